Source: an optimization exercise on an open RTL-to-GDS flow (aim: small area). Production flows keep margins and buffers that such runs may drop.
Only simulation tests tie the RTL to the original design; equivalence was not proved.
The runs stand in the order in which they began. Some may have run side by side, so a run need not build on the results above it, and the first need not be the original design.
The series may have gaps, and a smaller design here may also do less where the tests do not look.
The clock cells of runs 12 to 15 come from the design's own scripts or RTL, not from TritonCTS.
The flow treats the clock pin as an ideal source. Dropping or thinning the clock tree relies on that and would not hold on a real chip.
No activity file was given, so power comes from the tool's default toggle rates.

==> flow/design.v <==
`timescale 1ns/1ps
module btn_debounce_pulse #(
    parameter integer CLK_HZ = 50_000_000,
    parameter integer DEBOUNCE_MS = 10
)(
    input  wire clk,            
    input  wire rst,            
    input  wire btn_raw_n,       
    output wire press_pulse,     
    output wire btn_stable       
);
    wire btn_raw = ~btn_raw_n;
    reg sync_ff1, sync_ff2;
    always @(posedge clk) begin
        if (rst) begin
            sync_ff1 <= 1'b0;
            sync_ff2 <= 1'b0;
        end else begin
        sync_ff1 <= btn_raw;
        sync_ff2 <= sync_ff1;
        end
    end
    localparam integer DEBOUNCE_CNT_MAX =
        (CLK_HZ / 1000) * DEBOUNCE_MS;
    reg [$clog2(DEBOUNCE_CNT_MAX+1)-1:0] debounce_cnt;
    reg btn_filtered;    
    reg sync_prev;    
    always @(posedge clk) begin
        if (rst) begin
            sync_prev    <= 1'b0;
            debounce_cnt <= 0;
            btn_filtered <= 1'b0;
        end else
        if (sync_ff2 != sync_prev) begin
            sync_prev   <= sync_ff2;
            debounce_cnt <= 0;
        end else begin
            if (debounce_cnt < DEBOUNCE_CNT_MAX)
                debounce_cnt <= debounce_cnt + 1;
            else
                btn_filtered <= sync_prev;
        end
    end
    assign btn_stable = btn_filtered;
    reg btn_filtered_d;
    always @(posedge clk)
        if (rst)
            btn_filtered_d <= 1'b0;
        else
            btn_filtered_d <= btn_filtered;
    assign press_pulse = btn_filtered & ~btn_filtered_d;
endmodule
`timescale 1ns/1ps
module vending_machine(
    input  wire clk,             
    input  wire rst,             
    input  wire resetBtn_n,       
    input  wire nickelBtn_n,      
    input  wire dimeBtn_n,        
    input  wire quarterBtn_n,     
    output reg  dispenseLed,      
    output reg  changeLed,        
    output reg  [6:0] segOut,     
    output reg  [5:0] digitSel    
);
    localparam [6:0] itemPrice = 7'd40;
    wire resetPulse, resetLevel;
    wire nickelPulse, dimePulse, quarterPulse;
    wire nickelLevel, dimeLevel, quarterLevel;
    btn_debounce_pulse #(.CLK_HZ(50_000_000), .DEBOUNCE_MS(10)) debounceReset (
        .clk(clk),
        .rst(rst),
        .btn_raw_n(resetBtn_n),
        .press_pulse(resetPulse),
        .btn_stable(resetLevel)
    );
    btn_debounce_pulse #(.CLK_HZ(50_000_000), .DEBOUNCE_MS(10)) debounceNickel (
        .clk(clk),
        .rst(rst),
        .btn_raw_n(nickelBtn_n),
        .press_pulse(nickelPulse),
        .btn_stable(nickelLevel)
    );
    btn_debounce_pulse #(.CLK_HZ(50_000_000), .DEBOUNCE_MS(10)) debounceDime (
        .clk(clk),
        .rst(rst),
        .btn_raw_n(dimeBtn_n),
        .press_pulse(dimePulse),
        .btn_stable(dimeLevel)
    );
    btn_debounce_pulse #(.CLK_HZ(50_000_000), .DEBOUNCE_MS(10)) debounceQuarter (
        .clk(clk),
        .rst(rst),
        .btn_raw_n(quarterBtn_n),
        .press_pulse(quarterPulse),
        .btn_stable(quarterLevel)
    );
    function [6:0] sevenSegDecode;
        input [3:0] digitValue;
        begin
            case (digitValue)
                4'd0: sevenSegDecode = 7'b1000000;
                4'd1: sevenSegDecode = 7'b1111001;
                4'd2: sevenSegDecode = 7'b0100100;
                4'd3: sevenSegDecode = 7'b0110000;
                4'd4: sevenSegDecode = 7'b0011001;
                4'd5: sevenSegDecode = 7'b0010010;
                4'd6: sevenSegDecode = 7'b0000010;
                4'd7: sevenSegDecode = 7'b1111000;
                4'd8: sevenSegDecode = 7'b0000000;
                4'd9: sevenSegDecode = 7'b0010000;
                default: sevenSegDecode = 7'b1111111;  
            endcase
        end
    endfunction
    reg [6:0] totalCents;
    wire enableLogic = 1'b1;
    always @(posedge clk) begin
        if (rst || resetLevel) begin
            totalCents <= 7'd0;
        end else if (enableLogic) begin
            if      (nickelPulse)  totalCents <= totalCents + 7'd5;
            else if (dimePulse)    totalCents <= totalCents + 7'd10;
            else if (quarterPulse) totalCents <= totalCents + 7'd25;
            else                   totalCents <= totalCents;
        end
    end
    wire [6:0] displayValue =
        (totalCents >= itemPrice) ? (totalCents - itemPrice) : totalCents;
    wire [3:0] onesDigit = displayValue % 10;
    wire [3:0] tensDigit = displayValue / 10;
    reg [15:0] muxCounter;
    reg activeDigit;
    always @(posedge clk) begin
        if (rst) begin
            muxCounter  <= 16'd0;
            activeDigit <= 1'b0;
        end else begin
        muxCounter <= muxCounter + 1;
        if (muxCounter == 16'd25000) begin
            muxCounter <= 0;
            activeDigit <= ~activeDigit;
        end
        end
    end
    always @(*) begin
        dispenseLed = 1'b0;
        changeLed   = 1'b0;
        if (!resetLevel && totalCents >= itemPrice) begin
            dispenseLed = 1'b1;
            changeLed   = (totalCents > itemPrice);
        end
        segOut   = 7'b1111111;
        digitSel = 6'b111111;
        if (resetLevel) begin
            if (!activeDigit) begin
                digitSel = 6'b011111;  
                segOut   = sevenSegDecode(4'd0);
            end else begin
                digitSel = 6'b101111;  
                segOut   = sevenSegDecode(4'd0);
            end
        end else begin
            if (!activeDigit) begin
                digitSel = 6'b011111;  
                segOut   = sevenSegDecode(onesDigit);
            end else begin
                digitSel = 6'b101111;  
                segOut   = sevenSegDecode(tensDigit);
            end
        end
    end
endmodule
==> flow/run.sh <==
#!/bin/bash
# synth_recipe.tcl (not shown) runs the flow's synth.tcl, then flattens the netlist and writes it again
# the make line also repeats each setting of config.mk as NAME=value (left out here)
make -C /OpenROAD-flow-scripts/flow DESIGN_CONFIG=/design/flow/config.mk WORK_HOME=/design/flow/orfs CLKGATE_MAP_FILE= SYNTH_SCRIPT=/design/flow/synth_recipe.tcl finish
==> flow/config.mk <==
export PLATFORM = sky130hd
export DESIGN_NAME = vending_machine
export DESIGN_NICKNAME = vending_machine
export VERILOG_FILES = /design/flow/design.v
export SDC_FILE = /design/flow/constraint.sdc
export NUM_CORES = 4
export LEC_CHECK = 0
export CAP_MARGIN = 20
export CORE_MARGIN = 2
export CORE_UTILIZATION = 40
export SLEW_MARGIN = 20
==> flow/constraint.sdc <==
create_clock -name core_clock -period 10.0 [get_ports {clk}]
set_input_delay 2.0000 -clock core_clock [delete_from_list [all_inputs] [get_ports {clk}]]
set_output_delay 2.0000 -clock core_clock [all_outputs]
set_load 0.01 [all_outputs]
==> impl_results.md, run 1 <==
- R2R Setup Slk: 7.32 ns
- Compound-Gate Fraction of Synth Area: 14.7%
- Cell Area, Synth: 0.00670 mm^2
- Hold_sp: debounceQuarter.sync_ff1$_SDFF_PP0_
- CTS tree: built
- HP Class: reg -> reg
- MaxCap Viol Count: 0
- Fin crit share: 91.6%
- Largest family of logic cells by synthesized area: simple AND/OR/NAND/NOR gates
- Met1 usage: 20.6%
- Flops & latches, synth: 119
- Layout Nets: 869
- Final setup TNS: 0 ns
- Cts hold-fix bufs: 0
- Peak VDD IR: 138 uV
- Share of layout cells above drive strength 1: 5.44%
- Sw Share: 19.5%
- Root Driver: clkbuf_16
- Routability congestion estimate: 0.823
- Internal: 920 uW
- RSZ-0062 raised after global routing: false
- M2 GR Usage: 23.7%
- PD cells: 151 mW/mm^2
- Top Usage Layer GRT: met2
- Syn avg cell area: 8.06 um^2
- Max Clk Rate: 0.109 GHz
- Hold endpoint: debounceQuarter.sync_ff2$_SDFF_PP0_
- Final worst path period need: 9.16 ns
- P_sw: 222 uW
- Synth Area in Simple Gates: 26.8%
- LEAKAGE: 0.00281 uW
- Clock Path Buffers: 2
- Worst Hold Depth: 1
- Crit path launch type: flop
- Number of synthesized flops with an enable pin: 0
- CP endpoint kind: primary output
- GRT Total Usage: 15.2%
- Worst-path clk slew: 0.05 ns
- Post-Synth Adder-Cell Area: 5.79%
- Std cell rows: 47
- Pre-Repair DR Iteration Count: 5
- Crit path DAT: 7.16 ns
- Register area share after synthesis: 35.6%
- CP Class: reg -> out
- Largest stage delay on the critical path: 0.59 ns
- RR Startpoint: debounceNickel.debounce_cnt[9]$_SDFFE_PP0N_
- Vias per cell: 5.18
- Worst slew pin tran: 0.865 ns
- Diodes inserted: 0
- Die area: 0.0178 mm^2
- Syn. warnings: 2
- CTS HTree Levels: 4
- Asr flop ratio synth: 0%
- # IOs: 21
- Setup bufs post-CTS: 0
- Synth unique cells: 65
- Initial DRC Count: 407
- Vertical die dimension: 133 um
- Reg2reg path depth: 8
- Fin util: 46.0%
- Post-CTS sizing: 0
- Setup violators final: 0
- Global-route wire length before repair: 22,900 um
- Largest net degree at the start of global routing: 27
- Initial Util: 40.7%
- Clock Latency Late Sink: 0.41 ns
- Clk pwr share: 54.9%
- Antenna violations before repair: 0
- Post-synthesis mux area share: 1.36%
- Worst r2r dst: debounceNickel.debounce_cnt[11]$_SDFFE_PP0N_
- Commonest cells in the synthesized netlist: 124 x nor2_1, 119 x dfxtp_1, 74 x nand2_1
- Post-route non-filler standard cell count: 1,065
- Outcome: timing/DRC/antenna clean
- Core Region: 0.0165 mm^2
- Flop pwr share: 42.7%
- CP Max Fanout: 15
- Sink Count: 119
- HPWL Detailed: 8970 um
- Top post-synthesis cells by area: dfxtp_1 36%, nor2_1 6.9%, xor2_1 6.8%, ha_1 5.8%, xnor2_1 4.3%
- WL/cell: 12.1 um
- Post-DRT Antenna Nets: 0
- Port buffer count: 16
- Vias in the first global route: 5,058
- Num CTS Buffers: 17
- Syn-to-layout area delta: 13.2%
- GR Util met3: 4.22%
- Top-area cell type share of the netlist area: 35.6%
- Placed instance count: 1,033
- Top-count cell post-synth: nor2_1
- Via count: 5,519
- Fin Clk Skew: 0.00696 ns
- Die width: 133 um
- Critical Path RT: 8.00 ns
- WP buf/inv: 6
- Top delay family on crit path: simple AND/OR/NAND/NOR gates
- Max Slew Vio Count: 0
- Max-slew headroom: 42.1%
- XOR/XNOR Fraction of Synth Area: 11.7%
- Residual DRC: 0
- Final WL: 12,900 um
- Prevailing post-synth register cell: dfxtp_1
- Final Hold Vio Count: 0
- Fillers: 1,644
- GRT overflow: 0
- Crit path max-delay cell type: dfxtp_1
- Post-Synthesis Cells: 831
- Dominant cell type by area after synthesis: dfxtp_1
- Comb pwr share: 2.3%
[cells in the final DEF, fill, tap and decap left out, types with 10 or more instances in the layout]
| cell | instances |
|---|---|
| dfxtp_1 | 119 |
| ha_1 | 31 |
| xor2_1 | 52 |
| xnor2_1 | 33 |
| o21ai_0 | 30 |
| nand3_1 | 48 |
| or3_1 | 13 |
| nand2b_1 | 12 |
| a31oi_1 | 11 |
| clkdlybuf4s50_1 | 16 |
| nand4_1 | 14 |
| and3_1 | 19 |
| nor2b_1 | 18 |
| nor3_1 | 17 |
| nor2_1 | 124 |
| inv_1 | 20 |
| clkbuf_16 | 17 |
| a21oi_1 | 46 |
| nand2_1 | 74 |
| nor4_1 | 10 |
[flip-flops by register name, summed over array words and instances (netlist names), 7 cells and up]
name / count
muxCounter: 16
debounceNickel.debounce_cnt: 19
debounceQuarter.debounce_cnt: 19
debounceReset.debounce_cnt: 19
debounceDime.debounce_cnt: 19
totalCents: 7
[metal layers]
layer  wire [um]  up-vias
li1            -     2895
met1        6620     2527
met2        5700       83
met3         422       14
met4         148        0
met5           0        -
[through the flow]
step	worst slack (ns)	area (um^2)	total power [uW]	hold slack [ns]
floorplan	2.63	6710	519	0.414
global placement	1.45	6970	525	0.418
detailed placement	1.30	6970	525	0.429
CTS	0.847	7580	1160	0.441
global route	0.306	7580	1190	0.468
finish	0.843	7580	1140	0.436
[final cells by class]
cell class,instances,area [um^2],area share [%]
Clock buffer,23,468,6.17
Sequential cell,119,2380,31.4
Timing Repair Buffer,17,168,2.21
Tap cell,220,275,3.63
Multi-Input combinational cell,654,4050,53.5
Clock inverter,9,148,1.95
Inverter,23,87.6,1.16
[worst reg2reg max path, stage by stage (launching register included)]
cell and delay (ns):
dfxtp_1 0.34, nor4_1 0.31, a21boi_0 0.14, o211ai_1 0.71
nand4_1 0.39, nor2_1 0.32, nand3_1 0.13, xor2_1 0.15
nor2_1 0.05
[kinds of logic after synthesis]
| family | count (synthesis) |
|---|---|
| XOR/XNOR | 87 |
| AO/OA/AOI/OAI | 150 |
| multiplexers | 9 |
| adder cells (fa/ha/maj) | 31 |
| AND/OR/NAND/NOR | 373 |
| flip-flops | 119 |
| buffers and inverters | 61 |
| other | 1 |
[worst max-delay path by stage]
stage | from | end | slack (ns) | cells after the start
after detailed placement | totalCents[3]$_SDFFE_PP0P_ | segOut[4] | 1.30 | 25
after floorplan | totalCents[4]$_SDFFE_PP0P_ | segOut[4] | 2.63 | 29
after global routing | totalCents[3]$_SDFFE_PP0P_ | segOut[4] | 0.31 | 25
after CTS | totalCents[3]$_SDFFE_PP0P_ | segOut[4] | 0.85 | 25
after global placement | totalCents[3]$_SDFFE_PP0P_ | segOut[4] | 1.45 | 25
final | totalCents[3]$_SDFFE_PP0P_ | segOut[4] | 0.84 | 25
[power by group through the flow]
stage | Combinational [uW] | Sequential (uW) | Clock, uW
CTS | 27.5 | 488 | 644
detailed placement | 27.4 | 498 | 0
global route | 31.1 | 489 | 668
floorplan | 22.5 | 496 | 0
global placement | 27.1 | 497 | 0
finish | 26.7 | 488 | 628
==> run 2, diff against run 1 <==
==> flow/design.v (replaced) <==
`timescale 1ns/1ps
module btn_debounce_pulse #(
    parameter integer CLK_HZ = 50_000_000,
    parameter integer DEBOUNCE_MS = 10
)(
    input  wire clk,
    input  wire rst,
    input  wire btn_raw_n,
    output wire press_pulse,
    output wire btn_stable
);
    reg sync_ff1, sync_ff2, sync_prev;
    always @(posedge clk) begin
        sync_ff1  <= ~(btn_raw_n | rst);
        sync_ff2  <= sync_ff1 & ~rst;
        sync_prev <= sync_ff2 & ~rst;
    end
    wire change = sync_ff2 ^ sync_prev;
    reg [18:0] cnt;
    always @(posedge clk)
        cnt <= ~({cnt[17:0], ~(cnt[18] ^ cnt[5])} | {19{change}});
    wire fire = ~change & (cnt == 19'h5ce5e);
    reg btn_filtered, btn_filtered_d;
    always @(posedge clk) begin
        btn_filtered   <= ~rst & (fire ? sync_prev : btn_filtered);
        btn_filtered_d <= ~rst & btn_filtered;
    end
    assign btn_stable  = btn_filtered;
    assign press_pulse = btn_filtered & ~btn_filtered_d;
endmodule
`timescale 1ns/1ps
module vending_machine(
    input  wire clk,
    input  wire rst,
    input  wire resetBtn_n,
    input  wire nickelBtn_n,
    input  wire dimeBtn_n,
    input  wire quarterBtn_n,
    output reg  dispenseLed,
    output reg  changeLed,
    output reg  [6:0] segOut,
    output reg  [5:0] digitSel
);
    wire resetPulse, resetLevel;
    wire nickelPulse, dimePulse, quarterPulse;
    wire nickelLevel, dimeLevel, quarterLevel;
    btn_debounce_pulse debounceReset (.clk(clk), .rst(rst), .btn_raw_n(resetBtn_n),
        .press_pulse(resetPulse), .btn_stable(resetLevel));
    btn_debounce_pulse debounceNickel (.clk(clk), .rst(rst), .btn_raw_n(nickelBtn_n),
        .press_pulse(nickelPulse), .btn_stable(nickelLevel));
    btn_debounce_pulse debounceDime (.clk(clk), .rst(rst), .btn_raw_n(dimeBtn_n),
        .press_pulse(dimePulse), .btn_stable(dimeLevel));
    btn_debounce_pulse debounceQuarter (.clk(clk), .rst(rst), .btn_raw_n(quarterBtn_n),
        .press_pulse(quarterPulse), .btn_stable(quarterLevel));
    function [6:0] sevenSegDecode;
        input [3:0] digitValue;
        begin
            case (digitValue)
                4'd0: sevenSegDecode = 7'b1000000;
                4'd1: sevenSegDecode = 7'b1111001;
                4'd2: sevenSegDecode = 7'b0100100;
                4'd3: sevenSegDecode = 7'b0110000;
                4'd4: sevenSegDecode = 7'b0011001;
                4'd5: sevenSegDecode = 7'b0010010;
                4'd6: sevenSegDecode = 7'b0000010;
                4'd7: sevenSegDecode = 7'b1111000;
                4'd8: sevenSegDecode = 7'b0000000;
                4'd9: sevenSegDecode = 7'b0010000;
                default: sevenSegDecode = 7'b1111111;
            endcase
        end
    endfunction
    reg [6:0] totalCents;
    always @(posedge clk) begin
        if (rst || resetLevel)   totalCents <= 7'd0;
        else if (nickelPulse)    totalCents <= totalCents + 7'd5;
        else if (dimePulse)      totalCents <= totalCents + 7'd10;
        else if (quarterPulse)   totalCents <= totalCents + 7'd25;
    end
    wire [6:0] displayValue = (totalCents >= 7'd40) ? (totalCents - 7'd40) : totalCents;
    wire [3:0] onesDigit = displayValue % 10;
    wire [3:0] tensDigit = displayValue / 10;
    reg [14:0] muxCounter;
    reg activeDigit;
    wire muxWrap = (muxCounter == 15'h8c);
    wire muxClear = rst | muxWrap;
    always @(posedge clk) begin
        muxCounter  <= ~({muxCounter[13:0], ~(muxCounter[14] ^ muxCounter[0])} | {15{muxClear}});
        activeDigit <= ~rst & (activeDigit ^ muxWrap);
    end
    always @(*) begin
        dispenseLed = ~resetLevel & (totalCents >= 7'd40);
        changeLed   = ~resetLevel & (totalCents > 7'd40);
        digitSel    = activeDigit ? 6'b101111 : 6'b011111;
        if (resetLevel)
            segOut = sevenSegDecode(4'd0);
        else
            segOut = sevenSegDecode(activeDigit ? tensDigit : onesDigit);
    end
endmodule
==> run 2 against run 1 <==
  * Worst setup slack gained 0.74 ns
  * Utilization grew 2.2 points
  * Sequential power grew 26%
  * Synthesized cell count shrank 36%
  * Worst hold slack lost 0.040 ns
  * Combinational power grew to 2.8 times the previous value
  * Synthesized area shrank 27%
==> impl_results.md, run 2 <==
- HPWL Detailed: 6420 um (was 8970 um)
- Max Clk Rate: 0.119 GHz (was 0.109 GHz)
- Worst slew pin tran: 0.811 ns (was 0.865 ns)
- Initial DRC Count: 219 (was 407)
- Highest metal used: met4 (unchanged)
- Critical Path RT: 8.00 ns (about the same)
- GRT Total Usage: 15.2% (about the same)
- Setup bufs post-CTS: 0 (unchanged)
- Global-route wire length before repair: 16,000 um (was 22,900 um)
- Pre-Repair DR Iteration Count: 6 (was 5)
- Metal3 WL: 349 um (was 422 um)
- Worst-path clk slew: 0.06 ns (was 0.05 ns)
- HP Class: reg -> reg (unchanged)
- Cts hold-fix bufs: 0 (unchanged)
- WL met2: 4280 um (was 5700 um)
- Register area share after synthesis: 48.1% (was 35.6%)
- MaxCap Viol Count: 0 (unchanged)
- Post-CTS sizing: 0 (unchanged)
- Crit path launch type: flop (unchanged)
- Sink Count: 118 (was 119)
- Initial Util: 40.9% (was 40.7%)
- Fin crit share: 84.1% (was 91.6%)
- Fillers: 1,155 (was 1,644)
- Max-slew headroom: 45.8% (was 42.1%)
- Synth unique cells: 74 (was 65)
- Crit path max-delay cell type: dfxtp_1 (unchanged)
- Root Driver: clkbuf_16 (unchanged)
- Prevailing post-synth register cell: dfxtp_1 (unchanged)
- RSZ-0062 raised after global routing: false (unchanged)
- Most common library cell in the layout ignoring fill and taps: nor2_1 (unchanged)
- RR Startpoint: totalCents[3]$_SDFFE_PP0P_ (was debounceNickel.debounce_cnt[9]$_SDFFE_PP0N_)
- CP endpoint kind: primary output (unchanged)
- Placed inst area: 0.00518 mm^2 (was 0.00697 mm^2)
- Asr flop ratio synth: 0% (unchanged)
- Diodes inserted: 0 (unchanged)
- Syn avg cell area: 9.20 um^2 (was 8.06 um^2)
- Syn-to-layout area delta: 17.9% (was 13.2%)
- Final WL: 9240 um (was 12,900 um)
- Largest stage delay on the critical path: 0.70 ns (was 0.59 ns)
- WP buf/inv: 6 (unchanged)
- Peak VDD IR: 169 uV (was 138 uV)
- Largest net degree at the start of global routing: 24 (was 27)
- Layout Nets: 575 (was 869)
- Routability congestion estimate: 0.886 (was 0.823)
- Final worst path period need: 8.41 ns (was 9.16 ns)
- Core Region: 0.0120 mm^2 (was 0.0165 mm^2)
- PD cells: 225 mW/mm^2 (was 151 mW/mm^2)
- Top delay family on crit path: compound AO/OA/AOI/OAI gates (was simple AND/OR/NAND/NOR gates)
- Post-DRT Antenna Nets: 0 (unchanged)
- Cell Area, Synth: 0.00491 mm^2 (was 0.00670 mm^2)
- Hold_sp: debounceReset.cnt[8]$_DFF_P_ (was debounceQuarter.sync_ff1$_SDFF_PP0_)
- Dominant cell type by area after synthesis: dfxtp_1 (unchanged)
- Port buffer count: 16 (unchanged)
- CTS HTree Levels: 4 (unchanged)
- Post-route non-filler standard cell count: 711 (was 1,065)
- Die area: 0.0132 mm^2 (was 0.0178 mm^2)
- Vias in the first global route: 3,512 (was 5,058)
- Top post-synthesis cells by area: dfxtp_1 48%, nor2_1 9.8%, ha_1 4.6%, xnor2_1 2.7%, nor2b_1 2.2% (was dfxtp_1 36%, nor2_1 6.9%, xor2_1 6.8%, ha_1 5.8%, xnor2_1 4.3%)
- Antenna violations before repair: 0 (unchanged)
- CP Cell Sequence: inv_1 > ha_1 > inv_1 > o221a_2 > a21oi_1 > inv_1 > ha_1 > inv_1 > a221oi_2 > a41oi_2 > a21boi_1 > o221ai_2 > nor4_4 > o21ai_1 > a211oi_2 > nor2_1 > o31ai_2 > inv_1 > ha_1 > o21ai_0 > nand3_1 > a311oi_1 > o21ai_1 > clkdlybuf4s50_1
- Register area: 0.00236 mm^2 (was 0.00238 mm^2)
- Final Hold Vio Count: 0 (unchanged)
- CP Max Fanout: 18 (was 15)
- Fin Clk Skew: 0.00824 ns (was 0.00696 ns)
- Post-Synthesis Cells: 534 (was 831)
- Cell repeated most along the worst path: inv_1
- Most frequent cells in the layout: 128 x nor2_1, 118 x dfxtp_1, 21 x a21oi_1 (was 124 x nor2_1, 119 x dfxtp_1, 74 x nand2_1)
- Via count: 3,660 (was 5,519)
- CTS tree: built (unchanged)
- Crit path DAT: 6.41 ns (was 7.16 ns)
- Flops & latches, synth: 118 (was 119)
- Number of synthesized flops with an enable pin: 0 (unchanged)
- Placed instance count: 679 (was 1,033)
- Num CTS Buffers: 17 (unchanged)
- Setup violators final: 0 (unchanged)
- Commonest cells in the synthesized netlist: 128 x nor2_1, 118 x dfxtp_1, 21 x a21oi_1 (was 124 x nor2_1, 119 x dfxtp_1, 74 x nand2_1)
- Outcome: timing/DRC/antenna clean (unchanged)
- Syn. warnings: 2 (unchanged)
- Critical Path Start: totalCents[3]$_SDFFE_PP0P_ (unchanged)
- Multi-input gate area: 0.00239 mm^2 (was 0.00405 mm^2)
- Clock Latency Late Sink: 0.41 ns (about the same)
- WL/cell: 13.0 um (was 12.1 um)
- Top-area cell type share of the netlist area: 48.1% (was 35.6%)
- Max Slew Vio Count: 0 (unchanged)
- LEAKAGE: 0.00231 uW (was 0.00281 uW)
- Clock Path Buffers: 2 (unchanged)
- # IOs: 21 (unchanged)
- Top-count cell post-synth: nor2_1 (unchanged)
- Die width: 115 um (was 133 um)
- GRT overflow: 0 (unchanged)
- Std cell rows: 40 (was 47)
- CP Class: reg -> out (unchanged)
- Post-layout instance area: 0.00580 mm^2 (was 0.00758 mm^2)
- Vertical die dimension: 115 um (was 133 um)
- Share of layout cells above drive strength 1: 10.6% (was 5.44%)
- Vias per cell: 5.15 (was 5.18)
- WL met1: 4510 um (was 6620 um)
- Residual DRC: 0 (unchanged)
- Final setup TNS: 0 ns (unchanged)
==> run 2: changes by cell type in the layout (fill, tap and decap cells not counted), moves of 8 or more <==
cell | previous run | this run
and3_1 | 19 | 2
xor2_1 | 52 | 4
nand3_1 | 48 | 5
o21ai_0 | 30 | 14
nor3_1 | 17 | 3
xnor2_1 | 33 | 15
or3_1 | 13 | 5
ha_1 | 31 | 18
nand4b_1 | 0 | 9
a21oi_1 | 46 | 21
a31oi_1 | 11 | 3
nand2_1 | 74 | 20
==> run 2: worst register-to-register path: stages (launching register included) <==
cell and delay (ns):
dfxtp_1 0.70, inv_1 0.21, ha_1 0.25, nand2_1 0.06, a21oi_1 0.06, o21ai_0 0.21, a41oi_1 0.08, xnor2_1 0.21
nor2_1 0.05
==> run 2: worst paths after layout <==
| kind | endpoint | slack (ns) | cells after the start |
|---|---|---|---|
| worst max register to register | totalCents[5]$_SDFFE_PP0P_ | 8.05 | 8 |
| worst min register to register | debounceReset.cnt[9]$_DFF_P_ | 0.40 | 1 |
| worst min-delay path | debounceReset.cnt[9]$_DFF_P_ | 0.40 | 1 |
| worst max-delay path | segOut[6] | 1.59 | 24 |
==> run 2: power by group <==
part | switching (uW) | internal [uW]
sequential | 49.7 | 567
combinational | 33.8 | 39.9
clock | 214 | 401
total | 297 | 1010
==> run 2: kinds of logic after synthesis <==
family                     count (synthesis)  share of synthesized area [%]
xor gates and xnor gates                  20                           3.56
other                                      1                         0.0763
DFF                                      118                           48.1
muxes                                      8                           1.71
buffers and inverters                     40                           3.59
and+or+nand+nor                          242                           24.9
adders and majority gates                 19                           4.81
AOI/OAI and AO/OA                         86                           13.3
==> run 2: layout make-up <==
cell class | count | share of cell area, %
Timing Repair Buffer | 19 | 3.15
Clock buffer | 18 | 7.58
Inverter | 16 | 1.04
Tap cell | 147 | 3.17
Clock inverter | 14 | 3.00
Sequential cell | 118 | 40.8
Multi-Input combinational cell | 379 | 41.3
==> run 2: metrics by stage <==
step | power [uW] | util (%) | setup WS [ns] | hold slack [ns]
3_5_place_dp | 700 | 43.2 | 2.05 | 0.392
6_report | 1310 | 48.3 | 1.59 | 0.396
5_1_grt | 1370 | 48.3 | 0.949 | 0.412
2_1_floorplan | 674 | - | 3.03 | 0.378
4_1_cts | 1320 | 48.3 | 1.60 | 0.400
3_3_place_gp | 695 | 43.1 | 2.30 | 0.391
==> run 2: routing by layer <==
metal | global-route usage [%] | vias to the layer above
met4 | 6.35 | 0
met5 | 0 | -
met3 | 4.59 | 11
met2 | 24.3 | 74
met1 | 19.2 | 1695
li1 | - | 1880
==> run 3, diff against run 2 <==
--- a/flow/config.mk
+++ b/flow/config.mk
@@ -8,4 +8,6 @@
 export CAP_MARGIN = 20
 export CORE_MARGIN = 2
 export CORE_UTILIZATION = 40
+export CTS_BUF_LIST = sky130_fd_sc_hd__clkbuf_4
+export CTS_CLUSTER_SIZE = 30
 export SLEW_MARGIN = 20
==> run 3 against run 2 <==
  * Still clean
  * Combinational power is 0.7% lower
  * Cell area is 5.3% lower
  * Synthesized area stayed put
  * Register-to-register slack hardly changed
  * Sequential share of layout area is 2.3 points higher
  * Clock-buffer cell count is 1 lower
  * Final cell count stayed put
  * Fmax is 1.3% lower
  * Synthesized cell count stayed put
  * Highest routed layer unchanged
==> impl_results.md, run 3 <==
- Outcome: timing/DRC/antenna clean (unchanged)
- Die area: 0.0132 mm^2 (unchanged)
- Largest net degree at the start of global routing: 24 (unchanged)
- Max-slew headroom: 46.5% (was 45.8%)
- Register area share after synthesis: 48.1% (unchanged)
- Dominant cell type by area after synthesis: dfxtp_1 (unchanged)
- Max Slew Vio Count: 0 (unchanged)
- Die width: 115 um (unchanged)
- Final worst path period need: 8.53 ns (was 8.41 ns)
- Critical Path RT: 8.00 ns (about the same)
- Setup violators final: 0 (unchanged)
- CTS HTree Levels: 4 (unchanged)
- Syn-to-layout area delta: 11.7% (was 17.9%)
- Worst Hold Depth: 1 (unchanged)
- CP Max Fanout: 18 (unchanged)
- CP Class: reg -> out (unchanged)
- CTS tree: built (unchanged)
- Sink Count: 118 (unchanged)
- Diodes inserted: 0 (unchanged)
- Tot Pwr: 1050 uW (was 1310 uW)
- Antenna violations before repair: 0 (unchanged)
- Cell Area, Synth: 0.00491 mm^2 (unchanged)
- Post-CTS sizing: 0 (unchanged)
- Number of synthesized flops with an enable pin: 0 (unchanged)
- Synth unique cells: 74 (unchanged)
- Peak VDD IR: 106 uV (was 169 uV)
- Post-Synthesis Cells: 534 (unchanged)
- Vias per cell: 5.17 (was 5.15)
- Most common library cell in the layout ignoring fill and taps: nor2_1 (unchanged)
- Pre-Repair DR Iteration Count: 5 (was 6)
- Std cell rows: 40 (unchanged)
- # IOs: 21 (unchanged)
- RR Startpoint: totalCents[3]$_SDFFE_PP0P_ (unchanged)
- Reg2reg path depth: 8 (unchanged)
- MaxCap Viol Count: 0 (unchanged)
- HP Class: reg -> reg (unchanged)
- Flops & latches, synth: 118 (unchanged)
- Hold_sp: debounceReset.cnt[8]$_DFF_P_ (unchanged)
- Syn avg cell area: 9.20 um^2 (unchanged)
- Port buffer count: 16 (unchanged)
- Crit path launch type: flop (unchanged)
- Final Hold Vio Count: 0 (unchanged)
- Prevailing post-synth register cell: dfxtp_1 (unchanged)
- Fin util: 45.7% (was 48.3%)
- Final setup TNS: 0 ns (unchanged)
- Pre-CTS setup slack: 2.05 ns (unchanged)
- Num CTS Buffers: 17 (unchanged)
- Asr flop ratio synth: 0% (unchanged)
- Syn. warnings: 2 (unchanged)
- Top-count cell post-synth: nor2_1 (unchanged)
- Top post-synthesis cells by area: dfxtp_1 48%, nor2_1 9.8%, ha_1 4.6%, xnor2_1 2.7%, nor2b_1 2.2% (unchanged)
- GRT Total Usage: 14.7% (was 15.2%)
- Most frequent cells in the layout: 128 x nor2_1, 118 x dfxtp_1, 21 x a21oi_1 (unchanged)
- Clock Latency Late Sink: 0.50 ns (was 0.41 ns)
- Max Clk Rate: 0.117 GHz (was 0.119 GHz)
- Worst r2r dst: totalCents[5]$_SDFFE_PP0P_ (unchanged)
- Routability congestion estimate: 0.886 (unchanged)
- Root Driver: clkbuf_4 (was clkbuf_16)
- Largest stage delay on the critical path: 0.71 ns (was 0.70 ns)
- Vertical die dimension: 115 um (unchanged)
- Layout Nets: 575 (unchanged)
- Global-route wire length before repair: 15,500 um (was 16,000 um)
- RSZ-0062 raised after global routing: false (unchanged)
- R2R Setup Slk: 8.05 ns (about the same)
- Final WL: 9070 um (was 9240 um)
- CP Cell Sequence: inv_1 > ha_1 > inv_1 > o221a_2 > a21oi_1 > inv_1 > ha_1 > inv_1 > a221oi_2 > a41oi_2 > and2_1 > maj3_2 > a31oi_1 > o311ai_1 > a211oi_2 > nor2_1 > o31ai_2 > inv_1 > ha_1 > o21ai_0 > nand3_1 > a311oi_1 > o21ai_1 > clkdlybuf4s50_1 (was inv_1 > ha_1 > inv_1 > o221a_2 > a21oi_1 > inv_1 > ha_1 > inv_1 > a221oi_2 > a41oi_2 > a21boi_1 > o221ai_2 > nor4_4 > o21ai_1 > a211oi_2 > nor2_1 > o31ai_2 > inv_1 > ha_1 > o21ai_0 > nand3_1 > a311oi_1 > o21ai_1 > clkdlybuf4s50_1)
- HPWL Detailed: 6420 um (unchanged)
- Post-DRT Antenna Nets: 0 (unchanged)
- Crit path DAT: 6.53 ns (was 6.41 ns)
- Via count: 3,675 (was 3,660)
- WP buf/inv: 6 (unchanged)
- Commonest cells in the synthesized netlist: 128 x nor2_1, 118 x dfxtp_1, 21 x a21oi_1 (unchanged)
- Final worst slack: 1.47 ns (was 1.59 ns)
- Cell repeated most along the worst path: inv_1 (unchanged)
- Vias in the first global route: 3,435 (was 3,512)
- Worst slew pin tran: 0.799 ns (was 0.811 ns)
- Top delay family on crit path: compound AO/OA/AOI/OAI gates (unchanged)
- Core Region: 0.0120 mm^2 (unchanged)
- Initial Util: 40.9% (unchanged)
- Setup bufs post-CTS: 0 (unchanged)
- Residual DRC: 0 (unchanged)
- LEAKAGE: 0.00217 uW (was 0.00231 uW)
- Top-area cell type share of the netlist area: 48.1% (unchanged)
- Worst-path clk slew: 0.11 ns (was 0.06 ns)
- Share of layout cells above drive strength 1: 10.5% (was 10.6%)
- Post-route non-filler standard cell count: 711 (unchanged)
- Cts hold-fix bufs: 0 (unchanged)
- CP endpoint kind: primary output (unchanged)
- GRT overflow: 0 (unchanged)
- Fin crit share: 85.3% (was 84.1%)
- PD cells: 190 mW/mm^2 (was 225 mW/mm^2)
- WL/cell: 12.8 um (was 13.0 um)
- Initial DRC Count: 217 (was 219)
- Placed instance count: 679 (unchanged)
- Hold endpoint: debounceReset.cnt[9]$_DFF_P_ (unchanged)
- Fin Clk Skew: 0.0142 ns (was 0.00824 ns)
- Clock Path Buffers: 2 (unchanged)
- Crit path max-delay cell type: dfxtp_1 (unchanged)
-- run 3: cell count changes in the layout (fill, tap and decap cells not counted), sizes merged --
cell	delta
clkinv	+1
clkbuf	-1
-- run 3: how the worst max path moves through the flow --
stage | to | from | cells after the start
2_1_floorplan | segOut[6] | totalCents[3]$_SDFFE_PP0P_ | 25
3_3_place_gp | segOut[6] | totalCents[3]$_SDFFE_PP0P_ | 24
3_5_place_dp | segOut[6] | totalCents[3]$_SDFFE_PP0P_ | 24
4_1_cts | segOut[6] | totalCents[3]$_SDFFE_PP0P_ | 24
5_1_grt | segOut[6] | totalCents[3]$_SDFFE_PP0P_ | 24
6_report | segOut[6] | totalCents[3]$_SDFFE_PP0P_ | 24
-- run 3: final cells by class --
type	instances	area, um^2
fillers	1191	6520
multi-input cells	379	2390
flip-flops and latches	118	2360
well taps	147	184
repair buffers	19	183
clock inverters	15	178
clock buffers	17	128
inverters	16	60.1
-- run 3: kinds of logic after synthesis --
group	Yosys count	share of synthesized area, %
AND/OR/NAND/NOR	242	24.9
buffers and inverters	40	3.59
AO/OA/AOI/OAI	86	13.3
other	1	0.0763
adder cells (fa/ha/maj)	19	4.81
flip-flops	118	48.1
multiplexers	8	1.71
XOR/XNOR	20	3.56
-- run 3: where the power goes --
part	switching, uW	internal (uW)	leakage (uW)	total, uW
sequential	49.0	566	0.000986	615
clock	182	175	0.000165	357
combinational	33.3	39.9	0.00102	73.2
-- run 3: stage by stage --
step | hold slack (ns) | area (um^2)
floorplan | 0.378 | 4930
global route | 0.416 | 5490
global placement | 0.391 | 5180
detailed placement | 0.392 | 5180
CTS | 0.393 | 5490
finish | 0.393 | 5490
-- run 3: worst reg2reg max path: cells and delay by family (launching register included) --
kind | cells | cell delay (ns)
buffers and inverters | 1 | 0.21
AOI/OAI and AO/OA | 3 | 0.35
adders and majority gates | 1 | 0.25
and+or+nand+nor | 2 | 0.11
DFF | 1 | 0.71
xor gates and xnor gates | 1 | 0.21
-- run 3: metal layers --
metal / global-route usage (%) / part of all wire [%]
met1: 19.0 / 49
met2: 22.9 / 46
met3: 4.59 / 4.2
met4: 6.10 / 1.1
met5: 0 / 0
==> run 4, diff against run 3 <==
--- a/flow/config.mk
+++ b/flow/config.mk
@@ -8,6 +8,6 @@
 export CAP_MARGIN = 20
 export CORE_MARGIN = 2
 export CORE_UTILIZATION = 40
-export CTS_BUF_LIST = sky130_fd_sc_hd__clkbuf_4
-export CTS_CLUSTER_SIZE = 30
+export CTS_BUF_LIST = sky130_fd_sc_hd__clkbuf_8
+export CTS_CLUSTER_SIZE = 50
 export SLEW_MARGIN = 20
==> run 4 against run 3 <==
  * Still clean on timing, DRC and antenna
  * Combinational power barely moved
  * Via count rose by 0.44%
  * Routed wire length rose by 0.85%
  * Register-to-register slack barely moved
  * First-iteration DRC count fell by 10%
  * Synthesized area did not move
  * Utilization rose by 0.97 points
  * Non-clock buffer count did not move
  * Global-route usage rose by 0.067 points
  * Critical path type unchanged
  * Largest cell class unchanged
==> impl_results.md, run 4 <==
- WL met1: 4450 um (was 4420 um)
- Dominant cell type by area after synthesis: dfxtp_1 (unchanged)
- HP Class: reg -> reg (unchanged)
- Via count: 3,691 (was 3,675)
- Global-route wire length before repair: 15,600 um (was 15,500 um)
- Crit path launch type: flop (unchanged)
- Placed inst area: 0.00518 mm^2 (unchanged)
- CP Class: reg -> out (unchanged)
- Die width: 115 um (unchanged)
- Sink Count: 118 (unchanged)
- Critical Path RT: 8.00 ns (about the same)
- MaxCap Viol Count: 0 (unchanged)
- Most frequent cells in the layout: 128 x nor2_1, 118 x dfxtp_1, 21 x a21oi_1 (unchanged)
- Post-layout instance area: 0.00561 mm^2 (was 0.00549 mm^2)
- Pre-Repair DR Iteration Count: 4 (was 5)
- Max-slew headroom: 46.1% (was 46.5%)
- Std cell rows: 40 (unchanged)
- Flops & latches, synth: 118 (unchanged)
- Vertical die dimension: 115 um (unchanged)
- PD cells: 203 mW/mm^2 (was 190 mW/mm^2)
- Share of layout cells above drive strength 1: 10.6% (was 10.5%)
- Final worst path period need: 8.44 ns (was 8.53 ns)
- RSZ-0062 raised after global routing: false (unchanged)
- Peak VDD IR: 147 uV (was 106 uV)
- HPWL Detailed: 6420 um (unchanged)
- WL/cell: 12.9 um (was 12.8 um)
- Outcome: timing/DRC/antenna clean (unchanged)
- Asr flop ratio synth: 0% (unchanged)
- Final setup TNS: 0 ns (unchanged)
- Fin util: 46.7% (was 45.7%)
- GRT overflow: 0 (unchanged)
- Most common library cell in the layout ignoring fill and taps: nor2_1 (unchanged)
- Clock Path Buffers: 2 (unchanged)
- Vias per cell: 5.19 (was 5.17)
- WL met2: 4140 um (was 4170 um)
- Port buffer count: 16 (unchanged)
- Commonest cells in the synthesized netlist: 128 x nor2_1, 118 x dfxtp_1, 21 x a21oi_1 (unchanged)
- Crit path DAT: 6.44 ns (was 6.53 ns)
- Setup violators final: 0 (unchanged)
- Cell Area, Synth: 0.00491 mm^2 (unchanged)
- Flop pwr share: 54.1% (was 58.8%)
- LEAKAGE: 0.00222 uW (was 0.00217 uW)
- Comb pwr share: 6.4% (was 7.0%)
- Root Driver: clkbuf_8 (was clkbuf_4)
- CP Max Fanout: 18 (unchanged)
- Metal3 WL: 389 um (was 381 um)
- Top-count cell post-synth: nor2_1 (unchanged)
- Post-Synthesis Cells: 534 (unchanged)
- Syn avg cell area: 9.20 um^2 (unchanged)
- Clock Latency Late Sink: 0.42 ns (was 0.50 ns)
- Worst slew pin tran: 0.806 ns (was 0.799 ns)
- # IOs: 21 (unchanged)
- Diodes inserted: 0 (unchanged)
- Post-DRT Antenna Nets: 0 (unchanged)
- Register area share after synthesis: 48.1% (unchanged)
- CTS HTree Levels: 4 (unchanged)
- Core Region: 0.0120 mm^2 (unchanged)
- Top post-synthesis cells by area: dfxtp_1 48%, nor2_1 9.8%, ha_1 4.6%, xnor2_1 2.7%, nor2b_1 2.2% (unchanged)
- Max Slew Vio Count: 0 (unchanged)
- Internal: 862 uW (was 781 uW)
- Final Hold Vio Count: 0 (unchanged)
- Final WL: 9140 um (was 9070 um)
- Synth unique cells: 74 (unchanged)
- Vias in the first global route: 3,468 (was 3,435)
- Cts hold-fix bufs: 0 (unchanged)
- P_sw: 277 uW (was 264 uW)
- Sw Share: 24.3% (was 25.3%)
- CP endpoint kind: primary output (unchanged)
- Antenna violations before repair: 0 (unchanged)
- Largest net degree at the start of global routing: 24 (unchanged)
- Top-area cell type share of the netlist area: 48.1% (unchanged)
- Syn-to-layout area delta: 14.1% (was 11.7%)
- CTS tree: built (unchanged)
- Initial DRC Count: 195 (was 217)
- Highest metal used: met4 (unchanged)
- Die area: 0.0132 mm^2 (unchanged)
- Fin crit share: 84.4% (was 85.3%)
- GRT Total Usage: 14.8% (was 14.7%)
- Residual DRC: 0 (unchanged)
- Initial Util: 40.9% (unchanged)
- Num CTS Buffers: 17 (unchanged)
- Worst-path clk slew: 0.07 ns (was 0.11 ns)
- Syn. warnings: 2 (unchanged)
- Layout Nets: 575 (unchanged)
- Post-CTS sizing: 0 (unchanged)
- Fin Clk Skew: 0.0103 ns (was 0.0142 ns)
- Max Clk Rate: 0.118 GHz (was 0.117 GHz)
- Number of synthesized flops with an enable pin: 0 (unchanged)
- Routability congestion estimate: 0.886 (unchanged)
- Setup bufs post-CTS: 0 (unchanged)
- Clk pwr share: 39.5% (was 34.2%)
- Prevailing post-synth register cell: dfxtp_1 (unchanged)
==> run 4: cell type report <==
type,instances,area [um^2]
clock inverter,14,174
multi-input combinational,379,2390
clock buffer,18,248
tap,147,184
inverter,16,60.1
fill,1177,6410
sequential,118,2360
timing repair buffer,19,183
==> run 4: logic make-up after synthesis <==
family	count (synthesis)	share of synthesized area, %
AOI/OAI and AO/OA	86	13.3
xor gates and xnor gates	20	3.56
adders and majority gates	19	4.81
buffers and inverters	40	3.59
DFF	118	48.1
muxes	8	1.71
other	1	0.0763
and+or+nand+nor	242	24.9
==> run 4: critical path, cell delays in order, from the launching register on <==
cell	delay [ns]
dfxtp_1	0.71
inv_1	0.21
ha_1	0.50
inv_1	0.13
o221a_2	0.26
a21oi_1	0.15
inv_1	0.06
ha_1	0.33
inv_1	0.08
a221oi_2	0.30
a41oi_2	0.10
and2_1	0.24
maj3_2	0.32
a31oi_1	0.17
o311ai_1	0.18
a211oi_2	0.29
nor2_1	0.09
o31ai_2	0.42
inv_1	0.17
ha_1	0.26
o21ai_0	0.08
nand3_1	0.10
a311oi_1	0.28
o21ai_1	0.10
clkdlybuf4s50_1	0.48
==> run 4: final timing paths <==
path                                                    from  cells past startpoint                      endpoint  slack (ns)
worst max-delay path              totalCents[3]$_SDFFE_PP0P_                     24                     segOut[6]        1.56
worst min-delay path            debounceReset.cnt[8]$_DFF_P_                      1  debounceReset.cnt[9]$_DFF_P_        0.40
worst max register to register    totalCents[3]$_SDFFE_PP0P_                      8    totalCents[5]$_SDFFE_PP0P_        8.05
worst min register to register  debounceReset.cnt[8]$_DFF_P_                      1  debounceReset.cnt[9]$_DFF_P_        0.40
==> run 4: routing by layer <==
layer / vias to the layer above / global-route usage (%)
met2: 83 / 23.5
met3: 17 / 4.11
met1: 1711 / 18.9
met5: - / 0
met4: 0 / 6.35
li1: 1880 / -
==> run 4: power by group through the flow <==
stage / combinational [uW] / sequential, uW / clock, uW
5_1_grt: 85.9 / 628 / 482
6_report: 73.4 / 616 / 450
3_3_place_gp: 71.7 / 623 / 0
3_5_place_dp: 75.3 / 625 / 0
2_1_floorplan: 62.3 / 611 / 0
4_1_cts: 75.5 / 617 / 463
==> run 4: metrics by stage <==
step | hold slack [ns] | setup WS [ns] | power (uW) | cells
after floorplan | 0.378 | 3.03 | 674 | 537
after global placement | 0.391 | 2.30 | 695 | 679
after detailed placement | 0.392 | 2.05 | 700 | 679
after CTS | 0.401 | 1.56 | 1150 | 711
after global routing | 0.415 | 0.914 | 1200 | 711
final | 0.395 | 1.56 | 1140 | 711
==> run 5, diff against run 4 <==
==> flow/design.v (replaced) <==
`timescale 1ns/1ps
module btn_debounce_pulse #(
    parameter integer CLK_HZ = 50_000_000,
    parameter integer DEBOUNCE_MS = 10
)(
    input  wire clk,
    input  wire rst,
    input  wire btn_raw_n,
    output wire press_pulse,
    output wire btn_stable,
    output wire btn_stable_next      
);
    reg sync_ff1, sync_ff2, sync_prev;
    always @(posedge clk) begin
        sync_ff1  <= ~(btn_raw_n | rst);
        sync_ff2  <= sync_ff1 & ~rst;
        sync_prev <= sync_ff2 & ~rst;
    end
    wire change = sync_ff2 ^ sync_prev;
    reg [18:0] cnt;
    always @(posedge clk)
        cnt <= ~({cnt[17:0], ~(cnt[18] ^ cnt[5])} | {19{change}});
    wire fire = ~change & (cnt == 19'h5ce5e);
    reg btn_filtered, btn_filtered_d;
    assign btn_stable_next = ~rst & (fire ? sync_prev : btn_filtered);
    always @(posedge clk) begin
        btn_filtered   <= btn_stable_next;
        btn_filtered_d <= ~rst & btn_filtered;
    end
    assign btn_stable  = btn_filtered;
    assign press_pulse = btn_filtered & ~btn_filtered_d;
endmodule
`timescale 1ns/1ps
module vending_machine(
    input  wire clk,
    input  wire rst,
    input  wire resetBtn_n,
    input  wire nickelBtn_n,
    input  wire dimeBtn_n,
    input  wire quarterBtn_n,
    output wire dispenseLed,
    output wire changeLed,
    output wire [6:0] segOut,
    output wire [5:0] digitSel
);
    wire resetPulse, resetLevel, resetLevelNext;
    wire nickelPulse, dimePulse, quarterPulse;
    wire nickelLevel, dimeLevel, quarterLevel;
    wire nickelNext, dimeNext, quarterNext;
    btn_debounce_pulse debounceReset (.clk(clk), .rst(rst), .btn_raw_n(resetBtn_n),
        .press_pulse(resetPulse), .btn_stable(resetLevel), .btn_stable_next(resetLevelNext));
    btn_debounce_pulse debounceNickel (.clk(clk), .rst(rst), .btn_raw_n(nickelBtn_n),
        .press_pulse(nickelPulse), .btn_stable(nickelLevel), .btn_stable_next(nickelNext));
    btn_debounce_pulse debounceDime (.clk(clk), .rst(rst), .btn_raw_n(dimeBtn_n),
        .press_pulse(dimePulse), .btn_stable(dimeLevel), .btn_stable_next(dimeNext));
    btn_debounce_pulse debounceQuarter (.clk(clk), .rst(rst), .btn_raw_n(quarterBtn_n),
        .press_pulse(quarterPulse), .btn_stable(quarterLevel), .btn_stable_next(quarterNext));
    reg  [3:0] tensR;
    reg        fiveR;
    reg  [2:0] onesR;
    wire [7:0] totalNext;
    wire       clr = rst | resetLevel | resetLevelNext;
    vm_total_next totalLogic (
        .x0(onesR[0]), .x1(onesR[1]), .x2(onesR[2]), .x3(fiveR),
        .x4(tensR[0]), .x5(tensR[1]), .x6(tensR[2]), .x7(tensR[3]),
        .x8(nickelPulse), .x9(dimePulse), .x10(quarterPulse), .x11(clr),
        .z0(totalNext[0]), .z1(totalNext[1]), .z2(totalNext[2]), .z3(totalNext[3]),
        .z4(totalNext[4]), .z5(totalNext[5]), .z6(totalNext[6]), .z7(totalNext[7]));
    always @(posedge clk)
        {tensR, fiveR, onesR} <= totalNext;
    reg [14:0] muxCounter;
    reg activeDigit;
    wire muxWrap = (muxCounter == 15'h8c);
    wire muxClear = rst | muxWrap;
    always @(posedge clk) begin
        muxCounter  <= ~({muxCounter[13:0], ~(muxCounter[14] ^ muxCounter[0])} | {15{muxClear}});
        activeDigit <= ~rst & (activeDigit ^ muxWrap);
    end
    vm_display displayLogic (
        .x0(onesR[0]), .x1(onesR[1]), .x2(onesR[2]), .x3(fiveR),
        .x4(tensR[0]), .x5(tensR[1]), .x6(tensR[2]), .x7(tensR[3]), .x8(activeDigit),
        .z0(segOut[0]), .z1(segOut[1]), .z2(segOut[2]), .z3(segOut[3]),
        .z4(segOut[4]), .z5(segOut[5]), .z6(segOut[6]), .z7(dispenseLed), .z8(changeLed));
    assign digitSel = activeDigit ? 6'b101111 : 6'b011111;
endmodule
module vm_total_next ( 
    x0, x1, x2, x3, x4, x5, x6, x7, x8, x9, x10, x11,
    z0, z1, z2, z3, z4, z5, z6, z7  );
  input  x0, x1, x2, x3, x4, x5, x6, x7, x8, x9, x10, x11;
  output z0, z1, z2, z3, z4, z5, z6, z7;
  wire new_n21, new_n22, new_n23, new_n24, new_n25, new_n26, new_n27,
    new_n28, new_n29, new_n30, new_n31, new_n32, new_n33, new_n34, new_n35,
    new_n36, new_n37, new_n38, new_n39, new_n40, new_n41, new_n42, new_n43,
    new_n44, new_n45, new_n46, new_n47, new_n48, new_n49, new_n50, new_n51,
    new_n52, new_n53, new_n54, new_n55, new_n56, new_n57, new_n58, new_n59,
    new_n61, new_n62, new_n63, new_n64, new_n66, new_n68, new_n69, new_n71,
    new_n72, new_n73, new_n74, new_n75, new_n76, new_n77, new_n78, new_n79,
    new_n80, new_n82, new_n83, new_n84, new_n85, new_n86, new_n87, new_n88,
    new_n90, new_n91, new_n93;
  assign new_n21 = x0 & x1;
  assign new_n22 = ~x2 & ~new_n21;
  assign new_n23 = ~x8 & ~x9;
  assign new_n24 = x10 & new_n23;
  assign new_n25 = x5 & new_n24;
  assign new_n26 = ~x5 & ~new_n24;
  assign new_n27 = ~new_n25 & ~new_n26;
  assign new_n28 = ~x8 & x9;
  assign new_n29 = ~x8 & ~new_n24;
  assign new_n30 = x3 & ~new_n29;
  assign new_n31 = ~new_n28 & ~new_n30;
  assign new_n32 = ~x4 & new_n31;
  assign new_n33 = ~new_n27 & new_n32;
  assign new_n34 = ~x6 & ~new_n25;
  assign new_n35 = x7 & ~new_n34;
  assign new_n36 = ~new_n33 & new_n35;
  assign new_n37 = x4 & ~new_n31;
  assign new_n38 = new_n27 & ~new_n37;
  assign new_n39 = ~new_n26 & ~new_n38;
  assign new_n40 = ~x6 & ~new_n39;
  assign new_n41 = ~x3 & new_n29;
  assign new_n42 = ~new_n30 & ~new_n41;
  assign new_n43 = x7 & new_n42;
  assign new_n44 = ~new_n40 & new_n43;
  assign new_n45 = ~new_n36 & ~new_n44;
  assign new_n46 = ~new_n22 & ~new_n45;
  assign new_n47 = ~x0 & ~x1;
  assign new_n48 = x2 & ~new_n47;
  assign new_n49 = ~x11 & ~new_n48;
  assign new_n50 = ~x4 & ~x5;
  assign new_n51 = x6 & x7;
  assign new_n52 = ~new_n50 & new_n51;
  assign new_n53 = new_n49 & ~new_n52;
  assign new_n54 = x3 & ~x5;
  assign new_n55 = new_n53 & ~new_n54;
  assign new_n56 = new_n46 & new_n55;
  assign new_n57 = ~x0 & ~new_n56;
  assign new_n58 = ~new_n46 & new_n53;
  assign new_n59 = x0 & ~new_n58;
  assign z0 = ~new_n57 & ~new_n59;
  assign new_n61 = ~new_n36 & new_n58;
  assign new_n62 = x1 & ~new_n61;
  assign new_n63 = new_n36 & new_n58;
  assign new_n64 = ~x1 & ~new_n63;
  assign z1 = ~new_n62 & ~new_n64;
  assign new_n66 = ~x2 & ~new_n62;
  assign z2 = new_n58 & ~new_n66;
  assign new_n68 = ~new_n42 & ~new_n56;
  assign new_n69 = new_n42 & ~new_n58;
  assign z3 = ~new_n68 & ~new_n69;
  assign new_n71 = ~x3 & new_n22;
  assign new_n72 = new_n50 & new_n71;
  assign new_n73 = x4 & ~x6;
  assign new_n74 = ~new_n71 & new_n73;
  assign new_n75 = ~new_n72 & ~new_n74;
  assign new_n76 = new_n23 & ~new_n75;
  assign new_n77 = ~new_n45 & new_n76;
  assign new_n78 = ~new_n32 & ~new_n37;
  assign new_n79 = new_n45 & new_n78;
  assign new_n80 = ~new_n77 & ~new_n79;
  assign z4 = new_n49 & ~new_n80;
  assign new_n82 = x3 & ~new_n22;
  assign new_n83 = new_n50 & ~new_n71;
  assign new_n84 = ~new_n82 & new_n83;
  assign new_n85 = ~new_n45 & ~new_n84;
  assign new_n86 = ~new_n27 & new_n37;
  assign new_n87 = ~new_n38 & ~new_n86;
  assign new_n88 = new_n49 & ~new_n87;
  assign z5 = ~new_n85 & new_n88;
  assign new_n90 = x6 & new_n39;
  assign new_n91 = ~new_n40 & ~new_n90;
  assign z6 = new_n61 & new_n91;
  assign new_n93 = ~x7 & ~new_n90;
  assign z7 = new_n61 & ~new_n93;
endmodule
module vm_display ( 
    x0, x1, x2, x3, x4, x5, x6, x7, x8,
    z0, z1, z2, z3, z4, z5, z6, z7, z8  );
  input  x0, x1, x2, x3, x4, x5, x6, x7, x8;
  output z0, z1, z2, z3, z4, z5, z6, z7, z8;
  wire new_n19, new_n20, new_n21, new_n22, new_n23, new_n24, new_n25,
    new_n26, new_n27, new_n28, new_n29, new_n30, new_n31, new_n32, new_n33,
    new_n34, new_n35, new_n36, new_n37, new_n38, new_n39, new_n40, new_n41,
    new_n42, new_n44, new_n45, new_n46, new_n47, new_n48, new_n49, new_n50,
    new_n51, new_n52, new_n55, new_n56, new_n58, new_n59, new_n60, new_n61,
    new_n65, new_n67, new_n68, new_n69;
  assign new_n19 = ~x1 & ~x8;
  assign new_n20 = ~x5 & x8;
  assign new_n21 = ~new_n19 & ~new_n20;
  assign new_n22 = ~x0 & ~x1;
  assign new_n23 = x2 & ~new_n22;
  assign new_n24 = ~x4 & ~x5;
  assign new_n25 = ~x0 & ~x2;
  assign new_n26 = ~x1 & ~x2;
  assign new_n27 = x3 & ~new_n26;
  assign new_n28 = ~new_n25 & new_n27;
  assign new_n29 = new_n24 & ~new_n28;
  assign new_n30 = x6 & x7;
  assign new_n31 = ~new_n29 & new_n30;
  assign new_n32 = ~new_n23 & ~new_n31;
  assign new_n33 = x3 & ~x8;
  assign new_n34 = x0 & new_n33;
  assign new_n35 = new_n32 & ~new_n34;
  assign new_n36 = ~x5 & ~x6;
  assign new_n37 = x7 & new_n36;
  assign new_n38 = ~x4 & x8;
  assign new_n39 = ~new_n37 & new_n38;
  assign new_n40 = ~x3 & new_n25;
  assign new_n41 = ~x8 & new_n40;
  assign new_n42 = ~new_n39 & ~new_n41;
  assign z4 = new_n35 & new_n42;
  assign new_n44 = ~new_n21 & ~new_n33;
  assign new_n45 = x7 & x8;
  assign new_n46 = x1 & new_n33;
  assign new_n47 = ~new_n45 & ~new_n46;
  assign new_n48 = ~new_n44 & new_n47;
  assign new_n49 = z4 & ~new_n48;
  assign new_n50 = x4 & x5;
  assign new_n51 = new_n45 & ~new_n50;
  assign new_n52 = ~new_n24 & new_n51;
  assign z3 = new_n49 & ~new_n52;
  assign z0 = ~new_n21 & z3;
  assign new_n55 = new_n26 & new_n33;
  assign new_n56 = ~new_n52 & ~new_n55;
  assign z1 = new_n32 & ~new_n56;
  assign new_n58 = x2 & ~x8;
  assign new_n59 = ~new_n51 & ~new_n58;
  assign new_n60 = new_n35 & new_n59;
  assign new_n61 = ~new_n21 & ~new_n49;
  assign z5 = new_n60 & ~new_n61;
  assign z2 = ~z4 & z5;
  assign z6 = ~new_n48 & new_n60;
  assign new_n65 = ~x6 & ~x7;
  assign z7 = new_n32 & ~new_n65;
  assign new_n67 = ~x1 & ~x7;
  assign new_n68 = new_n24 & new_n67;
  assign new_n69 = new_n40 & new_n68;
  assign z8 = z7 & ~new_n69;
endmodule
--- a/flow/config.mk
+++ b/flow/config.mk
@@ -8,6 +8,6 @@
 export CAP_MARGIN = 20
 export CORE_MARGIN = 2
 export CORE_UTILIZATION = 40
-export CTS_BUF_LIST = sky130_fd_sc_hd__clkbuf_8
-export CTS_CLUSTER_SIZE = 50
+export CTS_BUF_LIST = sky130_fd_sc_hd__clkbuf_4
+export CTS_CLUSTER_SIZE = 30
 export SLEW_MARGIN = 20
==> run 5 against run 4 <==
  * Worst hold slack gained 0.0063 ns
  * Register-to-register slack lost 1.3 ns
  * Synthesized cell count down 23%
  * Combinational power rose by 3.0%
  * Clock skew rose by 0.014 ns
  * Utilization shrank 1.6 points
  * Sequential cell count is 1 higher
  * Final cell count is 20% lower
  * Critical endpoint is now segOut[2]
==> impl_results.md, run 5 <==
- Outcome: timing/DRC/antenna clean (unchanged)
- RR Startpoint: debounceNickel.btn_filtered_d$_DFF_P_ (was totalCents[3]$_SDFFE_PP0P_)
- Num CTS Buffers: 17 (unchanged)
- CP endpoint kind: primary output (unchanged)
- CP Max Fanout: 11 (was 18)
- CP Class: reg -> out (unchanged)
- Post-CTS sizing: 0 (unchanged)
- Vias per cell: 4.68 (was 5.19)
- Final worst path period need: 4.62 ns (was 8.44 ns)
- Cts hold-fix bufs: 0 (unchanged)
- HP Class: reg -> reg (unchanged)
- Placed inst area: 0.00431 mm^2 (was 0.00518 mm^2)
- LEAKAGE: 0.00184 uW (was 0.00222 uW)
- Dominant cell type by area after synthesis: dfxtp_1 (unchanged)
- Via count: 2,673 (was 3,691)
- Flops & latches, synth: 119 (was 118)
- Peak VDD IR: 70.0 uV (was 147 uV)
- Syn-to-layout area delta: 11.4% (was 14.1%)
- Vertical die dimension: 106 um (was 115 um)
- Hold_sp: muxCounter[7]$_DFF_P_ (was debounceReset.cnt[8]$_DFF_P_)
- Root Driver: clkbuf_4 (was clkbuf_8)
- Share of layout cells above drive strength 1: 11.0% (was 10.6%)
- Post-route non-filler standard cell count: 571 (was 711)
- Post-DRT Antenna Nets: 0 (unchanged)
- Residual DRC: 0 (unchanged)
- GRT overflow: 0 (unchanged)
- Clock Latency Late Sink: 0.49 ns (was 0.42 ns)
- CTS HTree Levels: 4 (unchanged)
- Post-layout instance area: 0.00459 mm^2 (was 0.00561 mm^2)
- Register area share after synthesis: 57.8% (was 48.1%)
- Worst slew pin tran: 0.931 ns (was 0.806 ns)
- MaxCap Viol Count: 0 (unchanged)
- Fin Clk Skew: 0.0248 ns (was 0.0103 ns)
- Max-slew headroom: 37.7% (was 46.1%)
- WL/cell: 11.5 um (was 12.9 um)
- # IOs: 21 (unchanged)
- Syn avg cell area: 10.0 um^2 (was 9.20 um^2)
- Core Region: 0.0102 mm^2 (was 0.0120 mm^2)
- Setup violators final: 0 (unchanged)
- Top-area cell type share of the netlist area: 57.8% (was 48.1%)
- Port buffer count: 16 (unchanged)
- Initial Util: 40.5% (was 40.9%)
- Die area: 0.0111 mm^2 (was 0.0132 mm^2)
- Worst Hold Depth: 1 (unchanged)
- Final WL: 6560 um (was 9140 um)
- Die width: 106 um (was 115 um)
- Crit path launch type: flop (unchanged)
- Most frequent cells in the layout: 119 x dfxtp_1, 111 x nor2_1, 17 x clkbuf_4 (was 128 x nor2_1, 118 x dfxtp_1, 21 x a21oi_1)
- PD cells: 223 mW/mm^2 (was 203 mW/mm^2)
- Sink Count: 119 (was 118)
- Max Slew Vio Count: 0 (unchanged)
- Top-count cell post-synth: dfxtp_1 (was nor2_1)
- GRT Total Usage: 13.1% (was 14.8%)
- CTS tree: built (unchanged)
- Max Clk Rate: 0.216 GHz (was 0.118 GHz)
- Clock Path Buffers: 2 (unchanged)
- Antenna violations before repair: 0 (unchanged)
- Most common library cell in the layout ignoring fill and taps: dfxtp_1 (was nor2_1)
- Placed instance count: 539 (was 679)
- Prevailing post-synth register cell: dfxtp_1 (unchanged)
- Number of synthesized flops with an enable pin: 0 (unchanged)
- Syn. warnings: 2 (unchanged)
- Crit path DAT: 2.62 ns (was 6.44 ns)
- Reg2reg path depth: 14 (was 8)
- Layout Nets: 436 (was 575)
- Std cell rows: 37 (was 40)
- RSZ-0062 raised after global routing: false (unchanged)
- Pre-Repair DR Iteration Count: 4 (unchanged)
- Global-route wire length before repair: 11,600 um (was 15,600 um)
- Asr flop ratio synth: 0% (unchanged)
- Largest net degree at the start of global routing: 25 (was 24)
- Post-Synthesis Cells: 411 (was 534)
- Cell Area, Synth: 0.00412 mm^2 (was 0.00491 mm^2)
- Commonest cells in the synthesized netlist: 119 x dfxtp_1, 111 x nor2_1, 13 x nor2b_1 (was 128 x nor2_1, 118 x dfxtp_1, 21 x a21oi_1)
- Fin crit share: 46.2% (was 84.4%)
- Setup bufs post-CTS: 0 (unchanged)
- Worst-path clk slew: 0.11 ns (was 0.07 ns)
- Critical Path RT: 8.00 ns (about the same)
- Top post-synthesis cells by area: dfxtp_1 58%, nor2_1 10%, buf_4 2.2%, ha_1 2.1%, nor2b_1 2.0% (was dfxtp_1 48%, nor2_1 9.8%, ha_1 4.6%, xnor2_1 2.7%, nor2b_1 2.2%)
- Final Hold Vio Count: 0 (unchanged)
- HPWL Detailed: 4450 um (was 6420 um)
- Synth unique cells: 57 (was 74)
- Routability congestion estimate: 0.847 (was 0.886)
- Final setup TNS: 0 ns (unchanged)
- Vias in the first global route: 2,566 (was 3,468)
- Critical Path Start: onesR[1]$_DFF_P_ (was totalCents[3]$_SDFFE_PP0P_)
- Diodes inserted: 0 (unchanged)
- Initial DRC Count: 83 (was 195)
==> run 5: cell count changes in the layout (fill, tap and decap cells not counted), sizes merged, moves of 5 or more <==
cell   previous run  this run
or3               6         1
nand2            21         7
mux2i             8         1
o31ai             6         0
a21oi            21         9
nor2            129       112
o21ai            20         5
ha               18         7
xnor2            15         8
nor4             11         5
==> run 5: cell type report <==
type                    instances  area, um^2
flip-flops and latches        119        2380
multi-input cells             255        1540
clock inverters                15         153
clock buffers                  17         128
fillers                       979        5600
well taps                     136         170
repair buffers                 17         168
inverters                      12        45.0
==> run 5: logic make-up after synthesis <==
family	count (synthesis)	synth area share, %
compound gates	35	6.65
xor+xnor	16	3.95
fa+ha+maj	8	2.61
buf+inv	40	5.01
flops	119	57.8
mux	2	0.516
other cells	1	0.0910
simple gates	190	23.4
==> run 5: worst max-delay path, cell delays in order, from the launching register on <==
cell,delay (ns)
dfxtp_1,0.59
a21oi_2,0.21
o211ai_2,0.34
a211oi_2,0.11
nor4_1,0.31
clkdlybuf4s50_1,0.59
==> run 5: final timing paths <==
path	to	slack, ns
worst max-delay path	segOut[2]	5.38
worst min-delay path	muxCounter[8]$_DFF_P_	0.40
worst max register to register	onesR[0]$_DFF_P_	6.80
worst min register to register	muxCounter[8]$_DFF_P_	0.40
==> run 5: layer usage <==
metal  track usage (%)  wire, um  share of wire, %  up-vias
met5                 0         0                 0        -
met4              5.45        67               1.0        0
met3              5.32       251               3.8        6
met2              19.2      2890                44       43
met1              17.0      3360                51     1234
li1                  -         -                 -     1390
==> run 5: power breakdown <==
group	switching (uW)	total (uW)	internal, uW	leakage, uW
clock network	182	331	150	0.000156
logic	34.8	75.6	40.9	0.000689
registers	48.8	618	570	0.000994
==> run 5: metrics by stage <==
stage                     setup WS [ns]  hold slack (ns)  power, uW  util (%)
final                              5.38            0.402       1030      45.1
after global routing               5.14            0.412       1090      45.1
after CTS                          5.32            0.398       1040      45.1
after detailed placement           5.90            0.392        707      42.3
after global placement             5.99            0.384        701      42.3
after floorplan                    6.54            0.378        680         -
==> run 6, diff against run 5 <==
==> flow/flow/run.sh (new file) <==
#!/bin/bash
# Own layout flow: the standard flow (standard.sh) with three changes.
#  1. Synthesis: the standard flow's synthesis script (flow/synth.tcl) with ORFS's adder extraction skipped
#     and ABC run with an area-oriented script (flow/area.abc) instead of the speed script.
#     Registers come from the same dfflibmap step, so their names and cells are unchanged.
#  2. CTS without dummy loads, with clkbuf_4 buffers and sink clusters of up to 30.
#  3. Port buffers are buf_1 cells.
# Each tool's full output goes to the ORFS logs under orfs/logs; make's own output to flow_make.log.
set -euo pipefail
W=$(pwd)
export AREA_ABC_SCRIPT="$W/flow/area.abc"
bash standard.sh \
  "SYNTH_SCRIPT=$W/flow/synth.tcl" \
  "CTS_ARGS=-sink_clustering_enable -repair_clock_nets -dont_use_dummy_load -buf_list sky130_fd_sc_hd__clkbuf_4 -sink_clustering_size 30" \
  "BUFFER_PORTS_ARGS=-buffer_cell sky130_fd_sc_hd__buf_1" \
  finish > "$W/flow_make.log" 2>&1
==> flow/flow/area.abc (new file) <==
strash
dc2
&get -n
&deepsyn -T 60
&put
dch -f
amap
topo
==> flow/flow/synth.tcl (new file) <==
proc synth {args} { yosys synth -nofsm -noshare {*}$args }
proc extract_fa {args} { puts "extract_fa skipped" }
proc abc {args} {
  set i [lsearch -exact $args -script]
  if {$i >= 0} { set args [lreplace $args $i [expr {$i+1}] -script $::env(AREA_ABC_SCRIPT)] }
  set j [lsearch -exact $args -D]
  if {$j >= 0} { set args [lreplace $args $j [expr {$j+1}]] }
  yosys abc {*}$args
}
source $::env(SCRIPTS_DIR)/synth.tcl
# left out here: clear keep_hierarchy, flatten, clean up, hide names made inside functions, write 1_2_yosys.v
==> flow/standard.sh (new file) <==
#!/bin/bash
# synth_recipe.tcl (not shown) runs the flow's synth.tcl, then flattens the netlist and writes it again
# the make line also repeats each setting of config.mk as NAME=value (left out here)
make -C /OpenROAD-flow-scripts/flow DESIGN_CONFIG=/design/flow/config.mk WORK_HOME=/design/flow/orfs CLKGATE_MAP_FILE= SYNTH_SCRIPT=/design/flow/synth_recipe.tcl "${@:-finish}"
--- a/flow/config.mk
+++ b/flow/config.mk
@@ -8,6 +8,4 @@
 export CAP_MARGIN = 20
 export CORE_MARGIN = 2
 export CORE_UTILIZATION = 40
-export CTS_BUF_LIST = sky130_fd_sc_hd__clkbuf_4
-export CTS_CLUSTER_SIZE = 30
 export SLEW_MARGIN = 20
removed: flow/run.sh
==> run 6 against run 5 <==
  * Die area is 9.1% lower
  * Total power decreased by 13%
  * Worst setup slack better by 0.14 ns
  * Worst hold slack worse by 0.031 ns
  * Synthesized cell count down 3.6%
  * Fmax up 3.1%
  * Largest power group unchanged
  * Sequential cell count unchanged
  * Non-clock buffer count rose by 4
  * Final cell count down 6.1%
==> impl_results.md, run 6 <==
- Commonest cells in the synthesized netlist: 128 x nor2_1, 119 x dfxtp_1, 24 x clkinv_1 (was 119 x dfxtp_1, 111 x nor2_1, 13 x nor2b_1)
- Critical Path RT: 8.00 ns (about the same)
- Number of synthesized flops with an enable pin: 0 (unchanged)
- Outcome: timing/DRC/antenna clean (unchanged)
- Top post-synthesis cells by area: dfxtp_1 64%, nor2_1 13%, buf_4 2.4%, clkinv_1 2.4%, nand4b_1 2.3% (was dfxtp_1 58%, nor2_1 10%, buf_4 2.2%, ha_1 2.1%, nor2b_1 2.0%)
- Die width: 101 um (was 106 um)
- Via count: 2,562 (was 2,673)
- CP endpoint kind: primary output (unchanged)
- Final WL: 5790 um (was 6560 um)
- CP Max Fanout: 4 (was 11)
- Prevailing post-synth register cell: dfxtp_1 (unchanged)
- Post-Synthesis Cells: 396 (was 411)
- Peak VDD IR: 109 uV (was 70.0 uV)
- # IOs: 21 (unchanged)
- Largest net degree at the start of global routing: 24 (was 25)
- Share of layout cells above drive strength 1: 5.18% (was 11.0%)
- Top-area cell type share of the netlist area: 63.8% (was 57.8%)
- Syn-to-layout area delta: 7.64% (was 11.4%)
- Max-slew headroom: 52.8% (was 37.7%)
- R2R Setup Slk: 7.08 ns (was 6.80 ns)
- Dominant cell type by area after synthesis: dfxtp_1 (unchanged)
- Worst r2r dst: onesR[0]$_DFF_P_ (unchanged)
- Clock Latency Late Sink: 0.49 ns (about the same)
- Crit path DAT: 2.48 ns (was 2.62 ns)
- Antenna violations before repair: 0 (unchanged)
- Crit path launch type: flop (unchanged)
- Syn avg cell area: 9.43 um^2 (was 10.0 um^2)
- WL/cell: 10.8 um (was 11.5 um)
- Critical Path Start: tensR[1]$_DFF_P_ (was onesR[1]$_DFF_P_)
- CTS tree: built (unchanged)
- Placed instance count: 519 (was 539)
- Fin crit share: 44.8% (was 46.2%)
- Top-count cell post-synth: nor2_1 (was dfxtp_1)
- Register area share after synthesis: 63.8% (was 57.8%)
- Cts hold-fix bufs: 0 (unchanged)
- LEAKAGE: 0.00153 uW (was 0.00184 uW)
- Routability congestion estimate: 0.905 (was 0.847)
- Reg2reg path depth: 12 (was 14)
- RR Startpoint: debounceNickel.btn_filtered$_DFF_P_ (was debounceNickel.btn_filtered_d$_DFF_P_)
- Top Usage Layer GRT: met2 (unchanged)
- Core Region: 0.00915 mm^2 (was 0.0102 mm^2)
- Pre-Repair DR Iteration Count: 4 (unchanged)
- Asr flop ratio synth: 0% (unchanged)
- GR Util met3: 5.89% (was 5.32%)
- Worst Hold Depth: 1 (unchanged)
- Port buffer count: 16 (unchanged)
- Vias per cell: 4.78 (was 4.68)
- Num CTS Buffers: 17 (unchanged)
- Std cell rows: 35 (was 37)
- MaxCap Viol Count: 0 (unchanged)
- HPWL Detailed: 4050 um (was 4450 um)
- Synth unique cells: 30 (was 57)
- Final setup TNS: 0 ns (unchanged)
- Clock Path Buffers: 2 (unchanged)
- RSZ-0062 raised after global routing: false (unchanged)
- Initial Util: 40.8% (was 40.5%)
- Final Hold Vio Count: 0 (unchanged)
- Post-DRT Antenna Nets: 0 (unchanged)
- GRT overflow: 0 (unchanged)
- GRT Total Usage: 13.2% (was 13.1%)
- Flops & latches, synth: 119 (unchanged)
- Die area: 0.0101 mm^2 (was 0.0111 mm^2)
- Met1 usage: 17.3% (was 17.0%)
- Layout Nets: 433 (was 436)
- Final hold slack: 0.370 ns (was 0.402 ns)
- Max Clk Rate: 0.223 GHz (was 0.216 GHz)
- Worst-path clk slew: 0.12 ns (was 0.11 ns)
- PD cells: 221 mW/mm^2 (was 223 mW/mm^2)
- Sink Count: 119 (unchanged)
- CP Class: reg -> out (unchanged)
- Vertical die dimension: 101 um (was 106 um)
- Setup violators final: 0 (unchanged)
- Final worst path period need: 4.48 ns (was 4.62 ns)
- Diodes inserted: 0 (unchanged)
- Cell Area, Synth: 0.00373 mm^2 (was 0.00412 mm^2)
- Fin Clk Skew: 0.0410 ns (was 0.0248 ns)
- HP Class: reg -> reg (unchanged)
- Root Driver: clkbuf_4 (unchanged)
- CTS HTree Levels: 4 (unchanged)
- Vias in the first global route: 2,370 (was 2,566)
- Worst slew pin tran: 0.708 ns (was 0.931 ns)
- Residual DRC: 0 (unchanged)
- Hold_sp: debounceReset.cnt[4]$_DFF_P_ (was muxCounter[7]$_DFF_P_)
- Post-route non-filler standard cell count: 536 (was 571)
- Post-CTS sizing: 0 (unchanged)
- Initial DRC Count: 132 (was 83)
- Most common library cell in the layout ignoring fill and taps: nor2_1 (was dfxtp_1)
- Most frequent cells in the layout: 128 x nor2_1, 119 x dfxtp_1, 24 x clkinv_1 (was 119 x dfxtp_1, 111 x nor2_1, 17 x clkbuf_4)
- Global-route wire length before repair: 10,500 um (was 11,600 um)
- Setup bufs post-CTS: 0 (unchanged)
- Max Slew Vio Count: 0 (unchanged)
- Hold endpoint: debounceReset.cnt[5]$_DFF_P_ (was muxCounter[8]$_DFF_P_)
- Syn. warnings: 2 (unchanged)
- M2 GR Usage: 18.6% (was 19.2%)
-- run 6: cell count changes in the layout (fill, tap and decap cells not counted), sizes merged, moves of 5 or more --
cell / previous run / this run
buf: 1 / 21
clkdlybuf4s50: 16 / 0
nand4: 7 / 1
clkinv: 10 / 24
xnor2: 8 / 0
nor4b: 6 / 1
xor2: 8 / 0
nand3: 4 / 10
nor2: 112 / 128
ha: 7 / 0
nand2: 7 / 15
o21ai: 5 / 10
o31ai: 0 / 5
inv: 15 / 0
-- run 6: worst max-delay path by stage --
stage                endpoint  slack [ns]  cells past startpoint
global route        segOut[2]        5.21                      9
detailed placement  segOut[2]        6.08                      9
finish              segOut[2]        5.52                      9
global placement    segOut[2]        6.12                     11
floorplan           segOut[2]        6.27                     11
CTS                 segOut[2]        5.55                      9
-- run 6: power breakdown --
group          switching (uW)  internal [uW]
Combinational            48.9           40.5
Clock                     134           77.6
Sequential               38.2            549
-- run 6: metrics by stage --
| step | power (uW) | setup slack [ns] | util (%) | instance area (um^2) |
|---|---|---|---|---|
| final | 888 | 5.52 | 43.9 | 4020 |
| after global routing | 945 | 5.21 | 43.9 | 4020 |
| after CTS | 900 | 5.55 | 43.9 | 4020 |
| after detailed placement | 689 | 6.08 | 42.5 | 3890 |
| after global placement | 685 | 6.12 | 42.5 | 3890 |
| after floorplan | 669 | 6.27 | - | 3740 |
-- run 6: metal layers --
| layer | up-vias | share of wire, % |
|---|---|---|
| met1 | 1137 | 51 |
| met4 | 0 | 2.1 |
| met2 | 54 | 42 |
| met5 | - | 0 |
| met3 | 10 | 4.7 |
| li1 | 1361 | - |
-- run 6: layout make-up --
class	instances	area [um^2]
fillers	903	5130
flip-flops and latches	119	2380
multi-input cells	244	1180
well taps	111	139
clock buffers	17	128
repair buffers	21	97.6
inverters	24	90.1
-- run 6: logic make-up (layout without fill, tap and decap cells) --
kind of cell           Yosys count  after routing  synth area share, %
other                            1              4                0.100
and+or+nand+nor                195            195                 23.4
AOI/OAI and AO/OA               45             45                 7.81
DFF                            119            119                 63.8
buffers and inverters           36             62                 4.83
-- run 6: worst max-delay path, stage by stage (launching register included) --
cell and delay [ns]:
dfxtp_1 0.34, nor2_1 0.25, o21ai_0 0.17, a31oi_1 0.27, o21ai_0 0.17, nor2b_1 0.18, nand3_1 0.14, a21oi_1 0.20
nor2b_1 0.14, buf_1 0.15
==> run 7, diff against run 6 <==
==> flow/flow/area.abc (replaced) <==
strash
dc2
dch -f
amap
topo
==> run 7 against run 6 <==
  * Highest routed layer unchanged
  * First-iteration DRC count shrank 16%
  * Largest cell class unchanged
  * Still clean
  * Final cell count grew 1.7%
  * Sequential cell count is the same
  * Total power shrank 4.1%
==> impl_results.md, run 7 <==
- # IOs: 21 (unchanged)
- Flops & latches, synth: 119 (unchanged)
- Asr flop ratio synth: 0% (unchanged)
- Tot Pwr: 851 uW (was 888 uW)
- Crit path launch type: flop (unchanged)
- Global-route wire length before repair: 10,300 um (was 10,500 um)
- Share of layout cells above drive strength 1: 5.07% (was 5.18%)
- Largest net degree at the start of global routing: 20 (was 24)
- Post-Synthesis Cells: 405 (was 396)
- Initial DRC Count: 111 (was 132)
- Core Region: 0.00915 mm^2 (unchanged)
- Final setup TNS: 0 ns (unchanged)
- Max Clk Rate: 0.211 GHz (was 0.223 GHz)
- Clock Path Buffers: 2 (unchanged)
- Register area: 0.00238 mm^2 (unchanged)
- PD cells: 212 mW/mm^2 (was 221 mW/mm^2)
- Syn. warnings: 2 (unchanged)
- Post-DRT Antenna Nets: 0 (unchanged)
- Max Slew Vio Count: 0 (unchanged)
- CP endpoint kind: primary output (unchanged)
- Final Hold Vio Count: 0 (unchanged)
- Hold_sp: muxCounter[7]$_DFF_P_ (was debounceReset.cnt[4]$_DFF_P_)
- HPWL Detailed: 4090 um (was 4050 um)
- Placed inst area: 0.00389 mm^2 (about the same)
- Layout Nets: 442 (was 433)
- Worst-path clk slew: 0.10 ns (was 0.12 ns)
- Fin crit share: 47.4% (was 44.8%)
- Die width: 101 um (about the same)
- Vertical die dimension: 101 um (about the same)
- Cell Area, Synth: 0.00374 mm^2 (was 0.00373 mm^2)
- Placed instance count: 528 (was 519)
- Sink Count: 119 (unchanged)
- RR Startpoint: debounceDime.btn_filtered$_DFF_P_ (was debounceNickel.btn_filtered$_DFF_P_)
- LEAKAGE: 0.00156 uW (was 0.00153 uW)
- Final WL: 5770 um (was 5790 um)
- Dominant cell type by area after synthesis: dfxtp_1 (unchanged)
- Setup bufs post-CTS: 0 (unchanged)
- Critical Path Start: tensR[0]$_DFF_P_ (was tensR[1]$_DFF_P_)
- Port buffer count: 16 (unchanged)
- Std cell rows: 35 (unchanged)
- Pre-Repair DR Iteration Count: 4 (unchanged)
- MaxCap Viol Count: 0 (unchanged)
- Routability congestion estimate: 0.907 (was 0.905)
- Number of synthesized flops with an enable pin: 0 (unchanged)
- CP Class: reg -> out (unchanged)
- CTS HTree Levels: 4 (unchanged)
- Syn-to-layout area delta: 7.63% (was 7.64%)
- Die area: 0.0101 mm^2 (about the same)
- GRT overflow: 0 (unchanged)
- Outcome: timing/DRC/antenna clean (unchanged)
- Vias per cell: 4.75 (was 4.78)
- Via count: 2,590 (was 2,562)
- Post-route non-filler standard cell count: 545 (was 536)
- Top post-synthesis cells by area: dfxtp_1 64%, nor2_1 13%, buf_4 2.4%, clkinv_1 2.4%, a21oi_1 2.3% (was dfxtp_1 64%, nor2_1 13%, buf_4 2.4%, clkinv_1 2.4%, nand4b_1 2.3%)
- GRT Total Usage: 13.0% (was 13.2%)
- Initial Util: 40.8% (about the same)
- Top-count cell post-synth: nor2_1 (unchanged)
- RSZ-0062 raised after global routing: false (unchanged)
- CP Max Fanout: 7 (was 4)
- Syn avg cell area: 9.23 um^2 (was 9.43 um^2)
- Num CTS Buffers: 17 (unchanged)
- Synth unique cells: 27 (was 30)
- HP Class: reg -> reg (unchanged)
- Final worst path period need: 4.74 ns (was 4.48 ns)
- Diodes inserted: 0 (unchanged)
- Most frequent cells in the layout: 133 x nor2_1, 119 x dfxtp_1, 24 x clkinv_1 (was 128 x nor2_1, 119 x dfxtp_1, 24 x clkinv_1)
- Critical Path RT: 8.00 ns (about the same)
- Vias in the first global route: 2,477 (was 2,370)
- Fin Clk Skew: 0.0300 ns (was 0.0410 ns)
- Root Driver: clkbuf_4 (unchanged)
- Fillers: 903 (unchanged)
- Setup violators final: 0 (unchanged)
- Prevailing post-synth register cell: dfxtp_1 (unchanged)
- Residual DRC: 0 (unchanged)
- Post-CTS sizing: 0 (unchanged)
- Multi-input gate area: 0.00119 mm^2 (was 0.00118 mm^2)
- Fin util: 44.0% (was 43.9%)
- Post-layout instance area: 0.00402 mm^2 (about the same)
- WL/cell: 10.6 um (was 10.8 um)
- Peak VDD IR: 91.5 uV (was 109 uV)
- Crit path DAT: 2.74 ns (was 2.48 ns)
- CTS tree: built (unchanged)
- Cts hold-fix bufs: 0 (unchanged)
- Register area share after synthesis: 63.7% (was 63.8%)
- Top-area cell type share of the netlist area: 63.7% (was 63.8%)
- Clock Latency Late Sink: 0.48 ns (was 0.49 ns)
- Antenna violations before repair: 0 (unchanged)
- Commonest cells in the synthesized netlist: 133 x nor2_1, 119 x dfxtp_1, 24 x clkinv_1 (was 128 x nor2_1, 119 x dfxtp_1, 24 x clkinv_1)
- Most common library cell in the layout ignoring fill and taps: nor2_1 (unchanged)
==> run 7: cell count changes in the layout (fill, tap and decap cells not counted), moves of 3 or more <==
| cell | previous run | this run |
|---|---|---|
| nor3_1 | 8 | 11 |
| a21oi_1 | 9 | 17 |
| nand4b_1 | 10 | 7 |
| nand2_1 | 15 | 20 |
| nor2_1 | 128 | 133 |
| o211ai_1 | 3 | 0 |
| o31ai_1 | 5 | 1 |
| nand3_1 | 10 | 5 |
| o21ai_0 | 10 | 13 |
==> run 7: critical path, cell delays in order, from the launching register on <==
cell and delay, ns:
dfxtp_1 0.37, nor2_1 0.31, o21ai_0 0.18, a31oi_1 0.27
o21ai_0 0.15, a211oi_1 0.35, nor2b_1 0.21, nor2_1 0.07
nor3_1 0.20, buf_1 0.17
==> run 7: area by class of cell <==
type | count | share of cell area, %
flip-flops and latches | 119 | 59.2
multi-input cells | 253 | 29.5
well taps | 111 | 3.45
clock buffers | 17 | 3.17
repair buffers | 21 | 2.43
inverters | 24 | 2.24
==> run 7: power breakdown <==
| group | total (uW) | leakage (uW) | internal, uW | switching, uW |
|---|---|---|---|---|
| Combinational | 58.6 | 0.000490 | 29.1 | 29.6 |
| Clock | 211 | 0.0000782 | 77.7 | 133 |
| Sequential | 582 | 0.000994 | 546 | 35.6 |
| Total | 851 | 0.00156 | 653 | 199 |
==> run 7: worst paths after layout <==
path | end | slack, ns | cells after the start
min reg2reg | muxCounter[8]$_DFF_P_ | 0.38 | 1
min | muxCounter[8]$_DFF_P_ | 0.38 | 1
max reg2reg | onesR[2]$_DFF_P_ | 7.15 | 16
max | segOut[2] | 5.26 | 9
==> run 7: through the flow <==
step / setup WS [ns] / hold slack, ns
after floorplan: 6.06 / 0.379
after global placement: 5.84 / 0.388
after detailed placement: 5.74 / 0.392
after CTS: 5.21 / 0.383
after global routing: 4.87 / 0.400
final: 5.26 / 0.379
==> run 7: cells by family after synthesis <==
logic type             after synthesis  synth area share [%]
other                                1                 0.100
DFF                                119                  63.7
and+or+nand+nor                    200                  23.5
AOI/OAI and AO/OA                   49                  7.80
buffers and inverters               36                  4.82
==> run 7: metal layers <==
layer | track usage, % | up-vias | routed length, um
met5 | 0 | - | 0
met4 | 7.80 | 0 | 90
met3 | 4.92 | 9 | 259
met2 | 19.7 | 42 | 2550
met1 | 15.6 | 1163 | 2870
li1 | - | 1376 | -
==> run 8, diff against run 7 <==
--- a/flow/config.mk
+++ b/flow/config.mk
@@ -7,5 +7,5 @@
 export LEC_CHECK = 0
 export CAP_MARGIN = 20
 export CORE_MARGIN = 2
-export CORE_UTILIZATION = 40
+export CORE_UTILIZATION = 55
 export SLEW_MARGIN = 20
==> run 8 against run 7 <==
  * Synthesized area is the same
  * Critical path type unchanged
  * Combinational power is 1% lower
  * Critical path depth unchanged
  * Sequential share of layout area increased by 0.69 points
  * Sequential cell count unchanged
  * Global-route usage is 3.8 points higher
==> impl_results.md, run 8 <==
- Cell Area, Synth: 0.00374 mm^2 (unchanged)
- Critical Path Start: tensR[0]$_DFF_P_ (unchanged)
- Die width: 86.4 um (was 101 um)
- RSZ-0062 raised after global routing: false (unchanged)
- Final worst path period need: 4.83 ns (was 4.74 ns)
- P_sw: 196 uW (was 199 uW)
- Layout Nets: 441 (was 442)
- Flops & latches, synth: 119 (unchanged)
- Crit path max-delay cell type: a211oi_1 (was dfxtp_1)
- Clk pwr share: 24.7% (was 24.8%)
- Routability congestion estimate: 0.786 (was 0.907)
- Initial Util: 55.9% (was 40.8%)
- Vias in the first global route: 2,285 (was 2,477)
- Clock Latency Late Sink: 0.47 ns (was 0.48 ns)
- HPWL Detailed: 3990 um (was 4090 um)
- Crit path depth: 9 (unchanged)
- Placed inst area: 0.00385 mm^2 (was 0.00389 mm^2)
- Max-slew headroom: 45.0%
- HP Class: reg -> reg (unchanged)
- # IOs: 21 (unchanged)
- Worst r2r dst: onesR[2]$_DFF_P_ (unchanged)
- Syn. warnings: 2 (unchanged)
- Post-CTS sizing: 0 (unchanged)
- Sink Count: 119 (unchanged)
- Port buffer count: 16 (unchanged)
- Number of synthesized flops with an enable pin: 0 (unchanged)
- Pre-Repair DR Iteration Count: 4 (unchanged)
- Root Driver: clkbuf_4 (unchanged)
- Residual DRC: 0 (unchanged)
- Register area share after synthesis: 63.7% (unchanged)
- Fin util: 59.5% (was 44.0%)
- WP buf/inv: 1 (unchanged)
- Final setup TNS: 0 ns (unchanged)
- Most frequent cells in the layout: 133 x nor2_1, 119 x dfxtp_1, 24 x clkinv_1 (unchanged)
- Hold_sp: muxCounter[2]$_DFF_P_ (was muxCounter[7]$_DFF_P_)
- Std cell rows: 30 (was 35)
- Top delay family on crit path: compound AO/OA/AOI/OAI gates (unchanged)
- Largest net degree at the start of global routing: 20 (unchanged)
- Final WL: 5710 um (was 5770 um)
- Global-route wire length before repair: 9670 um (was 10,300 um)
- Core Region: 0.00668 mm^2 (was 0.00915 mm^2)
- Internal: 653 uW (about the same)
- Syn avg cell area: 9.23 um^2 (unchanged)
- Num CTS Buffers: 17 (unchanged)
- Antenna violations before repair: 0 (unchanged)
- Prevailing post-synth register cell: dfxtp_1 (unchanged)
- Worst slew pin tran: 0.824 ns
- Top-area cell type share of the netlist area: 63.7% (unchanged)
- Final hold slack: 0.370 ns (was 0.379 ns)
- Most common library cell in the layout ignoring fill and taps: nor2_1 (unchanged)
- Final Hold Vio Count: 0 (unchanged)
- Via count: 2,596 (was 2,590)
- Peak VDD IR: 139 uV (was 91.5 uV)
- Reg2reg path depth: 16 (unchanged)
- Commonest cells in the synthesized netlist: 133 x nor2_1, 119 x dfxtp_1, 24 x clkinv_1 (unchanged)
- CTS tree: built (unchanged)
- Fin crit share: 48.3% (was 47.4%)
- Tot Pwr: 848 uW (was 851 uW)
- Die area: 0.00747 mm^2 (was 0.0101 mm^2)
- Outcome: timing/DRC/antenna clean (unchanged)
- CP Max Fanout: 7 (unchanged)
- Setup crit end: segOut[2] (unchanged)
- Asr flop ratio synth: 0% (unchanged)
- Vertical die dimension: 86.4 um (was 101 um)
- PD cells: 213 mW/mm^2 (was 212 mW/mm^2)
- Post-DRT Antenna Nets: 0 (unchanged)
- Multi-input gate area: 0.00119 mm^2 (unchanged)
- Crit path DAT: 2.83 ns (was 2.74 ns)
- Comb pwr share: 6.8% (was 6.9%)
- CP Cell Sequence: nor2_1 > o21ai_0 > a31oi_1 > o21ai_0 > a211oi_1 > nor2b_1 > nor2_1 > nor3_1 > buf_1 (unchanged)
- Clock Path Buffers: 2 (unchanged)
- WL/cell: 11.1 um (was 10.6 um)
- Largest stage delay on the critical path: 0.38 ns (was 0.37 ns)
- Dominant cell type by area after synthesis: dfxtp_1 (unchanged)
- CP endpoint kind: primary output (unchanged)
- Max Clk Rate: 0.207 GHz (was 0.211 GHz)
- Fillers: 622 (was 903)
- Setup violators final: 0 (unchanged)
- Cts hold-fix bufs: 0 (unchanged)
- Top-count cell post-synth: nor2_1 (unchanged)
- Diodes inserted: 0 (unchanged)
- GRT Total Usage: 16.8% (was 13.0%)
- Sw Share: 23.1% (was 23.3%)
- Worst-path clk slew: 0.10 ns (about the same)
- Share of layout cells above drive strength 1: 4.85% (was 5.07%)
- Top post-synthesis cells by area: dfxtp_1 64%, nor2_1 13%, buf_4 2.4%, clkinv_1 2.4%, a21oi_1 2.3% (unchanged)
- Critical Path RT: 8.00 ns (about the same)
- MaxCap Viol Count: 0 (unchanged)
- Post-layout instance area: 0.00398 mm^2 (was 0.00402 mm^2)
- Syn-to-layout area delta: 6.39% (was 7.63%)
- Vias per cell: 5.06 (was 4.75)
- Max Slew Vio Count: 0 (unchanged)
- Crit path launch type: flop (unchanged)
- CTS HTree Levels: 4 (unchanged)
- GRT overflow: 0 (unchanged)
- Flop pwr share: 68.5% (was 68.3%)
- Synth unique cells: 27 (unchanged)
- Register area: 0.00238 mm^2 (unchanged)
- R2R Setup Slk: 6.93 ns (was 7.15 ns)
- CP Class: reg -> out (unchanged)
- Post-Synthesis Cells: 405 (unchanged)
- Fin Clk Skew: 0.0419 ns (was 0.0300 ns)
- RR Startpoint: debounceDime.btn_filtered$_DFF_P_ (unchanged)
- Setup bufs post-CTS: 0 (unchanged)
- LEAKAGE: 0.00156 uW (about the same)
- Initial DRC Count: 114 (was 111)
-- run 8: cell counts after synthesis --
No cell type changed its count.
-- run 8: how the worst min path moves through the flow --
stage / end / slack, ns / depth (start not counted)
5_1_grt: debounceQuarter.cnt[10]$_DFF_P_ / 0.40 / 1
2_1_floorplan: debounceReset.cnt[13]$_DFF_P_ / 0.38 / 1
4_1_cts: muxCounter[3]$_DFF_P_ / 0.37 / 1
3_5_place_dp: debounceQuarter.cnt[1]$_DFF_P_ / 0.39 / 1
6_report: muxCounter[3]$_DFF_P_ / 0.37 / 1
3_3_place_gp: debounceQuarter.cnt[1]$_DFF_P_ / 0.39 / 1
-- run 8: area by class of cell --
| cell class | instances | area share (%) |
|---|---|---|
| flip-flops and latches | 119 | 59.9 |
| multi-input cells | 253 | 29.8 |
| clock buffers | 17 | 3.21 |
| well taps | 80 | 2.52 |
| repair buffers | 20 | 2.27 |
| inverters | 24 | 2.27 |
-- run 8: power by group through the flow --
stage               clock, uW  combinational (uW)  sequential [uW]
floorplan                   0                48.8              583
global route              240                69.2              590
CTS                       221                60.0              582
global placement            0                57.7              592
detailed placement          0                59.8              592
finish                    209                58.0              581
-- run 8: kinds of logic after synthesis --
kind of cell,after synthesis,synth area share [%]
buffers and inverters,36,4.82
AOI/OAI and AO/OA,49,7.80
and+or+nand+nor,200,23.5
other,1,0.100
DFF,119,63.7
-- run 8: layer usage --
metal / track usage, % / vias up / routed length (um) / share of wire [%]
met3: 6.29 / 7 / 237 / 4.1
met4: 7.67 / 0 / 63 / 1.1
met2: 25.5 / 53 / 2610 / 46
met1: 21.2 / 1168 / 2800 / 49
met5: 0 / - / 0 / 0
li1: - / 1368 / - / -
-- run 8: stage by stage --
| step | instances | worst slack, ns |
|---|---|---|
| final | 513 | 5.17 |
| after global placement | 496 | 5.66 |
| after floorplan | 408 | 6.06 |
| after CTS | 513 | 5.11 |
| after detailed placement | 496 | 5.48 |
| after global routing | 513 | 4.78 |
==> run 9, diff against run 8 <==
==> flow/design.v (replaced) <==
`timescale 1ns/1ps
module btn_debounce_pulse #(
    parameter integer CLK_HZ = 50_000_000,
    parameter integer DEBOUNCE_MS = 10
)(
    input  wire clk,
    input  wire rst,
    input  wire btn_raw_n,
    output wire press_pulse,
    output wire btn_stable,
    output wire btn_stable_next      
);
    reg sync_ff1, sync_ff2, sync_prev;
    always @(posedge clk) begin
        sync_ff1  <= ~(btn_raw_n | rst);
        sync_ff2  <= sync_ff1 & ~rst;
        sync_prev <= sync_ff2;
    end
    wire change = sync_ff2 ^ sync_prev;
    reg [18:0] cnt;
    always @(posedge clk)
        cnt <= change ? 19'h5b694 : ~{cnt[17:0], ~(cnt[18] ^ cnt[5])};
    wire fire = ~change & (cnt == 19'h0);
    reg btn_filtered, btn_filtered_d;
    assign btn_stable_next = ~rst & (fire ? sync_prev : btn_filtered);
    always @(posedge clk) begin
        btn_filtered   <= btn_stable_next;
        btn_filtered_d <= btn_filtered;
    end
    assign btn_stable  = btn_filtered;
    assign press_pulse = btn_filtered & ~btn_filtered_d;
endmodule
`timescale 1ns/1ps
module vending_machine(
    input  wire clk,
    input  wire rst,
    input  wire resetBtn_n,
    input  wire nickelBtn_n,
    input  wire dimeBtn_n,
    input  wire quarterBtn_n,
    output wire dispenseLed,
    output wire changeLed,
    output wire [6:0] segOut,
    output wire [5:0] digitSel
);
    wire resetPulse, resetLevel, resetLevelNext;
    wire nickelPulse, dimePulse, quarterPulse;
    wire nickelLevel, dimeLevel, quarterLevel;
    wire nickelNext, dimeNext, quarterNext;
    btn_debounce_pulse debounceReset (.clk(clk), .rst(rst), .btn_raw_n(resetBtn_n),
        .press_pulse(resetPulse), .btn_stable(resetLevel), .btn_stable_next(resetLevelNext));
    btn_debounce_pulse debounceNickel (.clk(clk), .rst(rst), .btn_raw_n(nickelBtn_n),
        .press_pulse(nickelPulse), .btn_stable(nickelLevel), .btn_stable_next(nickelNext));
    btn_debounce_pulse debounceDime (.clk(clk), .rst(rst), .btn_raw_n(dimeBtn_n),
        .press_pulse(dimePulse), .btn_stable(dimeLevel), .btn_stable_next(dimeNext));
    btn_debounce_pulse debounceQuarter (.clk(clk), .rst(rst), .btn_raw_n(quarterBtn_n),
        .press_pulse(quarterPulse), .btn_stable(quarterLevel), .btn_stable_next(quarterNext));
    reg  [3:0] tensR;
    reg        fiveR;
    reg  [2:0] onesR;
    wire [7:0] totalNext;
    wire       clr = rst | resetLevel | resetLevelNext;
    vm_total totalLogic (
        .x0(onesR[0]), .x1(onesR[1]), .x2(onesR[2]), .x3(fiveR),
        .x4(tensR[0]), .x5(tensR[1]), .x6(tensR[2]), .x7(tensR[3]),
        .x8(nickelPulse), .x9(dimePulse), .x10(quarterPulse), .x11(clr), .x12(activeDigit),
        .z0(totalNext[0]), .z1(totalNext[1]), .z2(totalNext[2]), .z3(totalNext[3]),
        .z4(totalNext[4]), .z5(totalNext[5]), .z6(totalNext[6]), .z7(totalNext[7]),
        .z8(segOut[0]), .z9(segOut[1]), .z10(segOut[2]), .z11(segOut[3]),
        .z12(segOut[4]), .z13(segOut[5]), .z14(segOut[6]), .z15(dispenseLed), .z16(changeLed));
    always @(posedge clk)
        {tensR, fiveR, onesR} <= totalNext;
    reg [14:0] muxCounter;
    reg activeDigit;
    wire muxWrap = (muxCounter == 15'h0);
    wire muxClear = rst | muxWrap;
    always @(posedge clk) begin
        muxCounter  <= muxClear ? 15'h3a52 : ~{muxCounter[13:0], ~(muxCounter[14] ^ muxCounter[0])};
        activeDigit <= ~rst & (activeDigit ^ muxWrap);
    end
    assign digitSel = activeDigit ? 6'b101111 : 6'b011111;
endmodule
module vm_total ( 
    x0, x1, x2, x3, x4, x5, x6, x7, x8, x9, x10, x11, x12,
    z0, z1, z2, z3, z4, z5, z6, z7, z8, z9, z10, z11, z12, z13,
    z14, z15, z16  );
  input  x0, x1, x2, x3, x4, x5, x6, x7, x8, x9, x10, x11, x12;
  output z0, z1, z2, z3, z4, z5, z6, z7, z8, z9, z10, z11, z12, z13,
    z14, z15, z16;
  wire new_n31, new_n32, new_n33, new_n34, new_n35, new_n36, new_n37,
    new_n38, new_n39, new_n40, new_n41, new_n42, new_n43, new_n44, new_n45,
    new_n46, new_n47, new_n48, new_n49, new_n50, new_n51, new_n52, new_n53,
    new_n54, new_n55, new_n56, new_n57, new_n59, new_n60, new_n61, new_n62,
    new_n63, new_n64, new_n65, new_n66, new_n67, new_n68, new_n69, new_n70,
    new_n71, new_n72, new_n73, new_n74, new_n75, new_n77, new_n79, new_n80,
    new_n81, new_n82, new_n84, new_n85, new_n86, new_n87, new_n88, new_n89,
    new_n90, new_n91, new_n93, new_n95, new_n96, new_n97, new_n98, new_n99,
    new_n101, new_n103, new_n104, new_n105, new_n106, new_n107, new_n108,
    new_n109, new_n110, new_n111, new_n112, new_n113, new_n114, new_n115,
    new_n116, new_n117, new_n119, new_n120, new_n121, new_n122, new_n123,
    new_n124, new_n125, new_n126, new_n127, new_n129, new_n132, new_n133,
    new_n135, new_n136, new_n139, new_n141, new_n142, new_n143, new_n144;
  assign new_n31 = ~x0 & ~x1;
  assign new_n32 = x2 & ~new_n31;
  assign new_n33 = ~x4 & ~x5;
  assign new_n34 = x0 & x1;
  assign new_n35 = ~x2 & ~new_n34;
  assign new_n36 = x3 & ~new_n35;
  assign new_n37 = new_n33 & ~new_n36;
  assign new_n38 = x6 & x7;
  assign new_n39 = ~new_n37 & new_n38;
  assign new_n40 = ~new_n32 & ~new_n39;
  assign new_n41 = ~x11 & new_n40;
  assign new_n42 = x5 & x7;
  assign new_n43 = ~x8 & new_n42;
  assign new_n44 = ~new_n38 & ~new_n43;
  assign new_n45 = ~x9 & x10;
  assign new_n46 = ~x8 & ~new_n45;
  assign new_n47 = ~x9 & new_n46;
  assign new_n48 = x3 & x4;
  assign new_n49 = x5 & x9;
  assign new_n50 = ~new_n48 & new_n49;
  assign new_n51 = ~new_n47 & ~new_n50;
  assign new_n52 = ~new_n44 & new_n51;
  assign new_n53 = ~new_n35 & new_n52;
  assign new_n54 = new_n41 & ~new_n53;
  assign new_n55 = x0 & ~new_n54;
  assign new_n56 = new_n41 & new_n53;
  assign new_n57 = ~x0 & ~new_n56;
  assign z0 = ~new_n55 & ~new_n57;
  assign new_n59 = ~x3 & ~new_n46;
  assign new_n60 = ~new_n47 & ~new_n59;
  assign new_n61 = ~x4 & ~new_n60;
  assign new_n62 = x4 & new_n60;
  assign new_n63 = ~new_n61 & ~new_n62;
  assign new_n64 = ~x8 & new_n45;
  assign new_n65 = new_n48 & new_n64;
  assign new_n66 = ~new_n62 & ~new_n64;
  assign new_n67 = ~new_n65 & ~new_n66;
  assign new_n68 = x5 & new_n67;
  assign new_n69 = ~x5 & ~new_n67;
  assign new_n70 = ~new_n68 & ~new_n69;
  assign new_n71 = ~new_n63 & ~new_n70;
  assign new_n72 = new_n52 & ~new_n71;
  assign new_n73 = ~x1 & ~new_n72;
  assign new_n74 = x1 & new_n72;
  assign new_n75 = new_n54 & ~new_n74;
  assign z1 = ~new_n73 & new_n75;
  assign new_n77 = ~x2 & ~new_n74;
  assign z2 = new_n54 & ~new_n77;
  assign new_n79 = x3 & new_n46;
  assign new_n80 = ~new_n59 & ~new_n79;
  assign new_n81 = ~new_n54 & ~new_n80;
  assign new_n82 = ~new_n56 & new_n80;
  assign z3 = ~new_n81 & ~new_n82;
  assign new_n84 = x3 & ~x9;
  assign new_n85 = ~x3 & x9;
  assign new_n86 = ~new_n84 & ~new_n85;
  assign new_n87 = ~new_n35 & new_n86;
  assign new_n88 = new_n72 & ~new_n87;
  assign new_n89 = new_n63 & ~new_n88;
  assign new_n90 = ~new_n63 & new_n88;
  assign new_n91 = ~new_n89 & ~new_n90;
  assign z4 = new_n41 & ~new_n91;
  assign new_n93 = new_n41 & new_n70;
  assign z5 = ~new_n90 & new_n93;
  assign new_n95 = new_n54 & ~new_n72;
  assign new_n96 = ~new_n65 & ~new_n68;
  assign new_n97 = x6 & ~new_n96;
  assign new_n98 = ~x6 & new_n96;
  assign new_n99 = ~new_n97 & ~new_n98;
  assign z6 = new_n95 & new_n99;
  assign new_n101 = ~x7 & ~new_n97;
  assign z7 = new_n95 & ~new_n101;
  assign new_n103 = ~x5 & x12;
  assign new_n104 = ~x1 & ~x12;
  assign new_n105 = ~new_n103 & ~new_n104;
  assign new_n106 = x3 & ~x12;
  assign new_n107 = x0 & new_n106;
  assign new_n108 = new_n40 & ~new_n107;
  assign new_n109 = ~x4 & x12;
  assign new_n110 = ~x0 & ~x3;
  assign new_n111 = ~x12 & new_n110;
  assign new_n112 = ~new_n109 & ~new_n111;
  assign new_n113 = ~x6 & x7;
  assign new_n114 = new_n103 & new_n113;
  assign new_n115 = x2 & ~x12;
  assign new_n116 = ~new_n114 & ~new_n115;
  assign new_n117 = ~new_n112 & new_n116;
  assign z12 = new_n108 & ~new_n117;
  assign new_n119 = x7 & x12;
  assign new_n120 = ~x2 & new_n106;
  assign new_n121 = ~new_n119 & ~new_n120;
  assign new_n122 = new_n105 & ~new_n109;
  assign new_n123 = ~new_n121 & ~new_n122;
  assign new_n124 = new_n108 & ~new_n123;
  assign new_n125 = ~x2 & new_n104;
  assign new_n126 = ~new_n103 & ~new_n125;
  assign new_n127 = new_n121 & new_n126;
  assign z14 = new_n124 & ~new_n127;
  assign new_n129 = new_n112 & ~z14;
  assign z11 = z12 & ~new_n129;
  assign z8 = ~new_n105 & z11;
  assign new_n132 = ~x4 & new_n103;
  assign new_n133 = new_n123 & ~new_n132;
  assign z9 = new_n40 & new_n133;
  assign new_n135 = ~x0 & new_n104;
  assign new_n136 = ~new_n132 & ~new_n135;
  assign z13 = new_n124 & new_n136;
  assign z10 = ~new_n112 & z13;
  assign new_n139 = ~x6 & ~x7;
  assign z15 = new_n40 & ~new_n139;
  assign new_n141 = ~x2 & ~x3;
  assign new_n142 = ~x7 & new_n141;
  assign new_n143 = new_n31 & new_n33;
  assign new_n144 = new_n142 & new_n143;
  assign z16 = z15 & ~new_n144;
endmodule
==> flow/flow/area.abc (replaced) <==
strash
dch -f
amap -F 3 -A 10
topo
--- a/flow/config.mk
+++ b/flow/config.mk
@@ -7,5 +7,5 @@
 export LEC_CHECK = 0
 export CAP_MARGIN = 20
 export CORE_MARGIN = 2
-export CORE_UTILIZATION = 55
+export CORE_UTILIZATION = 40
 export SLEW_MARGIN = 20
==> run 9 against run 8 <==
  * Still clean
  * First-iteration DRC count shrank 44%
  * Sequential power decreased by 3%
  * Final cell count is 0.78% higher
  * Routed wire length grew 3.4%
  * Worst hold slack worse by 0.015 ns
  * Clock skew is 0.0064 ns lower
  * Synthesized area fell by 2.4%
  * Total power shrank 0.68%
  * Utilization is 15 points lower
  * Clock power about the same
  * Cell area fell by 2.2%
  * Synthesized cell count shrank 4.9%
  * Largest power group unchanged
  * Highest routed layer unchanged
==> impl_results.md, run 9 <==
- Fillers: 874 (was 622)
- Syn avg cell area: 9.47 um^2 (was 9.23 um^2)
- PD cells: 217 mW/mm^2 (was 213 mW/mm^2)
- Post-DRT Antenna Nets: 0 (unchanged)
- Final setup TNS: 0 ns (unchanged)
- Fin crit share: 44.2% (was 48.3%)
- CP Max Fanout: 6 (was 7)
- Internal: 636 uW (was 653 uW)
- Layout Nets: 417 (was 441)
- Critical Path RT: 8.00 ns (about the same)
- Post-CTS sizing: 0 (unchanged)
- CTS tree: built (unchanged)
- Outcome: timing/DRC/antenna clean (unchanged)
- Cts hold-fix bufs: 0 (unchanged)
- LEAKAGE: 0.00154 uW (was 0.00156 uW)
- Flop pwr share: 66.9% (was 68.5%)
- Syn. warnings: 2 (unchanged)
- HP Class: reg -> reg (unchanged)
- Top delay family on crit path: compound AO/OA/AOI/OAI gates (unchanged)
- Vias per cell: 4.82 (was 5.06)
- Root Driver: clkbuf_4 (unchanged)
- Worst slew pin tran: 0.808 ns (was 0.824 ns)
- CP endpoint kind: primary output (unchanged)
- Initial DRC Count: 64 (was 114)
- Final Hold Vio Count: 0 (unchanged)
- Crit path launch type: flop (unchanged)
- R2R Setup Slk: 7.14 ns (was 6.93 ns)
- Fin Clk Skew: 0.0355 ns (was 0.0419 ns)
- Clock Latency Late Sink: 0.48 ns (was 0.47 ns)
- RSZ-0062 raised after global routing: false (unchanged)
- GRT Total Usage: 13.7% (was 16.8%)
- GRT overflow: 0 (unchanged)
- Flops & latches, synth: 119 (unchanged)
- Most common library cell in the layout ignoring fill and taps: dfxtp_1 (was nor2_1)
- HPWL Detailed: 4130 um (was 3990 um)
- Antenna violations before repair: 0 (unchanged)
- P_sw: 207 uW (was 196 uW)
- Final WL: 5910 um (was 5710 um)
- Sink Count: 119 (unchanged)
- Setup violators final: 0 (unchanged)
- CP Cell Sequence: a21oi_1 > o21ai_0 > a31oi_1 > o31ai_1 > nor2b_1 > o21a_1 > o21ai_0 > nor2_1 > buf_1 (was nor2_1 > o21ai_0 > a31oi_1 > o21ai_0 > a211oi_1 > nor2b_1 > nor2_1 > nor3_1 > buf_1)
- Asr flop ratio synth: 0% (unchanged)
- Port buffer count: 16 (unchanged)
- Via count: 2,493 (was 2,596)
- Vias in the first global route: 2,509 (was 2,285)
- Sw Share: 24.5% (was 23.1%)
- Post-Synthesis Cells: 385 (was 405)
- Crit path DAT: 2.42 ns (was 2.83 ns)
- Cell repeated most along the worst path: o21ai_0
- Diodes inserted: 0 (unchanged)
- Comb pwr share: 7.9% (was 6.8%)
- Top-count cell post-synth: dfxtp_1 (was nor2_1)
- Residual DRC: 0 (unchanged)
- Die width: 99.5 um (was 86.4 um)
- Initial Util: 41.6% (was 55.9%)
- Register area share after synthesis: 65.3% (was 63.7%)
- Top-area cell type share of the netlist area: 65.3% (was 63.7%)
- Largest stage delay on the critical path: 0.39 ns (was 0.38 ns)
- Clk pwr share: 25.2% (was 24.7%)
- Largest net degree at the start of global routing: 17 (was 20)
- Syn-to-layout area delta: 6.69% (was 6.39%)
- Commonest cells in the synthesized netlist: 119 x dfxtp_1, 78 x nor2_1, 60 x nand2_1 (was 133 x nor2_1, 119 x dfxtp_1, 24 x clkinv_1)
- Prevailing post-synth register cell: dfxtp_1 (unchanged)
- WL/cell: 11.4 um (was 11.1 um)
- Share of layout cells above drive strength 1: 4.16% (was 4.85%)
- Final worst path period need: 4.42 ns (was 4.83 ns)
- Clock Path Buffers: 2 (unchanged)
- Global-route wire length before repair: 10,700 um (was 9670 um)
- CTS HTree Levels: 4 (unchanged)
- Num CTS Buffers: 17 (unchanged)
- Cell Area, Synth: 0.00365 mm^2 (was 0.00374 mm^2)
- Core Region: 0.00876 mm^2 (was 0.00668 mm^2)
- Setup bufs post-CTS: 0 (unchanged)
- Die area: 0.00989 mm^2 (was 0.00747 mm^2)
- Crit path max-delay cell type: dfxtp_1 (was a211oi_1)
- Routability congestion estimate: 0.896 (was 0.786)
- Std cell rows: 34 (was 30)
- Max-slew headroom: 46.1% (was 45.0%)
- Dominant cell type by area after synthesis: dfxtp_1 (unchanged)
- Max Clk Rate: 0.226 GHz (was 0.207 GHz)
- Pre-Repair DR Iteration Count: 4 (unchanged)
- Tot Pwr: 843 uW (was 848 uW)
- CP Class: reg -> out (unchanged)
- Most frequent cells in the layout: 119 x dfxtp_1, 78 x nor2_1, 60 x nand2_1 (was 133 x nor2_1, 119 x dfxtp_1, 24 x clkinv_1)
- Max Slew Vio Count: 0 (unchanged)
- MaxCap Viol Count: 0 (unchanged)
- # IOs: 21 (unchanged)
- Vertical die dimension: 99.5 um (was 86.4 um)
- Number of synthesized flops with an enable pin: 0 (unchanged)
- Peak VDD IR: 66.4 uV (was 139 uV)
- Top post-synthesis cells by area: dfxtp_1 65%, nor2_1 8.0%, nand2_1 6.2%, nor4_1 3.6%, buf_4 2.5% (was dfxtp_1 64%, nor2_1 13%, buf_4 2.4%, clkinv_1 2.4%, a21oi_1 2.3%)
- Synth unique cells: 28 (was 27)
- WP buf/inv: 1 (unchanged)
- Worst-path clk slew: 0.10 ns (about the same)
[run 9: cell count changes in the layout (fill, tap and decap cells not counted), moves of 3 or more]
cell	delta
nor3_1	-3
a211oi_1	+3
nand2_1	+40
nor2_1	-55
buf_4	-4
nand3_1	-3
nand4b_1	-7
nor4_1	+16
clkinv_1	-3
nor2b_1	-4
[run 9: cell type report]
class,instances,area [um^2],share of cell area (%)
Sequential cell,119,2380,61.2
Multi-Input combinational cell,236,1110,28.4
Tap cell,108,135,3.47
Clock buffer,17,128,3.28
Inverter,21,78.8,2.03
Timing Repair Buffer,16,60.1,1.54
[run 9: logic make-up after synthesis]
logic type | share of synthesized area, %
compound gates | 8.03
other cells | 0.103
buf+inv | 4.63
simple gates | 21.9
flops | 65.3
[run 9: power groups by stage]
stage | Combinational [uW] | Sequential, uW | Clock, uW
global placement | 64.9 | 573 | 0
floorplan | 61.3 | 567 | 0
CTS | 68.3 | 564 | 224
detailed placement | 68.0 | 574 | 0
finish | 66.9 | 564 | 212
global route | 78.6 | 573 | 243
[run 9: path summary, 6_finish.rpt]
| kind | from | end | cells past startpoint |
|---|---|---|---|
| max | onesR[2]$_DFF_P_ | segOut[0] | 9 |
| min | debounceNickel.btn_filtered$_DFF_P_ | debounceNickel.btn_filtered_d$_DFF_P_ | 0 |
| max reg2reg | debounceReset.sync_ff2$_DFF_P_ | tensR[3]$_DFF_P_ | 9 |
| min reg2reg | debounceNickel.btn_filtered$_DFF_P_ | debounceNickel.btn_filtered_d$_DFF_P_ | 0 |
[run 9: stage by stage]
stage	std cells	setup WS, ns	utilization (%)	hold WS (ns)	area [um^2]
detailed placement	500	6.10	42.9	0.343	3760
global route	517	5.25	44.4	0.353	3890
finish	517	5.58	44.4	0.355	3890
floorplan	388	6.33	-	0.338	3660
CTS	517	5.55	44.4	0.346	3890
global placement	500	6.22	42.9	0.341	3760
[run 9: routing by layer]
layer,vias to the layer above,routed length (um),track usage [%]
met5,-,0,0
met4,0,113,6.95
met3,9,192,5.34
met2,39,2590,20.7
met1,1128,3010,16.9
li1,1317,-,-
==> run 10, diff against run 9 <==
--- a/flow/flow/run.sh
+++ b/flow/flow/run.sh
@@ -11,6 +11,6 @@
 export AREA_ABC_SCRIPT="$W/flow/area.abc"
 bash standard.sh \
   "SYNTH_SCRIPT=$W/flow/synth.tcl" \
-  "CTS_ARGS=-sink_clustering_enable -repair_clock_nets -dont_use_dummy_load -buf_list sky130_fd_sc_hd__clkbuf_4 -sink_clustering_size 30" \
+  "CTS_ARGS=-sink_clustering_enable -repair_clock_nets -dont_use_dummy_load -buf_list sky130_fd_sc_hd__clkbuf_8 -sink_clustering_size 40 -distance_between_buffers 200 -wire_unit 60" \
   "BUFFER_PORTS_ARGS=-buffer_cell sky130_fd_sc_hd__buf_1" \
   finish > "$W/flow_make.log" 2>&1
==> run 10 against run 9 <==
  * Die area stayed put
  * Critical endpoint unchanged
  * Routed wire length rose by 0.78%
  * Clock power grew about 40%
  * Sequential share of layout area fell by 1.6 points
  * Global-route usage is 0.33 points higher
==> impl_results.md, run 10 <==
- Critical Path RT: 8.00 ns (about the same)
- CP Class: reg -> out (unchanged)
- Fin Clk Skew: 0.0254 ns (was 0.0355 ns)
- Max-slew headroom: 46.3% (was 46.1%)
- CTS HTree Levels: 4 (unchanged)
- Crit path launch type: flop (unchanged)
- Residual DRC: 0 (unchanged)
- XOR/XNOR Fraction of Synth Area: 0% (unchanged)
- Worst-path clk slew: 0.07 ns (was 0.10 ns)
- Sink Count: 119 (unchanged)
- Fillers: 850 (was 874)
- Crit path DAT: 2.36 ns (was 2.42 ns)
- Cell Area, Synth: 0.00365 mm^2 (unchanged)
- RR Startpoint: debounceReset.sync_prev$_DFF_P_ (was debounceReset.sync_ff2$_DFF_P_)
- Register area share after synthesis: 65.3% (unchanged)
- Num CTS Buffers: 17 (unchanged)
- GRT overflow: 0 (unchanged)
- Largest family of logic cells by synthesized area: simple AND/OR/NAND/NOR gates (unchanged)
- Number of synthesized flops with an enable pin: 0 (unchanged)
- Max Slew Vio Count: 0 (unchanged)
- Initial Util: 41.6% (unchanged)
- Pre-CTS setup slack: 6.10 ns (unchanged)
- CTS tree: built (unchanged)
- # IOs: 21 (unchanged)
- Hold endpoint: debounceDime.btn_filtered_d$_DFF_P_ (was debounceNickel.btn_filtered_d$_DFF_P_)
- Post-Synth Adder-Cell Area: 0% (unchanged)
- Largest net degree at the start of global routing: 17 (unchanged)
- RSZ-0062 raised after global routing: false (unchanged)
- Setup violators final: 0 (unchanged)
- Syn. warnings: 2 (unchanged)
- Antenna violations before repair: 0 (unchanged)
- Flops & latches, synth: 119 (unchanged)
- Diodes inserted: 0 (unchanged)
- Initial DRC Count: 73 (was 64)
- Synth Area in Simple Gates: 21.9% (unchanged)
- Vias per cell: 4.81 (was 4.82)
- Final setup TNS: 0 ns (unchanged)
- HPWL Detailed: 4130 um (unchanged)
- Top-count cell post-synth: dfxtp_1 (unchanged)
- Final Hold Vio Count: 0 (unchanged)
- Clock Path Buffers: 2 (unchanged)
- PD cells: 232 mW/mm^2 (was 217 mW/mm^2)
- Commonest cells in the synthesized netlist: 119 x dfxtp_1, 78 x nor2_1, 60 x nand2_1 (unchanged)
- Compound-Gate Fraction of Synth Area: 8.03% (unchanged)
- Max Clk Rate: 0.230 GHz (was 0.226 GHz)
- Global-route wire length before repair: 10,800 um (was 10,700 um)
- CP endpoint kind: primary output (unchanged)
- Final WL: 5950 um (was 5910 um)
- WL/cell: 11.5 um (was 11.4 um)
- Final worst path period need: 4.36 ns (was 4.42 ns)
- Worst Hold Depth: 0 (unchanged)
- Post-synthesis mux area share: 0% (unchanged)
- HP Class: reg -> reg (unchanged)
- Clock Latency Late Sink: 0.42 ns (was 0.48 ns)
- Port buffer count: 16 (unchanged)
- Pre-Repair DR Iteration Count: 4 (unchanged)
- Prevailing post-synth register cell: dfxtp_1 (unchanged)
- Die width: 99.5 um (unchanged)
- Top post-synthesis cells by area: dfxtp_1 65%, nor2_1 8.0%, nand2_1 6.2%, nor4_1 3.6%, buf_4 2.5% (unchanged)
- Routability congestion estimate: 0.896 (unchanged)
- Syn avg cell area: 9.47 um^2 (unchanged)
- Post-DRT Antenna Nets: 0 (unchanged)
- Std cell rows: 34 (unchanged)
- Core Region: 0.00876 mm^2 (unchanged)
- Peak VDD IR: 84.8 uV (was 66.4 uV)
- Post-CTS sizing: 0 (unchanged)
- Share of layout cells above drive strength 1: 4.16% (unchanged)
- Outcome: timing/DRC/antenna clean (unchanged)
- Die area: 0.00989 mm^2 (unchanged)
- Setup bufs post-CTS: 0 (unchanged)
- GRT Total Usage: 14.0% (was 13.7%)
- Post-layout instance area: 0.00400 mm^2 (was 0.00389 mm^2)
- Cts hold-fix bufs: 0 (unchanged)
- CP Max Fanout: 6 (unchanged)
- Layout Nets: 417 (unchanged)
- Synth unique cells: 28 (unchanged)
- Most common library cell in the layout ignoring fill and taps: dfxtp_1 (unchanged)
- Post-Synthesis Cells: 385 (unchanged)
- Most frequent cells in the layout: 119 x dfxtp_1, 78 x nor2_1, 60 x nand2_1 (unchanged)
- LEAKAGE: 0.00158 uW (was 0.00154 uW)
- Reg2reg path depth: 9 (unchanged)
- Worst r2r dst: tensR[3]$_DFF_P_ (unchanged)
- R2R Setup Slk: 7.18 ns (was 7.14 ns)
- Via count: 2,488 (was 2,493)
- Worst slew pin tran: 0.806 ns (was 0.808 ns)
- Root Driver: clkbuf_8 (was clkbuf_4)
- Top-area cell type share of the netlist area: 65.3% (unchanged)
- Dominant cell type by area after synthesis: dfxtp_1 (unchanged)
- Asr flop ratio synth: 0% (unchanged)
- Placed inst area: 0.00376 mm^2 (unchanged)
- Hold_sp: debounceDime.btn_filtered$_DFF_P_ (was debounceNickel.btn_filtered$_DFF_P_)
- Fin crit share: 43.6% (was 44.2%)
- Vias in the first global route: 2,504 (was 2,509)
- MaxCap Viol Count: 0 (unchanged)
- Syn-to-layout area delta: 9.61% (was 6.69%)
- Final worst slack: 5.64 ns (was 5.58 ns)
- Vertical die dimension: 99.5 um (unchanged)
run 10: cell counts after synthesis:
No cell type changed its count.
run 10: metal layers:
metal	vias up	wire length, um	GRT usage (%)
met5	-	0	0
met4	0	130	9.17
met3	13	182	5.34
met2	41	2590	20.4
met1	1119	3050	17.2
li1	1315	-	-
run 10: worst max path at each step:
stage	start	endpoint	slack [ns]	cells past startpoint
3_3_place_gp	fiveR$_DFF_P_	segOut[3]	6.22	8
4_1_cts	onesR[2]$_DFF_P_	segOut[2]	5.62	8
6_report	onesR[2]$_DFF_P_	segOut[0]	5.64	9
2_1_floorplan	fiveR$_DFF_P_	segOut[3]	6.33	8
3_5_place_dp	onesR[2]$_DFF_P_	segOut[2]	6.10	8
5_1_grt	onesR[2]$_DFF_P_	segOut[2]	5.34	8
run 10: cell families after synthesis:
family,after synthesis
buffers and inverters,33
AOI/OAI and AO/OA,48
DFF,119
and+or+nand+nor,184
other,1
run 10: stage by stage:
step	utilization (%)	total power, uW	hold WS [ns]	cells
detailed placement	42.9	642	0.343	500
floorplan	-	628	0.338	388
CTS	45.6	942	0.351	517
global placement	42.9	638	0.341	500
finish	45.6	928	0.349	517
global route	45.6	981	0.355	517
run 10: worst max-delay path: stages (launching register included):
cell and delay, ns:
dfxtp_1 0.38, a21oi_1 0.24, o21ai_0 0.11, a31oi_1 0.34, o31ai_1 0.16, nor2b_1 0.18
o21a_1 0.16, o21ai_0 0.10, nor2_1 0.11, buf_1 0.15
run 10: power breakdown:
part	switching [uW]	total, uW	leakage [uW]	internal [uW]
clock	147	296	0.000122	149
sequential	31.5	565	0.000990	533
combinational	40.5	66.8	0.000468	26.3
total	219	928	0.00158	708
run 10: cell type report:
class | instances | area (um^2) | share of cell area (%)
timing repair buffer | 16 | 60.1 | 1.50
sequential | 119 | 2380 | 59.6
tap | 108 | 135 | 3.38
inverter | 21 | 78.8 | 1.97
multi-input combinational | 236 | 1110 | 27.7
clock buffer | 17 | 234 | 5.85
==> run 11, diff against run 10 <==
--- a/flow/flow/run.sh
+++ b/flow/flow/run.sh
@@ -11,6 +11,6 @@
 export AREA_ABC_SCRIPT="$W/flow/area.abc"
 bash standard.sh \
   "SYNTH_SCRIPT=$W/flow/synth.tcl" \
-  "CTS_ARGS=-sink_clustering_enable -repair_clock_nets -dont_use_dummy_load -buf_list sky130_fd_sc_hd__clkbuf_8 -sink_clustering_size 40 -distance_between_buffers 200 -wire_unit 60" \
+  "CTS_ARGS=-sink_clustering_enable -repair_clock_nets -dont_use_dummy_load -buf_list sky130_fd_sc_hd__clkbuf_8 -sink_clustering_size 30 -sink_clustering_max_diameter 200 -sink_clustering_levels 1" \
   "BUFFER_PORTS_ARGS=-buffer_cell sky130_fd_sc_hd__buf_1" \
   finish > "$W/flow_make.log" 2>&1
==> run 11 against run 10 <==
  * Sequential share of layout area is the same
  * Sequential power hardly changed
  * Largest cell class unchanged
  * Sequential cell count stayed put
  * Critical path depth did not move
  * Critical path type unchanged
  * Via count is 0.12% lower
  * Synthesized area did not move
  * Clock-buffer cell count unchanged
  * Global-route usage fell by 0.21 points
==> impl_results.md, run 11 <==
- Outcome: timing/DRC/antenna clean (unchanged)
- Vertical die dimension: 99.5 um (unchanged)
- Die width: 99.5 um (unchanged)
- Pre-Repair DR Iteration Count: 4 (unchanged)
- Crit path launch type: flop (unchanged)
- RSZ-0062 raised after global routing: false (unchanged)
- R2R Setup Slk: 7.14 ns (was 7.18 ns)
- Fillers: 855 (was 850)
- HPWL Detailed: 4130 um (unchanged)
- Placed instance count: 500 (unchanged)
- CP endpoint kind: primary output (unchanged)
- Std cell rows: 34 (unchanged)
- HP Class: reg -> reg (unchanged)
- Hold_sp: debounceDime.btn_filtered$_DFF_P_ (unchanged)
- Sink Count: 119 (unchanged)
- Worst r2r dst: tensR[3]$_DFF_P_ (unchanged)
- Register area share after synthesis: 65.3% (unchanged)
- # IOs: 21 (unchanged)
- MaxCap Viol Count: 0 (unchanged)
- Worst-path clk slew: 0.07 ns (about the same)
- GRT Total Usage: 13.8% (was 14.0%)
- Final setup TNS: 0 ns (unchanged)
- Most frequent cells in the layout: 119 x dfxtp_1, 78 x nor2_1, 60 x nand2_1 (unchanged)
- P_sw: 218 uW (was 219 uW)
- Final worst path period need: 4.34 ns (was 4.36 ns)
- Residual DRC: 0 (unchanged)
- Peak VDD IR: 75.8 uV (was 84.8 uV)
- Multi-input gate area: 0.00111 mm^2 (unchanged)
- Top-count cell post-synth: dfxtp_1 (unchanged)
- Final worst slack: 5.66 ns (was 5.64 ns)
- Cell Area, Synth: 0.00365 mm^2 (unchanged)
- Max Slew Vio Count: 0 (unchanged)
- Worst Hold Depth: 0 (unchanged)
- Die area: 0.00989 mm^2 (unchanged)
- Antenna violations before repair: 0 (unchanged)
- Initial DRC Count: 67 (was 73)
- Dominant cell type by area after synthesis: dfxtp_1 (unchanged)
- Setup bufs post-CTS: 0 (unchanged)
- Vias in the first global route: 2,506 (was 2,504)
- Asr flop ratio synth: 0% (unchanged)
- Diodes inserted: 0 (unchanged)
- GRT overflow: 0 (unchanged)
- CTS HTree Levels: 4 (unchanged)
- Port buffer count: 16 (unchanged)
- Tot Pwr: 926 uW (was 928 uW)
- Syn. warnings: 2 (unchanged)
- Max-slew headroom: 46.2% (was 46.3%)
- CP Class: reg -> out (unchanged)
- Flop pwr share: 61.0% (was 60.9%)
- Final Hold Vio Count: 0 (unchanged)
- Prevailing post-synth register cell: dfxtp_1 (unchanged)
- Number of synthesized flops with an enable pin: 0 (unchanged)
- Syn-to-layout area delta: 9.61% (unchanged)
- Vias per cell: 4.81 (about the same)
- Top-area cell type share of the netlist area: 65.3% (unchanged)
- Max Clk Rate: 0.230 GHz (about the same)
- Reg2reg path depth: 9 (unchanged)
- Share of layout cells above drive strength 1: 4.16% (unchanged)
- Commonest cells in the synthesized netlist: 119 x dfxtp_1, 78 x nor2_1, 60 x nand2_1 (unchanged)
- Crit path DAT: 2.34 ns (was 2.36 ns)
- Worst slew pin tran: 0.807 ns (was 0.806 ns)
- RR Startpoint: debounceReset.sync_ff2$_DFF_P_ (was debounceReset.sync_prev$_DFF_P_)
- Sw Share: 23.5% (was 23.7%)
- Global-route wire length before repair: 10,700 um (was 10,800 um)
- Most common library cell in the layout ignoring fill and taps: dfxtp_1 (unchanged)
- Largest net degree at the start of global routing: 17 (unchanged)
- Clock Path Buffers: 2 (unchanged)
- Post-CTS sizing: 0 (unchanged)
- Pre-CTS setup slack: 6.10 ns (unchanged)
- Core Region: 0.00876 mm^2 (unchanged)
- Via count: 2,485 (was 2,488)
- WL/cell: 11.4 um (was 11.5 um)
- Routability congestion estimate: 0.896 (unchanged)
- Clock Latency Late Sink: 0.41 ns (was 0.42 ns)
- Root Driver: clkbuf_8 (unchanged)
- Internal: 708 uW (about the same)
- Post-DRT Antenna Nets: 0 (unchanged)
- Fin Clk Skew: 0.0257 ns (was 0.0254 ns)
- Layout Nets: 417 (unchanged)
- Post-Synthesis Cells: 385 (unchanged)
- CTS tree: built (unchanged)
- Num CTS Buffers: 17 (unchanged)
- Fin util: 45.6% (unchanged)
- Top post-synthesis cells by area: dfxtp_1 65%, nor2_1 8.0%, nand2_1 6.2%, nor4_1 3.6%, buf_4 2.5% (unchanged)
- PD cells: 232 mW/mm^2 (about the same)
- Comb pwr share: 7.2% (about the same)
- Syn avg cell area: 9.47 um^2 (unchanged)
- LEAKAGE: 0.00158 uW (unchanged)
- Fin crit share: 43.4% (was 43.6%)
- Final WL: 5920 um (was 5950 um)
- Setup violators final: 0 (unchanged)
- Initial Util: 41.6% (unchanged)
- Hold endpoint: debounceDime.btn_filtered_d$_DFF_P_ (unchanged)
- Cts hold-fix bufs: 0 (unchanged)
- Synth unique cells: 28 (unchanged)
- Post-route non-filler standard cell count: 517 (unchanged)
- Register area: 0.00238 mm^2 (unchanged)
- Critical Path RT: 8.00 ns (about the same)
- CP Max Fanout: 6 (unchanged)
- Clk pwr share: 31.8% (was 31.9%)
- Flops & latches, synth: 119 (unchanged)
==> run 11: cell counts after synthesis <==
No cell type changed its count.
==> run 11: power by group through the flow <==
stage,registers (uW),clock network (uW),logic (uW)
5_1_grt,573,329,78.6
6_report,565,294,66.9
3_3_place_gp,573,0,64.9
3_5_place_dp,574,0,68.0
2_1_floorplan,567,0,61.3
4_1_cts,565,307,68.3
==> run 11: how the worst max path moves through the flow <==
stage / depth (start not counted) / endpoint / slack (ns) / from
2_1_floorplan: 8 / segOut[3] / 6.33 / fiveR$_DFF_P_
5_1_grt: 8 / segOut[2] / 5.35 / onesR[2]$_DFF_P_
3_5_place_dp: 8 / segOut[2] / 6.10 / onesR[2]$_DFF_P_
4_1_cts: 8 / segOut[2] / 5.64 / onesR[2]$_DFF_P_
6_report: 9 / segOut[0] / 5.66 / onesR[2]$_DFF_P_
3_3_place_gp: 8 / segOut[3] / 6.22 / fiveR$_DFF_P_
==> run 11: cells by family (layout without fill, tap and decap cells) <==
logic type / Yosys count / count (layout) / share of synthesized area [%]
compound gates: 48 / 48 / 8.03
buf+inv: 33 / 54 / 4.63
flops: 119 / 119 / 65.3
other cells: 1 / 4 / 0.103
simple gates: 184 / 184 / 21.9
==> run 11: layout make-up <==
cell class                      count  share of cell area [%]
Clock buffer                       17                    5.85
Inverter                           21                    1.97
Multi-Input combinational cell    236                    27.7
Sequential cell                   119                    59.6
Tap cell                          108                    3.38
Timing Repair Buffer               16                    1.50
==> run 11: metrics by stage <==
stage               cell area [um^2]  hold slack (ns)
floorplan                       3660            0.338
global placement                3760            0.341
detailed placement              3760            0.343
CTS                             4000            0.350
global route                    4000            0.355
finish                          4000            0.350
==> run 11: worst max-delay path, stage by stage, from the launching register on <==
cell	delay (ns)
dfxtp_1	0.38
a21oi_1	0.24
o21ai_0	0.11
a31oi_1	0.34
o31ai_1	0.16
nor2b_1	0.18
o21a_1	0.16
o21ai_0	0.10
nor2_1	0.11
buf_1	0.15
==> run 11: routing by layer <==
layer,track usage (%),part of all wire [%],vias up
li1,-,-,1314
met1,17.1,51,1127
met2,20.8,44,36
met3,5.34,3.5,8
met4,7.27,1.4,0
met5,0,0,-
==> run 12, diff against run 11 <==
==> flow/flow/run.sh (replaced) <==
#!/bin/bash
# Own layout flow: the standard flow (standard.sh) with three changes.
#  1. Synthesis: the standard flow's synthesis script (flow/synth.tcl) with ORFS's adder extraction skipped
#     and ABC run with an area-oriented script (flow/area.abc) instead of the speed script.
#     Registers come from the same dfflibmap step, so their names and cells are unchanged.
#  2. A hand-built two-level clock tree (flow/cts_pre.tcl, run as ORFS's PRE_CTS_TCL hook):
#     CTS_K leaf buffers over equal groups of flip-flops, one root buffer.
#  3. Port buffers are buf_1 cells.
# Each tool's full output goes to the ORFS logs under orfs/logs; make's own output to flow_make.log.
set -euo pipefail
W=$(pwd)
export AREA_ABC_SCRIPT="$W/flow/area.abc"
export CTS_K=${CTS_K:-8} CTS_LEAF=${CTS_LEAF:-sky130_fd_sc_hd__clkbuf_8} CTS_ROOT=${CTS_ROOT:-sky130_fd_sc_hd__clkbuf_4}
bash standard.sh \
  "SYNTH_SCRIPT=$W/flow/synth.tcl" \
  "PRE_CTS_TCL=$W/flow/cts_pre.tcl" \
  "BUFFER_PORTS_ARGS=-buffer_cell sky130_fd_sc_hd__buf_1" \
  finish > "$W/flow_make.log" 2>&1
==> flow/flow/cts_pre.tcl (new file) <==
# Hand-built clock tree, sourced by ORFS cts.tcl as its PRE_CTS_TCL hook: the flip-flops are split
# by recursive median bisection of their placed locations into CTS_K equal groups; each group
# gets a leaf buffer (CTS_LEAF) at its centroid, and one root buffer (CTS_ROOT) drives the leaves
# from the clk port. clock_tree_synthesis is then replaced by setting the clock propagated,
# and cts.tcl goes on as usual (legalisation, timing repair).
proc bisect {pts K} {
  if {$K <= 1} { return [list $pts] }
  set xs [lsort -integer [lmap p $pts {lindex $p 1}]]; set ys [lsort -integer [lmap p $pts {lindex $p 2}]]
  set dx [expr {[lindex $xs end]-[lindex $xs 0]}]; set dy [expr {[lindex $ys end]-[lindex $ys 0]}]
  set ax [expr {$dx >= $dy ? 1 : 2}]
  set sorted [lsort -integer -index $ax $pts]
  set K1 [expr {$K/2}]; set K2 [expr {$K-$K1}]
  set n1 [expr {int(round(double([llength $pts])*$K1/$K))}]
  return [concat [bisect [lrange $sorted 0 [expr {$n1-1}]] $K1] [bisect [lrange $sorted $n1 end] $K2]]
}
# manual clock tree: K equal clusters (recursive bisection of flop locations), each driven by a leaf buffer LEAF;
# leaves driven by one root buffer ROOT from the clk port.
proc manual_clock_tree {K LEAF ROOT} {
  set block [ord::get_db_block]
  set db [ord::get_db]
  set clknet [$block findNet clk]
  set sinks {}
  foreach it [$clknet getITerms] { lappend sinks $it }
  set n [llength $sinks]
  set idx {}
  set pts {}
  set i 0
  foreach it $sinks { set inst [$it getInst]; set bb [$inst getBBox]; lappend pts [list $i [expr {([$bb xMin]+[$bb xMax])/2}] [expr {([$bb yMin]+[$bb yMax])/2}]]; incr i }
  set groups [bisect $pts $K]
  set asg [lrepeat $n 0]
  set cent {}
  set k 0
  foreach g $groups {
    set sx 0; set sy 0
    foreach p $g { lset asg [lindex $p 0] $k; set sx [expr {$sx+[lindex $p 1]}]; set sy [expr {$sy+[lindex $p 2]}] }
    lappend cent [list [expr {int($sx/[llength $g])}] [expr {int($sy/[llength $g])}]]
    incr k
  }
  set rmaster [$db findMaster $ROOT]
  set lmaster [$db findMaster $LEAF]
  set root [odb::dbInst_create $block $rmaster "clkroot_buf"]
  set rnet [odb::dbNet_create $block "clknet_root"]
  $rnet setSigType CLOCK
  # root at centroid of all
  set sx 0; set sy 0; foreach c $cent { set sx [expr {$sx+[lindex $c 0]}]; set sy [expr {$sy+[lindex $c 1]}] }
  $root setLocation [expr {int($sx/$K)}] [expr {int($sy/$K)}]
  $root setPlacementStatus PLACED
  for {set k 0} {$k < $K} {incr k} {
    set inst [odb::dbInst_create $block $lmaster "clkleaf_buf_$k"]
    set net [odb::dbNet_create $block "clknet_leaf_$k"]
    $net setSigType CLOCK
    [$inst findITerm A] connect $rnet
    [$inst findITerm X] connect $net
    set c [lindex $cent $k]
    $inst setLocation [lindex $c 0] [lindex $c 1]
    $inst setPlacementStatus PLACED
    foreach it $sinks a $asg { if {$a == $k} { $it disconnect; $it connect $net } }
  }
  [$root findITerm A] connect $clknet
  [$root findITerm X] connect $rnet
}
manual_clock_tree $::env(CTS_K) $::env(CTS_LEAF) $::env(CTS_ROOT)
rename clock_tree_synthesis orig_clock_tree_synthesis
proc clock_tree_synthesis {args} {
  puts "clock tree built by cts_pre.tcl: $::env(CTS_K) x $::env(CTS_LEAF), root $::env(CTS_ROOT)"
  set_propagated_clock [all_clocks]
}
==> run 12 against run 11 <==
  * Largest cell class unchanged
  * Sequential share of layout area rose by 1.8 points
  * Sequential cell count did not move
  * Highest routed layer unchanged
  * Critical path type unchanged
  * Total power fell by 9.7%
  * Die area did not move
==> impl_results.md, run 12 <==
- Crit path launch type: flop (unchanged)
- WL/cell: 11.4 um (about the same)
- CP Class: reg -> out (unchanged)
- Global-route wire length before repair: 10,500 um (was 10,700 um)
- PD cells: 215 mW/mm^2 (was 232 mW/mm^2)
- Hold endpoint: debounceNickel.btn_filtered_d$_DFF_P_ (was debounceDime.btn_filtered_d$_DFF_P_)
- CP Max Fanout: 6 (unchanged)
- Cell Area, Synth: 0.00365 mm^2 (unchanged)
- Final Hold Vio Count: 0 (unchanged)
- Post-CTS sizing: 0 (unchanged)
- Layout Nets: 409 (was 417)
- Fin crit share: 44.0% (was 43.4%)
- Initial Util: 41.6% (unchanged)
- Syn avg cell area: 9.47 um^2 (unchanged)
- Post-Synthesis Cells: 385 (unchanged)
- Clk pwr share: 24.6% (was 31.8%)
- HPWL Detailed: 4130 um (unchanged)
- Worst slew pin tran: 0.803 ns (was 0.807 ns)
- Final WL: 5790 um (was 5920 um)
- Final setup TNS: 0 ns (unchanged)
- Fillers: 860 (was 855)
- Dominant cell type by area after synthesis: dfxtp_1 (unchanged)
- Asr flop ratio synth: 0% (unchanged)
- P_sw: 202 uW (was 218 uW)
- Core Region: 0.00876 mm^2 (unchanged)
- Final worst path period need: 4.40 ns (was 4.34 ns)
- Multi-input gate area: 0.00111 mm^2 (unchanged)
- Cell repeated most along the worst path: o21ai_0 (unchanged)
- Residual DRC: 0 (unchanged)
- Vertical die dimension: 99.5 um (unchanged)
- RSZ-0062 raised after global routing: false (unchanged)
- Outcome: timing/DRC/antenna clean (unchanged)
- Setup bufs post-CTS: 0 (unchanged)
- Crit path max-delay cell type: dfxtp_1 (unchanged)
- MaxCap Viol Count: 0 (unchanged)
- Peak VDD IR: 88.6 uV (was 75.8 uV)
- Most common library cell in the layout ignoring fill and taps: dfxtp_1 (unchanged)
- Antenna violations before repair: 0 (unchanged)
- Share of layout cells above drive strength 1: 2.24% (was 4.16%)
- Register area share after synthesis: 65.3% (unchanged)
- HP Class: reg -> reg (unchanged)
- Largest net degree at the start of global routing: 16 (was 17)
- Cts hold-fix bufs: 0 (unchanged)
- Most frequent cells in the layout: 119 x dfxtp_1, 78 x nor2_1, 60 x nand2_1 (unchanged)
- Critical Path RT: 8.00 ns (about the same)
- Flops & latches, synth: 119 (unchanged)
- Hold_sp: debounceNickel.btn_filtered$_DFF_P_ (was debounceDime.btn_filtered$_DFF_P_)
- Prevailing post-synth register cell: dfxtp_1 (unchanged)
- Pre-Repair DR Iteration Count: 4 (unchanged)
- Syn. warnings: 2 (unchanged)
- Max-slew headroom: 46.4% (was 46.2%)
- GRT Total Usage: 12.1% (was 13.8%)
- Flop pwr share: 67.4% (was 61.0%)
- Number of synthesized flops with an enable pin: 0 (unchanged)
- Clock Latency Late Sink: 0.46 ns (was 0.41 ns)
- Max Clk Rate: 0.227 GHz (was 0.230 GHz)
- # IOs: 21 (unchanged)
- Top-count cell post-synth: dfxtp_1 (unchanged)
- Final hold slack: 0.358 ns (was 0.350 ns)
- Crit path DAT: 2.40 ns (was 2.34 ns)
- R2R Setup Slk: 7.18 ns (was 7.14 ns)
- Initial DRC Count: 57 (was 67)
- Crit path depth: 9 (unchanged)
- Top delay family on crit path: compound AO/OA/AOI/OAI gates (unchanged)
- Fin Clk Skew: 0.00391 ns (was 0.0257 ns)
- LEAKAGE: 0.00152 uW (was 0.00158 uW)
- Std cell rows: 34 (unchanged)
- Critical Path Start: onesR[2]$_DFF_P_ (unchanged)
- Via count: 2,441 (was 2,485)
- Syn-to-layout area delta: 6.42% (was 9.61%)
- Worst Hold Depth: 0 (unchanged)
- Reg2reg path depth: 9 (unchanged)
- Internal: 634 uW (was 708 uW)
- Die width: 99.5 um (unchanged)
- Die area: 0.00989 mm^2 (unchanged)
- Setup violators final: 0 (unchanged)
- Post-DRT Antenna Nets: 0 (unchanged)
- WP buf/inv: 1 (unchanged)
- Port buffer count: 16 (unchanged)
- RR Startpoint: debounceReset.sync_prev$_DFF_P_ (was debounceReset.sync_ff2$_DFF_P_)
- Register area: 0.00238 mm^2 (unchanged)
- Synth unique cells: 28 (unchanged)
- Worst r2r dst: tensR[3]$_DFF_P_ (unchanged)
- Commonest cells in the synthesized netlist: 119 x dfxtp_1, 78 x nor2_1, 60 x nand2_1 (unchanged)
- Sw Share: 24.2% (was 23.5%)
- Largest stage delay on the critical path: 0.38 ns (about the same)
- Vias per cell: 4.80 (was 4.81)
- Max Slew Vio Count: 0 (unchanged)
- Vias in the first global route: 2,450 (was 2,506)
- Diodes inserted: 0 (unchanged)
- CP endpoint kind: primary output (unchanged)
- Routability congestion estimate: 0.896 (unchanged)
- CP Cell Sequence: a21oi_1 > o21ai_0 > a31oi_1 > o31ai_1 > nor2b_1 > o21a_1 > o21ai_0 > nor2_1 > buf_1 (unchanged)
- Comb pwr share: 8.0% (was 7.2%)
- Tot Pwr: 836 uW (was 926 uW)
- Top post-synthesis cells by area: dfxtp_1 65%, nor2_1 8.0%, nand2_1 6.2%, nor4_1 3.6%, buf_4 2.5% (unchanged)
- Top-area cell type share of the netlist area: 65.3% (unchanged)
- GRT overflow: 0 (unchanged)
- Worst-path clk slew: 0.09 ns (was 0.07 ns)
==> run 12: cell counts after synthesis <==
Identical to the previous run, type by type.
==> run 12: power groups by stage <==
stage / clock network, uW / logic (uW) / registers, uW
after global routing: 232 / 78.6 / 573
after global placement: 0 / 64.9 / 573
after detailed placement: 0 / 68.0 / 574
after CTS: 217 / 68.3 / 564
after floorplan: 0 / 61.3 / 567
final: 206 / 66.7 / 563
==> run 12: how the worst max path moves through the flow <==
| stage | to | slack, ns |
|---|---|---|
| finish | segOut[0] | 5.60 |
| global route | segOut[2] | 5.32 |
| CTS | segOut[2] | 5.59 |
| detailed placement | segOut[2] | 6.10 |
| global placement | segOut[3] | 6.22 |
| floorplan | segOut[3] | 6.33 |
==> run 12: per-stage QoR <==
| step | std cells | cell area, um^2 | util [%] | setup slack (ns) |
|---|---|---|---|---|
| floorplan | 388 | 3660 | - | 6.33 |
| global placement | 500 | 3760 | 42.9 | 6.22 |
| detailed placement | 500 | 3760 | 42.9 | 6.10 |
| CTS | 509 | 3880 | 44.3 | 5.59 |
| global route | 509 | 3880 | 44.3 | 5.32 |
| finish | 509 | 3880 | 44.3 | 5.60 |
==> run 12: kinds of logic after synthesis <==
logic type	Yosys count	share of synthesized area (%)
compound gates	48	8.03
buf+inv	33	4.63
flops	119	65.3
other cells	1	0.103
simple gates	184	21.9
==> run 12: metal layers <==
metal / track usage (%) / vias to the layer above / part of all wire, %
met2: 20.3 / 37 / 43
met1: 16.8 / 1100 / 51
met3: 1.12 / 12 / 3.0
met4: 2.95 / 0 / 2.9
met5: 0 / - / 0
li1: - / 1292 / -
==> run 12: area by class of cell <==
cell class / count / area share, %
repair buffers: 16 / 1.55
plain buffers: 9 / 3.03
well taps: 108 / 3.48
inverters: 21 / 2.03
flip-flops and latches: 119 / 61.4
multi-input cells: 236 / 28.5
==> run 13, diff against run 12 <==
--- a/flow/flow/run.sh
+++ b/flow/flow/run.sh
@@ -10,7 +10,7 @@
 set -euo pipefail
 W=$(pwd)
 export AREA_ABC_SCRIPT="$W/flow/area.abc"
-export CTS_K=${CTS_K:-8} CTS_LEAF=${CTS_LEAF:-sky130_fd_sc_hd__clkbuf_8} CTS_ROOT=${CTS_ROOT:-sky130_fd_sc_hd__clkbuf_4}
+export CTS_K=${CTS_K:-10} CTS_LEAF=${CTS_LEAF:-sky130_fd_sc_hd__clkbuf_4} CTS_ROOT=${CTS_ROOT:-sky130_fd_sc_hd__clkbuf_4}
 bash standard.sh \
   "SYNTH_SCRIPT=$W/flow/synth.tcl" \
   "PRE_CTS_TCL=$W/flow/cts_pre.tcl" \
==> run 13 against run 12 <==
  * Worst setup slack got worse by 0.0061 ns
  * Worst hold slack better by 0.0036 ns
  * Register-to-register slack about the same
  * Final cell count grew 0.39%
  * Routed wire length grew 1.6%
  * Sequential share of layout area rose by 0.56 points
  * Cell area is 0.90% lower
  * Critical path depth decreased by 1
  * Sequential power is essentially flat
  * First-iteration DRC count grew 12%
==> impl_results.md, run 13 <==
- LEAKAGE: 0.00151 uW (was 0.00152 uW)
- Post-CTS sizing: 0 (unchanged)
- Fin Clk Skew: 0.00883 ns (was 0.00391 ns)
- CP Cell Sequence: a21oi_1 > o21ai_0 > a31oi_1 > o31ai_1 > nor2b_1 > o311ai_0 > nor2_1 > buf_1 (was a21oi_1 > o21ai_0 > a31oi_1 > o31ai_1 > nor2b_1 > o21a_1 > o21ai_0 > nor2_1 > buf_1)
- Commonest cells in the synthesized netlist: 119 x dfxtp_1, 78 x nor2_1, 60 x nand2_1 (unchanged)
- Fin crit share: 44.1% (was 44.0%)
- Initial Util: 41.6% (unchanged)
- Syn avg cell area: 9.47 um^2 (unchanged)
- Post-Synthesis Cells: 385 (unchanged)
- RSZ-0062 raised after global routing: false (unchanged)
- Peak VDD IR: 78.3 uV (was 88.6 uV)
- Final WL: 5880 um (was 5790 um)
- Vias in the first global route: 2,450 (unchanged)
- GRT overflow: 0 (unchanged)
- Max Slew Vio Count: 0 (unchanged)
- Final setup TNS: 0 ns (unchanged)
- Pre-CTS setup slack: 6.10 ns (unchanged)
- Placed inst area: 0.00376 mm^2 (unchanged)
- CP Class: reg -> out (unchanged)
- Post-DRT Antenna Nets: 0 (unchanged)
- Die width: 99.5 um (unchanged)
- Post-layout instance area: 0.00384 mm^2 (was 0.00388 mm^2)
- Crit path max-delay cell type: dfxtp_1 (unchanged)
- Core Region: 0.00876 mm^2 (unchanged)
- Via count: 2,454 (was 2,441)
- CP Max Fanout: 6 (unchanged)
- Antenna violations before repair: 0 (unchanged)
- Most common library cell in the layout ignoring fill and taps: dfxtp_1 (unchanged)
- Max Clk Rate: 0.227 GHz (about the same)
- Routability congestion estimate: 0.896 (unchanged)
- Syn. warnings: 2 (unchanged)
- Vertical die dimension: 99.5 um (unchanged)
- Syn-to-layout area delta: 5.46% (was 6.42%)
- Final worst path period need: 4.41 ns (was 4.40 ns)
- Number of synthesized flops with an enable pin: 0 (unchanged)
- Residual DRC: 0 (unchanged)
- Layout Nets: 411 (was 409)
- Initial DRC Count: 64 (was 57)
- Tot Pwr: 812 uW (was 836 uW)
- Cts hold-fix bufs: 0 (unchanged)
- Final worst slack: 5.59 ns (was 5.60 ns)
- Synth unique cells: 28 (unchanged)
- Worst-path clk slew: 0.12 ns (was 0.09 ns)
- Largest net degree at the start of global routing: 16 (unchanged)
- Clock Latency Late Sink: 0.45 ns (was 0.46 ns)
- Share of layout cells above drive strength 1: 2.73% (was 2.24%)
- Largest stage delay on the critical path: 0.40 ns (was 0.38 ns)
- Pre-Repair DR Iteration Count: 4 (unchanged)
- Top-area cell type share of the netlist area: 65.3% (unchanged)
- Vias per cell: 4.80 (about the same)
- Final Hold Vio Count: 0 (unchanged)
- Outcome: timing/DRC/antenna clean (unchanged)
- Top-count cell post-synth: dfxtp_1 (unchanged)
- Register area share after synthesis: 65.3% (unchanged)
- Port buffer count: 16 (unchanged)
- Diodes inserted: 0 (unchanged)
- Max-slew headroom: 46.9% (was 46.4%)
- Flops & latches, synth: 119 (unchanged)
- PD cells: 211 mW/mm^2 (was 215 mW/mm^2)
- Setup bufs post-CTS: 0 (unchanged)
- # IOs: 21 (unchanged)
- WL/cell: 11.5 um (was 11.4 um)
- Dominant cell type by area after synthesis: dfxtp_1 (unchanged)
- Std cell rows: 34 (unchanged)
- HP Class: reg -> reg (unchanged)
- Crit path DAT: 2.41 ns (was 2.40 ns)
- Most frequent cells in the layout: 119 x dfxtp_1, 78 x nor2_1, 60 x nand2_1 (unchanged)
- HPWL Detailed: 4130 um (unchanged)
- Setup violators final: 0 (unchanged)
- Top post-synthesis cells by area: dfxtp_1 65%, nor2_1 8.0%, nand2_1 6.2%, nor4_1 3.6%, buf_4 2.5% (unchanged)
- Asr flop ratio synth: 0% (unchanged)
- Cell Area, Synth: 0.00365 mm^2 (unchanged)
- Fin util: 43.9% (was 44.3%)
- Worst slew pin tran: 0.797 ns (was 0.803 ns)
- Critical Path RT: 8.00 ns (about the same)
- Prevailing post-synth register cell: dfxtp_1 (unchanged)
- MaxCap Viol Count: 0 (unchanged)
- Die area: 0.00989 mm^2 (unchanged)
- Global-route wire length before repair: 10,600 um (was 10,500 um)
- CP endpoint kind: primary output (unchanged)
- Crit path launch type: flop (unchanged)
- GRT Total Usage: 12.1% (about the same)
run 13: cell type report:
class	instances	area, um^2
fill	867	4920
multi-input combinational	236	1110
buffer	11	82.6
sequential	119	2380
tap	108	135
timing repair buffer	16	60.1
inverter	21	78.8
run 13: critical path, delay by kind of cell (launching register included):
family / cells / cell delay, ns
AO/OA/AOI/OAI: 5 / 1.07
flip-flops: 1 / 0.40
AND/OR/NAND/NOR: 2 / 0.33
buffers and inverters: 1 / 0.16
run 13: final timing paths:
kind	startpoint	endpoint	slack [ns]	cells after the start
setup / recovery	onesR[2]$_DFF_P_	segOut[2]	5.59	8
hold / removal	debounceNickel.btn_filtered$_DFF_P_	debounceNickel.btn_filtered_d$_DFF_P_	0.36	0
setup reg to reg	debounceReset.sync_prev$_DFF_P_	tensR[3]$_DFF_P_	7.17	9
hold reg to reg	debounceNickel.btn_filtered$_DFF_P_	debounceNickel.btn_filtered_d$_DFF_P_	0.36	0
run 13: kinds of logic after synthesis:
| group | count (synthesis) | synth area share, % |
|---|---|---|
| flops | 119 | 65.3 |
| buf+inv | 33 | 4.63 |
| compound gates | 48 | 8.03 |
| other cells | 1 | 0.103 |
| simple gates | 184 | 21.9 |
run 13: layer usage:
metal / global-route usage, % / vias up / share of wire, %
met3: 1.48 / 8 / 3.4
met4: 2.74 / 0 / 1.8
met2: 20.2 / 35 / 44
met1: 17.0 / 1101 / 51
met5: 0 / - / 0
li1: - / 1310 / -
run 13: power by group:
| group | leakage, uW | internal, uW | switching (uW) |
|---|---|---|---|
| logic | 0.000468 | 26.3 | 40.7 |
| clock network | 0.0000506 | 51.1 | 131 |
| registers | 0.000990 | 532 | 31.5 |
| total | 0.00151 | 609 | 203 |
run 13: per-stage QoR:
stage,cells,hold WS [ns]
floorplan,388,0.338
global placement,500,0.341
detailed placement,500,0.343
CTS,511,0.362
global route,511,0.375
finish,511,0.362
==> run 14, diff against run 13 <==
--- a/flow/flow/run.sh
+++ b/flow/flow/run.sh
@@ -10,7 +10,7 @@
 set -euo pipefail
 W=$(pwd)
 export AREA_ABC_SCRIPT="$W/flow/area.abc"
-export CTS_K=${CTS_K:-10} CTS_LEAF=${CTS_LEAF:-sky130_fd_sc_hd__clkbuf_4} CTS_ROOT=${CTS_ROOT:-sky130_fd_sc_hd__clkbuf_4}
+export CTS_K=${CTS_K:-6} CTS_LEAF=${CTS_LEAF:-sky130_fd_sc_hd__clkbuf_8} CTS_ROOT=${CTS_ROOT:-sky130_fd_sc_hd__clkbuf_4}
 bash standard.sh \
   "SYNTH_SCRIPT=$W/flow/synth.tcl" \
   "PRE_CTS_TCL=$W/flow/cts_pre.tcl" \
==> run 14 against run 13 <==
  * Highest routed layer unchanged
  * Synthesized area is the same
  * Critical path depth grew 1
  * Worst setup slack gained 0.032 ns
  * Routed wire length is 2.0% lower
  * Still clean on timing, DRC and antenna
  * Cell area increased by 0.20%
  * Global-route usage down 0.13 points
  * Utilization up 0.086 points
==> impl_results.md, run 14 <==
- Final setup TNS: 0 ns (unchanged)
- HP Class: reg -> reg (unchanged)
- Vias per cell: 4.81 (was 4.80)
- Prevailing post-synth register cell: dfxtp_1 (unchanged)
- Via count: 2,437 (was 2,454)
- Global-route wire length before repair: 10,400 um (was 10,600 um)
- Post-CTS sizing: 0 (unchanged)
- LEAKAGE: 0.00151 uW (about the same)
- Number of synthesized flops with an enable pin: 0 (unchanged)
- Final Hold Vio Count: 0 (unchanged)
- Max Clk Rate: 0.229 GHz (was 0.227 GHz)
- Setup bufs post-CTS: 0 (unchanged)
- Commonest cells in the synthesized netlist: 119 x dfxtp_1, 78 x nor2_1, 60 x nand2_1 (unchanged)
- Max Slew Vio Count: 0 (unchanged)
- Worst slew pin tran: 0.813 ns (was 0.797 ns)
- Max-slew headroom: 45.8% (was 46.9%)
- CP Class: reg -> out (unchanged)
- Fin crit share: 43.7% (was 44.1%)
- Fin Clk Skew: 0.00610 ns (was 0.00883 ns)
- Initial Util: 41.6% (unchanged)
- Top-area cell type share of the netlist area: 65.3% (unchanged)
- Asr flop ratio synth: 0% (unchanged)
- HPWL Detailed: 4130 um (unchanged)
- Outcome: timing/DRC/antenna clean (unchanged)
- R2R Setup Slk: 7.16 ns (was 7.17 ns)
- Die area: 0.00989 mm^2 (unchanged)
- Top-count cell post-synth: dfxtp_1 (unchanged)
- Core Region: 0.00876 mm^2 (unchanged)
- Initial DRC Count: 61 (was 64)
- Antenna violations before repair: 0 (unchanged)
- Die width: 99.5 um (unchanged)
- Routability congestion estimate: 0.896 (unchanged)
- Diodes inserted: 0 (unchanged)
- Pre-Repair DR Iteration Count: 4 (unchanged)
- Setup violators final: 0 (unchanged)
- GRT overflow: 0 (unchanged)
- Share of layout cells above drive strength 1: 1.75% (was 2.73%)
- WL/cell: 11.4 um (was 11.5 um)
- Dominant cell type by area after synthesis: dfxtp_1 (unchanged)
- Port buffer count: 16 (unchanged)
- Syn avg cell area: 9.47 um^2 (unchanged)
- Final WL: 5760 um (was 5880 um)
- Syn-to-layout area delta: 5.66% (was 5.46%)
- Register area share after synthesis: 65.3% (unchanged)
- Syn. warnings: 2 (unchanged)
- Largest net degree at the start of global routing: 21 (was 16)
- Most frequent cells in the layout: 119 x dfxtp_1, 78 x nor2_1, 60 x nand2_1 (unchanged)
- Crit path launch type: flop (unchanged)
- GRT Total Usage: 12.0% (was 12.1%)
- RSZ-0062 raised after global routing: false (unchanged)
- Vertical die dimension: 99.5 um (unchanged)
- MaxCap Viol Count: 0 (unchanged)
- Cts hold-fix bufs: 0 (unchanged)
- # IOs: 21 (unchanged)
- Layout Nets: 407 (was 411)
- Synth unique cells: 28 (unchanged)
- Fillers: 868 (was 867)
- Clock Latency Late Sink: 0.42 ns (was 0.45 ns)
- Peak VDD IR: 91.9 uV (was 78.3 uV)
- Cell Area, Synth: 0.00365 mm^2 (unchanged)
- CP endpoint kind: primary output (unchanged)
- Final worst path period need: 4.37 ns (was 4.41 ns)
- Most common library cell in the layout ignoring fill and taps: dfxtp_1 (unchanged)
- Critical Path RT: 8.00 ns (about the same)
- Post-DRT Antenna Nets: 0 (unchanged)
- Flops & latches, synth: 119 (unchanged)
- Std cell rows: 34 (unchanged)
- Post-Synthesis Cells: 385 (unchanged)
- CP Max Fanout: 6 (unchanged)
- PD cells: 212 mW/mm^2 (was 211 mW/mm^2)
- Worst-path clk slew: 0.11 ns (was 0.12 ns)
- Residual DRC: 0 (unchanged)
- Vias in the first global route: 2,429 (was 2,450)
- Fin util: 44.0% (was 43.9%)
- Top post-synthesis cells by area: dfxtp_1 65%, nor2_1 8.0%, nand2_1 6.2%, nor4_1 3.6%, buf_4 2.5% (unchanged)
- Crit path DAT: 2.37 ns (was 2.41 ns)
==> run 14: changes by cell type in the layout (fill, tap and decap cells not counted) <==
cell      previous run  this run
clkbuf_4            11         1
clkbuf_8             0         6
==> run 14: final cells by class <==
type	instances	area [um^2]	share of cell area [%]
flip-flops and latches	119	2380	61.8
multi-input cells	236	1110	28.7
well taps	108	135	3.51
plain buffers	7	90.1	2.34
inverters	21	78.8	2.05
repair buffers	16	60.1	1.56
==> run 14: cells by family (layout without fill, tap and decap cells) <==
| kind of cell | count (synthesis) | in the layout | synth area share [%] |
|---|---|---|---|
| flip-flops | 119 | 119 | 65.3 |
| AO/OA/AOI/OAI | 48 | 48 | 8.03 |
| AND/OR/NAND/NOR | 184 | 184 | 21.9 |
| other | 1 | 4 | 0.103 |
| buffers and inverters | 33 | 44 | 4.63 |
==> run 14: metal layers <==
| metal | global-route usage (%) | up-vias | wire, um |
|---|---|---|---|
| met5 | 0 | - | 0 |
| met4 | 1.90 | 0 | 106 |
| met3 | 1.48 | 8 | 192 |
| met2 | 20.7 | 33 | 2530 |
| met1 | 16.6 | 1104 | 2940 |
| li1 | - | 1292 | - |
==> run 14: worst max-delay path, stage by stage, from the launching register on <==
cell and delay [ns]:
dfxtp_1 0.39, a21oi_1 0.24, o21ai_0 0.11, a31oi_1 0.34, o31ai_1 0.16, nor2b_1 0.18, o21a_1 0.16, o21ai_0 0.10
nor2_1 0.11, buf_1 0.15
==> run 14: path summary, 6_finish.rpt <==
check,end,cells past startpoint,start
setup / recovery,segOut[0],9,onesR[2]$_DFF_P_
hold / removal,debounceNickel.btn_filtered_d$_DFF_P_,0,debounceNickel.btn_filtered$_DFF_P_
setup reg to reg,tensR[3]$_DFF_P_,9,debounceReset.sync_ff2$_DFF_P_
hold reg to reg,debounceNickel.btn_filtered_d$_DFF_P_,0,debounceNickel.btn_filtered$_DFF_P_
==> run 14: where the power goes <==
part | total (uW) | switching, uW | internal (uW)
clock | 185 | 126 | 59.1
combinational | 66.7 | 40.4 | 26.3
sequential | 564 | 31.6 | 532
==> run 14: metrics by stage <==
step	std cells	instance area (um^2)	power [uW]	hold slack, ns	setup slack [ns]
after floorplan	388	3660	628	0.338	6.33
after global placement	500	3760	638	0.341	6.22
after detailed placement	500	3760	642	0.343	6.10
after CTS	507	3850	828	0.362	5.60
after global routing	507	3850	863	0.375	5.31
final	507	3850	815	0.359	5.63
==> run 15, diff against run 14 <==
--- a/flow/flow/run.sh
+++ b/flow/flow/run.sh
@@ -10,7 +10,7 @@
 set -euo pipefail
 W=$(pwd)
 export AREA_ABC_SCRIPT="$W/flow/area.abc"
-export CTS_K=${CTS_K:-6} CTS_LEAF=${CTS_LEAF:-sky130_fd_sc_hd__clkbuf_8} CTS_ROOT=${CTS_ROOT:-sky130_fd_sc_hd__clkbuf_4}
+export CTS_K=${CTS_K:-12} CTS_LEAF=${CTS_LEAF:-sky130_fd_sc_hd__clkbuf_4} CTS_ROOT=${CTS_ROOT:-sky130_fd_sc_hd__clkbuf_4}
 bash standard.sh \
   "SYNTH_SCRIPT=$W/flow/synth.tcl" \
   "PRE_CTS_TCL=$W/flow/cts_pre.tcl" \
==> run 15 against run 14 <==
  * Highest routed layer unchanged
  * Worst setup slack worse by 0.064 ns
  * Fmax fell by 1.4%
  * Routed wire length is 1.7% higher
  * Total power grew 1.1%
  * Sequential share of layout area fell by 0.12 points
  * Synthesized cell count unchanged
  * Clock skew is 0.0015 ns higher
==> impl_results.md, run 15 <==
- WP buf/inv: 1 (unchanged)
- Initial Util: 41.6% (unchanged)
- Worst r2r dst: tensR[3]$_DFF_P_ (unchanged)
- Share of layout cells above drive strength 1: 3.21% (was 1.75%)
- Fin crit share: 44.4% (was 43.7%)
- Hold_sp: debounceNickel.btn_filtered$_DFF_P_ (unchanged)
- Final worst path period need: 4.44 ns (was 4.37 ns)
- Max-slew headroom: 46.9% (was 45.8%)
- Reg2reg path depth: 9 (unchanged)
- Post-CTS sizing: 0 (unchanged)
- Via count: 2,486 (was 2,437)
- Pre-CTS setup slack: 6.10 ns (unchanged)
- Post-DRT Antenna Nets: 0 (unchanged)
- Global-route wire length before repair: 10,700 um (was 10,400 um)
- Max Clk Rate: 0.225 GHz (was 0.229 GHz)
- Number of synthesized flops with an enable pin: 0 (unchanged)
- Syn-to-layout area delta: 5.87% (was 5.66%)
- Largest stage delay on the critical path: 0.39 ns (about the same)
- Clock Latency Late Sink: 0.49 ns (was 0.42 ns)
- Syn avg cell area: 9.47 um^2 (unchanged)
- Residual DRC: 0 (unchanged)
- Layout Nets: 413 (was 407)
- GRT Total Usage: 12.3% (was 12.0%)
- Most common library cell in the layout ignoring fill and taps: dfxtp_1 (unchanged)
- Vias in the first global route: 2,479 (was 2,429)
- CP Max Fanout: 6 (unchanged)
- HPWL Detailed: 4130 um (unchanged)
- Final setup TNS: 0 ns (unchanged)
- PD cells: 213 mW/mm^2 (was 212 mW/mm^2)
- Post-layout instance area: 0.00386 mm^2 (was 0.00385 mm^2)
- Comb pwr share: 8.1% (was 8.2%)
- Port buffer count: 16 (unchanged)
- CP Cell Sequence: a21oi_1 > o21ai_0 > a31oi_1 > o31ai_1 > nor2b_1 > o311ai_0 > nor2_1 > buf_1 (was a21oi_1 > o21ai_0 > a31oi_1 > o31ai_1 > nor2b_1 > o21a_1 > o21ai_0 > nor2_1 > buf_1)
- MaxCap Viol Count: 0 (unchanged)
- Commonest cells in the synthesized netlist: 119 x dfxtp_1, 78 x nor2_1, 60 x nand2_1 (unchanged)
- Flops & latches, synth: 119 (unchanged)
- Initial DRC Count: 60 (was 61)
- Top post-synthesis cells by area: dfxtp_1 65%, nor2_1 8.0%, nand2_1 6.2%, nor4_1 3.6%, buf_4 2.5% (unchanged)
- Largest net degree at the start of global routing: 16 (was 21)
- Vias per cell: 4.85 (was 4.81)
- Worst-path clk slew: 0.10 ns (was 0.11 ns)
- Crit path DAT: 2.44 ns (was 2.37 ns)
- Setup violators final: 0 (unchanged)
- Syn. warnings: 2 (unchanged)
- Crit path launch type: flop (unchanged)
- Top-count cell post-synth: dfxtp_1 (unchanged)
- Internal: 618 uW (was 617 uW)
- Outcome: timing/DRC/antenna clean (unchanged)
- Asr flop ratio synth: 0% (unchanged)
- Dominant cell type by area after synthesis: dfxtp_1 (unchanged)
- Flop pwr share: 68.4% (was 69.1%)
- Final WL: 5860 um (was 5760 um)
- Final worst slack: 5.56 ns (was 5.63 ns)
- Antenna violations before repair: 0 (unchanged)
- Core Region: 0.00876 mm^2 (unchanged)
- # IOs: 21 (unchanged)
- Clk pwr share: 23.5% (was 22.7%)
- Crit path max-delay cell type: dfxtp_1 (unchanged)
- Worst Hold Depth: 0 (unchanged)
- Top delay family on crit path: compound AO/OA/AOI/OAI gates (unchanged)
- RR Startpoint: debounceReset.sync_ff2$_DFF_P_ (unchanged)
- P_sw: 206 uW (was 198 uW)
- WL/cell: 11.4 um (about the same)
- Vertical die dimension: 99.5 um (unchanged)
- HP Class: reg -> reg (unchanged)
- RSZ-0062 raised after global routing: false (unchanged)
- CP endpoint kind: primary output (unchanged)
- Cell Area, Synth: 0.00365 mm^2 (unchanged)
- Most frequent cells in the layout: 119 x dfxtp_1, 78 x nor2_1, 60 x nand2_1 (unchanged)
- Critical Path RT: 8.00 ns (about the same)
- Die area: 0.00989 mm^2 (unchanged)
- GRT overflow: 0 (unchanged)
- Setup bufs post-CTS: 0 (unchanged)
- Peak VDD IR: 61.1 uV (was 91.9 uV)
- Pre-Repair DR Iteration Count: 4 (unchanged)
- Prevailing post-synth register cell: dfxtp_1 (unchanged)
- Std cell rows: 34 (unchanged)
- Cts hold-fix bufs: 0 (unchanged)
- Final Hold Vio Count: 0 (unchanged)
- Placed inst area: 0.00376 mm^2 (unchanged)
- Register area share after synthesis: 65.3% (unchanged)
- Top-area cell type share of the netlist area: 65.3% (unchanged)
- Synth unique cells: 28 (unchanged)
- Post-Synthesis Cells: 385 (unchanged)
- Sw Share: 25.0% (was 24.3%)
- Max Slew Vio Count: 0 (unchanged)
- R2R Setup Slk: 7.15 ns (was 7.16 ns)
- Diodes inserted: 0 (unchanged)
- Worst slew pin tran: 0.797 ns (was 0.813 ns)
- Fin Clk Skew: 0.00760 ns (was 0.00610 ns)
- Routability congestion estimate: 0.896 (unchanged)
- LEAKAGE: 0.00152 uW (was 0.00151 uW)
- Hold endpoint: debounceNickel.btn_filtered_d$_DFF_P_ (unchanged)
- Die width: 99.5 um (unchanged)
- CP Class: reg -> out (unchanged)
[run 15: worst max-delay path by stage]
stage | start | endpoint | cells past startpoint
floorplan | fiveR$_DFF_P_ | segOut[3] | 8
global placement | fiveR$_DFF_P_ | segOut[3] | 8
detailed placement | onesR[2]$_DFF_P_ | segOut[2] | 8
CTS | onesR[2]$_DFF_P_ | segOut[2] | 8
global route | onesR[2]$_DFF_P_ | segOut[2] | 8
finish | onesR[2]$_DFF_P_ | segOut[2] | 8
[run 15: worst reg2reg max path, cell delays in order, from the launching register on]
cell and delay (ns):
dfxtp_1 0.36, nor2_1 0.05, a21oi_1 0.58, clkinv_1 0.52
a32oi_1 0.30, nor2_1 0.07, nor3_1 0.16, nand2_1 0.13
or2_0 0.36, a211oi_1 0.24
[run 15: layout make-up]
cell class                      count  area [um^2]
Multi-Input combinational cell    236         1110
Timing Repair Buffer               16         60.1
Inverter                           21         78.8
Fill cell                         871         4900
Tap cell                          108          135
Buffer                             13         97.6
Sequential cell                   119         2380
[run 15: power by group through the flow]
stage               registers [uW]  logic (uW)  clock network, uW
finish                         564        66.7                194
global route                   573        78.6                224
CTS                            564        68.2                204
detailed placement             574        68.0                  0
global placement               573        64.9                  0
floorplan                      567        61.3                  0
[run 15: through the flow]
stage	total power, uW	hold slack, ns	instances	utilization, %
floorplan	628	0.338	388	-
global placement	638	0.341	500	42.9
detailed placement	642	0.343	500	42.9
CTS	836	0.358	513	44.0
global route	875	0.367	513	44.0
finish	824	0.363	513	44.0
[run 15: logic make-up (layout without fill, tap and decap cells)]
| family | count (synthesis) | count (layout) | share of synthesized area, % |
|---|---|---|---|
| AO/OA/AOI/OAI | 48 | 48 | 8.03 |
| buffers and inverters | 33 | 50 | 4.63 |
| flip-flops | 119 | 119 | 65.3 |
| other | 1 | 4 | 0.103 |
| AND/OR/NAND/NOR | 184 | 184 | 21.9 |
[run 15: routing by layer]
layer	vias to the layer above	global-route usage [%]	wire, um
met2	39	20.4	2460
met3	15	1.41	212
met1	1117	17.1	2980
met5	-	0	0
met4	0	3.69	206
li1	1315	-	-

==> port drivers added, routing unchanged <==
The results above use ideal ports. As a check the final layouts listed here were re-extracted and re-timed, cells and wires unchanged.
Step 1 (the two cells are an assumption about what drives the block):
set clk [get_ports {clk}]
set_driving_cell -lib_cell sky130_fd_sc_hd__clkbuf_16 $clk
set_driving_cell -lib_cell sky130_fd_sc_hd__buf_2 [delete_from_list [all_inputs] $clk]
Step 2, shift: input delay + t, output delay - t, t = (earliest + latest rising clock arrival at the registers) / 2. This alone moves slack from input paths to output paths.
Slacks: ideal / step 1 / step 2; pairs: ideal / step 1.
run | shift t [ns] | setup slack, ns | worst hold slack (ns) | worst slew at a driven data input, ns
run 1 | 0.446 | 0.843 / 0.803 / 1.249 | 0.436 / 0.436 / 0.436 | 0.03
run 2 | 0.437 | 1.587 / 1.551 / 1.988 | 0.396 / 0.396 / 0.396 | 0.04
run 3 | 0.527 | 1.472 / 1.442 / 1.969 | 0.393 / 0.393 / 0.393 | 0.04
run 4 | 0.451 | 1.560 / 1.528 / 1.978 | 0.395 / 0.395 / 0.395 | 0.04
run 5 | 0.506 | 5.377 / 5.346 / 5.852 | 0.402 / 0.402 / 0.402 | 0.03
run 6 | 0.500 | 5.518 / 5.489 / 5.989 | 0.370 / 0.370 / 0.370 | 0.03
run 7 | 0.497 | 5.257 / 5.228 / 5.725 | 0.379 / 0.379 / 0.379 | 0.03
run 8 | 0.481 | 5.175 / 5.147 / 5.366 | 0.370 / 0.370 / 0.370 | 0.04
run 9 | 0.486 | 5.579 / 5.552 / 6.038 | 0.355 / 0.355 / 0.355 | 0.03
run 10 | 0.439 | 5.644 / 5.614 / 6.053 | 0.349 / 0.349 / 0.349 | 0.03
run 11 | 0.426 | 5.656 / 5.627 / 6.053 | 0.350 / 0.350 / 0.350 | 0.03
run 12 | 0.484 | 5.600 / 5.569 / 6.054 | 0.358 / 0.358 / 0.358 | 0.03
run 13 | 0.477 | 5.594 / 5.566 / 6.043 | 0.362 / 0.362 / 0.362 | 0.03
run 14 | 0.447 | 5.626 / 5.598 / 6.045 | 0.359 / 0.359 / 0.359 | 0.03
run 15 | 0.516 | 5.561 / 5.533 / 6.050 | 0.363 / 0.363 / 0.363 | 0.03
After both steps every run listed still meets setup and hold.
